This design comes from an exercise in tuning for small area on the open sky130 flow, not from production work. In this exercise RTL edits were held to simulation tests only and were not proved equivalent to the original. Runs are listed by start time; runs that overlapped did not see each other's results, and the first one shown may already differ from the original design. Some runs may be left out. An edit can pass the tests and still lose a function that they never use.

$ cat design/flow/run.sh
#!/bin/bash
# synth_recipe.tcl (not shown) runs the flow's synth.tcl, then flattens the netlist and writes it again
# the make line also repeats each setting of config.mk as NAME=value (left out here)
make -C /OpenROAD-flow-scripts/flow DESIGN_CONFIG=/design/flow/config.mk WORK_HOME=/design/flow/orfs CLKGATE_MAP_FILE= SYNTH_SCRIPT=/design/flow/synth_recipe.tcl finish
$ cat design/flow/config.mk
export PLATFORM = sky130hd
export DESIGN_NAME = simple_gemac
export DESIGN_NICKNAME = simple_gemac
export VERILOG_FILES = /design/flow/design.v
export SDC_FILE = /design/flow/constraint.sdc
export NUM_CORES = 4
export LEC_CHECK = 0
export CAP_MARGIN = 20
export CORE_MARGIN = 2
export CORE_UTILIZATION = 40
export PLACE_DENSITY = 0.6
export SLEW_MARGIN = 20
$ cat design/flow/constraint.sdc
create_clock -name core_clock -period 8.0 [get_ports {clk}]
set_input_delay 1.6000 -clock core_clock [delete_from_list [all_inputs] [get_ports {clk}]]
set_output_delay 1.6000 -clock core_clock [all_outputs]
set_load 0.01 [all_outputs]
$ cat design/flow/design.v
`timescale 1ns / 1ps
module crc
  (input clk, 
   input reset,
   input clear, 
   input [7:0] data,
   input calc,
   output [31:0] crc_out,
   output match);
   function[31:0]  NextCRC;
      input[7:0]      D;
      input[31:0]     C;
      reg[31:0]       NewCRC;
      begin
	 NewCRC[0]   = C[24]^C[30]^D[1]^D[7];
	 NewCRC[1]   = C[25]^C[31]^D[0]^D[6]^C[24]^C[30]^D[1]^D[7];
	 NewCRC[2]   = C[26]^D[5]^C[25]^C[31]^D[0]^D[6]^C[24]^C[30]^D[1]^D[7];
	 NewCRC[3]   = C[27]^D[4]^C[26]^D[5]^C[25]^C[31]^D[0]^D[6];
	 NewCRC[4]   = C[28]^D[3]^C[27]^D[4]^C[26]^D[5]^C[24]^C[30]^D[1]^D[7];
	 NewCRC[5]   = C[29]^D[2]^C[28]^D[3]^C[27]^D[4]^C[25]^C[31]^D[0]^D[6]^C[24]^C[30]^D[1]^D[7];
	 NewCRC[6]   = C[30]^D[1]^C[29]^D[2]^C[28]^D[3]^C[26]^D[5]^C[25]^C[31]^D[0]^D[6];
	 NewCRC[7]   = C[31]^D[0]^C[29]^D[2]^C[27]^D[4]^C[26]^D[5]^C[24]^D[7];
	 NewCRC[8]   = C[0]^C[28]^D[3]^C[27]^D[4]^C[25]^D[6]^C[24]^D[7];
	 NewCRC[9]   = C[1]^C[29]^D[2]^C[28]^D[3]^C[26]^D[5]^C[25]^D[6];
	 NewCRC[10]  = C[2]^C[29]^D[2]^C[27]^D[4]^C[26]^D[5]^C[24]^D[7];
	 NewCRC[11]  = C[3]^C[28]^D[3]^C[27]^D[4]^C[25]^D[6]^C[24]^D[7];
	 NewCRC[12]  = C[4]^C[29]^D[2]^C[28]^D[3]^C[26]^D[5]^C[25]^D[6]^C[24]^C[30]^D[1]^D[7];
	 NewCRC[13]  = C[5]^C[30]^D[1]^C[29]^D[2]^C[27]^D[4]^C[26]^D[5]^C[25]^C[31]^D[0]^D[6];
	 NewCRC[14]  = C[6]^C[31]^D[0]^C[30]^D[1]^C[28]^D[3]^C[27]^D[4]^C[26]^D[5];
	 NewCRC[15]  = C[7]^C[31]^D[0]^C[29]^D[2]^C[28]^D[3]^C[27]^D[4];
	 NewCRC[16]  = C[8]^C[29]^D[2]^C[28]^D[3]^C[24]^D[7];
	 NewCRC[17]  = C[9]^C[30]^D[1]^C[29]^D[2]^C[25]^D[6];
	 NewCRC[18]  = C[10]^C[31]^D[0]^C[30]^D[1]^C[26]^D[5];
	 NewCRC[19]  = C[11]^C[31]^D[0]^C[27]^D[4];
	 NewCRC[20]  = C[12]^C[28]^D[3];
	 NewCRC[21]  = C[13]^C[29]^D[2];
	 NewCRC[22]  = C[14]^C[24]^D[7];
	 NewCRC[23]  = C[15]^C[25]^D[6]^C[24]^C[30]^D[1]^D[7];
	 NewCRC[24]  = C[16]^C[26]^D[5]^C[25]^C[31]^D[0]^D[6];
	 NewCRC[25]  = C[17]^C[27]^D[4]^C[26]^D[5];
	 NewCRC[26]  = C[18]^C[28]^D[3]^C[27]^D[4]^C[24]^C[30]^D[1]^D[7];
	 NewCRC[27]  = C[19]^C[29]^D[2]^C[28]^D[3]^C[25]^C[31]^D[0]^D[6];
	 NewCRC[28]  = C[20]^C[30]^D[1]^C[29]^D[2]^C[26]^D[5];
	 NewCRC[29]  = C[21]^C[31]^D[0]^C[30]^D[1]^C[27]^D[4];
	 NewCRC[30]  = C[22]^C[31]^D[0]^C[28]^D[3];
	 NewCRC[31]  = C[23]^C[29]^D[2];
	 NextCRC     = NewCRC;
      end
   endfunction
   reg [31:0] crc_reg;
   always @ (posedge clk)
     if (reset | clear)
       crc_reg 	    <= 32'hffffffff;
     else if (calc)
       crc_reg 	    <= NextCRC(data,crc_reg);
   assign crc_out    = ~{crc_reg[24],crc_reg[25],crc_reg[26],crc_reg[27],crc_reg[28],crc_reg[29],crc_reg[30],crc_reg[31],
		      crc_reg[16],crc_reg[17],crc_reg[18],crc_reg[19],crc_reg[20],crc_reg[21],crc_reg[22],crc_reg[23],
		      crc_reg[8],crc_reg[9],crc_reg[10],crc_reg[11],crc_reg[12],crc_reg[13],crc_reg[14],crc_reg[15],
		      crc_reg[0],crc_reg[1],crc_reg[2],crc_reg[3],crc_reg[4],crc_reg[5],crc_reg[6],crc_reg[7] };
   assign match  = (crc_reg == 32'hc704_dd7b);
endmodule
`timescale 1ns / 1ps
module address_filter
  (input clk,
   input reset,
   input go,
   input [7:0] data,
   input [47:0] address,
   output match,
   output done);
   reg [2:0] af_state;
   always @(posedge clk)
     if(reset)
       af_state     <= 0;
     else
       if(go)
	 af_state <= (data == address[47:40]) ? 3'd1 : 3'd7;
       else
	 case(af_state)
	   1 : af_state <= (data == address[39:32]) ? 3'd2 : 3'd7;
	   2 : af_state <= (data == address[31:24]) ? 3'd3 : 3'd7;
	   3 : af_state <= (data == address[23:16]) ? 3'd4 : 3'd7;
	   4 : af_state <= (data == address[15:8])  ? 3'd5 : 3'd7;
	   5 : af_state <= (data == address[7:0]) ? 3'd6 : 3'd7;
	   6, 7 : af_state <= 0;
	 endcase  
   assign match  = (af_state==6);
   assign done 	 = (af_state==6)|(af_state==7);
endmodule
`timescale 1ns / 1ps
module reset_sync
  (input clk,
   input reset_in,
   output reg reset_out);
   reg 	      reset_int;
   always @(posedge clk or posedge reset_in)
     if(reset_in)
       {reset_out,reset_int} <= 2'b11;
     else
       {reset_out,reset_int} <= {reset_int,1'b0};
endmodule
`timescale 1ns / 1ps
module flow_ctrl_tx 
(input        rst,
   input        tx_clk,
   input        tx_pause_en,
   input [15:0] pause_quanta,
   input        pause_quanta_val,
   output       pause_apply,
   input        paused);
   reg [15+6:0] pause_quanta_counter;
   reg 		pqval_d1, pqval_d2;		
   always @(posedge tx_clk) pqval_d1 <= pause_quanta_val;
   always @(posedge tx_clk) pqval_d2 <= pqval_d1;
   always @ (posedge tx_clk or posedge rst)
     if (rst)
       pause_quanta_counter <= 0;
     else if (pqval_d1 & ~pqval_d2)
       pause_quanta_counter <= {pause_quanta, 6'b0}; 
     else if((pause_quanta_counter!=0) & paused)
       pause_quanta_counter <= pause_quanta_counter - 1'b1;
   assign	pause_apply = tx_pause_en & (pause_quanta_counter != 0);
endmodule
`timescale 1ns / 1ps
module delay_line
  #(parameter WIDTH=32)
   (input clk,
    input [3:0] delay,
    input [WIDTH-1:0] din,
    output [WIDTH-1:0] dout);
   reg [WIDTH-1:0] srl [0:15];
   integer 	   k;
   always @(posedge clk)
     begin
	srl[0] <= din;
	for (k=1;k<16;k=k+1)
	  srl[k] <= srl[k-1];
     end
   assign dout = srl[delay];
endmodule
`timescale 1ns / 1ps
module simple_gemac_tx
  (input clk125, input reset,
   output GMII_GTX_CLK, output reg GMII_TX_EN, output reg GMII_TX_ER, output reg [7:0] GMII_TXD,
   output tx_clk, input [7:0] tx_data, input tx_valid, input tx_error, output tx_ack,
   input [7:0] ifg, input [47:0] mac_addr,
   input pause_req, input [15:0] pause_time,
   input pause_apply, output reg paused,
	output [7:0] debug
   );
   reg tx_en_pre, tx_er_pre;
   reg [7:0] txd_pre;
   assign GMII_GTX_CLK 	= clk125;
   assign tx_clk 	= clk125;
	(* fsm_encoding = "user" *)
   reg [7:0] tx_state;
   reg [7:0] ifg_ctr;
   reg [15:0] frame_len_ctr;
   reg [7:0] pause_ctr, pause_dat;
   wire in_ifg 		     = (ifg_ctr != 0);
   wire [31:0] crc_out;
   localparam TX_IDLE 	     = 0;
   localparam TX_PREAMBLE    = 1;
   localparam TX_SOF_DEL     = TX_PREAMBLE + 7;  
   localparam TX_FIRSTBYTE   = TX_SOF_DEL + 1;  
   localparam TX_IN_FRAME    = TX_FIRSTBYTE + 1;  
   localparam TX_IN_FRAME_2  = TX_IN_FRAME + 1;  
   localparam TX_PAD 	     = TX_IN_FRAME_2 + 1;  
   localparam TX_CRC_0 	     = 16;
   localparam TX_CRC_1 	     = TX_CRC_0 + 1;  
   localparam TX_CRC_2 	     = TX_CRC_0 + 2;  
   localparam TX_CRC_3 	     = TX_CRC_0 + 3;  
   localparam TX_ERROR 	     = 32;
   localparam TX_PAUSE 	     = 55;
   localparam TX_PAUSE_SOF   = TX_PAUSE + 7;  
   localparam TX_PAUSE_FIRST = TX_PAUSE_SOF + 1;  
   localparam TX_PAUSE_END   = TX_PAUSE_SOF + 18;  
   localparam MIN_FRAME_LEN  = 64 + 8 - 4;  
   localparam MAX_FRAME_LEN  = 8192;        
   always @(posedge tx_clk)
     if(reset |(tx_state == TX_IDLE))
       frame_len_ctr 	    <= 0;
     else
       frame_len_ctr 	    <= frame_len_ctr + 1'b1;
   reg send_pause;
   reg [15:0] pause_time_held;
   always @(posedge tx_clk)
     if(reset)
       send_pause      <= 1'b0;
     else if(pause_req)
       send_pause      <= 1'b1;
     else if(tx_state == TX_PAUSE)
       send_pause      <= 1'b0;
   always @(posedge tx_clk)
     if(pause_req)
       pause_time_held <= pause_time;
   always @(posedge tx_clk)
     if(reset)
       tx_state        <= TX_IDLE;
     else 
       case(tx_state)
	 TX_IDLE :
	   if(~in_ifg)
	     if(send_pause)
	       tx_state <= TX_PAUSE;
	     else if(tx_valid & ~pause_apply)
	       tx_state <= TX_PREAMBLE;
	 TX_FIRSTBYTE :
	   if(tx_error)
	     tx_state <= TX_ERROR;    
	   else if(~tx_valid)
	     tx_state <= TX_PAD;
	   else
	     tx_state <= TX_IN_FRAME;
	 TX_IN_FRAME :
	   if(tx_error)
	     tx_state <= TX_ERROR;    
	   else if(~tx_valid)
	     tx_state <= TX_PAD;
	   else if(frame_len_ctr == MIN_FRAME_LEN - 1)
	     tx_state <= TX_IN_FRAME_2;
	 TX_IN_FRAME_2 :
	   if(tx_error)
	     tx_state <= TX_ERROR;    
	   else if(~tx_valid)
	     tx_state <= TX_CRC_0;
	 TX_PAD :
	   if(frame_len_ctr == MIN_FRAME_LEN)
	     tx_state <= TX_CRC_0;
	 TX_CRC_3 :
	   tx_state <= TX_IDLE;
	 TX_ERROR :
	   tx_state <= TX_IDLE;
	 TX_PAUSE_END :
	   tx_state <= TX_PAD;
	 default :
	   tx_state <= tx_state + 1'b1;
       endcase  
   always @(posedge tx_clk)
     if(reset)
       begin
	  tx_en_pre <= 0;
	  tx_er_pre <= 0;
	  txd_pre   <= 0;
       end
     else
       casex(tx_state)
	 TX_IDLE :
	   begin
	      tx_en_pre <= 0;
	      tx_er_pre <= 0;
	      txd_pre <= 0;
	   end
	 TX_PREAMBLE, TX_PAUSE :
	   begin
	      txd_pre 	 <= 8'h55;
	      tx_en_pre <= 1;
	   end
	 TX_SOF_DEL, TX_PAUSE_SOF :
	   txd_pre <= 8'hD5;
	 TX_FIRSTBYTE, TX_IN_FRAME, TX_IN_FRAME_2 :
	   txd_pre <= tx_valid ? tx_data : 1'b0;
	 TX_ERROR :
	   begin
	      tx_er_pre <= 1;
	      txd_pre 	 <= 0;
	   end
	 TX_CRC_3 :
	   tx_en_pre <= 0;
	 TX_PAD :
	   txd_pre <= 0;
	 TX_PAUSE_FIRST, 8'b01xx_xxxx :   
	   txd_pre <= pause_dat;
       endcase  
   localparam SGE_FLOW_CTRL_ADDR  = 48'h01_80_C2_00_00_01;
   always @(posedge tx_clk)
     case(tx_state)
       TX_PAUSE_SOF :
	 pause_dat    <= SGE_FLOW_CTRL_ADDR[47:40];   
       TX_PAUSE_SOF + 1:
	 pause_dat    <= SGE_FLOW_CTRL_ADDR[39:32];
       TX_PAUSE_SOF + 2:
	 pause_dat    <= SGE_FLOW_CTRL_ADDR[31:24];
       TX_PAUSE_SOF + 3:
	 pause_dat    <= SGE_FLOW_CTRL_ADDR[23:16];
       TX_PAUSE_SOF + 4:
	 pause_dat    <= SGE_FLOW_CTRL_ADDR[15:8];
       TX_PAUSE_SOF + 5:
	 pause_dat    <= SGE_FLOW_CTRL_ADDR[7:0];
       TX_PAUSE_SOF + 6:
	 pause_dat    <= mac_addr[47:40];
       TX_PAUSE_SOF + 7:
	 pause_dat    <= mac_addr[39:32];
       TX_PAUSE_SOF + 8:
	 pause_dat    <= mac_addr[31:24];
       TX_PAUSE_SOF + 9:
	 pause_dat    <= mac_addr[23:16];
       TX_PAUSE_SOF + 10:
	 pause_dat    <= mac_addr[15:8];
       TX_PAUSE_SOF + 11:
	 pause_dat <= mac_addr[7:0];
       TX_PAUSE_SOF + 12:
	 pause_dat <= 8'h88;    
       TX_PAUSE_SOF + 13:
	 pause_dat <= 8'h08;
       TX_PAUSE_SOF + 14:
	 pause_dat <= 8'h00;    
       TX_PAUSE_SOF + 15:
	 pause_dat <= 8'h01;
       TX_PAUSE_SOF + 16:
	 pause_dat <= pause_time_held[15:8];
       TX_PAUSE_SOF + 17:
	 pause_dat <= pause_time_held[7:0];
     endcase  
   wire start_ifg   = (tx_state == TX_CRC_3);
   always @(posedge tx_clk)
     if(reset)
       ifg_ctr 	   <= 100;
     else if(start_ifg)
       ifg_ctr 	   <= ifg;
     else if(ifg_ctr != 0)
       ifg_ctr 	   <= ifg_ctr - 1'b1;
   wire clear_crc   = (tx_state == TX_IDLE);
   wire calc_crc    = 
	(tx_state==TX_IN_FRAME) |
	(tx_state==TX_IN_FRAME_2) |
	(tx_state==TX_PAD) |
	(tx_state[6]);
   crc crc(.clk(tx_clk), .reset(reset), .clear(clear_crc),
	    .data(txd_pre), .calc(calc_crc), .crc_out(crc_out));
   assign tx_ack    = (tx_state == TX_FIRSTBYTE);
   always @(posedge tx_clk) 
     begin
	GMII_TX_EN <= tx_en_pre;
	GMII_TX_ER <= tx_er_pre;
	case(tx_state)
	  TX_CRC_0 :
	    GMII_TXD <= crc_out[31:24];
	  TX_CRC_1 :
	    GMII_TXD <= crc_out[23:16];
	  TX_CRC_2 :
	    GMII_TXD <= crc_out[15:8];
	  TX_CRC_3 :
	    GMII_TXD <= crc_out[7:0];
	  default :
	    GMII_TXD <= txd_pre;
	endcase  
     end
   always @(posedge tx_clk)
     if(reset)
       paused 	     <= 0;
     else if(~pause_apply)
       paused 	     <= 0;
     else if(tx_state == TX_IDLE)
       paused 	     <= 1;
	assign debug = tx_state;
endmodule  
`timescale 1ns / 1ps
module simple_gemac_rx (
  input reset,
   input GMII_RX_CLK, input GMII_RX_DV, input GMII_RX_ER, input [7:0] GMII_RXD,
   output rx_clk, output [7:0] rx_data, output reg rx_valid, output rx_error, output reg rx_ack,
   input [47:0] ucast_addr, input [47:0] mcast_addr, 
   input pass_ucast, input pass_mcast, input pass_bcast, input pass_pause, input pass_all,
   output reg [15:0] pause_quanta_rcvd, output pause_rcvd,
   output [31:0] debug );
   localparam RX_IDLE 		  = 0;
   localparam RX_PREAMBLE 	  = 1;
   localparam RX_FRAME 		  = 2;
   localparam RX_GOODFRAME 	  = 3;
   localparam RX_DO_PAUSE 	  = 4;
   localparam RX_ERROR 		  = 5;
   localparam RX_DROP 		  = 6;
   localparam RX_PAUSE 		  = 16;
   localparam RX_PAUSE_CHK88 	  = RX_PAUSE + 5;
   localparam RX_PAUSE_CHK08 	  = RX_PAUSE_CHK88 + 1;
   localparam RX_PAUSE_CHK00 	  = RX_PAUSE_CHK08 + 1;
   localparam RX_PAUSE_CHK01 	  = RX_PAUSE_CHK00 + 1;
   localparam RX_PAUSE_STORE_MSB  = RX_PAUSE_CHK01 + 1;
   localparam RX_PAUSE_STORE_LSB  = RX_PAUSE_STORE_MSB + 1;
   localparam RX_PAUSE_WAIT_CRC   = RX_PAUSE_STORE_LSB + 1;
   reg [7:0] 	     rxd_d1;
   reg rx_dv_d1, rx_er_d1;
   assign rx_clk     = GMII_RX_CLK;
   always @(posedge rx_clk)
     begin
	rx_dv_d1    <= GMII_RX_DV;
	rx_er_d1    <= GMII_RX_ER;
	rxd_d1 	    <= GMII_RXD;
     end
   reg [7:0] rx_state;
   wire [7:0] rxd_del;
   wire rx_dv_del, rx_er_del;
   reg go_filt;
   wire match_crc;
   wire clear_crc 	 = rx_state == RX_IDLE;
   wire calc_crc 	 = (rx_state == RX_FRAME) | rx_state[7:4]==4'h1;
   localparam DELAY  = 4'd6;
   delay_line #(.WIDTH(10)) rx_delay
     (.clk(rx_clk), .delay(DELAY), .din({rx_dv_d1,rx_er_d1,rxd_d1}),.dout({rx_dv_del,rx_er_del,rxd_del}));
   always @(posedge rx_clk)
     if(reset)
       rx_ack 	   <= 0;
     else
       rx_ack <= (rx_state == RX_GOODFRAME);
   wire is_ucast, is_bcast, is_mcast, is_pause;
   wire keep_packet  = (pass_ucast & is_ucast) | (pass_mcast & is_mcast) | 
	(pass_bcast & is_bcast) | (pass_pause & is_pause) | pass_all;
   assign rx_data   = rxd_del;
   assign rx_error  = (rx_state == RX_ERROR);
   always @(posedge rx_clk)
     if(reset)
       rx_valid <= 0;
     else if(keep_packet)
       rx_valid <= 1;
     else if((rx_state == RX_IDLE)|(rx_state == RX_ERROR))
       rx_valid <= 0;
   address_filter af_ucast (.clk(rx_clk), .reset(reset), .go(go_filt), .data(rxd_d1),
			    .address(ucast_addr), .match(is_ucast), .done());
   address_filter af_mcast (.clk(rx_clk), .reset(reset), .go(go_filt), .data(rxd_d1),
			    .address(mcast_addr), .match(is_mcast), .done());
   address_filter af_bcast (.clk(rx_clk), .reset(reset), .go(go_filt), .data(rxd_d1),
			    .address(48'hFFFF_FFFF_FFFF), .match(is_bcast), .done());
   address_filter af_pause (.clk(rx_clk), .reset(reset), .go(go_filt), .data(rxd_d1),
			    .address(48'h0180_c200_0001), .match(is_pause), .done());
   always @(posedge rx_clk)
     go_filt 			 <= (rx_state==RX_PREAMBLE) & (rxd_d1 == 8'hD5);
   reg [15:0] pkt_len_ctr;
   always @(posedge rx_clk)
     if(reset |(rx_state == RX_IDLE))
       pkt_len_ctr 	<= 0;
     else
       pkt_len_ctr 	<= pkt_len_ctr + 1'b1;
   localparam MIN_PAUSE_LEN = 71;   
   wire pkt_long_enough  = (pkt_len_ctr >= MIN_PAUSE_LEN);
   always @(posedge rx_clk)
     if(reset)
       rx_state 	<= RX_IDLE;
     else
       if(rx_er_d1)  
	 rx_state 	<= RX_ERROR;
       else
	 case(rx_state)
	   RX_IDLE :
	     if(rx_dv_d1)
	       if(rxd_d1 == 8'h55)
		 rx_state   <= RX_PREAMBLE;
	       else
		 rx_state   <= RX_ERROR;
	   RX_PREAMBLE :
	     if(~rx_dv_d1)
	       rx_state   <= RX_ERROR;
	     else if(rxd_d1 == 8'hD5)
	       rx_state   <= RX_FRAME;
	     else if(rxd_d1 != 8'h55)
	       rx_state   <= RX_ERROR;
	   RX_FRAME :
	     if(is_pause)
	       rx_state <= RX_PAUSE;
	     else if(~rx_dv_d1)
	       if(match_crc)
		 rx_state <= RX_GOODFRAME;
	       else
		 rx_state <= RX_ERROR;
	   RX_PAUSE_CHK88 :
	     if(rxd_d1 != 8'h88)
	       rx_state <= RX_DROP;
	     else
	       rx_state <= RX_PAUSE_CHK08;
	   RX_PAUSE_CHK08 :
	     if(rxd_d1 != 8'h08)
	       rx_state <= RX_DROP;
	     else
	       rx_state <= RX_PAUSE_CHK00;
	   RX_PAUSE_CHK00 :
	     if(rxd_d1 != 8'h00)
	       rx_state <= RX_DROP;
	     else
	       rx_state <= RX_PAUSE_CHK01;
	   RX_PAUSE_CHK01 :
	     if(rxd_d1 != 8'h01)
	       rx_state <= RX_DROP;
	     else
	       rx_state <= RX_PAUSE_STORE_MSB;
	   RX_PAUSE_WAIT_CRC :
	     if(pkt_long_enough)
	       if(match_crc)
		 rx_state <= RX_DO_PAUSE;
	       else
		 rx_state <= RX_DROP;
	   RX_DO_PAUSE :
	     rx_state <= RX_IDLE;
	   RX_GOODFRAME :
	     rx_state <= RX_IDLE;
	   RX_DROP, RX_ERROR :
	     if(~rx_dv_d1)
	       rx_state <= RX_IDLE;
	   default
	     rx_state <= rx_state + 1'b1;
	 endcase  
   assign pause_rcvd = (rx_state == RX_DO_PAUSE);
   crc crc_check(.clk(rx_clk),.reset(reset),.clear(clear_crc),
		 .data(rxd_d1),.calc(calc_crc),.crc_out(),.match(match_crc));
   always @(posedge rx_clk)
     if(reset)
       pause_quanta_rcvd <= 0;
     else if(rx_state == RX_PAUSE_STORE_MSB)
       pause_quanta_rcvd[15:8] <= rxd_d1;
     else if(rx_state == RX_PAUSE_STORE_LSB)
       pause_quanta_rcvd[7:0] <= rxd_d1;
   assign debug = rx_state;
endmodule
`timescale 1ns / 1ps
module simple_gemac(
   input clk, input reset,
   output GMII_TX_EN, output GMII_TX_ER, output [7:0] GMII_TXD,
   input GMII_RX_DV, input GMII_RX_ER, input [7:0] GMII_RXD,
   input pause_req, input [15:0] pause_time_req, input pause_respect_en,
   input [47:0] ucast_addr, input [47:0] mcast_addr,
   input pass_ucast, input pass_mcast, input pass_bcast, input pass_pause, input pass_all,
   output [7:0] rx_data, output rx_valid, output rx_error, output rx_ack,
   input [7:0] tx_data, input tx_valid, input tx_error, output tx_ack
    );
   localparam SGE_IFG 		     = 8'd12;   
   wire rst_rxclk, rst_txclk;   
   reset_sync reset_sync_tx (.clk(clk),.reset_in(reset),.reset_out(rst_txclk));
   reset_sync reset_sync_rx (.clk(clk),.reset_in(reset),.reset_out(rst_rxclk));
   wire [15:0] pause_quanta_rcvd;
   wire        pause_rcvd, pause_apply, paused;
   simple_gemac_tx simple_gemac_tx
     (.clk125(clk),.reset(rst_txclk),
      .GMII_GTX_CLK(), .GMII_TX_EN(GMII_TX_EN),
      .GMII_TX_ER(GMII_TX_ER), .GMII_TXD(GMII_TXD),
      .tx_clk(), .tx_data(tx_data), .tx_valid(tx_valid), .tx_error(tx_error), .tx_ack(tx_ack),
      .ifg(SGE_IFG), .mac_addr(ucast_addr),
      .pause_req(pause_req), .pause_time(pause_time_req),   
      .pause_apply(pause_apply), .paused(paused),   
      .debug()
      );
   simple_gemac_rx simple_gemac_rx
     (.reset(rst_rxclk),
      .GMII_RX_CLK(clk), .GMII_RX_DV(GMII_RX_DV), 
      .GMII_RX_ER(GMII_RX_ER), .GMII_RXD(GMII_RXD),
      .rx_clk(), .rx_data(rx_data), .rx_valid(rx_valid), .rx_error(rx_error), .rx_ack(rx_ack),
      .ucast_addr(ucast_addr), .mcast_addr(mcast_addr),
      .pass_ucast(pass_ucast), .pass_mcast(pass_mcast), .pass_bcast(pass_bcast), 
      .pass_pause(pass_pause), .pass_all(pass_all),
      .pause_quanta_rcvd(pause_quanta_rcvd), .pause_rcvd(pause_rcvd),
      .debug()
      );
   flow_ctrl_tx flow_ctrl_tx
     (.rst(rst_txclk), .tx_clk(clk),
      .tx_pause_en(pause_respect_en),
      .pause_quanta(pause_quanta_rcvd),  
      .pause_quanta_val(pause_rcvd),
      .pause_apply(pause_apply),
      .paused(paused)
      );
endmodule
==> results of run 1 <==
-- placed cells by master, fill, tap and decap left out, types with 8 or more instances in the layout --
master	instances
o21ai_0	20
a21oi_1	76
nand3_1	48
buf_4	17
nor2b_1	8
or3_1	14
edfxtp_1	24
nand2_1	128
o21ai_1	41
nand4b_1	10
and3_1	16
o211ai_1	26
nor2_1	125
a31oi_1	9
ha_1	14
nor4_1	29
nand2b_1	10
nand4_1	25
dfxtp_1	241
clkbuf_16	35
xnor2_1	181
a22oi_1	19
clkdlybuf4s50_1	162
a221oi_1	9
nor3_1	48
inv_1	23
a221o_1	11
dfrtp_1	22
mux2i_1	12
o22ai_1	23
clkbuf_1	8
xor2_1	120
-- cell type report --
class | count | area [um2]
clock buffers | 51 | 1010
well taps | 455 | 569.3
flip-flops and latches | 289 | 6148
repair buffers | 179 | 1749
fillers | 3281 | 17400
inverters | 23 | 86.33
multi-input cells | 1149 | 7625
clock inverters | 12 | 130.1
-- layer usage --
metal	global-route usage, %	vias up
met5	0	-
met4	6.019	4
met3	4.546	60
met2	32.66	347
met1	32.27	5694
li1	-	5736
-- worst max-delay path: cells and delay by family, from the launching register on --
kind	cells	cell delay, ns
flops	1	0.34
simple gates	1	0.34
fa+ha+maj	1	0.65
buf+inv	2	0.69
-- path summary, 6_finish.rpt --
check	from	to	slack, ns	depth (start not counted)
setup / recovery	simple_gemac_tx.tx_state[1]$_SDFFE_PP0P_	tx_ack	3.85	4
hold / removal	simple_gemac_rx.rx_delay.srl[2][7]$_DFF_P_	simple_gemac_rx.rx_delay.srl[3][7]$_DFF_P_	0.31	0
setup reg to reg	simple_gemac_tx.tx_state[0]$_SDFFE_PP0P_	simple_gemac_tx.GMII_TXD[4]$_DFF_P_	4.66	8
hold reg to reg	simple_gemac_rx.rx_delay.srl[2][7]$_DFF_P_	simple_gemac_rx.rx_delay.srl[3][7]$_DFF_P_	0.31	0
max in group asynchronous	reset	reset_sync_rx.reset_out$_DFF_PP1_	6.58	2
min in group asynchronous	reset_sync_rx.reset_out$_DFF_PP1_	flow_ctrl_tx.pause_quanta_counter[16]$_DFFE_PP0P_	0.82	3
-- kinds of logic after synthesis --
| group | share of synthesized area (%) |
|---|---|
| other | 0.02645 |
| AND/OR/NAND/NOR | 18.76 |
| buffers and inverters | 2.921 |
| AO/OA/AOI/OAI | 13.86 |
| adder cells (fa/ha/maj) | 1.235 |
| multiplexers | 1.006 |
| flip-flops | 43.36 |
| XOR/XNOR | 18.82 |
-- metrics by stage --
step / cells / cell area (um2)
2_1_floorplan: 1547 / 14180
3_3_place_gp: 2095 / 16180
3_5_place_dp: 2095 / 16180
4_1_cts: 2158 / 17320
5_1_grt: 2158 / 17320
6_report: 2158 / 17320
==> results.ini, run 1 <==
[cells_and_area]
finalNetCount=1832
diodes=0
drive_above_1_share_pct=5.520
largest_reg_flops=56
area_growth_pct=22.14
fin_util_pct=49.89

[timing]
rsz0062_at_grt=false
finalSetupViolCount=0
relSlewSlack_pct=31.50
slew_violations=0
fin_hold_ws_ns=0.3147
period_share_pct=51.87
setup_slack_ns=3.850
worstMarginPinSlew_ns=1.028
max_freq_ghz=0.2410
fin_skew_ns=0.01097
finalCriticalPeriod_ns=4.150
finalSetupTns_ns=0
final-hold-violation-count=0

[route]
wl_per_cell_um=18.67
dr.pass1.iters=5
drt_iter0_markers=1013
top_layer=met5
wl_met1_um=19420
wl_met2_um=17310
routed_wl_um=40290
drcViolationCount=0
antenna_left=0
avgViaCountPerCell=5.487
route.met3.wl_um=2614
vias=11840

[global_route]
grt_pass1_vias=11420
grt.overflow.total=0
track_usage_pct=22.02
grt_pass1_wl_um=63830
antenna_found_initial=2
grt_max_degree=52

[clock_network]
ctsHoldBuffers=0
cts_setup_buffers=0
cts_root_buf=clkbuf_16
cts_buffers=35
cts.htree.levels=2
cts_tree=yes
post_cts_resized=0
clock_sinks=289
clock_latency_ns=0.52
clk_pin_slew_ns=0.06
clock_path_buffers=3

[worst_setup_path]
worstSetupStartpointType=flip-flop
cpPeakStageDelay_ns=0.65
path_cells=inv_1 -> ha_1 -> and3_1 -> clkdlybuf4s50_1
required_ns=6.40
end_kind=output pin
cp_slowest_cell=ha_1
crit_type=flip-flop to output pin
worstPathArrival_ns=2.55
crit_fanout=17

[die]
die_w_um=192.3
io_pins=163
die_y_um=192.3
core_area_um2=34710
start_util_pct=40.84
dieArea_um2=36970
row_count=68

[run]
drv_cap=0

[yosys]
yosysSeqAreaShare_pct=43.36
async_flop_share_pct=8.304
synthTopCellsByCount=dfxtp_1, xnor2_1, nand2_1
synth.top_cell.area_share_pct=34.03
synthMostInstantiatedCell=dfxtp_1
syn-instance-count=1547
synth_area_leaders=dfxtp_1, xnor2_1, xor2_1
synth_top_area_cell=dfxtp_1
synth_ff_type=dfxtp_1
yosysUniqueCellTypes=85
synth_nets=1702
ys_ff_latch=289
postSynthAreaPerCell_um2=9.165
synth-edff-count=24
yosys_warnings=8
syn_area_um2=14180

[worst_hold_path]
hold_path_class=flip-flop to flip-flop

[placement]
place_hpwl_um=28710
gp_congestion=0.8725
dp_slack_ns=4.425
io_buffers=162

[status]
outcome=finished clean

Power of run 1 is not shown: the default activity estimate is doubtful for this run.
==> inputs of run 2 (changes only) <==
==> design/flow/design.v (replaced) <==
`timescale 1ns / 1ps
module simple_gemac(
   input clk, input reset,
   output reg GMII_TX_EN, output reg GMII_TX_ER, output reg [7:0] GMII_TXD,
   input GMII_RX_DV, input GMII_RX_ER, input [7:0] GMII_RXD,
   input pause_req, input [15:0] pause_time_req, input pause_respect_en,
   input [47:0] ucast_addr, input [47:0] mcast_addr,
   input pass_ucast, input pass_mcast, input pass_bcast, input pass_pause, input pass_all,
   output [7:0] rx_data, output reg rx_valid, output rx_error, output reg rx_ack,
   input [7:0] tx_data, input tx_valid, input tx_error, output tx_ack
    );
   function [31:0] NextCRC;
      input [7:0]  D;
      input [31:0] C;
      reg [31:0]   N;
      begin
	 N[0]   = C[24]^C[30]^D[1]^D[7];
	 N[1]   = C[25]^C[31]^D[0]^D[6]^C[24]^C[30]^D[1]^D[7];
	 N[2]   = C[26]^D[5]^C[25]^C[31]^D[0]^D[6]^C[24]^C[30]^D[1]^D[7];
	 N[3]   = C[27]^D[4]^C[26]^D[5]^C[25]^C[31]^D[0]^D[6];
	 N[4]   = C[28]^D[3]^C[27]^D[4]^C[26]^D[5]^C[24]^C[30]^D[1]^D[7];
	 N[5]   = C[29]^D[2]^C[28]^D[3]^C[27]^D[4]^C[25]^C[31]^D[0]^D[6]^C[24]^C[30]^D[1]^D[7];
	 N[6]   = C[30]^D[1]^C[29]^D[2]^C[28]^D[3]^C[26]^D[5]^C[25]^C[31]^D[0]^D[6];
	 N[7]   = C[31]^D[0]^C[29]^D[2]^C[27]^D[4]^C[26]^D[5]^C[24]^D[7];
	 N[8]   = C[0]^C[28]^D[3]^C[27]^D[4]^C[25]^D[6]^C[24]^D[7];
	 N[9]   = C[1]^C[29]^D[2]^C[28]^D[3]^C[26]^D[5]^C[25]^D[6];
	 N[10]  = C[2]^C[29]^D[2]^C[27]^D[4]^C[26]^D[5]^C[24]^D[7];
	 N[11]  = C[3]^C[28]^D[3]^C[27]^D[4]^C[25]^D[6]^C[24]^D[7];
	 N[12]  = C[4]^C[29]^D[2]^C[28]^D[3]^C[26]^D[5]^C[25]^D[6]^C[24]^C[30]^D[1]^D[7];
	 N[13]  = C[5]^C[30]^D[1]^C[29]^D[2]^C[27]^D[4]^C[26]^D[5]^C[25]^C[31]^D[0]^D[6];
	 N[14]  = C[6]^C[31]^D[0]^C[30]^D[1]^C[28]^D[3]^C[27]^D[4]^C[26]^D[5];
	 N[15]  = C[7]^C[31]^D[0]^C[29]^D[2]^C[28]^D[3]^C[27]^D[4];
	 N[16]  = C[8]^C[29]^D[2]^C[28]^D[3]^C[24]^D[7];
	 N[17]  = C[9]^C[30]^D[1]^C[29]^D[2]^C[25]^D[6];
	 N[18]  = C[10]^C[31]^D[0]^C[30]^D[1]^C[26]^D[5];
	 N[19]  = C[11]^C[31]^D[0]^C[27]^D[4];
	 N[20]  = C[12]^C[28]^D[3];
	 N[21]  = C[13]^C[29]^D[2];
	 N[22]  = C[14]^C[24]^D[7];
	 N[23]  = C[15]^C[25]^D[6]^C[24]^C[30]^D[1]^D[7];
	 N[24]  = C[16]^C[26]^D[5]^C[25]^C[31]^D[0]^D[6];
	 N[25]  = C[17]^C[27]^D[4]^C[26]^D[5];
	 N[26]  = C[18]^C[28]^D[3]^C[27]^D[4]^C[24]^C[30]^D[1]^D[7];
	 N[27]  = C[19]^C[29]^D[2]^C[28]^D[3]^C[25]^C[31]^D[0]^D[6];
	 N[28]  = C[20]^C[30]^D[1]^C[29]^D[2]^C[26]^D[5];
	 N[29]  = C[21]^C[31]^D[0]^C[30]^D[1]^C[27]^D[4];
	 N[30]  = C[22]^C[31]^D[0]^C[28]^D[3];
	 N[31]  = C[23]^C[29]^D[2];
	 NextCRC = N;
      end
   endfunction
   reg rst, rst_int;
   always @(posedge clk or posedge reset)
     if(reset)
       {rst,rst_int} <= 2'b11;
     else
       {rst,rst_int} <= {rst_int,1'b0};
   localparam RX_IDLE 		  = 5'd0;
   localparam RX_PREAMBLE 	  = 5'd1;
   localparam RX_FRAME 		  = 5'd2;
   localparam RX_GOODFRAME 	  = 5'd3;
   localparam RX_DO_PAUSE 	  = 5'd4;
   localparam RX_ERROR 		  = 5'd5;
   localparam RX_DROP 		  = 5'd6;
   localparam RX_PAUSE 		  = 5'd16;
   localparam RX_PAUSE_CHK88 	  = 5'd21;
   localparam RX_PAUSE_CHK08 	  = 5'd22;
   localparam RX_PAUSE_CHK00 	  = 5'd23;
   localparam RX_PAUSE_CHK01 	  = 5'd24;
   localparam RX_PAUSE_STORE_MSB  = 5'd25;
   localparam RX_PAUSE_STORE_LSB  = 5'd26;
   localparam RX_PAUSE_WAIT_CRC   = 5'd27;
   reg [7:0] rxd_d1;
   reg 	     rx_dv_d1, rx_er_d1;
   always @(posedge clk)
     begin
	rx_dv_d1 <= GMII_RX_DV;
	rx_er_d1 <= GMII_RX_ER;
	rxd_d1 	 <= GMII_RXD;
     end
   reg [7:0] rx_dl0, rx_dl1, rx_dl2, rx_dl3, rx_dl4, rx_dl5, rx_dl6;
   always @(posedge clk)
     begin
	rx_dl0 <= rxd_d1;
	rx_dl1 <= rx_dl0;
	rx_dl2 <= rx_dl1;
	rx_dl3 <= rx_dl2;
	rx_dl4 <= rx_dl3;
	rx_dl5 <= rx_dl4;
	rx_dl6 <= rx_dl5;
     end
   assign rx_data = rx_dl6;
   reg [4:0] rx_state;
   wire rx_idle = (rx_state == RX_IDLE);
   assign rx_error = (rx_state == RX_ERROR);
   wire rx_calc = (rx_state == RX_FRAME) | rx_state[4];
   reg go_filt;
   always @(posedge clk)
     go_filt <= (rx_state == RX_PREAMBLE) & (rxd_d1 == 8'hD5);
   reg [2:0] af_pos;      
   reg af_u, af_m, af_b, af_p;
   always @(posedge clk)
     if(rst)
       af_pos <= 3'd0;
     else if(go_filt)
       af_pos <= 3'd1;
     else if((af_pos != 3'd0) & (af_pos != 3'd6))
       af_pos <= af_pos + 3'd1;
     else
       af_pos <= 3'd0;
   wire [2:0] af_idx = go_filt ? 3'd0 : af_pos;
   reg [7:0] u_byte, m_byte, p_byte;
   always @*
     case(af_idx)
       3'd0 : begin u_byte = ucast_addr[47:40]; m_byte = mcast_addr[47:40]; p_byte = 8'h01; end
       3'd1 : begin u_byte = ucast_addr[39:32]; m_byte = mcast_addr[39:32]; p_byte = 8'h80; end
       3'd2 : begin u_byte = ucast_addr[31:24]; m_byte = mcast_addr[31:24]; p_byte = 8'hC2; end
       3'd3 : begin u_byte = ucast_addr[23:16]; m_byte = mcast_addr[23:16]; p_byte = 8'h00; end
       3'd4 : begin u_byte = ucast_addr[15:8];  m_byte = mcast_addr[15:8];  p_byte = 8'h00; end
       default : begin u_byte = ucast_addr[7:0]; m_byte = mcast_addr[7:0]; p_byte = 8'h01; end
     endcase
   wire af_cont = go_filt;
   always @(posedge clk)
     begin
	af_u <= (go_filt | af_u) & (rxd_d1 == u_byte);
	af_m <= (go_filt | af_m) & (rxd_d1 == m_byte);
	af_b <= (go_filt | af_b) & (rxd_d1 == 8'hFF);
	af_p <= (go_filt | af_p) & (rxd_d1 == p_byte);
     end
   wire af_done = (af_pos == 3'd6);
   wire is_pause = af_done & af_p;
   wire keep_packet = pass_all | (af_done & ((pass_ucast & af_u) | (pass_mcast & af_m) |
					     (pass_bcast & af_b) | (pass_pause & af_p)));
   always @(posedge clk)
     if(rst)
       rx_ack <= 1'b0;
     else
       rx_ack <= (rx_state == RX_GOODFRAME);
   always @(posedge clk)
     if(rst)
       rx_valid <= 1'b0;
     else if(keep_packet)
       rx_valid <= 1'b1;
     else if(rx_idle | rx_error)
       rx_valid <= 1'b0;
   reg [15:0] pkt_len_ctr;
   always @(posedge clk)
     if(rx_idle)
       pkt_len_ctr <= 16'd0;
     else
       pkt_len_ctr <= pkt_len_ctr + 16'd1;
   wire pkt_long_enough = (pkt_len_ctr >= 16'd71);
   reg [31:0] rx_crc;
   always @(posedge clk)
     if(rx_calc)
       rx_crc <= NextCRC(rxd_d1, rx_crc);
     else
       rx_crc <= 32'hffffffff;
   wire match_crc = (rx_crc == 32'hc704_dd7b);
   always @(posedge clk)
     if(rst)
       rx_state <= RX_IDLE;
     else if(rx_er_d1)
       rx_state <= RX_ERROR;
     else
       case(rx_state)
	 RX_IDLE :
	   if(rx_dv_d1)
	     if(rxd_d1 == 8'h55)
	       rx_state <= RX_PREAMBLE;
	     else
	       rx_state <= RX_ERROR;
	 RX_PREAMBLE :
	   if(~rx_dv_d1)
	     rx_state <= RX_ERROR;
	   else if(rxd_d1 == 8'hD5)
	     rx_state <= RX_FRAME;
	   else if(rxd_d1 != 8'h55)
	     rx_state <= RX_ERROR;
	 RX_FRAME :
	   if(is_pause)
	     rx_state <= RX_PAUSE;
	   else if(~rx_dv_d1)
	     if(match_crc)
	       rx_state <= RX_GOODFRAME;
	     else
	       rx_state <= RX_ERROR;
	 RX_PAUSE_CHK88 :
	   rx_state <= (rxd_d1 != 8'h88) ? RX_DROP : RX_PAUSE_CHK08;
	 RX_PAUSE_CHK08 :
	   rx_state <= (rxd_d1 != 8'h08) ? RX_DROP : RX_PAUSE_CHK00;
	 RX_PAUSE_CHK00 :
	   rx_state <= (rxd_d1 != 8'h00) ? RX_DROP : RX_PAUSE_CHK01;
	 RX_PAUSE_CHK01 :
	   rx_state <= (rxd_d1 != 8'h01) ? RX_DROP : RX_PAUSE_STORE_MSB;
	 RX_PAUSE_WAIT_CRC :
	   if(pkt_long_enough)
	     rx_state <= match_crc ? RX_DO_PAUSE : RX_DROP;
	 RX_DO_PAUSE, RX_GOODFRAME :
	   rx_state <= RX_IDLE;
	 RX_DROP, RX_ERROR :
	   if(~rx_dv_d1)
	     rx_state <= RX_IDLE;
	 default :
	   rx_state <= rx_state + 5'd1;
       endcase
   reg [15:0] pause_quanta_rcvd;
   always @(posedge clk)
     if(rx_state == RX_PAUSE_STORE_MSB)
       pause_quanta_rcvd[15:8] <= rxd_d1;
     else if(rx_state == RX_PAUSE_STORE_LSB)
       pause_quanta_rcvd[7:0] <= rxd_d1;
   reg pqval_d1;
   always @(posedge clk)
     pqval_d1 <= (rx_state == RX_DO_PAUSE);    
   reg [21:0] pause_quanta_counter;
   reg 	      paused;
   wire       pause_cnt_nz = (pause_quanta_counter != 22'd0);
   always @(posedge clk or posedge rst)
     if(rst)
       pause_quanta_counter <= 22'd0;
     else if(pqval_d1)
       pause_quanta_counter <= {pause_quanta_rcvd, 6'b0};
     else if(pause_cnt_nz & paused)
       pause_quanta_counter <= pause_quanta_counter - 22'd1;
   wire pause_apply = pause_respect_en & pause_cnt_nz;
   localparam TX_IDLE  = 4'd0;
   localparam TX_HDR   = 4'd1;     
   localparam TX_FIRST = 4'd2;
   localparam TX_INF   = 4'd3;
   localparam TX_INF2  = 4'd4;
   localparam TX_PAD   = 4'd5;
   localparam TX_ERR   = 4'd6;
   localparam TX_PHDR  = 4'd7;     
   localparam TX_CRC0  = 4'd12;
   localparam TX_CRC1  = 4'd13;
   localparam TX_CRC2  = 4'd14;
   localparam TX_CRC3  = 4'd15;
   reg [3:0] tx_state;
   reg [6:0] tx_ctr;
   wire      tx_idle = (tx_state == TX_IDLE);
   wire      tx_in_crc = (tx_state[3:2] == 2'b11);
   wire      tx_ctr_z = (tx_ctr == 7'd0);
   reg 	     send_pause;
   reg [15:0] pause_time_held;
   reg [7:0]  pause_dat;
   reg 	      tx_en_pre, tx_er_pre;
   reg [7:0]  txd_pre;
   reg [31:0] tx_crc;
   always @(posedge clk)
     if(rst)
       send_pause <= 1'b0;
     else if(pause_req)
       send_pause <= 1'b1;
     else if((tx_state == TX_PHDR) & tx_ctr_z)
       send_pause <= 1'b0;
   always @(posedge clk)
     if(pause_req)
       pause_time_held <= pause_time_req;
   always @(posedge clk)
     if(rst)
       begin
	  tx_state <= TX_IDLE;
	  tx_ctr   <= 7'd28;          
       end
     else
       begin
	  case(tx_state)
	    TX_CRC3 : tx_ctr <= 7'd116;   
	    TX_ERR  : tx_ctr <= 7'd0;
	    TX_IDLE : if(~tx_ctr_z) tx_ctr <= tx_ctr + 7'd1;
	    default : tx_ctr <= tx_ctr + 7'd1;
	  endcase
	  case(tx_state)
	    TX_IDLE :
	      if(tx_ctr_z)
		if(send_pause)
		  tx_state <= TX_PHDR;
		else if(tx_valid & ~pause_apply)
		  tx_state <= TX_HDR;
	    TX_HDR :
	      if(tx_ctr == 7'd7)
		tx_state <= TX_FIRST;
	    TX_FIRST :
	      if(tx_error)
		tx_state <= TX_ERR;
	      else if(~tx_valid)
		tx_state <= TX_PAD;
	      else
		tx_state <= TX_INF;
	    TX_INF :
	      if(tx_error)
		tx_state <= TX_ERR;
	      else if(~tx_valid)
		tx_state <= TX_PAD;
	      else if(tx_ctr == 7'd67)
		tx_state <= TX_INF2;
	    TX_INF2 :
	      if(tx_error)
		tx_state <= TX_ERR;
	      else if(~tx_valid)
		tx_state <= TX_CRC0;
	    TX_PAD :
	      if(tx_ctr == 7'd68)
		tx_state <= TX_CRC0;
	    TX_PHDR :
	      if(tx_ctr == 7'd25)
		tx_state <= TX_PAD;
	    TX_ERR, TX_CRC3 :
	      tx_state <= TX_IDLE;
	    TX_CRC0, TX_CRC1, TX_CRC2 :
	      tx_state <= tx_state + 4'd1;
	    default :
	      tx_state <= TX_IDLE;
	  endcase
       end
   always @(posedge clk)
     case(tx_ctr)
       7'd7  : pause_dat <= 8'h01;
       7'd8  : pause_dat <= 8'h80;
       7'd9  : pause_dat <= 8'hC2;
       7'd10 : pause_dat <= 8'h00;
       7'd11 : pause_dat <= 8'h00;
       7'd12 : pause_dat <= 8'h01;
       7'd13 : pause_dat <= ucast_addr[47:40];
       7'd14 : pause_dat <= ucast_addr[39:32];
       7'd15 : pause_dat <= ucast_addr[31:24];
       7'd16 : pause_dat <= ucast_addr[23:16];
       7'd17 : pause_dat <= ucast_addr[15:8];
       7'd18 : pause_dat <= ucast_addr[7:0];
       7'd19 : pause_dat <= 8'h88;
       7'd20 : pause_dat <= 8'h08;
       7'd21 : pause_dat <= 8'h00;
       7'd22 : pause_dat <= 8'h01;
       7'd23 : pause_dat <= pause_time_held[15:8];
       7'd24 : pause_dat <= pause_time_held[7:0];
     endcase
   wire tx_data_st = (tx_state == TX_FIRST) | (tx_state == TX_INF) | (tx_state == TX_INF2);
   always @(posedge clk)
     if(rst)
       begin
	  tx_en_pre <= 1'b0;
	  tx_er_pre <= 1'b0;
	  txd_pre   <= 8'h00;
       end
     else
       begin
	  tx_en_pre <= ~tx_idle & (tx_state != TX_CRC3);
	  tx_er_pre <= (tx_state == TX_ERR);
	  if((tx_state == TX_HDR) | (tx_state == TX_PHDR))
	    txd_pre <= (tx_ctr < 7'd7) ? 8'h55 : (tx_ctr == 7'd7) ? 8'hD5 : pause_dat;
	  else if(tx_data_st & tx_valid)
	    txd_pre <= tx_data;
	  else
	    txd_pre <= 8'h00;
       end
   wire tx_calc = (tx_state == TX_INF) | (tx_state == TX_INF2) | (tx_state == TX_PAD) |
		  ((tx_state == TX_PHDR) & (tx_ctr >= 7'd9));
   always @(posedge clk)
     if(tx_calc)
       tx_crc <= NextCRC(txd_pre, tx_crc);
     else if(~tx_in_crc)
       tx_crc <= 32'hffffffff;
   assign tx_ack = (tx_state == TX_FIRST);
   always @(posedge clk)
     begin
	GMII_TX_EN <= tx_en_pre;
	GMII_TX_ER <= tx_er_pre;
	case(tx_state)
	  TX_CRC0 : GMII_TXD <= ~{tx_crc[24],tx_crc[25],tx_crc[26],tx_crc[27],tx_crc[28],tx_crc[29],tx_crc[30],tx_crc[31]};
	  TX_CRC1 : GMII_TXD <= ~{tx_crc[16],tx_crc[17],tx_crc[18],tx_crc[19],tx_crc[20],tx_crc[21],tx_crc[22],tx_crc[23]};
	  TX_CRC2 : GMII_TXD <= ~{tx_crc[8],tx_crc[9],tx_crc[10],tx_crc[11],tx_crc[12],tx_crc[13],tx_crc[14],tx_crc[15]};
	  TX_CRC3 : GMII_TXD <= ~{tx_crc[0],tx_crc[1],tx_crc[2],tx_crc[3],tx_crc[4],tx_crc[5],tx_crc[6],tx_crc[7]};
	  default : GMII_TXD <= txd_pre;
	endcase
     end
   always @(posedge clk)
     paused <= pause_apply & (paused | tx_idle);
endmodule
==> run 2 against run 1 <==
Compared with the run above: clock skew barely moved; sequential share of layout area increased by 2.8 points; cell area decreased by 9.2%; critical path depth unchanged; synthesized area down 9.7%; global-route usage decreased by 1.9 points; via count fell by 13%; setup slack better by 0.14 ns; count of clock-buffer cells in the layout down 11; largest cell class unchanged; highest routed layer is now met4.
==> results.ini, run 2 <==
[timing]
relSlewSlack_pct=33.25  ; +1.8 points
period_share_pct=50.08  ; -1.8 points
max_freq_ghz=0.2496  ; +3.6%
fin_skew_ns=0.01113  ; +0.0001578 ns
finalCriticalPeriod_ns=4.007  ; -0.1432 ns
finalSetupViolCount=0  ; unchanged
rsz0062_at_grt=false
slew_violations=0  ; unchanged
final-hold-violation-count=0  ; unchanged
worstMarginPinSlew_ns=0.9941  ; -0.03348 ns
finalSetupTns_ns=0  ; unchanged

[die]
io_pins=163  ; unchanged
start_util_pct=40.56  ; -0.29 points
die_w_um=182.9  ; -4.9%
die_y_um=182.9  ; -4.9%
row_count=65  ; -4.4%
dieArea_um2=33440  ; -9.5%
core_area_um2=31560  ; -9.1%

[global_route]
grt_max_degree=46  ; -12%
track_usage_pct=20.14  ; -1.9 points
antenna_found_initial=0  ; -2
grt_pass1_vias=9762  ; -15%
grt.overflow.total=0  ; unchanged
grt_pass1_wl_um=54030  ; -15%

[yosys]
syn_area_um2=12800  ; -9.7%
postSynthAreaPerCell_um2=9.688  ; +5.7%
synth_top_area_cell=dfxtp_1
yosysUniqueCellTypes=81  ; -4.7%
synth-edff-count=72  ; +200%
synth_nets=1480  ; -13%
yosys_warnings=1  ; -7
synth_ff_type=dfxtp_1
synth.top_cell.area_share_pct=25.50  ; -8.5 points
synth_area_leaders=dfxtp_1, edfxtp_1, xnor2_1
yosysSeqAreaShare_pct=47.11  ; +3.7 points
syn-instance-count=1321  ; -15%
ys_ff_latch=259  ; -10%
async_flop_share_pct=9.266  ; +0.96 points
synthMostInstantiatedCell=dfxtp_1
synthTopCellsByCount=dfxtp_1, nand2_1, xnor2_1

[clock_network]
ctsHoldBuffers=0  ; unchanged
clk_pin_slew_ns=0.06  ; about the same
post_cts_resized=0  ; unchanged
cts_setup_buffers=0  ; unchanged
clock_path_buffers=3  ; unchanged
clock_latency_ns=0.56  ; +0.04 ns
clock_sinks=259  ; -10%
cts.htree.levels=1  ; -1
cts_root_buf=clkbuf_16
cts_tree=yes
cts_buffers=29  ; -17%

[worst_setup_path]
crit_fanout=15  ; -2
worstPathArrival_ns=2.41  ; -0.14 ns
reg2reg_depth=5  ; -3
end_kind=output pin
required_ns=6.40  ; about the same
worstSetupStartpointType=flip-flop
crit_type=flip-flop to output pin

[worst_hold_path]
worstHoldPathCells=0  ; unchanged
hold_path_class=flip-flop to flip-flop

[cells_and_area]
finalNetCount=1617  ; -12%
drive_above_1_share_pct=7.225  ; +1.7 points
final_cell_mix=dfxtp_1, clkdlybuf4s50_1, nand2_1, xnor2_1, nor2_1
diodes=0  ; unchanged
fillers=2958  ; -9.8%
area_growth_pct=22.92

[run]
drv_cap=0  ; unchanged

[route]
wl_per_cell_um=18.22  ; -2.4%
dr.pass1.iters=7  ; +2
antenna_left=0  ; unchanged
avgViaCountPerCell=5.451  ; -0.65%
vias=10270  ; -13%
drt_iter0_markers=899  ; -11%
routed_wl_um=34310  ; -15%
drcViolationCount=0  ; unchanged

[placement]
gp_congestion=0.9010  ; +3.3%
place_hpwl_um=24270  ; -15%
io_buffers=162  ; unchanged

[status]
outcome=finished clean

## run 2: through the flow
stage / worst slack (ns) / utilization [%] / cells / hold WS [ns] / area [um2]
final: 3.993 / 49.85 / 1883 / 0.3223 / 15730
after global routing: 3.862 / 49.85 / 1883 / 0.3297 / 15730
after CTS: 3.966 / 49.81 / 1883 / 0.3239 / 15720
after detailed placement: 4.489 / 46.77 / 1829 / 0.3121 / 14760
after global placement: 4.528 / 46.77 / 1829 / 0.3104 / 14760
after floorplan: 5.189 / - / 1321 / 0.3096 / 12800
## run 2: worst paths after layout
kind | from | end | slack, ns
min reg2reg | rx_dl0[2]$_DFF_P_ | rx_dl1[2]$_DFF_P_ | 0.32
max | tx_state[0]$_SDFFE_PP0P_ | tx_ack | 3.99
max in group asynchronous | reset | rst_int$_DFF_PP1_ | 6.60
min | rx_dl0[2]$_DFF_P_ | rx_dl1[2]$_DFF_P_ | 0.32
min in group asynchronous | rst$_DFF_PP1_ | pause_quanta_counter[18]$_DFFE_PP0P_ | 0.70
max reg2reg | rxd_d1[7]$_DFF_P_ | rx_crc[4]$_SDFF_PN1_ | 5.17
## run 2: per-layer routing
layer	vias to the layer above	share of wire, %	routed length [um]	GRT usage, %
met5	-	0	0	0
met4	0	1.9	655	4.896
met3	56	7.6	2621	3.813
met2	393	45	15440	31.67
met1	4837	45	15600	28.67
li1	4979	-	-	-
## run 2: layout make-up
type	count	area, um2	share of cell area (%)
clock buffer	40	807.0	5.130
clock inverter	14	152.6	0.9704
inverter	38	142.6	0.9068
multi-input combinational	952	6354	40.39
sequential	259	6030	38.33
tap	402	503.0	3.198
timing repair buffer	178	1742	11.07
## run 2: critical path: stages, from the launching register on
cell	delay [ns]
dfxtp_1	0.35
inv_1	0.12
ha_1	0.60
and2_1	0.24
clkdlybuf4s50_1	0.54
## run 2: cell families after synthesis
group | Yosys count | synth area share, %
simple gates | 457 | 18.65
compound gates | 263 | 13.86
flops | 259 | 47.11
xor+xnor | 194 | 13.63
buf+inv | 110 | 3.363
mux | 19 | 1.594
fa+ha+maj | 18 | 1.760
other cells | 1 | 0.02930
Power of run 2 is not shown: the default activity estimate is doubtful for this run.
==> inputs of run 3 (changes only) <==
--- a/design/flow/config.mk
+++ b/design/flow/config.mk
@@ -5,8 +5,10 @@
 export SDC_FILE = /design/flow/constraint.sdc
 export NUM_CORES = 4
 export LEC_CHECK = 0
+export ABC_AREA = 1
 export CAP_MARGIN = 20
 export CORE_MARGIN = 2
 export CORE_UTILIZATION = 40
+export CTS_BUF_LIST = sky130_fd_sc_hd__clkbuf_2
 export PLACE_DENSITY = 0.6
 export SLEW_MARGIN = 20
==> run 3 against run 2 <==
Compared with the run above: wire length increased by 21%; synthesized cell count grew 26%; setup slack lost 0.098 ns; flip-flop and latch count unchanged; utilization down 0.88 points; critical path depth stayed put; hold slack got worse by 0.0068 ns; synthesized area increased by 5.9%; cell area up 4.1%; via count rose by 19%; cell count is 27% higher; count of clock-buffer cells in the layout is 76 higher; critical path type unchanged; highest routed layer unchanged.
==> results.ini, run 3 <==
[route]
vias=12210  ; +19%
drt_iter0_markers=968  ; +7.7%
antenna_left=0  ; unchanged
routed_wl_um=41490  ; +21%
dr.pass1.iters=5  ; -2
wl_per_cell_um=17.42  ; -4.4%
drcViolationCount=0  ; unchanged
avgViaCountPerCell=5.125  ; -6.0%

[yosys]
syn-instance-count=1660  ; +26%
yosysSeqAreaShare_pct=44.48  ; -2.6 points
synth_top_area_cell=dfxtp_1
synthMostInstantiatedCell=nand2_1
yosys_warnings=1  ; unchanged
synth_ff_type=dfxtp_1
yosysUniqueCellTypes=55  ; -32%
async_flop_share_pct=9.266  ; unchanged
synthTopCellsByCount=nand2_1, nor2_1, inv_1
synth_nets=1819  ; +23%
synth.top_cell.area_share_pct=24.07  ; -1.4 points
syn_area_um2=13550  ; +5.9%
ys_ff_latch=259  ; unchanged
synth-edff-count=72  ; unchanged
postSynthAreaPerCell_um2=8.165  ; -16%
synth_area_leaders=dfxtp_1, edfxtp_1, nand2_1

[timing]
finalCriticalPeriod_ns=4.105  ; +0.09832 ns
rsz0062_at_grt=false
worstMarginPinSlew_ns=1.125  ; +0.1311 ns
finalSetupViolCount=0  ; unchanged
finalSetupTns_ns=0  ; unchanged
final-hold-violation-count=0  ; unchanged
relSlewSlack_pct=24.42  ; -8.8 points
period_share_pct=51.31  ; +1.2 points
max_freq_ghz=0.2436  ; -2.4%
slew_violations=0  ; unchanged
fin_skew_ns=0.07369  ; +0.06256 ns

[global_route]
grt_max_degree=35  ; -24%
grt_pass1_wl_um=65360  ; +21%
grt.overflow.total=0  ; unchanged
antenna_found_initial=2  ; +2
track_usage_pct=23.60  ; +3.5 points
grt_pass1_vias=11880  ; +22%

[cells_and_area]
final_cell_mix=nand2_1, nor2_1, inv_1, dfxtp_1, clkdlybuf4s50_1
fin_cells=2382  ; +27%
final_common_cell=nand2_1
fin_util_pct=48.97  ; -0.88 points
area_growth_pct=20.84
drive_above_1_share_pct=9.839  ; +2.6 points
finalNetCount=2029  ; +25%

[worst_hold_path]
min-delay-start=rx_dl0[1]$_DFF_P_
hold_path_class=flip-flop to flip-flop
min_to=rx_dl1[1]$_DFF_P_
worstHoldPathCells=0  ; unchanged

[die]
core_area_um2=33450  ; +6.0%
start_util_pct=40.52  ; about the same
row_count=67  ; +3.1%
die_w_um=188.1  ; +2.9%
dieArea_um2=35370  ; +5.8%
die_y_um=188.1  ; +2.9%
io_pins=163  ; unchanged

[worst_setup_path]
timing.rr.end=GMII_TXD[5]$_DFF_P_
path_cells=nor2_1 -> nand2_1 -> inv_1 -> clkdlybuf4s50_1
required_ns=6.40  ; about the same
reg2reg_depth=7  ; +2
r2r-start=tx_state[2]$_SDFFE_PP0P_
worstSetupStartpointType=flip-flop
cpPeakStageDelay_ns=0.57  ; -0.03 ns
end_kind=output pin
regToRegSetupSlack_ns=4.89  ; -0.28 ns
crit_type=flip-flop to output pin
worstPathArrival_ns=2.50  ; +0.09 ns
cp_slowest_cell=clkdlybuf4s50_1
crit_fanout=6  ; -9

[clock_network]
clk_pin_slew_ns=0.11  ; +0.05 ns
clock_sinks=259  ; unchanged
post_cts_resized=0  ; unchanged
clock_path_buffers=3  ; unchanged
cts_tree=yes
cts.htree.levels=3  ; +2
ctsHoldBuffers=0  ; unchanged
clock_latency_ns=0.94  ; +0.38 ns
cts_root_buf=clkbuf_2
cts_setup_buffers=0  ; unchanged
cts_buffers=74  ; +160%

[placement]
place_hpwl_um=30750  ; +27%
placed_cells=2242  ; +23%
io_buffers=162  ; unchanged
gp_congestion=0.9540  ; +5.9%

[status]
outcome=finished clean

[run]
drv_cap=0  ; unchanged

==> run 3: cell types whose count changed after synthesis, sizes merged, moves of 17 or more <==
cell and change:
xor2 +43, nor2 +81, nor2b -21, nand2 +223
inv +133, a31oi -18, clkbuf -34, or2 +21
xnor2 -51, nand4 +44, and2 -17, nand3 +70
==> run 3: critical path: cells and delay by family (launching register included) <==
| family | cells | cell delay, ns |
|---|---|---|
| flip-flops | 1 | 0.38 |
| AND/OR/NAND/NOR | 2 | 0.47 |
| buffers and inverters | 2 | 0.73 |
==> run 3: cell families (layout without fill, tap and decap cells) <==
| logic type | Yosys count | after routing | share of synthesized area, % |
|---|---|---|---|
| compound gates | 208 | 208 | 9.360 |
| xor+xnor | 186 | 186 | 13.26 |
| fa+ha+maj | 18 | 18 | 1.662 |
| buf+inv | 211 | 482 | 6.194 |
| flops | 259 | 259 | 44.48 |
| other cells | 1 | 4 | 0.02767 |
| simple gates | 777 | 777 | 25.02 |
==> run 3: worst max-delay path by stage <==
stage	from	to	depth (start not counted)
after global routing	tx_state[2]$_SDFFE_PP0P_	tx_ack	4
after global placement	tx_valid	tx_state[2]$_SDFFE_PP0P_	8
final	tx_state[2]$_SDFFE_PP0P_	tx_ack	4
after CTS	tx_state[2]$_SDFFE_PP0P_	tx_ack	4
after floorplan	rx_state[1]$_SDFFE_PP0P_	rx_error	4
after detailed placement	rx_state[1]$_SDFFE_PP0P_	rx_error	5
==> run 3: cell type report <==
cell class                 count  area (um2)
sequential                   259        6028
clock inverter                21       147.6
clock buffer                 116       580.6
timing repair buffer         174        1712
antenna                        3       7.507
fill                        3288       17070
multi-input combinational   1190        6701
inverter                     171       641.9
tap                          448       560.5
==> run 3: metrics by stage <==
| step | hold slack, ns | setup slack (ns) | instance area [um2] |
|---|---|---|---|
| finish | 0.3155 | 3.895 | 16380 |
| global route | 0.3094 | 3.669 | 16380 |
| CTS | 0.3125 | 3.805 | 16360 |
| detailed placement | 0.3121 | 4.850 | 15630 |
| global placement | 0.3097 | 4.826 | 15630 |
| floorplan | 0.3096 | 5.514 | 13550 |
==> run 3: layer usage <==
metal	global-route usage, %	up-vias	share of wire [%]
met2	38.36	468	46
met4	7.965	0	2.1
met5	0	-	0
met1	31.27	5698	45
li1	-	5961	-
met3	4.885	81	6.5
Power of run 3 is not shown: the default activity estimate is doubtful for this run.
==> inputs of run 4 (changes only) <==
--- a/design/flow/design.v
+++ b/design/flow/design.v
@@ -1,4 +1,59 @@
 `timescale 1ns / 1ps
+module crc32_next
+  (input [7:0] T,
+   input [23:0] C,
+   output [31:0] N);
+   wire x0 = T[2] ^ T[7];
+   wire x1 = T[0] ^ T[6];
+   wire x2 = T[1] ^ T[4];
+   wire x3 = T[5] ^ x2;
+   wire x4 = T[0] ^ T[3];
+   wire x5 = T[3] ^ T[7];
+   wire x6 = T[1] ^ x0;
+   wire x7 = T[6] ^ x0;
+   wire x8 = T[3] ^ T[4];
+   wire x9 = T[5] ^ T[6];
+   wire x10 = T[3] ^ x6;
+   wire x11 = x1 ^ x8;
+   wire x12 = T[2] ^ x3;
+   wire x13 = x2 ^ x4;
+   wire x14 = T[4] ^ T[5];
+   wire x15 = T[5] ^ x4;
+   wire x16 = T[1] ^ x1;
+   assign N[0] = x1;
+   assign N[1] = T[7] ^ x16;
+   assign N[2] = x1 ^ x6;
+   assign N[3] = x10;
+   assign N[4] = T[2] ^ x11;
+   assign N[5] = x1 ^ x3 ^ x5;
+   assign N[6] = x3 ^ x7;
+   assign N[7] = x0 ^ x15;
+   assign N[8] = C[0] ^ x13;
+   assign N[9] = C[1] ^ x12;
+   assign N[10] = C[2] ^ T[2] ^ x15;
+   assign N[11] = C[3] ^ x13;
+   assign N[12] = C[4] ^ x1 ^ x12;
+   assign N[13] = C[5] ^ x10 ^ x9;
+   assign N[14] = C[6] ^ x7 ^ x8;
+   assign N[15] = C[7] ^ x14 ^ x5;
+   assign N[16] = C[8] ^ T[0] ^ x14;
+   assign N[17] = C[9] ^ T[1] ^ x9;
+   assign N[18] = C[10] ^ x7;
+   assign N[19] = C[11] ^ x5;
+   assign N[20] = C[12] ^ T[4];
+   assign N[21] = C[13] ^ T[5];
+   assign N[22] = C[14] ^ T[0];
+   assign N[23] = C[15] ^ x16;
+   assign N[24] = C[16] ^ x6;
+   assign N[25] = C[17] ^ T[2] ^ T[3];
+   assign N[26] = C[18] ^ x11;
+   assign N[27] = C[19] ^ T[7] ^ x3;
+   assign N[28] = C[20] ^ T[2] ^ x9;
+   assign N[29] = C[21] ^ T[6] ^ x5;
+   assign N[30] = C[22] ^ T[4] ^ T[7];
+   assign N[31] = C[23] ^ T[5];
+endmodule
+`timescale 1ns / 1ps
 module simple_gemac(
    input clk, input reset,
    output reg GMII_TX_EN, output reg GMII_TX_ER, output reg [7:0] GMII_TXD,
@@ -9,46 +64,6 @@
    output [7:0] rx_data, output reg rx_valid, output rx_error, output reg rx_ack,
    input [7:0] tx_data, input tx_valid, input tx_error, output tx_ack
     );
-   function [31:0] NextCRC;
-      input [7:0]  D;
-      input [31:0] C;
-      reg [31:0]   N;
-      begin
-	 N[0]   = C[24]^C[30]^D[1]^D[7];
-	 N[1]   = C[25]^C[31]^D[0]^D[6]^C[24]^C[30]^D[1]^D[7];
-	 N[2]   = C[26]^D[5]^C[25]^C[31]^D[0]^D[6]^C[24]^C[30]^D[1]^D[7];
-	 N[3]   = C[27]^D[4]^C[26]^D[5]^C[25]^C[31]^D[0]^D[6];
-	 N[4]   = C[28]^D[3]^C[27]^D[4]^C[26]^D[5]^C[24]^C[30]^D[1]^D[7];
-	 N[5]   = C[29]^D[2]^C[28]^D[3]^C[27]^D[4]^C[25]^C[31]^D[0]^D[6]^C[24]^C[30]^D[1]^D[7];
-	 N[6]   = C[30]^D[1]^C[29]^D[2]^C[28]^D[3]^C[26]^D[5]^C[25]^C[31]^D[0]^D[6];
-	 N[7]   = C[31]^D[0]^C[29]^D[2]^C[27]^D[4]^C[26]^D[5]^C[24]^D[7];
-	 N[8]   = C[0]^C[28]^D[3]^C[27]^D[4]^C[25]^D[6]^C[24]^D[7];
-	 N[9]   = C[1]^C[29]^D[2]^C[28]^D[3]^C[26]^D[5]^C[25]^D[6];
-	 N[10]  = C[2]^C[29]^D[2]^C[27]^D[4]^C[26]^D[5]^C[24]^D[7];
-	 N[11]  = C[3]^C[28]^D[3]^C[27]^D[4]^C[25]^D[6]^C[24]^D[7];
-	 N[12]  = C[4]^C[29]^D[2]^C[28]^D[3]^C[26]^D[5]^C[25]^D[6]^C[24]^C[30]^D[1]^D[7];
-	 N[13]  = C[5]^C[30]^D[1]^C[29]^D[2]^C[27]^D[4]^C[26]^D[5]^C[25]^C[31]^D[0]^D[6];
-	 N[14]  = C[6]^C[31]^D[0]^C[30]^D[1]^C[28]^D[3]^C[27]^D[4]^C[26]^D[5];
-	 N[15]  = C[7]^C[31]^D[0]^C[29]^D[2]^C[28]^D[3]^C[27]^D[4];
-	 N[16]  = C[8]^C[29]^D[2]^C[28]^D[3]^C[24]^D[7];
-	 N[17]  = C[9]^C[30]^D[1]^C[29]^D[2]^C[25]^D[6];
-	 N[18]  = C[10]^C[31]^D[0]^C[30]^D[1]^C[26]^D[5];
-	 N[19]  = C[11]^C[31]^D[0]^C[27]^D[4];
-	 N[20]  = C[12]^C[28]^D[3];
-	 N[21]  = C[13]^C[29]^D[2];
-	 N[22]  = C[14]^C[24]^D[7];
-	 N[23]  = C[15]^C[25]^D[6]^C[24]^C[30]^D[1]^D[7];
-	 N[24]  = C[16]^C[26]^D[5]^C[25]^C[31]^D[0]^D[6];
-	 N[25]  = C[17]^C[27]^D[4]^C[26]^D[5];
-	 N[26]  = C[18]^C[28]^D[3]^C[27]^D[4]^C[24]^C[30]^D[1]^D[7];
-	 N[27]  = C[19]^C[29]^D[2]^C[28]^D[3]^C[25]^C[31]^D[0]^D[6];
-	 N[28]  = C[20]^C[30]^D[1]^C[29]^D[2]^C[26]^D[5];
-	 N[29]  = C[21]^C[31]^D[0]^C[30]^D[1]^C[27]^D[4];
-	 N[30]  = C[22]^C[31]^D[0]^C[28]^D[3];
-	 N[31]  = C[23]^C[29]^D[2];
-	 NextCRC = N;
-      end
-   endfunction
    reg rst, rst_int;
    always @(posedge clk or posedge reset)
      if(reset)
@@ -151,9 +166,13 @@
        pkt_len_ctr <= pkt_len_ctr + 16'd1;
    wire pkt_long_enough = (pkt_len_ctr >= 16'd71);
    reg [31:0] rx_crc;
+   wire [31:0] rx_crc_next;
+   crc32_next rx_crc32
+     (.T(rx_crc[31:24] ^ {rxd_d1[0],rxd_d1[1],rxd_d1[2],rxd_d1[3],rxd_d1[4],rxd_d1[5],rxd_d1[6],rxd_d1[7]}),
+      .C(rx_crc[23:0]), .N(rx_crc_next));
    always @(posedge clk)
      if(rx_calc)
-       rx_crc <= NextCRC(rxd_d1, rx_crc);
+       rx_crc <= rx_crc_next;
      else
        rx_crc <= 32'hffffffff;
    wire match_crc = (rx_crc == 32'hc704_dd7b);
@@ -336,6 +355,10 @@
        7'd24 : pause_dat <= pause_time_held[7:0];
      endcase
    wire tx_data_st = (tx_state == TX_FIRST) | (tx_state == TX_INF) | (tx_state == TX_INF2);
+   wire tx_fcs_next = ((tx_state == TX_INF2) & ~tx_error & ~tx_valid) |
+		      ((tx_state == TX_PAD) & (tx_ctr == 7'd68)) |
+		      (tx_state == TX_CRC0) | (tx_state == TX_CRC1) | (tx_state == TX_CRC2);
+   wire [31:0] tx_crc_next;
    always @(posedge clk)
      if(rst)
        begin
@@ -349,30 +372,30 @@
 	  tx_er_pre <= (tx_state == TX_ERR);
 	  if((tx_state == TX_HDR) | (tx_state == TX_PHDR))
 	    txd_pre <= (tx_ctr < 7'd7) ? 8'h55 : (tx_ctr == 7'd7) ? 8'hD5 : pause_dat;
+	  else if(tx_fcs_next)
+	    txd_pre <= ~{tx_crc_next[24],tx_crc_next[25],tx_crc_next[26],tx_crc_next[27],
+			 tx_crc_next[28],tx_crc_next[29],tx_crc_next[30],tx_crc_next[31]};
 	  else if(tx_data_st & tx_valid)
 	    txd_pre <= tx_data;
 	  else
 	    txd_pre <= 8'h00;
        end
    wire tx_calc = (tx_state == TX_INF) | (tx_state == TX_INF2) | (tx_state == TX_PAD) |
-		  ((tx_state == TX_PHDR) & (tx_ctr >= 7'd9));
+		  ((tx_state == TX_PHDR) & (tx_ctr >= 7'd9)) | tx_in_crc;
+   crc32_next tx_crc32
+     (.T((tx_crc[31:24] ^ {txd_pre[0],txd_pre[1],txd_pre[2],txd_pre[3],txd_pre[4],txd_pre[5],txd_pre[6],txd_pre[7]}) & {8{~tx_in_crc}}),
+      .C(tx_crc[23:0]), .N(tx_crc_next));
    always @(posedge clk)
      if(tx_calc)
-       tx_crc <= NextCRC(txd_pre, tx_crc);
-     else if(~tx_in_crc)
+       tx_crc <= tx_crc_next;
+     else
        tx_crc <= 32'hffffffff;
    assign tx_ack = (tx_state == TX_FIRST);
    always @(posedge clk)
      begin
 	GMII_TX_EN <= tx_en_pre;
 	GMII_TX_ER <= tx_er_pre;
-	case(tx_state)
-	  TX_CRC0 : GMII_TXD <= ~{tx_crc[24],tx_crc[25],tx_crc[26],tx_crc[27],tx_crc[28],tx_crc[29],tx_crc[30],tx_crc[31]};
-	  TX_CRC1 : GMII_TXD <= ~{tx_crc[16],tx_crc[17],tx_crc[18],tx_crc[19],tx_crc[20],tx_crc[21],tx_crc[22],tx_crc[23]};
-	  TX_CRC2 : GMII_TXD <= ~{tx_crc[8],tx_crc[9],tx_crc[10],tx_crc[11],tx_crc[12],tx_crc[13],tx_crc[14],tx_crc[15]};
-	  TX_CRC3 : GMII_TXD <= ~{tx_crc[0],tx_crc[1],tx_crc[2],tx_crc[3],tx_crc[4],tx_crc[5],tx_crc[6],tx_crc[7]};
-	  default : GMII_TXD <= txd_pre;
-	endcase
+	GMII_TXD   <= txd_pre;
      end
    always @(posedge clk)
      paused <= pause_apply & (paused | tx_idle);
==> design/flow/flow/run.sh (new file) <==
#!/bin/bash
# Own layout flow: the standard flow, with
#  - the combinational logic of the standard synthesis re-mapped by ABC for area
#    (registers kept exactly as the standard synthesis made them),
#  - small port buffers (every port still gets its own buffer),
#  - a clock tree of smaller buffers and no dummy loads.
set -euo pipefail
cd "$(dirname "$0")/.."
W=$PWD
R=$W/orfs/results/$FLOW_PLATFORM/simple_gemac/base

export BUFFER_PORTS_ARGS="-buffer_cell sky130_fd_sc_hd__buf_1"
export CTS_ARGS="-sink_clustering_enable -repair_clock_nets -buf_list sky130_fd_sc_hd__clkbuf_8 -root_buf sky130_fd_sc_hd__clkbuf_8 -dont_use_dummy_load"

bash standard.sh synth > $W/flow_synth.log 2>&1
cp $R/1_2_yosys.v $W/1_2_yosys.standard.v
bash flow/resynth.ys.sh $W/1_2_yosys.standard.v $W/1_2_yosys.resynth.v $W/flow/deepsyn.abc $W/flow_resynth.log
cp $W/1_2_yosys.resynth.v $R/1_2_yosys.v
touch $R/1_2_yosys.v
bash standard.sh finish > $W/flow_finish.log 2>&1
==> design/flow/flow/deepsyn.abc (new file) <==
strash
&get -n
&deepsyn -T 60
&put
dch -f
amap
topo
==> design/flow/flow/resynth.ys.sh (new file) <==
#!/bin/bash
# resynth.ys.sh IN.v OUT.v ABC_SCRIPT LOG
# Re-maps the combinational cells of the standard synthesis's netlist with ABC.
# Flip-flops (and tie cells) stay as they are: same instances, names and cell types.
set -euo pipefail
IN=$1; OUT=$2; SCR=$3; LOG=$4
LIB=$FLOW_HOME/platforms/sky130hd/lib/sky130_fd_sc_hd__tt_025C_1v80.lib
DU=""
for c in $(sed -n '/DONT_USE_CELLS/,/^$/p' $FLOW_HOME/platforms/sky130hd/config.mk | grep -o 'sky130_fd_sc_hd__[a-z0-9_]*'); do DU="$DU -dont_use $c"; done
yosys -l $LOG -p "
read_liberty -ignore_miss_func $LIB
blackbox sky130_fd_sc_hd__df* sky130_fd_sc_hd__edf* sky130_fd_sc_hd__sdf* sky130_fd_sc_hd__dl* sky130_fd_sc_hd__sedf* sky130_fd_sc_hd__conb*
read_verilog $IN
hierarchy -top $FLOW_TOP
flatten
opt -purge
abc -liberty $LIB $DU -script $SCR
opt_clean -purge
hilomap -singleton -hicell sky130_fd_sc_hd__conb_1 HI -locell sky130_fd_sc_hd__conb_1 LO
splitnets
opt_clean -purge
stat -liberty $LIB
write_verilog -noattr -nohex -nodec -selected $OUT
" > /dev/null
==> design/flow/standard.sh (new file) <==
#!/bin/bash
# synth_recipe.tcl (not shown) runs the flow's synth.tcl, then flattens the netlist and writes it again
# the make line also repeats each setting of config.mk as NAME=value (left out here)
make -C /OpenROAD-flow-scripts/flow DESIGN_CONFIG=/design/flow/config.mk WORK_HOME=/design/flow/orfs CLKGATE_MAP_FILE= SYNTH_SCRIPT=/design/flow/synth_recipe.tcl "${@:-finish}"
==> design/flow/config.mk (replaced) <==
export PLATFORM = sky130hd
export DESIGN_NAME = simple_gemac
export DESIGN_NICKNAME = simple_gemac
export VERILOG_FILES = /design/flow/design.v
export SDC_FILE = /design/flow/constraint.sdc
export NUM_CORES = 4
export LEC_CHECK = 0
export CAP_MARGIN = 20
export CORE_MARGIN = 2
export CORE_UTILIZATION = 40
export PLACE_DENSITY = 0.6
export SLEW_MARGIN = 20
removed: design/flow/run.sh
==> run 4 against run 3 <==
Compared with the run above: via count shrank 17%; first-iteration DRC count down 1.5%; sequential share of layout area is 9.1 points higher; register-to-register slack worse by 1.6 ns; synthesized area shrank 21%; flip-flop and latch count stayed put; clock skew fell by 0.041 ns.
==> results.ini, run 4 <==
[timing]
relSlewSlack_pct=30.36  ; +5.9 points
fin_skew_ns=0.03288  ; -0.04081 ns
finalCriticalPeriod_ns=4.686  ; +0.5807 ns
worstMarginPinSlew_ns=1.041  ; -0.08434 ns
rsz0062_at_grt=false
period_share_pct=58.57  ; +7.3 points
finalSetupViolCount=0  ; unchanged
max_freq_ghz=0.2134  ; -12%
fin_hold_ws_ns=0.3151  ; -0.0003880 ns
finalSetupTns_ns=0  ; unchanged
slew_violations=0  ; unchanged
final-hold-violation-count=0  ; unchanged

[worst_setup_path]
worstPathArrival_ns=5.13  ; +2.63 ns
cp_slowest_cell=or3_1
crit_type=flip-flop to flip-flop
timing.rr.end=pause_quanta_counter[21]$_DFFE_PP0P_
end_kind=flip-flop
cpPeakStageDelay_ns=0.38  ; -0.19 ns
crit_top_cell=nor2_1
reg2reg_depth=32  ; +25
regToRegSetupSlack_ns=3.31  ; -1.58 ns
crit_fanout=3  ; -3
r2r-start=pause_quanta_counter[3]$_DFFE_PP0P_
worstSetupStartpointType=flip-flop
required_ns=8.44  ; +2.04 ns

[clock_network]
ctsHoldBuffers=0  ; unchanged
cts_setup_buffers=0  ; unchanged
clk_pin_slew_ns=0.06  ; -0.05 ns
clock_sinks=259  ; unchanged
cts.htree.levels=2  ; -1
post_cts_resized=0  ; unchanged
cts_tree=yes
cts_buffers=44  ; -41%
cts_root_buf=clkbuf_8
clock_path_buffers=3  ; unchanged
clock_latency_ns=0.55  ; -0.39 ns

[worst_hold_path]
worstHoldPathCells=0  ; unchanged
min-delay-start=rx_dl4[3]$_DFF_P_
hold_path_class=flip-flop to flip-flop
min_to=rx_dl5[3]$_DFF_P_

[yosys]
yosys_warnings=1  ; unchanged
syn-instance-count=1250  ; -25%
syn_area_um2=10750  ; -21%
synth_nets=1391  ; -24%
postSynthAreaPerCell_um2=8.602  ; +5.4%

[cells_and_area]
area_growth_pct=15.53
fin_cells=1801  ; -24%
multi_input_area_um2=4365  ; -35%
fillers=2640  ; -20%
final_common_cell=nor2_1
finalNetCount=1603  ; -21%
regArea_um2=5708  ; -5.3%
drive_above_1_share_pct=3.425  ; -6.4 points
diodes=0  ; -3
final_cell_mix=nor2_1, dfxtp_1, clkinv_1, buf_1, a21oi_1

[global_route]
grt_pass1_vias=9351  ; -21%
track_usage_pct=24.18  ; +0.58 points
antenna_found_initial=0  ; -2
grt.overflow.total=0  ; unchanged
grt_max_degree=33  ; -5.7%
grt_pass1_wl_um=52950  ; -19%

[die]
core_area_um2=26650  ; -20%
io_pins=163  ; unchanged
die_w_um=168.0  ; -11%
die_y_um=168.0  ; -11%
row_count=60  ; -10%
dieArea_um2=28210  ; -20%
start_util_pct=40.35  ; -0.18 points

[route]
drcViolationCount=0  ; unchanged
routed_wl_um=34530  ; -17%
drt_iter0_markers=953  ; -1.5%
antenna_left=0  ; unchanged
avgViaCountPerCell=5.618  ; +9.6%
dr.pass1.iters=5  ; unchanged
wl_per_cell_um=19.17  ; +10%
vias=10120  ; -17%

[placement]
io_buffers=162  ; unchanged
gp_congestion=0.9765  ; +2.4%
placed_cells=1757  ; -22%
place_hpwl_um=26390  ; -14%

[run]
drv_cap=0  ; unchanged

[status]
outcome=finished clean

-- run 4: how the worst max path moves through the flow --
stage                                               from                                   end  slack (ns)  depth (start not counted)
floorplan           pause_quanta_counter[14]$_DFFE_PP0P_  pause_quanta_counter[21]$_DFFE_PP0P_        3.86                         32
global placement     pause_quanta_counter[3]$_DFFE_PP0P_  pause_quanta_counter[21]$_DFFE_PP0P_        3.47                         32
detailed placement   pause_quanta_counter[3]$_DFFE_PP0P_  pause_quanta_counter[21]$_DFFE_PP0P_        3.32                         32
CTS                  pause_quanta_counter[3]$_DFFE_PP0P_  pause_quanta_counter[21]$_DFFE_PP0P_        3.28                         32
global route         pause_quanta_counter[3]$_DFFE_PP0P_  pause_quanta_counter[21]$_DFFE_PP0P_        2.57                         32
finish               pause_quanta_counter[3]$_DFFE_PP0P_  pause_quanta_counter[21]$_DFFE_PP0P_        3.31                         32
-- run 4: per-layer routing --
layer | vias up | global-route usage [%] | share of wire, %
met1 | 4654 | 33.65 | 44
met4 | 0 | 8.847 | 3.5
met3 | 92 | 5.101 | 8.0
met5 | - | 0 | 0
met2 | 461 | 37.17 | 44
li1 | 4911 | - | -
-- run 4: critical path, delay by kind of cell, from the launching register on --
kind                   cells  cell delay (ns)
flip-flops                 1             0.36
AO/OA/AOI/OAI              1             0.13
buffers and inverters     10             1.03
AND/OR/NAND/NOR           21             3.07
-- run 4: cell type report --
type / instances / area share, %
clock buffers: 44 / 4.875
inverters: 181 / 5.469
multi-input cells: 810 / 35.14
flip-flops and latches: 259 / 45.95
well taps: 341 / 3.434
repair buffers: 166 / 5.136
-- run 4: through the flow --
step	setup slack, ns	cell area (um2)	util [%]
2_1_floorplan	3.862	10750	-
4_1_cts	3.284	12420	46.62
5_1_grt	2.571	12420	46.62
3_3_place_gp	3.466	11820	44.34
6_report	3.314	12420	46.62
3_5_place_dp	3.324	11820	44.34
Power of run 4 is not shown: the default activity estimate is doubtful for this run.
==> inputs of run 5 (changes only) <==
--- a/design/flow/flow/run.sh
+++ b/design/flow/flow/run.sh
@@ -10,11 +10,11 @@
 R=$W/orfs/results/$FLOW_PLATFORM/simple_gemac/base
 
 export BUFFER_PORTS_ARGS="-buffer_cell sky130_fd_sc_hd__buf_1"
-export CTS_ARGS="-sink_clustering_enable -repair_clock_nets -buf_list sky130_fd_sc_hd__clkbuf_8 -root_buf sky130_fd_sc_hd__clkbuf_8 -dont_use_dummy_load"
+export CTS_ARGS="-sink_clustering_enable -repair_clock_nets -buf_list sky130_fd_sc_hd__clkbuf_8 -root_buf sky130_fd_sc_hd__clkbuf_8 -dont_use_dummy_load -sink_clustering_size 20 -sink_clustering_max_diameter 50"
 
 bash standard.sh synth > $W/flow_synth.log 2>&1
 cp $R/1_2_yosys.v $W/1_2_yosys.standard.v
-bash flow/resynth.ys.sh $W/1_2_yosys.standard.v $W/1_2_yosys.resynth.v $W/flow/deepsyn.abc $W/flow_resynth.log
+bash flow/resynth.ys.sh $W/1_2_yosys.standard.v $W/1_2_yosys.resynth.v $W/flow/area.abc $W/flow_resynth.log
 cp $W/1_2_yosys.resynth.v $R/1_2_yosys.v
 touch $R/1_2_yosys.v
 bash standard.sh finish > $W/flow_finish.log 2>&1
==> design/flow/flow/area.abc (new file) <==
strash
&get -n
&deepsyn -T 60
&dch -f
&nf -R 1000
&put
--- a/design/flow/config.mk
+++ b/design/flow/config.mk
@@ -7,6 +7,6 @@
 export LEC_CHECK = 0
 export CAP_MARGIN = 20
 export CORE_MARGIN = 2
-export CORE_UTILIZATION = 40
-export PLACE_DENSITY = 0.6
+export CORE_UTILIZATION = 70
+export PLACE_DENSITY = 0.8
 export SLEW_MARGIN = 20
removed: design/flow/flow/deepsyn.abc
==> run 5 against run 4 <==
Compared with the run above: via count is 9.9% lower; setup slack worse by 0.33 ns; still clean on timing, DRC and antenna; critical endpoint is now pause_quanta_counter[20]$_DFFE_PP0P_; first-iteration DRC count is 13% lower; critical path depth is 13 lower; flip-flop and latch count stayed put; synthesized area is 2.2% lower; register-to-register slack worse by 0.33 ns; die area is 43% lower; cell area is 6.0% lower.
==> results.ini, run 5 <==
[timing]
final-hold-violation-count=0  ; unchanged
fin_skew_ns=0.07137  ; +0.03849 ns
period_share_pct=62.71  ; +4.1 points
slew_violations=0  ; unchanged
finalSetupTns_ns=0  ; unchanged
rsz0062_at_grt=false
finalSetupViolCount=0  ; unchanged
worstMarginPinSlew_ns=0.9659  ; -0.07481 ns
max_freq_ghz=0.1993  ; -6.6%
finalCriticalPeriod_ns=5.017  ; +0.3316 ns
relSlewSlack_pct=35.21  ; +4.8 points

[yosys]
syn-instance-count=1072  ; -14%
postSynthAreaPerCell_um2=9.810  ; +14%
synth_nets=1213  ; -13%
syn_area_um2=10520  ; -2.2%
yosys_warnings=1  ; unchanged

[cells_and_area]
area_growth_pct=11.08
fin_util_pct=80.07  ; +33 points
final_cell_mix=dfxtp_1, buf_1, nor2_1, nand2_1, a21oi_1
drive_above_1_share_pct=2.303  ; -1.1 points
diodes=0  ; unchanged
finalNetCount=1402  ; -13%
fin_cells=1443  ; -20%
fillers=980  ; -63%
final_common_cell=dfxtp_1

[clock_network]
cts_root_buf=clkbuf_8
clock_sinks=259  ; unchanged
cts_buffers=21  ; -52%
cts_tree=yes
clk_pin_slew_ns=0.10  ; +0.04 ns
ctsHoldBuffers=0  ; unchanged
clock_path_buffers=3  ; unchanged
cts_setup_buffers=0  ; unchanged
cts.htree.levels=1  ; -1
clock_latency_ns=0.54  ; about the same
post_cts_resized=0  ; unchanged

[die]
core_area_um2=14590  ; -45%
row_count=44  ; -27%
dieArea_um2=16020  ; -43%
io_pins=163  ; unchanged
die_w_um=126.6  ; -25%
start_util_pct=72.08  ; +32 points
die_y_um=126.6  ; -25%

[global_route]
grt_pass1_wl_um=44480  ; -16%
grt_pass1_vias=8982  ; -3.9%
grt_max_degree=38  ; +15%
track_usage_pct=34.48  ; +10 points
grt_util_met1_pct=43.32  ; +9.7 points
grt_most_used_layer=met2
antenna_found_initial=0  ; unchanged
grt_util_met3_pct=5.905  ; +0.80 points
met2_usage_pct=58.19  ; +21 points
grt.overflow.total=0  ; unchanged

[worst_setup_path]
end_kind=flip-flop
crit_fanout=4  ; +1
worstPathArrival_ns=5.43  ; +0.30 ns
crit_type=flip-flop to flip-flop
cp_slowest_cell=dfrtp_1
path_cells=nor4_1 -> nand4_1 -> nor2_1 -> or3b_1 -> nor3_1 -> clkinv_1 -> or3_1 -> nor3_1 -> nand2b_1 -> nor3_1 -> nand2b_1 -> nor2_1 -> nand2_1 -> or3_1 -> nor3_1 -> nand2b_1 -> nor2_1 -> nor2_1 -> a221o_1
required_ns=8.41  ; -0.03 ns
cpPeakStageDelay_ns=0.43  ; +0.05 ns
worstSetupStartpointType=flip-flop

[route]
avgViaCountPerCell=6.316  ; +12%
vias=9114  ; -9.9%
drcViolationCount=0  ; unchanged
routed_wl_um=27650  ; -20%
wl_per_cell_um=19.16  ; about the same
dr.pass1.iters=7  ; +2
antenna_left=0  ; unchanged
drt_iter0_markers=833  ; -13%

[placement]
place_hpwl_um=19900  ; -25%
io_buffers=162  ; unchanged
placed_cells=1422  ; -19%
gp_congestion=0.9754  ; -0.11%

[run]
drv_cap=0  ; unchanged

[status]
outcome=finished clean

[worst_hold_path]
hold_path_class=flip-flop to flip-flop

run 5: layer usage:
layer | part of all wire (%) | vias to the layer above
li1 | - | 4272
met3 | 8.0 | 98
met5 | 0 | -
met2 | 48 | 527
met4 | 4.5 | 0
met1 | 39 | 4217
run 5: per-stage QoR:
| stage | area (um2) | worst slack, ns | hold WS [ns] |
|---|---|---|---|
| 2_1_floorplan | 10520 | 3.800 | 0.3096 |
| 3_3_place_gp | 11390 | 3.513 | 0.3100 |
| 3_5_place_dp | 11390 | 3.128 | 0.3121 |
| 4_1_cts | 11680 | 3.051 | 0.3245 |
| 5_1_grt | 11680 | 2.558 | 0.3261 |
| 6_report | 11680 | 2.983 | 0.3200 |
run 5: path summary, 6_finish.rpt:
path                                                       from                                   end  slack, ns  depth (start not counted)
max in group asynchronous                                 reset                         rst$_DFF_PP1_       6.92                          2
min in group asynchronous                         rst$_DFF_PP1_   pause_quanta_counter[9]$_DFFE_PP0P_       0.56                          1
hold / removal                                rx_dl2[7]$_DFF_P_                     rx_dl3[7]$_DFF_P_       0.32                          0
setup / recovery           pause_quanta_counter[14]$_DFFE_PP0P_  pause_quanta_counter[20]$_DFFE_PP0P_       2.98                         19
hold reg to reg                               rx_dl2[7]$_DFF_P_                     rx_dl3[7]$_DFF_P_       0.32                          0
setup reg to reg           pause_quanta_counter[14]$_DFFE_PP0P_  pause_quanta_counter[20]$_DFFE_PP0P_       2.98                         19
run 5: cell type report:
type | instances | area (um2) | share of cell area (%)
Clock buffer | 21 | 289.0 | 2.474
Tap cell | 184 | 230.2 | 1.971
Timing Repair Buffer | 166 | 638.1 | 5.463
Sequential cell | 259 | 5709 | 48.88
Multi-Input combinational cell | 803 | 4777 | 40.90
Inverter | 10 | 37.54 | 0.3213
run 5: critical path, delay by kind of cell, from the launching register on:
kind,cells,cell delay (ns)
and+or+nand+nor,17,3.93
buffers and inverters,1,0.20
AOI/OAI and AO/OA,1,0.33
DFF,1,0.43
Power of run 5 is not shown: the default activity estimate is doubtful for this run.
==> inputs of run 6 (changes only) <==
--- a/design/flow/design.v
+++ b/design/flow/design.v
@@ -232,16 +232,28 @@
    reg pqval_d1;
    always @(posedge clk)
      pqval_d1 <= (rx_state == RX_DO_PAUSE);    
-   reg [21:0] pause_quanta_counter;
+   reg [15:0] pause_hi;
+   reg [5:0]  pause_lo;
    reg 	      paused;
-   wire       pause_cnt_nz = (pause_quanta_counter != 22'd0);
+   wire       pause_lo_z = (pause_lo == 6'd0);
+   wire       pause_cnt_nz = (pause_hi != 16'd0) | ~pause_lo_z;
    always @(posedge clk or posedge rst)
      if(rst)
-       pause_quanta_counter <= 22'd0;
+       begin
+	  pause_hi <= 16'd0;
+	  pause_lo <= 6'd0;
+       end
      else if(pqval_d1)
-       pause_quanta_counter <= {pause_quanta_rcvd, 6'b0};
+       begin
+	  pause_hi <= pause_quanta_rcvd;
+	  pause_lo <= 6'd0;
+       end
      else if(pause_cnt_nz & paused)
-       pause_quanta_counter <= pause_quanta_counter - 22'd1;
+       begin
+	  pause_lo <= {pause_lo[4:0], pause_lo[5] ^ pause_lo[4] ^ (pause_lo[4:0] == 5'd0)};
+	  if(pause_lo_z)
+	    pause_hi <= pause_hi - 16'd1;
+       end
    wire pause_apply = pause_respect_en & pause_cnt_nz;
    localparam TX_IDLE  = 4'd0;
    localparam TX_HDR   = 4'd1;     
@@ -352,7 +364,7 @@
        7'd21 : pause_dat <= 8'h00;
        7'd22 : pause_dat <= 8'h01;
        7'd23 : pause_dat <= pause_time_held[15:8];
-       7'd24 : pause_dat <= pause_time_held[7:0];
+       default : pause_dat <= pause_time_held[7:0];    
      endcase
    wire tx_data_st = (tx_state == TX_FIRST) | (tx_state == TX_INF) | (tx_state == TX_INF2);
    wire tx_fcs_next = ((tx_state == TX_INF2) & ~tx_error & ~tx_valid) |
==> run 6 against run 5 <==
Compared with the run above: synthesized area is 1.7% lower; sequential share of layout area is essentially flat; clock skew rose by 0.0036 ns; largest cell class unchanged; via count grew 4.4%; wire length rose by 11%; setup slack improved by 1.0 ns; register-to-register slack improved by 1.0 ns.
==> results.ini, run 6 <==
[route]
vias=9519  ; +4.4%
drt_iter0_markers=1207  ; +45%
drcViolationCount=0  ; unchanged
wl_per_cell_um=21.44  ; +12%
avgViaCountPerCell=6.652  ; +5.3%
antenna_left=0  ; unchanged
dr.pass1.iters=6  ; -1
routed_wl_um=30680  ; +11%

[worst_setup_path]
worstPathArrival_ns=4.36  ; -1.07 ns
crit_type=flip-flop to flip-flop
path_cells=nor4_1 -> nor2_1 -> or2_0 -> nor2_1 -> nand2_1 -> or2_0 -> nor4_1 -> nand2b_1 -> nor3_1 -> nand2b_1 -> nor3_1 -> xnor2_1 -> o21ai_0
cp_slowest_cell=nor3_1
worstSetupStartpointType=flip-flop
end_kind=flip-flop
cp_top_family=simple AND/OR/NAND/NOR gates
crit_fanout=5  ; +1
worst-path-buf-inv=0  ; -1
r2r-start=pause_lo[1]$_DFFE_PP0P_
required_ns=8.37  ; -0.04 ns
cpPeakStageDelay_ns=0.44  ; about the same
startpoint=pause_lo[1]$_DFFE_PP0P_

[die]
row_count=44  ; unchanged
core_area_um2=14480  ; -0.75%
die_y_um=125.5  ; -0.83%
dieArea_um2=15750  ; -1.7%
io_pins=163  ; unchanged
die_w_um=125.5  ; -0.83%
start_util_pct=71.39  ; -0.70 points

[clock_network]
cts.htree.levels=1  ; unchanged
clock_latency_ns=0.56  ; +0.02 ns
cts_root_buf=clkbuf_8
post_cts_resized=0  ; unchanged
clk_pin_slew_ns=0.11  ; about the same
cts_setup_buffers=0  ; unchanged
ctsHoldBuffers=0  ; unchanged
cts_buffers=22  ; +4.8%
clock_sinks=259  ; unchanged
clock_path_buffers=3  ; unchanged
cts_tree=yes

[yosys]
synth_nets=1199  ; -1.2%
postSynthAreaPerCell_um2=9.770  ; -0.41%
yosys_warnings=1  ; unchanged
syn-instance-count=1058  ; -1.3%
syn_area_um2=10340  ; -1.7%

[timing]
worstMarginPinSlew_ns=1.173  ; +0.2066 ns
fin_skew_ns=0.07495  ; +0.003584 ns
period_share_pct=49.85  ; -13 points
finalSetupTns_ns=0  ; unchanged
rsz0062_at_grt=false
max_freq_ghz=0.2508  ; +26%
slew_violations=0  ; unchanged
finalCriticalPeriod_ns=3.988  ; -1.029 ns
fin_hold_ws_ns=0.2945  ; -0.02551 ns
final-hold-violation-count=0  ; unchanged
relSlewSlack_pct=21.23  ; -14 points
finalSetupViolCount=0  ; unchanged

[worst_hold_path]
min-delay-start=rx_dl0[5]$_DFF_P_
hold_path_class=flip-flop to flip-flop

[global_route]
met2_usage_pct=63.75  ; +5.6 points
grt_util_met1_pct=48.97  ; +5.7 points
track_usage_pct=38.10  ; +3.6 points
grt_most_used_layer=met2
grt_pass1_vias=9085  ; +1.1%
grt_max_degree=31  ; -18%
grt_pass1_wl_um=47650  ; +7.1%
grt.overflow.total=0  ; unchanged
antenna_found_initial=0  ; unchanged
grt_util_met3_pct=5.691  ; -0.21 points

[run]
drv_cap=0  ; unchanged

[placement]
place_hpwl_um=22330  ; +12%
gp_congestion=1.080  ; +11%
io_buffers=162  ; unchanged

[cells_and_area]
final_cell_mix=dfxtp_1, buf_1, nand2_1, nor2_1, o21ai_0
final_common_cell=dfxtp_1
finalNetCount=1389  ; -0.93%
area_growth_pct=11.35
drive_above_1_share_pct=2.247  ; -0.056 points

[status]
outcome=finished clean

[run 6: path summary, 6_finish.rpt]
check | slack [ns] | end | cells past startpoint
max | 4.01 | pause_hi[10]$_DFFE_PP0P_ | 13
min | 0.29 | rx_dl1[5]$_DFF_P_ | 0
max reg2reg | 4.01 | pause_hi[10]$_DFFE_PP0P_ | 13
min reg2reg | 0.29 | rx_dl1[5]$_DFF_P_ | 0
max in group asynchronous | 6.98 | rst$_DFF_PP1_ | 2
min in group asynchronous | 0.58 | pause_hi[8]$_DFFE_PP0P_ | 2
[run 6: per-layer routing]
metal,wire (um),part of all wire [%]
met5,0,0
met2,14590,48
met3,3160,10
met1,11300,37
met4,1637,5.3
[run 6: layout make-up]
cell class | instances | area, um2
Inverter | 16 | 60.06
Tap cell | 184 | 230.2
Multi-Input combinational cell | 783 | 4648
Sequential cell | 259 | 5628
Clock buffer | 22 | 302.8
Timing Repair Buffer | 166 | 638.1
Antenna cell | 1 | 2.502
Fill cell | 923 | 2969
[run 6: per-stage QoR]
stage | worst slack [ns] | std cells | utilization (%) | cell area [um2]
floorplan | 5.109 | 1058 | - | 10340
global placement | 4.865 | 1408 | 77.39 | 11200
detailed placement | 4.452 | 1408 | 77.39 | 11200
CTS | 4.258 | 1430 | 79.48 | 11510
global route | 3.759 | 1430 | 79.48 | 11510
finish | 4.012 | 1431 | 79.49 | 11510
Power of run 6 is not shown: the default activity estimate is doubtful for this run.
==> inputs of run 7 (changes only) <==
==> design/flow/flow/run.sh (replaced) <==
#!/bin/bash
# Own layout flow: the standard flow, with
#  - the combinational logic of the standard synthesis re-mapped by ABC for area
#    (registers kept exactly as the standard synthesis made them): a few ABC runs
#    from two starting netlists, keeping the smallest,
#  - small port buffers (every port still gets its own buffer),
#  - a clock tree of clkbuf_8 clusters and no dummy loads.
set -euo pipefail
cd "$(dirname "$0")/.."
W=$PWD
R=$W/orfs/results/$FLOW_PLATFORM/simple_gemac/base

export BUFFER_PORTS_ARGS="-buffer_cell sky130_fd_sc_hd__buf_1"
export CTS_ARGS="-sink_clustering_enable -repair_clock_nets -buf_list sky130_fd_sc_hd__clkbuf_8 -root_buf sky130_fd_sc_hd__clkbuf_8 -dont_use_dummy_load -sink_clustering_size 18 -sink_clustering_max_diameter 70"

# standard synthesis, and a second one with ABC's area script as another starting point
bash standard.sh synth > $W/flow_synth.log 2>&1
sed -e "s#WORK_HOME=[^ ]*#WORK_HOME=$W/orfs_alt#" -e "s#^make #make ABC_AREA=1 #" standard.sh > $W/standard_alt.sh
bash $W/standard_alt.sh synth > $W/flow_synth_alt.log 2>&1 || true
RA=$W/orfs_alt/results/$FLOW_PLATFORM/simple_gemac/base

cp $R/1_2_yosys.v $W/1_2_yosys.standard.v
flops() { grep -E '^\s*sky130_fd_sc_hd__(df|edf|sdf|dl)' "$1" | awk '{print $1, $2}' | sort; }
flops $W/1_2_yosys.standard.v > $W/flops.standard.txt

mkdir -p $W/resynth
i=0
for start in $W/1_2_yosys.standard.v $RA/1_2_yosys.v; do
  [ -f $start ] || continue
  for scr in $W/flow/deepsyn_a.abc $W/flow/deepsyn_b.abc; do
    i=$((i+1))
    bash flow/resynth.ys.sh $start $W/resynth/c$i.v $scr $W/resynth/c$i.log &
  done
done
wait || true

best=$W/1_2_yosys.standard.v
bestarea=1e12
bestarea=${bestarea:-1e12}
for c in $W/resynth/c*.v; do
  [ -f $c ] || continue
  flops $c > ${c%.v}.flops
  if ! cmp -s ${c%.v}.flops $W/flops.standard.txt; then echo "$c: registers differ, skipped"; continue; fi
  a=$(grep -E "Chip area" ${c%.v}.log | tail -1 | awk "{print \$NF}" || true)
  [ -n "$a" ] || continue
  echo "$c: $a"
  if awk -v a="$a" -v b="$bestarea" 'BEGIN{exit !(a<b)}'; then best=$c; bestarea=$a; fi
done > $W/flow_resynth_pick.log
echo "picked $best $bestarea" >> $W/flow_resynth_pick.log

cp $best $R/1_2_yosys.v
touch $R/1_2_yosys.v
bash standard.sh finish > $W/flow_finish.log 2>&1
==> design/flow/flow/deepsyn_a.abc (new file) <==
strash
&get -n
&deepsyn -T 60
&dch -f
&nf -R 1000
&put
==> design/flow/flow/deepsyn_b.abc (new file) <==
strash
&get -n
&syn4
&deepsyn -T 60
&dch -f
&nf -R 1000
&put
removed: design/flow/flow/area.abc
==> run 7 against run 6 <==
Compared with the run above: still clean on timing, DRC and antenna; critical path depth unchanged; cell area shrank 0.97%; synthesized area fell by 0.99%; utilization down 0.47 points; hold slack improved by 0.027 ns; maximum frequency rose by 2.3%; critical path type unchanged; highest routed layer unchanged.
==> results.ini, run 7 <==
[global_route]
track_usage_pct=32.90  ; -5.2 points
antenna_found_initial=1  ; +1
grt_pass1_wl_um=41720  ; -12%
grt_max_degree=32  ; +3.2%
grt.overflow.total=0  ; unchanged
grt_pass1_vias=8361  ; -8.0%

[clock_network]
clock_path_buffers=3  ; unchanged
cts_setup_buffers=0  ; unchanged
cts_tree=yes
cts_root_buf=clkbuf_8
cts_buffers=18  ; -18%
clock_latency_ns=0.54  ; -0.02 ns
clk_pin_slew_ns=0.11  ; about the same
clock_sinks=259  ; unchanged
cts.htree.levels=1  ; unchanged
post_cts_resized=0  ; unchanged
ctsHoldBuffers=0  ; unchanged

[die]
row_count=44  ; unchanged
die_y_um=124.9  ; -0.48%
start_util_pct=70.95  ; -0.44 points
core_area_um2=14420  ; -0.38%
die_w_um=124.9  ; -0.48%
dieArea_um2=15600  ; -0.96%
io_pins=163  ; unchanged

[worst_hold_path]
min-delay-start=tx_en_pre$_SDFF_PP0_
hold_path_class=flip-flop to flip-flop

[worst_setup_path]
cp-endpoint=txd_pre[3]$_SDFF_PP0_
worstSetupStartpointType=flip-flop
required_ns=8.41  ; +0.04 ns
regToRegSetupSlack_ns=4.10  ; +0.09 ns
crit_fanout=28  ; +23
worstPathArrival_ns=4.31  ; -0.05 ns
timing.rr.end=txd_pre[3]$_SDFF_PP0_
reg2reg_depth=13  ; unchanged
crit_type=flip-flop to flip-flop
r2r-start=tx_state[3]$_SDFFE_PP0P_
end_kind=flip-flop
startpoint=tx_state[3]$_SDFFE_PP0P_

[timing]
finalSetupViolCount=0  ; unchanged
slew_violations=0  ; unchanged
max_freq_ghz=0.2566  ; +2.3%
final-hold-violation-count=0  ; unchanged
period_share_pct=48.72  ; -1.1 points
finalCriticalPeriod_ns=3.898  ; -0.09020 ns
finalSetupTns_ns=0  ; unchanged
worstMarginPinSlew_ns=0.9948  ; -0.1778 ns
fin_skew_ns=0.03973  ; -0.03522 ns
rsz0062_at_grt=false
relSlewSlack_pct=33.64  ; +12 points

[status]
outcome=finished clean

[cells_and_area]
fin_cells=1386  ; -3.1%
fin_util_pct=79.03  ; -0.47 points
final_cell_mix=dfxtp_1, buf_1, nand2_1, nor2_1, xnor2_1
regArea_um2=5628  ; unchanged
area_growth_pct=11.38  ; about the same
multi_input_area_um2=4569  ; -1.7%
final_common_cell=dfxtp_1
finalNetCount=1344  ; -3.2%
fillers=995  ; +7.8%
drive_above_1_share_pct=2.581  ; +0.33 points

[route]
drt_iter0_markers=913  ; -24%
avgViaCountPerCell=6.354  ; -4.5%
routed_wl_um=26300  ; -14%
drcViolationCount=0  ; unchanged
dr.pass1.iters=9  ; +3
antenna_left=0  ; unchanged
wl_per_cell_um=18.98  ; -11%
vias=8806  ; -7.5%

[yosys]
synth_nets=1155  ; -3.7%
yosys_warnings=1  ; unchanged
syn-instance-count=1014  ; -4.2%
postSynthAreaPerCell_um2=10.09  ; +3.3%
syn_area_um2=10230  ; -0.99%

[placement]
place_hpwl_um=18790  ; -16%
gp_congestion=0.9962  ; -7.8%
placed_cells=1367  ; -2.9%
io_buffers=162  ; unchanged

[run]
drv_cap=0  ; unchanged

## run 7: worst min path at each step
| stage | end | slack, ns | depth (start not counted) |
|---|---|---|---|
| 2_1_floorplan | GMII_TX_EN$_DFF_P_ | 0.31 | 0 |
| 3_3_place_gp | rx_dl4[4]$_DFF_P_ | 0.31 | 0 |
| 3_5_place_dp | rx_dl1[7]$_DFF_P_ | 0.31 | 0 |
| 4_1_cts | GMII_TX_EN$_DFF_P_ | 0.30 | 0 |
| 5_1_grt | GMII_TX_EN$_DFF_P_ | 0.32 | 0 |
| 6_report | GMII_TX_EN$_DFF_P_ | 0.32 | 0 |
## run 7: per-layer routing
| metal | GRT usage, % | routed length (um) | up-vias |
|---|---|---|---|
| met4 | 13.01 | 1133 | 0 |
| met3 | 4.811 | 2239 | 89 |
| met1 | 44.59 | 10570 | 4104 |
| met2 | 53.97 | 12360 | 501 |
| met5 | 0 | 0 | - |
| li1 | - | - | 4112 |
## run 7: layout make-up
cell class | instances | share of cell area (%)
Clock buffer | 18 | 2.173
Multi-Input combinational cell | 739 | 40.09
Tap cell | 184 | 2.020
Timing Repair Buffer | 169 | 5.796
Inverter | 16 | 0.5269
Antenna cell | 1 | 0.02195
Sequential cell | 259 | 49.37
## run 7: worst max-delay path, cell delays in order, from the launching register on
cell,delay (ns)
dfxtp_1,0.90
nor2_1,0.22
nand2_1,0.14
nor2_1,0.11
or3_1,0.45
nor3_1,0.34
and2_0,0.36
a21oi_1,0.15
nand3_1,0.13
a21oi_1,0.06
nor3b_1,0.22
and2_0,0.23
a222oi_1,0.35
clkinv_1,0.10
## run 7: metrics by stage
step	hold WS (ns)	area, um2	setup WS [ns]
3_3_place_gp	0.3098	11130	4.359
5_1_grt	0.3159	11400	3.626
6_report	0.3216	11400	4.102
2_1_floorplan	0.3096	10230	4.774
4_1_cts	0.3009	11380	4.184
3_5_place_dp	0.3121	11140	4.230
Power of run 7 is not shown: the default activity estimate is doubtful for this run.
==> inputs of run 8 (changes only) <==
--- a/design/flow/design.v
+++ b/design/flow/design.v
@@ -367,9 +367,6 @@
        default : pause_dat <= pause_time_held[7:0];    
      endcase
    wire tx_data_st = (tx_state == TX_FIRST) | (tx_state == TX_INF) | (tx_state == TX_INF2);
-   wire tx_fcs_next = ((tx_state == TX_INF2) & ~tx_error & ~tx_valid) |
-		      ((tx_state == TX_PAD) & (tx_ctr == 7'd68)) |
-		      (tx_state == TX_CRC0) | (tx_state == TX_CRC1) | (tx_state == TX_CRC2);
    wire [31:0] tx_crc_next;
    always @(posedge clk)
      if(rst)
@@ -384,9 +381,6 @@
 	  tx_er_pre <= (tx_state == TX_ERR);
 	  if((tx_state == TX_HDR) | (tx_state == TX_PHDR))
 	    txd_pre <= (tx_ctr < 7'd7) ? 8'h55 : (tx_ctr == 7'd7) ? 8'hD5 : pause_dat;
-	  else if(tx_fcs_next)
-	    txd_pre <= ~{tx_crc_next[24],tx_crc_next[25],tx_crc_next[26],tx_crc_next[27],
-			 tx_crc_next[28],tx_crc_next[29],tx_crc_next[30],tx_crc_next[31]};
 	  else if(tx_data_st & tx_valid)
 	    txd_pre <= tx_data;
 	  else
@@ -407,7 +401,8 @@
      begin
 	GMII_TX_EN <= tx_en_pre;
 	GMII_TX_ER <= tx_er_pre;
-	GMII_TXD   <= txd_pre;
+	GMII_TXD   <= tx_in_crc ? ~{tx_crc[24],tx_crc[25],tx_crc[26],tx_crc[27],
+				    tx_crc[28],tx_crc[29],tx_crc[30],tx_crc[31]} : txd_pre;
      end
    always @(posedge clk)
      paused <= pause_apply & (paused | tx_idle);
--- a/design/flow/flow/run.sh
+++ b/design/flow/flow/run.sh
@@ -1,8 +1,8 @@
 #!/bin/bash
 # Own layout flow: the standard flow, with
 #  - the combinational logic of the standard synthesis re-mapped by ABC for area
-#    (registers kept exactly as the standard synthesis made them): a few ABC runs
-#    from two starting netlists, keeping the smallest,
+#    (registers kept exactly as the standard synthesis made them): ABC runs with
+#    several seeds from two starting netlists, keeping the smallest,
 #  - small port buffers (every port still gets its own buffer),
 #  - a clock tree of clkbuf_8 clusters and no dummy loads.
 set -euo pipefail
@@ -24,15 +24,23 @@
 flops $W/1_2_yosys.standard.v > $W/flops.standard.txt
 
 mkdir -p $W/resynth
-i=0
+# ABC scripts: deep synthesis with several random seeds, then area mapping
+for seed in 0 1 2 3 4 5; do
+  printf 'strash\n&get -n\n&syn4\n&deepsyn -S %d -T 60\n&dch -f\n&nf -R 1000\n&put\n' $seed > $W/resynth/s$seed.abc
+done
+jobs=()
 for start in $W/1_2_yosys.standard.v $RA/1_2_yosys.v; do
   [ -f $start ] || continue
-  for scr in $W/flow/deepsyn_a.abc $W/flow/deepsyn_b.abc; do
-    i=$((i+1))
-    bash flow/resynth.ys.sh $start $W/resynth/c$i.v $scr $W/resynth/c$i.log &
+  for seed in 0 1 2 3 4 5; do
+    jobs+=("$start $W/resynth/s$seed.abc")
   done
 done
-wait || true
+i=0
+for j in "${jobs[@]}"; do
+  i=$((i+1)); set -- $j
+  echo "$1 $W/resynth/c$i.v $2 $W/resynth/c$i.log"
+done > $W/resynth/jobs.txt
+xargs -P ${NUM_CORES:-4} -L 1 bash flow/resynth.ys.sh < $W/resynth/jobs.txt || true
 
 best=$W/1_2_yosys.standard.v
 bestarea=1e12
removed: design/flow/flow/deepsyn_a.abc
removed: design/flow/flow/deepsyn_b.abc
==> run 8 against run 7 <==
Compared with the run above: global-route usage increased by 0.44 points; synthesized cell count shrank 0.20%; cell count about the same; hold slack got worse by 0.0030 ns; critical endpoint is now pause_hi[15]$_DFFE_PP0P_.
==> results.ini, run 8 <==
[clock_network]
clk_pin_slew_ns=0.10  ; about the same
cts.htree.levels=1  ; unchanged
cts_setup_buffers=0  ; unchanged
clock_path_buffers=3  ; unchanged
cts_tree=yes
post_cts_resized=0  ; unchanged
clock_sinks=259  ; unchanged
cts_root_buf=clkbuf_8
cts_buffers=18  ; unchanged
ctsHoldBuffers=0  ; unchanged
clock_latency_ns=0.54  ; about the same

[route]
wl_per_cell_um=19.21  ; +1.2%
avgViaCountPerCell=6.331  ; -0.36%
antenna_left=0  ; unchanged
dr.pass1.iters=6  ; -3
routed_wl_um=26610  ; +1.2%
vias=8768  ; -0.43%
drcViolationCount=0  ; unchanged
drt_iter0_markers=1104  ; +21%

[worst_hold_path]
worstHoldPathCells=0  ; unchanged
min-delay-start=rx_dl0[6]$_DFF_P_
hold_path_class=flip-flop to flip-flop
min_to=rx_dl1[6]$_DFF_P_

[global_route]
grt_pass1_wl_um=42390  ; +1.6%
grt.overflow.total=0  ; unchanged
antenna_found_initial=0  ; -1
track_usage_pct=33.34  ; +0.44 points
grt_max_degree=34  ; +6.3%
grt_pass1_vias=8588  ; +2.7%

[timing]
worstMarginPinSlew_ns=1.102  ; +0.1073 ns
fin_skew_ns=0.05990  ; +0.02017 ns
final-hold-violation-count=0  ; unchanged
period_share_pct=50.34  ; +1.6 points
max_freq_ghz=0.2483  ; -3.2%
finalSetupTns_ns=0  ; unchanged
rsz0062_at_grt=false
finalCriticalPeriod_ns=4.027  ; +0.1299 ns
slew_violations=0  ; unchanged
finalSetupViolCount=0  ; unchanged
relSlewSlack_pct=26.53  ; -7.1 points
setup_slack_ns=3.973  ; -0.1299 ns

[cells_and_area]
drive_above_1_share_pct=2.581  ; unchanged
finalNetCount=1344  ; unchanged
final_cell_mix=dfxtp_1, buf_1, nand2_1, nor2_1, o21ai_0
area_growth_pct=11.43  ; about the same
final_common_cell=dfxtp_1
diodes=0  ; -1

[die]
dieArea_um2=15550  ; -0.37%
core_area_um2=14370  ; -0.38%
io_pins=163  ; unchanged
die_y_um=124.7  ; -0.18%
start_util_pct=70.95  ; about the same
row_count=44  ; unchanged
die_w_um=124.7  ; -0.18%

[yosys]
synth_nets=1153  ; -0.17%
postSynthAreaPerCell_um2=10.07  ; -0.18%
syn_area_um2=10190  ; -0.38%
syn-instance-count=1012  ; -0.20%
yosys_warnings=1  ; unchanged

[placement]
dp_slack_ns=4.032  ; -0.1986 ns
io_buffers=162  ; unchanged
place_hpwl_um=19040  ; +1.3%
gp_congestion=0.9739  ; -2.2%

[worst_setup_path]
r2r-start=pause_lo[3]$_DFFE_PP0P_
startpoint=pause_lo[3]$_DFFE_PP0P_
timing.rr.end=pause_hi[15]$_DFFE_PP0P_
end_kind=flip-flop
crit_type=flip-flop to flip-flop
reg2reg_depth=12  ; -1
crit_fanout=5  ; -82%
required_ns=8.42  ; about the same
worstSetupStartpointType=flip-flop
regToRegSetupSlack_ns=3.97  ; -0.13 ns
worstPathArrival_ns=4.44  ; +0.13 ns

[status]
outcome=finished clean

[run]
drv_cap=0  ; unchanged

[run 8: cell count changes in the layout (fill, tap and decap cells not counted), sizes merged, moves of 9 or more]
cell,change
xor2,+15
nor2b,+9
a22oi,-22
a222oi,+11
xnor2,-16
o21ai,+26
[run 8: area by class of cell]
| type | count | area, um2 |
|---|---|---|
| Inverter | 11 | 41.29 |
| Fill cell | 937 | 3009 |
| Multi-Input combinational cell | 742 | 4537 |
| Clock buffer | 18 | 247.7 |
| Tap cell | 184 | 230.2 |
| Timing Repair Buffer | 171 | 675.6 |
| Sequential cell | 259 | 5628 |
[run 8: routing by layer]
metal  routed length (um)  track usage (%)  share of wire [%]
met4                  874            12.03                3.3
met5                    0                0                  0
met3                 2269            4.467                8.5
met1                10610            43.68                 40
met2                12850            56.93                 48
[run 8: worst max-delay path by stage]
stage,to,slack [ns],cells after the start
2_1_floorplan,pause_hi[15]$_DFFE_PP0P_,4.59,12
3_3_place_gp,pause_hi[15]$_DFFE_PP0P_,4.38,12
3_5_place_dp,pause_hi[15]$_DFFE_PP0P_,4.03,12
4_1_cts,pause_hi[15]$_DFFE_PP0P_,4.00,12
5_1_grt,pause_hi[15]$_DFFE_PP0P_,3.68,12
6_report,pause_hi[15]$_DFFE_PP0P_,3.97,12
[run 8: through the flow]
step / hold WS, ns / util (%) / area, um2 / instances
floorplan: 0.3096 / - / 10190 / 1012
global placement: 0.3096 / 77.33 / 11110 / 1367
detailed placement: 0.3121 / 77.33 / 11110 / 1367
CTS: 0.3121 / 79.06 / 11360 / 1385
global route: 0.3236 / 79.06 / 11360 / 1385
finish: 0.3186 / 79.06 / 11360 / 1385
[run 8: worst max-delay path: stages, from the launching register on]
cell      delay, ns
dfrtp_1        0.40
or4_1          0.54
or3_1          0.39
or3_1          0.47
nor4_1         0.38
nand2b_1       0.19
nor4_1         0.44
nand2_1        0.20
nor3_1         0.34
nand2b_1       0.12
nor2_1         0.11
nor2_1         0.07
a22o_1         0.25
Power of run 8 is not shown: the default activity estimate is doubtful for this run.
==> inputs of run 9 (changes only) <==
--- a/design/flow/design.v
+++ b/design/flow/design.v
@@ -71,12 +71,18 @@
      else
        {rst,rst_int} <= {rst_int,1'b0};
    localparam RX_IDLE 		  = 5'd0;
-   localparam RX_PREAMBLE 	  = 5'd1;
-   localparam RX_FRAME 		  = 5'd2;
-   localparam RX_GOODFRAME 	  = 5'd3;
-   localparam RX_DO_PAUSE 	  = 5'd4;
-   localparam RX_ERROR 		  = 5'd5;
-   localparam RX_DROP 		  = 5'd6;
+   localparam RX_IDLE_A 	  = 5'd1;     
+   localparam RX_IDLE_P 	  = 5'd2;     
+   localparam RX_FRAME_G 	  = 5'd3;     
+   localparam RX_ERROR 		  = 5'd4;
+   localparam RX_ERROR_A 	  = 5'd5;     
+   localparam RX_ERROR_P 	  = 5'd6;     
+   localparam RX_ERROR_G 	  = 5'd7;     
+   localparam RX_PREAMBLE 	  = 5'd8;
+   localparam RX_FRAME 		  = 5'd9;
+   localparam RX_GOODFRAME 	  = 5'd10;
+   localparam RX_DO_PAUSE 	  = 5'd11;
+   localparam RX_DROP 		  = 5'd12;
    localparam RX_PAUSE 		  = 5'd16;
    localparam RX_PAUSE_CHK88 	  = 5'd21;
    localparam RX_PAUSE_CHK08 	  = 5'd22;
@@ -106,12 +112,13 @@
      end
    assign rx_data = rx_dl6;
    reg [4:0] rx_state;
-   wire rx_idle = (rx_state == RX_IDLE);
-   assign rx_error = (rx_state == RX_ERROR);
-   wire rx_calc = (rx_state == RX_FRAME) | rx_state[4];
-   reg go_filt;
-   always @(posedge clk)
-     go_filt <= (rx_state == RX_PREAMBLE) & (rxd_d1 == 8'hD5);
+   wire rx_idle  = (rx_state[4:2] == 3'b000) & (rx_state[1:0] != 2'b11);
+   assign rx_error = (rx_state[4:2] == 3'b001);
+   wire rx_frame = (rx_state == RX_FRAME) | (rx_state == RX_FRAME_G);
+   wire rx_calc  = rx_frame | rx_state[4];
+   wire go_filt  = (rx_state[4:3] == 2'b00) & (rx_state[1:0] == 2'b11);
+   wire pqval_d1 = (rx_state[4:3] == 2'b00) & (rx_state[1:0] == 2'b10);
+   always @* rx_ack = (rx_state[4:3] == 2'b00) & (rx_state[1:0] == 2'b01);
    reg [2:0] af_pos;      
    reg af_u, af_m, af_b, af_p;
    always @(posedge clk)
@@ -134,7 +141,6 @@
        3'd4 : begin u_byte = ucast_addr[15:8];  m_byte = mcast_addr[15:8];  p_byte = 8'h00; end
        default : begin u_byte = ucast_addr[7:0]; m_byte = mcast_addr[7:0]; p_byte = 8'h01; end
      endcase
-   wire af_cont = go_filt;
    always @(posedge clk)
      begin
 	af_u <= (go_filt | af_u) & (rxd_d1 == u_byte);
@@ -148,11 +154,6 @@
 					     (pass_bcast & af_b) | (pass_pause & af_p)));
    always @(posedge clk)
      if(rst)
-       rx_ack <= 1'b0;
-     else
-       rx_ack <= (rx_state == RX_GOODFRAME);
-   always @(posedge clk)
-     if(rst)
        rx_valid <= 1'b0;
      else if(keep_packet)
        rx_valid <= 1'b1;
@@ -176,62 +177,78 @@
      else
        rx_crc <= 32'hffffffff;
    wire match_crc = (rx_crc == 32'hc704_dd7b);
-   always @(posedge clk)
-     if(rst)
-       rx_state <= RX_IDLE;
-     else if(rx_er_d1)
-       rx_state <= RX_ERROR;
+   reg [4:0] rx_next;
+   always @*
+     if(rx_er_d1)
+       rx_next = RX_ERROR;
      else
        case(rx_state)
-	 RX_IDLE :
+	 RX_IDLE, RX_IDLE_A, RX_IDLE_P :
 	   if(rx_dv_d1)
 	     if(rxd_d1 == 8'h55)
-	       rx_state <= RX_PREAMBLE;
+	       rx_next = RX_PREAMBLE;
 	     else
-	       rx_state <= RX_ERROR;
+	       rx_next = RX_ERROR;
+	   else
+	     rx_next = RX_IDLE;
 	 RX_PREAMBLE :
 	   if(~rx_dv_d1)
-	     rx_state <= RX_ERROR;
+	     rx_next = RX_ERROR;
 	   else if(rxd_d1 == 8'hD5)
-	     rx_state <= RX_FRAME;
+	     rx_next = RX_FRAME;
 	   else if(rxd_d1 != 8'h55)
-	     rx_state <= RX_ERROR;
-	 RX_FRAME :
+	     rx_next = RX_ERROR;
+	   else
+	     rx_next = RX_PREAMBLE;
+	 RX_FRAME, RX_FRAME_G :
 	   if(is_pause)
-	     rx_state <= RX_PAUSE;
+	     rx_next = RX_PAUSE;
 	   else if(~rx_dv_d1)
 	     if(match_crc)
-	       rx_state <= RX_GOODFRAME;
+	       rx_next = RX_GOODFRAME;
 	     else
-	       rx_state <= RX_ERROR;
+	       rx_next = RX_ERROR;
+	   else
+	     rx_next = RX_FRAME;
 	 RX_PAUSE_CHK88 :
-	   rx_state <= (rxd_d1 != 8'h88) ? RX_DROP : RX_PAUSE_CHK08;
+	   rx_next = (rxd_d1 != 8'h88) ? RX_DROP : RX_PAUSE_CHK08;
 	 RX_PAUSE_CHK08 :
-	   rx_state <= (rxd_d1 != 8'h08) ? RX_DROP : RX_PAUSE_CHK00;
+	   rx_next = (rxd_d1 != 8'h08) ? RX_DROP : RX_PAUSE_CHK00;
 	 RX_PAUSE_CHK00 :
-	   rx_state <= (rxd_d1 != 8'h00) ? RX_DROP : RX_PAUSE_CHK01;
+	   rx_next = (rxd_d1 != 8'h00) ? RX_DROP : RX_PAUSE_CHK01;
 	 RX_PAUSE_CHK01 :
-	   rx_state <= (rxd_d1 != 8'h01) ? RX_DROP : RX_PAUSE_STORE_MSB;
+	   rx_next = (rxd_d1 != 8'h01) ? RX_DROP : RX_PAUSE_STORE_MSB;
 	 RX_PAUSE_WAIT_CRC :
 	   if(pkt_long_enough)
-	     rx_state <= match_crc ? RX_DO_PAUSE : RX_DROP;
+	     rx_next = match_crc ? RX_DO_PAUSE : RX_DROP;
+	   else
+	     rx_next = RX_PAUSE_WAIT_CRC;
 	 RX_DO_PAUSE, RX_GOODFRAME :
-	   rx_state <= RX_IDLE;
-	 RX_DROP, RX_ERROR :
-	   if(~rx_dv_d1)
-	     rx_state <= RX_IDLE;
+	   rx_next = RX_IDLE;
+	 RX_DROP :
+	   rx_next = rx_dv_d1 ? RX_DROP : RX_IDLE;
+	 RX_ERROR, RX_ERROR_A, RX_ERROR_P, RX_ERROR_G :
+	   rx_next = rx_dv_d1 ? RX_ERROR : RX_IDLE;
 	 default :
-	   rx_state <= rx_state + 5'd1;
+	   rx_next = rx_state + 5'd1;
        endcase
+   always @(posedge clk)
+     if(rst)
+       rx_state <= RX_IDLE;
+     else if(rx_state == RX_GOODFRAME)
+       rx_state <= {rx_next[4:2], 2'b01};        
+     else if(rx_state == RX_DO_PAUSE)
+       rx_state <= {rx_next[4:2], 2'b10};        
+     else if((rx_state == RX_PREAMBLE) & (rxd_d1 == 8'hD5))
+       rx_state <= rx_er_d1 | ~rx_dv_d1 ? RX_ERROR_G : RX_FRAME_G;
+     else
+       rx_state <= rx_next;
    reg [15:0] pause_quanta_rcvd;
    always @(posedge clk)
      if(rx_state == RX_PAUSE_STORE_MSB)
        pause_quanta_rcvd[15:8] <= rxd_d1;
      else if(rx_state == RX_PAUSE_STORE_LSB)
        pause_quanta_rcvd[7:0] <= rxd_d1;
-   reg pqval_d1;
-   always @(posedge clk)
-     pqval_d1 <= (rx_state == RX_DO_PAUSE);    
    reg [15:0] pause_hi;
    reg [5:0]  pause_lo;
    reg 	      paused;
@@ -263,19 +280,20 @@
    localparam TX_PAD   = 4'd5;
    localparam TX_ERR   = 4'd6;
    localparam TX_PHDR  = 4'd7;     
+   localparam TX_IDLE_E = 4'd8;    
    localparam TX_CRC0  = 4'd12;
    localparam TX_CRC1  = 4'd13;
    localparam TX_CRC2  = 4'd14;
    localparam TX_CRC3  = 4'd15;
    reg [3:0] tx_state;
    reg [6:0] tx_ctr;
-   wire      tx_idle = (tx_state == TX_IDLE);
+   wire      tx_idle = (tx_state[2:0] == 3'd0);    
    wire      tx_in_crc = (tx_state[3:2] == 2'b11);
    wire      tx_ctr_z = (tx_ctr == 7'd0);
    reg 	     send_pause;
    reg [15:0] pause_time_held;
    reg [7:0]  pause_dat;
-   reg 	      tx_en_pre, tx_er_pre;
+   wire       tx_en_pre, tx_er_pre;
    reg [7:0]  txd_pre;
    reg [31:0] tx_crc;
    always @(posedge clk)
@@ -299,16 +317,17 @@
 	  case(tx_state)
 	    TX_CRC3 : tx_ctr <= 7'd116;   
 	    TX_ERR  : tx_ctr <= 7'd0;
-	    TX_IDLE : if(~tx_ctr_z) tx_ctr <= tx_ctr + 7'd1;
+	    TX_IDLE, TX_IDLE_E : if(~tx_ctr_z) tx_ctr <= tx_ctr + 7'd1;
 	    default : tx_ctr <= tx_ctr + 7'd1;
 	  endcase
 	  case(tx_state)
-	    TX_IDLE :
-	      if(tx_ctr_z)
-		if(send_pause)
-		  tx_state <= TX_PHDR;
-		else if(tx_valid & ~pause_apply)
-		  tx_state <= TX_HDR;
+	    TX_IDLE, TX_IDLE_E :
+	      if(tx_ctr_z & send_pause)
+		tx_state <= TX_PHDR;
+	      else if(tx_ctr_z & tx_valid & ~pause_apply)
+		tx_state <= TX_HDR;
+	      else
+		tx_state <= TX_IDLE;
 	    TX_HDR :
 	      if(tx_ctr == 7'd7)
 		tx_state <= TX_FIRST;
@@ -337,7 +356,9 @@
 	    TX_PHDR :
 	      if(tx_ctr == 7'd25)
 		tx_state <= TX_PAD;
-	    TX_ERR, TX_CRC3 :
+	    TX_ERR :
+	      tx_state <= TX_IDLE_E;
+	    TX_CRC3 :
 	      tx_state <= TX_IDLE;
 	    TX_CRC0, TX_CRC1, TX_CRC2 :
 	      tx_state <= tx_state + 4'd1;
@@ -366,19 +387,19 @@
        7'd23 : pause_dat <= pause_time_held[15:8];
        default : pause_dat <= pause_time_held[7:0];    
      endcase
+   assign tx_er_pre = (tx_state == TX_IDLE_E);
+   assign tx_en_pre = (((tx_state == TX_HDR) | (tx_state == TX_PHDR)) & ~tx_ctr_z) |
+		      (tx_state == TX_FIRST) | (tx_state == TX_INF) | (tx_state == TX_INF2) |
+		      (tx_state == TX_PAD) | (tx_state == TX_ERR) | tx_in_crc | (tx_state == TX_IDLE_E);
    wire tx_data_st = (tx_state == TX_FIRST) | (tx_state == TX_INF) | (tx_state == TX_INF2);
    wire [31:0] tx_crc_next;
    always @(posedge clk)
      if(rst)
        begin
-	  tx_en_pre <= 1'b0;
-	  tx_er_pre <= 1'b0;
 	  txd_pre   <= 8'h00;
        end
      else
        begin
-	  tx_en_pre <= ~tx_idle & (tx_state != TX_CRC3);
-	  tx_er_pre <= (tx_state == TX_ERR);
 	  if((tx_state == TX_HDR) | (tx_state == TX_PHDR))
 	    txd_pre <= (tx_ctr < 7'd7) ? 8'h55 : (tx_ctr == 7'd7) ? 8'hD5 : pause_dat;
 	  else if(tx_data_st & tx_valid)
==> run 9 against run 8 <==
Compared with the run above: sequential share of layout area decreased by 0.47 points; register-to-register slack gained 0.54 ns; cell count up 0.51%; first-iteration DRC count increased by 12%; die area fell by 0.89%; critical endpoint is now pause_hi[14]$_DFFE_PP0P_; clock skew fell by 0.026 ns; maximum frequency increased by 16%.
==> results.ini, run 9 <==
[status]
outcome=finished clean

[route]
dr.pass1.iters=7  ; +1
drt_iter0_markers=1232  ; +12%
wl_per_cell_um=18.79  ; -2.2%
vias=8891  ; +1.4%
drcViolationCount=0  ; unchanged
routed_wl_um=26160  ; -1.7%
avgViaCountPerCell=6.387  ; +0.89%
antenna_left=0  ; unchanged

[cells_and_area]
diodes=0  ; unchanged
finalNetCount=1355  ; +0.82%
drive_above_1_share_pct=2.640  ; +0.059 points
regArea_um2=5528  ; -1.8%
final_common_cell=dfxtp_1
multi_input_area_um2=4564  ; +0.61%
area_growth_pct=11.51  ; about the same
fillers=988  ; +5.4%
final_cell_mix=dfxtp_1, buf_1, nand2_1, nor2_1, a21oi_1

[die]
core_area_um2=13990  ; -2.6%
die_w_um=124.1  ; -0.45%
row_count=43  ; -2.3%
start_util_pct=72.21  ; +1.3 points
die_y_um=124.1  ; -0.45%
io_pins=163  ; unchanged
dieArea_um2=15410  ; -0.89%

[global_route]
grt_pass1_wl_um=40250  ; -5.1%
antenna_found_initial=0  ; unchanged
track_usage_pct=33.41  ; +0.069 points
grt_pass1_vias=8398  ; -2.2%
grt_max_degree=28  ; -18%
grt.overflow.total=0  ; unchanged

[clock_network]
clock_latency_ns=0.52  ; -0.02 ns
cts_root_buf=clkbuf_8
cts_tree=yes
clk_pin_slew_ns=0.10  ; about the same
ctsHoldBuffers=0  ; unchanged
cts_setup_buffers=0  ; unchanged
clock_sinks=254  ; -1.9%
cts.htree.levels=1  ; unchanged
clock_path_buffers=3  ; unchanged
cts_buffers=18  ; unchanged
post_cts_resized=0  ; unchanged

[run]
drv_cap=0  ; unchanged

[timing]
finalCriticalPeriod_ns=3.487  ; -0.5407 ns
finalSetupTns_ns=0  ; unchanged
max_freq_ghz=0.2868  ; +16%
rsz0062_at_grt=false
relSlewSlack_pct=32.34  ; +5.8 points
final-hold-violation-count=0  ; unchanged
slew_violations=0  ; unchanged
period_share_pct=43.58  ; -6.8 points
worstMarginPinSlew_ns=1.009  ; -0.09348 ns
finalSetupViolCount=0  ; unchanged
setup_slack_ns=4.513  ; +0.5407 ns
fin_skew_ns=0.03382  ; -0.02607 ns

[yosys]
yosys_warnings=1  ; unchanged
synth_nets=1166  ; +1.1%
postSynthAreaPerCell_um2=9.855  ; -2.2%
syn_area_um2=10100  ; -0.92%
syn-instance-count=1025  ; +1.3%

[worst_setup_path]
crit_type=flip-flop to flip-flop
cp_slowest_cell=or4_1
cpPeakStageDelay_ns=0.59  ; +0.05 ns
required_ns=8.44  ; +0.02 ns
crit_fanout=5  ; unchanged
end_kind=flip-flop
worstPathArrival_ns=3.93  ; -0.51 ns
path_cells=or4_1 -> or3_1 -> nor2_1 -> nand3_1 -> nor3_1 -> clkinv_1 -> or3_1 -> nor2_1 -> nand2_1 -> nor3_1 -> o21bai_1
worstSetupStartpointType=flip-flop

[placement]
gp_congestion=0.9637  ; -1.0%
io_buffers=162  ; unchanged
place_hpwl_um=18890  ; -0.77%
dp_slack_ns=4.675  ; +0.6432 ns

[worst_hold_path]
hold_path_class=flip-flop to flip-flop

run 9: final cells by class:
class | instances | area share (%)
Multi-Input combinational cell | 761 | 40.52
Timing Repair Buffer | 169 | 5.865
Tap cell | 180 | 2.000
Clock buffer | 18 | 2.200
Inverter | 10 | 0.3333
Sequential cell | 254 | 49.08
run 9: through the flow:
| stage | cells | area (um2) | hold WS [ns] | util [%] |
|---|---|---|---|---|
| 2_1_floorplan | 1025 | 10100 | 0.3096 | - |
| 3_3_place_gp | 1374 | 11010 | 0.3097 | 78.69 |
| 3_5_place_dp | 1374 | 11010 | 0.3121 | 78.69 |
| 4_1_cts | 1392 | 11250 | 0.3351 | 80.46 |
| 5_1_grt | 1392 | 11260 | 0.3399 | 80.52 |
| 6_report | 1392 | 11260 | 0.3332 | 80.52 |
run 9: per-layer routing:
metal  vias to the layer above  global-route usage [%]  wire length, um
met4                         0                   15.10             1091
met2                       562                   55.19            12260
met5                         -                       0                0
met3                       117                   5.678             2348
li1                       4122                       -                -
met1                      4090                   43.10            10460
run 9: worst paths after layout:
path                                              start                       end  cells past startpoint  slack, ns
max in group asynchronous                         reset             rst$_DFF_PP1_                      2       6.92
min in group asynchronous                 rst$_DFF_PP1_   pause_hi[3]$_DFFE_PP0P_                      1       0.56
worst max register to register  pause_lo[3]$_DFFE_PP0P_  pause_hi[14]$_DFFE_PP0P_                     11       4.51
worst min-delay path                  rx_dl4[1]$_DFF_P_         rx_dl5[1]$_DFF_P_                      0       0.33
worst max-delay path            pause_lo[3]$_DFFE_PP0P_  pause_hi[14]$_DFFE_PP0P_                     11       4.51
worst min register to register        rx_dl4[1]$_DFF_P_         rx_dl5[1]$_DFF_P_                      0       0.33
run 9: critical path, delay by kind of cell (launching register included):
family                 cells  cell delay, ns
buffers and inverters      1            0.18
AND/OR/NAND/NOR            9            2.64
AO/OA/AOI/OAI              1            0.16
flip-flops                 1            0.42
Power of run 9 is not shown: the default activity estimate is doubtful for this run.
==> inputs of run 10 (changes only) <==
--- a/design/flow/config.mk
+++ b/design/flow/config.mk
@@ -8,5 +8,6 @@
 export CAP_MARGIN = 20
 export CORE_MARGIN = 2
 export CORE_UTILIZATION = 70
+export GPL_TIMING_DRIVEN = 0
 export PLACE_DENSITY = 0.8
 export SLEW_MARGIN = 20
==> run 10 against run 9 <==
Compared with the run above: global-route usage down 0.58 points; hold slack gained 0.00083 ns; flip-flop and latch count is the same; synthesized cell count unchanged; setup slack worse by 0.35 ns; critical path depth did not move; register-to-register slack worse by 0.35 ns; wire length down 2.5%; cell area grew 0.16%.
==> results.ini, run 10 <==
[clock_network]
ctsHoldBuffers=0  ; unchanged
clock_path_buffers=3  ; unchanged
cts_root_buf=clkbuf_8
cts_tree=yes
cts_buffers=18  ; unchanged
post_cts_resized=0  ; unchanged
cts.htree.levels=1  ; unchanged
clock_latency_ns=0.54  ; +0.02 ns
cts_setup_buffers=0  ; unchanged
clk_pin_slew_ns=0.11  ; about the same
clock_sinks=254  ; unchanged

[die]
dieArea_um2=15410  ; unchanged
start_util_pct=72.21  ; unchanged
io_pins=163  ; unchanged
die_w_um=124.1  ; unchanged
core_area_um2=13990  ; unchanged
row_count=43  ; unchanged
die_y_um=124.1  ; unchanged

[yosys]
synth_nets=1166  ; unchanged
postSynthAreaPerCell_um2=9.855  ; unchanged
syn_area_um2=10100  ; unchanged
yosys_warnings=1  ; unchanged
syn-instance-count=1025  ; unchanged

[timing]
finalSetupViolCount=0  ; unchanged
setup_slack_ns=4.163  ; -0.3500 ns
fin_hold_ws_ns=0.3340  ; +0.0008280 ns
finalSetupTns_ns=0  ; unchanged
relSlewSlack_pct=26.37  ; -6.0 points
rsz0062_at_grt=false
max_freq_ghz=0.2606  ; -9.1%
finalCriticalPeriod_ns=3.837  ; +0.3500 ns
fin_skew_ns=0.07328  ; +0.03946 ns
slew_violations=0  ; unchanged
final-hold-violation-count=0  ; unchanged
worstMarginPinSlew_ns=1.104  ; +0.09518 ns
period_share_pct=47.96  ; +4.4 points

[run]
drv_cap=0  ; unchanged

[status]
outcome=finished clean

[route]
routed_wl_um=25500  ; -2.5%
wl_per_cell_um=18.34  ; -2.4%
dr.pass1.iters=9  ; +2
vias=8770  ; -1.4%
drt_iter0_markers=1182  ; -4.1%
antenna_left=0  ; unchanged
avgViaCountPerCell=6.309  ; -1.2%
drcViolationCount=0  ; unchanged

[cells_and_area]
diodes=0  ; unchanged
fillers=935  ; -5.4%
area_growth_pct=11.68
final_cell_mix=dfxtp_1, buf_1, nand2_1, nor2_1, a21oi_1
final_common_cell=dfxtp_1
finalNetCount=1353  ; -0.15%
drive_above_1_share_pct=2.645  ; +0.0044 points

[worst_setup_path]
crit_top_cell=nand2_1
required_ns=8.41  ; -0.03 ns
path_cells=nor2_1 -> nand2_1 -> nand2_1 -> nor2_2 -> nor3_1 -> and2_0 -> a21oi_1 -> xnor2_1 -> a221oi_1 -> o2111ai_1 -> nor4_1
cp_slowest_cell=dfxtp_1
worstPathArrival_ns=4.25  ; +0.32 ns
cpPeakStageDelay_ns=0.68  ; +0.09 ns
regToRegSetupSlack_ns=4.16  ; -0.35 ns
end_kind=flip-flop
crit_type=flip-flop to flip-flop
worstSetupStartpointType=flip-flop
crit_fanout=19  ; +14

[global_route]
antenna_found_initial=0  ; unchanged
grt_max_degree=28  ; unchanged
grt_pass1_wl_um=39830  ; -1.0%
grt.overflow.total=0  ; unchanged
track_usage_pct=32.83  ; -0.58 points
grt_pass1_vias=8284  ; -1.4%

[placement]
dp_slack_ns=4.332  ; -0.3432 ns
gp_congestion=0.9440  ; -2.0%
io_buffers=162  ; unchanged
place_hpwl_um=18390  ; -2.7%

[worst_hold_path]
hold_path_class=flip-flop to flip-flop

run 10: changes by cell type in the layout (fill, tap and decap cells not counted), sizes merged:
cell	before	now
buf	169	167
run 10: worst max-delay path: cells and delay by family, from the launching register on:
family / cells / cell delay (ns)
xor gates and xnor gates: 1 / 0.09
AOI/OAI and AO/OA: 3 / 0.77
DFF: 1 / 0.68
and+or+nand+nor: 7 / 2.21
run 10: metrics by stage:
stage                     util, %  std cells  instance area (um2)
after global placement      78.17       1367                10930
after CTS                   80.64       1390                11280
after detailed placement    78.87       1372                11030
after global routing        80.64       1390                11280
final                       80.64       1390                11280
after floorplan                 -       1025                10100
run 10: final cells by class:
cell class | instances | area (um2) | area share (%)
clock buffers | 18 | 247.7 | 2.196
inverters | 10 | 37.54 | 0.3327
multi-input cells | 761 | 4578 | 40.58
flip-flops and latches | 254 | 5528 | 49.00
well taps | 180 | 225.2 | 1.996
repair buffers | 167 | 664.4 | 5.890
run 10: path summary, 6_finish.rpt:
| check | from | to | cells after the start |
|---|---|---|---|
| setup reg to reg | rx_state[4]$_SDFF_PP0_ | af_m$_DFF_P_ | 11 |
| max in group asynchronous | reset | rst_int$_DFF_PP1_ | 2 |
| setup / recovery | rx_state[4]$_SDFF_PP0_ | af_m$_DFF_P_ | 11 |
| hold / removal | rx_dl5[3]$_DFF_P_ | rx_dl6[3]$_DFF_P_ | 0 |
| min in group asynchronous | rst$_DFF_PP1_ | pause_hi[2]$_DFFE_PP0P_ | 1 |
| hold reg to reg | rx_dl5[3]$_DFF_P_ | rx_dl6[3]$_DFF_P_ | 0 |
run 10: routing by layer:
layer  part of all wire (%)  track usage (%)  wire length (um)
met5                      0                0                 0
met3                    7.8            4.533              1991
met2                     48            55.70             12320
met1                     40            42.35             10200
met4                    3.9            13.34               984
Power of run 10 is not shown: the default activity estimate is doubtful for this run.
==> inputs of run 11 (changes only) <==
--- a/design/flow/design.v
+++ b/design/flow/design.v
@@ -79,9 +79,9 @@
    localparam RX_ERROR_P 	  = 5'd6;     
    localparam RX_ERROR_G 	  = 5'd7;     
    localparam RX_PREAMBLE 	  = 5'd8;
-   localparam RX_FRAME 		  = 5'd9;
+   localparam RX_DO_PAUSE 	  = 5'd9;
    localparam RX_GOODFRAME 	  = 5'd10;
-   localparam RX_DO_PAUSE 	  = 5'd11;
+   localparam RX_FRAME 		  = 5'd11;
    localparam RX_DROP 		  = 5'd12;
    localparam RX_PAUSE 		  = 5'd16;
    localparam RX_PAUSE_CHK88 	  = 5'd21;
@@ -114,7 +114,7 @@
    reg [4:0] rx_state;
    wire rx_idle  = (rx_state[4:2] == 3'b000) & (rx_state[1:0] != 2'b11);
    assign rx_error = (rx_state[4:2] == 3'b001);
-   wire rx_frame = (rx_state == RX_FRAME) | (rx_state == RX_FRAME_G);
+   wire rx_frame = (rx_state[4] == 1'b0) & (rx_state[2:0] == 3'b011);    
    wire rx_calc  = rx_frame | rx_state[4];
    wire go_filt  = (rx_state[4:3] == 2'b00) & (rx_state[1:0] == 2'b11);
    wire pqval_d1 = (rx_state[4:3] == 2'b00) & (rx_state[1:0] == 2'b10);
--- a/design/flow/flow/run.sh
+++ b/design/flow/flow/run.sh
@@ -2,7 +2,8 @@
 # Own layout flow: the standard flow, with
 #  - the combinational logic of the standard synthesis re-mapped by ABC for area
 #    (registers kept exactly as the standard synthesis made them): ABC runs with
-#    several seeds from two starting netlists, keeping the smallest,
+#    several seeds from two starting netlists, keeping the smallest whose registers
+#    match the standard synthesis's,
 #  - small port buffers (every port still gets its own buffer),
 #  - a clock tree of clkbuf_8 clusters and no dummy loads.
 set -euo pipefail
@@ -13,11 +14,16 @@
 export BUFFER_PORTS_ARGS="-buffer_cell sky130_fd_sc_hd__buf_1"
 export CTS_ARGS="-sink_clustering_enable -repair_clock_nets -buf_list sky130_fd_sc_hd__clkbuf_8 -root_buf sky130_fd_sc_hd__clkbuf_8 -dont_use_dummy_load -sink_clustering_size 18 -sink_clustering_max_diameter 70"
 
-# standard synthesis, and a second one with ABC's area script as another starting point
+# Standard synthesis, plus two more runs of it as starting points for ABC:
+# with ABC's area script, and with ABC's area script module by module.
 bash standard.sh synth > $W/flow_synth.log 2>&1
 sed -e "s#WORK_HOME=[^ ]*#WORK_HOME=$W/orfs_alt#" -e "s#^make #make ABC_AREA=1 #" standard.sh > $W/standard_alt.sh
-bash $W/standard_alt.sh synth > $W/flow_synth_alt.log 2>&1 || true
+sed -e "s#WORK_HOME=[^ ]*#WORK_HOME=$W/orfs_alt2#" -e "s#^make #make ABC_AREA=1 SYNTH_HIERARCHICAL=1 #" standard.sh > $W/standard_alt2.sh
+bash $W/standard_alt.sh synth > $W/flow_synth_alt.log 2>&1 &
+bash $W/standard_alt2.sh synth > $W/flow_synth_alt2.log 2>&1 &
+wait || true
 RA=$W/orfs_alt/results/$FLOW_PLATFORM/simple_gemac/base
+RA2=$W/orfs_alt2/results/$FLOW_PLATFORM/simple_gemac/base
 
 cp $R/1_2_yosys.v $W/1_2_yosys.standard.v
 flops() { grep -E '^\s*sky130_fd_sc_hd__(df|edf|sdf|dl)' "$1" | awk '{print $1, $2}' | sort; }
@@ -25,16 +31,17 @@
 
 mkdir -p $W/resynth
 # ABC scripts: deep synthesis with several random seeds, then area mapping
-for seed in 0 1 2 3 4 5; do
+for seed in 0 1 2 3 4 5 6 7; do
   printf 'strash\n&get -n\n&syn4\n&deepsyn -S %d -T 60\n&dch -f\n&nf -R 1000\n&put\n' $seed > $W/resynth/s$seed.abc
 done
 jobs=()
-for start in $W/1_2_yosys.standard.v $RA/1_2_yosys.v; do
-  [ -f $start ] || continue
-  for seed in 0 1 2 3 4 5; do
-    jobs+=("$start $W/resynth/s$seed.abc")
-  done
-done
+if [ -f $RA/1_2_yosys.v ]; then
+  for seed in 0 1 2 3 4 5 6 7; do jobs+=("$RA/1_2_yosys.v $W/resynth/s$seed.abc"); done
+fi
+if [ -f $RA2/1_2_yosys.v ]; then
+  for seed in 0 1 2 3; do jobs+=("$RA2/1_2_yosys.v $W/resynth/s$seed.abc"); done
+fi
+if [ ${#jobs[@]} -eq 0 ]; then jobs+=("$W/1_2_yosys.standard.v $W/resynth/s0.abc"); fi
 i=0
 for j in "${jobs[@]}"; do
   i=$((i+1)); set -- $j
@@ -44,7 +51,6 @@
 
 best=$W/1_2_yosys.standard.v
 bestarea=1e12
-bestarea=${bestarea:-1e12}
 for c in $W/resynth/c*.v; do
   [ -f $c ] || continue
   flops $c > ${c%.v}.flops
--- a/design/flow/config.mk
+++ b/design/flow/config.mk
@@ -8,6 +8,5 @@
 export CAP_MARGIN = 20
 export CORE_MARGIN = 2
 export CORE_UTILIZATION = 70
-export GPL_TIMING_DRIVEN = 0
 export PLACE_DENSITY = 0.8
 export SLEW_MARGIN = 20
==> run 11 against run 10 <==
Compared with the run above: synthesized cell count shrank 2.0%; critical path depth increased by 1; still clean on timing, DRC and antenna; first-iteration DRC count grew 14%; utilization shrank 0.14 points; maximum frequency increased by 3.5%; setup slack better by 0.13 ns; hold slack got worse by 0.0059 ns; register-to-register slack gained 0.13 ns; count of clock-buffer cells in the layout unchanged.
==> results.ini, run 11 <==
[clock_network]
clk_pin_slew_ns=0.10  ; about the same
ctsHoldBuffers=0  ; unchanged
clock_sinks=254  ; unchanged
clock_path_buffers=3  ; unchanged
cts_root_buf=clkbuf_8
cts_tree=yes
cts_buffers=18  ; unchanged
post_cts_resized=0  ; unchanged
clock_latency_ns=0.52  ; -0.02 ns
cts_setup_buffers=0  ; unchanged
cts.htree.levels=1  ; unchanged

[die]
row_count=43  ; unchanged
io_pins=163  ; unchanged
dieArea_um2=15320  ; -0.54%
start_util_pct=72.08  ; -0.13 points
die_y_um=123.8  ; -0.27%
core_area_um2=13930  ; -0.38%
die_w_um=123.8  ; -0.27%

[global_route]
grt_pass1_vias=8344  ; +0.72%
grt_pass1_wl_um=40480  ; +1.6%
antenna_found_initial=0  ; unchanged
grt_max_degree=29  ; +3.6%
grt.overflow.total=0  ; unchanged
track_usage_pct=33.49  ; +0.67 points

[timing]
worstMarginPinSlew_ns=1.174  ; +0.07054 ns
final-hold-violation-count=0  ; unchanged
period_share_pct=46.35  ; -1.6 points
slew_violations=0  ; unchanged
rsz0062_at_grt=false
finalCriticalPeriod_ns=3.708  ; -0.1290 ns
fin_skew_ns=0.08245  ; +0.009169 ns
max_freq_ghz=0.2697  ; +3.5%
relSlewSlack_pct=21.11  ; -5.3 points
finalSetupTns_ns=0  ; unchanged
finalSetupViolCount=0  ; unchanged

[worst_hold_path]
min_to=rx_dl3[0]$_DFF_P_
worstHoldPathCells=0  ; unchanged
min-delay-start=rx_dl2[0]$_DFF_P_
hold_path_class=flip-flop to flip-flop

[worst_setup_path]
worstPathArrival_ns=4.12  ; -0.13 ns
crit_type=flip-flop to flip-flop
r2r-start=pause_lo[3]$_DFFE_PP0P_
worstSetupStartpointType=flip-flop
reg2reg_depth=12  ; +1
crit_fanout=7  ; -12
regToRegSetupSlack_ns=4.29  ; +0.13 ns
required_ns=8.41  ; about the same
end_kind=flip-flop
timing.rr.end=pause_hi[4]$_DFFE_PP0P_

[cells_and_area]
fin_util_pct=80.51  ; -0.14 points
final_cell_mix=dfxtp_1, buf_1, nand2_1, nor2_1, o21ai_0
fin_area_um2=11220  ; -0.55%
finalNetCount=1337  ; -1.2%
area_growth_pct=11.68  ; about the same
drive_above_1_share_pct=2.931  ; +0.29 points
diodes=0  ; unchanged
final_common_cell=dfxtp_1

[route]
routed_wl_um=25820  ; +1.2%
antenna_left=0  ; unchanged
avgViaCountPerCell=6.497  ; +3.0%
vias=8927  ; +1.8%
drt_iter0_markers=1346  ; +14%
drcViolationCount=0  ; unchanged
dr.pass1.iters=10  ; +1
wl_per_cell_um=18.79  ; +2.4%

[placement]
place_area_um2=10970  ; -0.57%
place_hpwl_um=18510  ; +0.70%
gp_congestion=0.9418  ; -0.23%
io_buffers=162  ; unchanged

[yosys]
syn-instance-count=1005  ; -2.0%
synth_nets=1146  ; -1.7%
yosys_warnings=1  ; unchanged
syn_area_um2=10040  ; -0.56%
postSynthAreaPerCell_um2=9.995  ; +1.4%

[status]
outcome=finished clean

[run]
drv_cap=0  ; unchanged

run 11: through the flow:
step	setup slack [ns]	instances	hold WS, ns
2_1_floorplan	4.988	1005	0.3096
3_3_place_gp	4.849	1356	0.3096
3_5_place_dp	4.507	1356	0.3121
4_1_cts	4.421	1374	0.3238
5_1_grt	4.107	1374	0.3369
6_report	4.292	1374	0.3281
run 11: cell type report:
| cell class | instances | area, um2 |
|---|---|---|
| fillers | 908 | 2716 |
| flip-flops and latches | 254 | 5528 |
| inverters | 10 | 37.54 |
| repair buffers | 171 | 675.6 |
| clock buffers | 18 | 247.7 |
| well taps | 180 | 225.2 |
| multi-input cells | 741 | 4504 |
run 11: how the worst max path moves through the flow:
stage                                       start                       to  slack, ns  depth (start not counted)
after global routing      pause_lo[2]$_DFFE_PP0P_  pause_hi[4]$_DFFE_PP0P_       4.11                         12
after detailed placement  pause_lo[3]$_DFFE_PP0P_  pause_hi[4]$_DFFE_PP0P_       4.51                         12
after CTS                 pause_lo[3]$_DFFE_PP0P_  pause_hi[4]$_DFFE_PP0P_       4.42                         12
after global placement    pause_lo[3]$_DFFE_PP0P_  pause_hi[4]$_DFFE_PP0P_       4.85                         12
final                     pause_lo[3]$_DFFE_PP0P_  pause_hi[4]$_DFFE_PP0P_       4.29                         12
after floorplan            rx_state[4]$_SDFF_PP0_             af_m$_DFF_P_       4.99                          9
run 11: routing by layer:
metal  global-route usage [%]  routed length (um)
met2                    55.15               12170
met4                    13.21                 947
met3                    5.815                2262
met1                    44.11               10440
met5                        0                   0
run 11: worst max-delay path, cell delays in order (launching register included):
cell and delay [ns]:
dfrtp_1 0.40, or4_1 0.54, or3_1 0.37, nand3b_1 0.24, or3_1 0.39, nand3b_1 0.24
nand2_1 0.22, or3_1 0.17, or2_0 0.27, or3_1 0.25, o21ai_0 0.15, a21oi_1 0.28
nor2_1 0.06
Power of run 11 is not shown: the default activity estimate is doubtful for this run.
==> inputs of run 12 (changes only) <==
--- a/design/flow/design.v
+++ b/design/flow/design.v
@@ -3,54 +3,68 @@
   (input [7:0] T,
    input [23:0] C,
    output [31:0] N);
-   wire x0 = T[2] ^ T[7];
-   wire x1 = T[0] ^ T[6];
-   wire x2 = T[1] ^ T[4];
-   wire x3 = T[5] ^ x2;
-   wire x4 = T[0] ^ T[3];
-   wire x5 = T[3] ^ T[7];
-   wire x6 = T[1] ^ x0;
-   wire x7 = T[6] ^ x0;
-   wire x8 = T[3] ^ T[4];
-   wire x9 = T[5] ^ T[6];
-   wire x10 = T[3] ^ x6;
-   wire x11 = x1 ^ x8;
-   wire x12 = T[2] ^ x3;
-   wire x13 = x2 ^ x4;
-   wire x14 = T[4] ^ T[5];
-   wire x15 = T[5] ^ x4;
-   wire x16 = T[1] ^ x1;
-   assign N[0] = x1;
-   assign N[1] = T[7] ^ x16;
-   assign N[2] = x1 ^ x6;
-   assign N[3] = x10;
-   assign N[4] = T[2] ^ x11;
-   assign N[5] = x1 ^ x3 ^ x5;
-   assign N[6] = x3 ^ x7;
-   assign N[7] = x0 ^ x15;
-   assign N[8] = C[0] ^ x13;
-   assign N[9] = C[1] ^ x12;
-   assign N[10] = C[2] ^ T[2] ^ x15;
-   assign N[11] = C[3] ^ x13;
-   assign N[12] = C[4] ^ x1 ^ x12;
-   assign N[13] = C[5] ^ x10 ^ x9;
-   assign N[14] = C[6] ^ x7 ^ x8;
-   assign N[15] = C[7] ^ x14 ^ x5;
-   assign N[16] = C[8] ^ T[0] ^ x14;
-   assign N[17] = C[9] ^ T[1] ^ x9;
-   assign N[18] = C[10] ^ x7;
-   assign N[19] = C[11] ^ x5;
+   wire x0 = T[0] ^ T[6];
+   wire x1 = T[3] ^ T[7];
+   wire x2 = T[1] ^ T[2];
+   wire x3 = T[4] ^ T[5];
+   wire x4 = T[7] ^ x2;
+   wire x5 = T[1] ^ x0;
+   wire x6 = T[2] ^ T[6];
+   wire x7 = T[5] ^ x6;
+   wire x8 = x1 ^ x3;
+   wire x9 = T[3] ^ x0;
+   wire x10 = x7 ^ x9;
+   wire x11 = x2 ^ x3;
+   wire x12 = T[7] ^ x10;
+   wire x13 = x5 ^ x8;
+   wire x14 = x9 ^ x13;
+   wire x15 = T[4] ^ x9;
+   wire x16 = T[3] ^ x4;
+   wire x17 = T[6] ^ x1;
+   wire x18 = x9 ^ x16;
+   wire x19 = T[4] ^ T[7];
+   wire x20 = T[7] ^ x5;
+   wire x21 = x7 ^ x8;
+   wire x22 = T[2] ^ x15;
+   wire x23 = x0 ^ x11;
+   wire x24 = x2 ^ x7;
+   wire x25 = T[0] ^ x3;
+   wire x26 = T[2] ^ T[3];
+   wire x27 = x18 ^ x25;
+   wire x28 = x17 ^ x26;
+   wire x29 = x10 ^ x11;
+   wire x30 = x10 ^ x20;
+   assign N[0] = x0;
+   assign N[1] = x20;
+   assign N[2] = x18;
+   assign N[3] = x16;
+   assign N[4] = x22;
+   assign N[5] = x13;
+   assign N[6] = x27;
+   assign N[7] = x12;
+   assign N[8] = C[0] ^ x29;
+   assign N[9] = C[1] ^ x11;
+   assign N[10] = C[2] ^ x10;
+   assign N[11] = C[3] ^ x29;
+   assign N[12] = C[4] ^ x23;
+   assign N[13] = C[5] ^ x30;
+   assign N[14] = C[6] ^ x21;
+   assign N[15] = C[7] ^ x8;
+   assign N[16] = C[8] ^ x25;
+   assign N[17] = C[9] ^ x24;
+   assign N[18] = C[10] ^ x28;
+   assign N[19] = C[11] ^ x1;
    assign N[20] = C[12] ^ T[4];
    assign N[21] = C[13] ^ T[5];
    assign N[22] = C[14] ^ T[0];
-   assign N[23] = C[15] ^ x16;
-   assign N[24] = C[16] ^ x6;
-   assign N[25] = C[17] ^ T[2] ^ T[3];
-   assign N[26] = C[18] ^ x11;
-   assign N[27] = C[19] ^ T[7] ^ x3;
-   assign N[28] = C[20] ^ T[2] ^ x9;
-   assign N[29] = C[21] ^ T[6] ^ x5;
-   assign N[30] = C[22] ^ T[4] ^ T[7];
+   assign N[23] = C[15] ^ x5;
+   assign N[24] = C[16] ^ x4;
+   assign N[25] = C[17] ^ x26;
+   assign N[26] = C[18] ^ x15;
+   assign N[27] = C[19] ^ x14;
+   assign N[28] = C[20] ^ x7;
+   assign N[29] = C[21] ^ x17;
+   assign N[30] = C[22] ^ x19;
    assign N[31] = C[23] ^ T[5];
 endmodule
 `timescale 1ns / 1ps
--- a/design/flow/flow/run.sh
+++ b/design/flow/flow/run.sh
@@ -26,7 +26,7 @@
 RA2=$W/orfs_alt2/results/$FLOW_PLATFORM/simple_gemac/base
 
 cp $R/1_2_yosys.v $W/1_2_yosys.standard.v
-flops() { grep -E '^\s*sky130_fd_sc_hd__(df|edf|sdf|dl)' "$1" | awk '{print $1, $2}' | sort; }
+flops() { grep -E '^\s*sky130_fd_sc_hd__(df|edf|sdf|sedf|dlx|dlr)' "$1" | awk '{print $1, $2}' | sort; }
 flops $W/1_2_yosys.standard.v > $W/flops.standard.txt
 
 mkdir -p $W/resynth
==> run 12 against run 11 <==
Compared with the run above: non-clock buffer count unchanged; maximum frequency increased by 7.7%; die area decreased by 0.60%; register-to-register slack improved by 0.27 ns; first-iteration DRC count decreased by 22%; critical path depth decreased by 2; sequential share of layout area increased by 0.24 points; count of clock-buffer cells in the layout unchanged.
==> results.ini, run 12 <==
[status]
outcome=finished clean

[cells_and_area]
drive_above_1_share_pct=2.864  ; -0.067 points
final_cell_mix=dfxtp_1, buf_1, nand2_1, nor2_1, a21oi_1
finalNetCount=1330  ; -0.52%
final_common_cell=dfxtp_1
area_growth_pct=11.83
diodes=0  ; unchanged

[global_route]
antenna_found_initial=0  ; unchanged
grt_max_degree=30  ; +3.4%
grt_pass1_wl_um=38080  ; -5.9%
grt_pass1_vias=8009  ; -4.0%
track_usage_pct=31.41  ; -2.1 points
grt.overflow.total=0  ; unchanged

[worst_setup_path]
crit_fanout=17  ; +10
crit_type=flip-flop to flip-flop
critical_path_depth=10  ; -2
path_cells=nand2_1 -> nor3_1 -> nor2_1 -> nand2_1 -> nor2_2 -> a222oi_1 -> and2_0 -> o21ai_0 -> or4_1 -> a2111oi_0
worstSetupStartpointType=flip-flop
end_kind=flip-flop
startpoint=rx_state[0]$_SDFF_PP0_
required_ns=8.38  ; -0.03 ns
crit_top_cell=nand2_1
worst-path-buf-inv=0  ; unchanged
reg2reg_depth=10  ; -2
cp_slowest_cell=nor3_1
regToRegSetupSlack_ns=4.56  ; +0.27 ns
cp-endpoint=af_m$_DFF_P_
worstPathArrival_ns=3.82  ; -0.30 ns
r2r-start=rx_state[0]$_SDFF_PP0_
timing.rr.end=af_m$_DFF_P_
cp_top_family=simple AND/OR/NAND/NOR gates
cpPeakStageDelay_ns=0.82  ; +0.28 ns

[route]
drcViolationCount=0  ; unchanged
wl_per_cell_um=18.00  ; -4.2%
drt_iter0_markers=1055  ; -22%
avgViaCountPerCell=6.307  ; -2.9%
antenna_left=0  ; unchanged
vias=8622  ; -3.4%
routed_wl_um=24610  ; -4.7%
dr.pass1.iters=11  ; +1

[die]
io_pins=163  ; unchanged
die_y_um=123.4  ; -0.30%
start_util_pct=71.91  ; -0.17 points
dieArea_um2=15230  ; -0.60%
core_area_um2=13880  ; -0.39%
row_count=43  ; unchanged
die_w_um=123.4  ; -0.30%

[clock_network]
clk_pin_slew_ns=0.11  ; about the same
clock_path_buffers=3  ; unchanged
cts.htree.levels=1  ; unchanged
ctsHoldBuffers=0  ; unchanged
cts_tree=yes
post_cts_resized=0  ; unchanged
cts_buffers=18  ; unchanged
clock_latency_ns=0.53  ; about the same
cts_setup_buffers=0  ; unchanged
cts_root_buf=clkbuf_8
clock_sinks=254  ; unchanged

[timing]
slew_violations=0  ; unchanged
finalCriticalPeriod_ns=3.442  ; -0.2654 ns
fin_skew_ns=0.08616  ; +0.003712 ns
final-hold-violation-count=0  ; unchanged
max_freq_ghz=0.2905  ; +7.7%
period_share_pct=43.03  ; -3.3 points
rsz0062_at_grt=false
worstMarginPinSlew_ns=1.109  ; -0.06549 ns
relSlewSlack_pct=25.51  ; +4.4 points
finalSetupTns_ns=0  ; unchanged
finalSetupViolCount=0  ; unchanged

[yosys]
synth_nets=1139  ; -0.61%
yosys_warnings=1  ; unchanged
syn-instance-count=998  ; -0.70%
postSynthAreaPerCell_um2=10.00  ; about the same
syn_area_um2=9982  ; -0.62%

[placement]
place_hpwl_um=17620  ; -4.8%
io_buffers=162  ; unchanged
gp_congestion=0.9221  ; -2.1%

[worst_hold_path]
hold_path_class=flip-flop to flip-flop
worstHoldPathCells=0  ; unchanged

[run]
drv_cap=0  ; unchanged

run 12: how the worst min path moves through the flow:
stage,from,to,slack [ns]
floorplan,rx_dl0[0]$_DFF_P_,rx_dl1[0]$_DFF_P_,0.31
global placement,rx_dl0[6]$_DFF_P_,rx_dl1[6]$_DFF_P_,0.31
detailed placement,rx_dl1[7]$_DFF_P_,rx_dl2[7]$_DFF_P_,0.31
CTS,rx_dl0[7]$_DFF_P_,rx_dl1[7]$_DFF_P_,0.33
global route,rx_dl5[6]$_DFF_P_,rx_dl6[6]$_DFF_P_,0.34
finish,rx_dl0[7]$_DFF_P_,rx_dl1[7]$_DFF_P_,0.33
run 12: routing by layer:
layer  part of all wire, %  up-vias  track usage [%]  wire (um)
met2                    47      500            51.75      11580
met3                   8.8       98            5.304       2155
li1                      -     4034                -          -
met1                    41     3990            41.74      10070
met5                     0        -                0          0
met4                   3.3        0            11.72        806
run 12: area by class of cell:
| cell class | count | area [um2] |
|---|---|---|
| Multi-Input combinational cell | 737 | 4457 |
| Inverter | 7 | 26.28 |
| Timing Repair Buffer | 171 | 679.4 |
| Fill cell | 931 | 2718 |
| Clock buffer | 18 | 247.7 |
| Tap cell | 180 | 225.2 |
| Sequential cell | 254 | 5528 |
run 12: through the flow:
step                      hold WS, ns  setup WS (ns)  area, um2  util [%]  instances
after detailed placement       0.3121          4.383      10900     78.49       1348
after global placement         0.3095          4.517      10900     78.49       1348
after CTS                      0.3338          4.371      11140     80.28       1366
after global routing           0.3391          4.215      11160     80.42       1367
after floorplan                0.3096          4.649       9982         -        998
final                          0.3322          4.558      11160     80.42       1367
Power of run 12 is not shown: the default activity estimate is doubtful for this run.
==> inputs of run 13 (changes only) <==
--- a/design/flow/flow/run.sh
+++ b/design/flow/flow/run.sh
@@ -5,14 +5,14 @@
 #    several seeds from two starting netlists, keeping the smallest whose registers
 #    match the standard synthesis's,
 #  - small port buffers (every port still gets its own buffer),
-#  - a clock tree of clkbuf_8 clusters and no dummy loads.
+#  - a clock tree of clkbuf_8 clusters under a clkbuf_4 root, and no dummy loads.
 set -euo pipefail
 cd "$(dirname "$0")/.."
 W=$PWD
 R=$W/orfs/results/$FLOW_PLATFORM/simple_gemac/base
 
 export BUFFER_PORTS_ARGS="-buffer_cell sky130_fd_sc_hd__buf_1"
-export CTS_ARGS="-sink_clustering_enable -repair_clock_nets -buf_list sky130_fd_sc_hd__clkbuf_8 -root_buf sky130_fd_sc_hd__clkbuf_8 -dont_use_dummy_load -sink_clustering_size 18 -sink_clustering_max_diameter 70"
+export CTS_ARGS="-sink_clustering_enable -repair_clock_nets -buf_list sky130_fd_sc_hd__clkbuf_8 -root_buf sky130_fd_sc_hd__clkbuf_4 -dont_use_dummy_load -sink_clustering_size 19 -sink_clustering_max_diameter 80"
 
 # Standard synthesis, plus two more runs of it as starting points for ABC:
 # with ABC's area script, and with ABC's area script module by module.
==> run 13 against run 12 <==
Compared with the run above: still clean; first-iteration DRC count down 5.1%; clock skew is 0.036 ns lower; die area unchanged; sequential share of layout area is 0.16 points higher; utilization is 0.25 points lower; global-route usage shrank 0.13 points.
==> results.ini, run 13 <==
[timing]
worstMarginPinSlew_ns=1.085  ; -0.02343 ns
finalSetupViolCount=0  ; unchanged
period_share_pct=43.16  ; +0.13 points
finalSetupTns_ns=0  ; unchanged
fin_skew_ns=0.05051  ; -0.03565 ns
rsz0062_at_grt=false
fin_hold_ws_ns=0.3338  ; +0.001584 ns
relSlewSlack_pct=27.08  ; +1.6 points
finalCriticalPeriod_ns=3.453  ; +0.01015 ns
final-hold-violation-count=0  ; unchanged
slew_violations=0  ; unchanged
max_freq_ghz=0.2896  ; -0.29%

[worst_setup_path]
cp_top_family=simple AND/OR/NAND/NOR gates
cp_slowest_cell=nor3_1
reg2reg_depth=8  ; -2
crit_type=flip-flop to flip-flop
required_ns=8.48  ; +0.10 ns
worst-path-buf-inv=0  ; unchanged
worstSetupStartpointType=flip-flop
critical_path_depth=8  ; -2
path_cells=nand2_1 -> nor3_1 -> nor3b_2 -> a222oi_1 -> nand3_1 -> xor2_1 -> or4_1 -> a2111oi_0
crit_fanout=9  ; -8
cpPeakStageDelay_ns=0.82  ; about the same
end_kind=flip-flop
worstPathArrival_ns=3.93  ; +0.11 ns

[clock_network]
cts_setup_buffers=0  ; unchanged
clk_pin_slew_ns=0.12  ; about the same
post_cts_resized=0  ; unchanged
cts.htree.levels=1  ; unchanged
cts_tree=yes
cts_buffers=17  ; -1
cts_root_buf=clkbuf_4
clock_path_buffers=3  ; unchanged
clock_sinks=254  ; unchanged
clock_latency_ns=0.61  ; +0.08 ns
ctsHoldBuffers=0  ; unchanged

[placement]
place_hpwl_um=17620  ; unchanged
gp_congestion=0.9221  ; unchanged
placed_cells=1348  ; unchanged
io_buffers=162  ; unchanged

[yosys]
postSynthAreaPerCell_um2=10.00  ; unchanged
syn_area_um2=9982  ; unchanged
yosys_warnings=1  ; unchanged
syn-instance-count=998  ; unchanged
synth_nets=1139  ; unchanged

[route]
drcViolationCount=0  ; unchanged
routed_wl_um=24710  ; +0.41%
dr.pass1.iters=10  ; -1
vias=8542  ; -0.93%
wl_per_cell_um=18.09  ; +0.48%
avgViaCountPerCell=6.253  ; -0.86%
drt_iter0_markers=1001  ; -5.1%
antenna_left=0  ; unchanged

[worst_hold_path]
hold_path_class=flip-flop to flip-flop
worstHoldPathCells=0  ; unchanged

[die]
dieArea_um2=15230  ; unchanged
die_w_um=123.4  ; unchanged
start_util_pct=71.91  ; unchanged
row_count=43  ; unchanged
die_y_um=123.4  ; unchanged
core_area_um2=13880  ; unchanged
io_pins=163  ; unchanged

[cells_and_area]
drive_above_1_share_pct=2.700  ; -0.16 points
final_cell_mix=dfxtp_1, buf_1, nand2_1, nor2_1, a21oi_1
fin_cells=1366  ; -0.073%
area_growth_pct=11.48
fin_util_pct=80.17  ; -0.25 points
final_common_cell=dfxtp_1
finalNetCount=1328  ; -0.15%

[global_route]
grt_pass1_wl_um=37910  ; -0.45%
grt.overflow.total=0  ; unchanged
antenna_found_initial=1  ; +1
grt_pass1_vias=8009  ; unchanged
track_usage_pct=31.28  ; -0.13 points
grt_max_degree=30  ; unchanged

[run]
drv_cap=0  ; unchanged

[status]
outcome=finished clean

run 13: cell types whose count changed in the layout (fill, tap and decap cells not counted), sizes merged:
cell,before,now
clkbuf,18,17
diode,0,1
buf,171,170
run 13: worst paths after layout:
check / startpoint / endpoint / slack, ns
max reg2reg: rx_state[0]$_SDFF_PP0_ / af_m$_DFF_P_ / 4.55
max: rx_state[0]$_SDFF_PP0_ / af_m$_DFF_P_ / 4.55
min: rx_dl4[2]$_DFF_P_ / rx_dl5[2]$_DFF_P_ / 0.33
min reg2reg: rx_dl4[2]$_DFF_P_ / rx_dl5[2]$_DFF_P_ / 0.33
min in group asynchronous: rst$_DFF_PP1_ / pause_hi[11]$_DFFE_PP0P_ / 0.48
max in group asynchronous: reset / rst$_DFF_PP1_ / 6.96
run 13: layer usage:
layer	up-vias	wire length (um)	track usage [%]
met5	-	0	0
met4	0	746	10.87
met3	89	2104	5.212
met2	481	11730	52.44
met1	3943	10120	41.15
li1	4029	-	-
run 13: final cells by class:
cell class,instances,area (um2)
multi-input cells,737,4463
fillers,943,2753
inverters,7,26.28
diodes,1,2.502
flip-flops and latches,254,5528
repair buffers,170,668.1
clock buffers,17,215.2
well taps,180,225.2
run 13: per-stage QoR:
step	instance area, um2	setup slack [ns]
6_report	11130	4.547
5_1_grt	11130	4.214
4_1_cts	11110	4.367
3_5_place_dp	10900	4.383
3_3_place_gp	10900	4.517
2_1_floorplan	9982	4.649
Power of run 13 is not shown: the default activity estimate is doubtful for this run.

==> separate check: timing with driven ports <==
How much do the figures lean on ideal ports? The routed layouts below were timed once more, with nothing changed but the port constraints. Step 1: set_driving_cell puts a clkbuf_16 on clk and a buf_2 on each other input, an assumption about the parent block. Step 2 adds t to the input delays and takes it off the output delays; t is the mean of the earliest and latest rising clock arrival at the registers after step 1. Input paths then give back, and output paths get back, about the clock's delay inside the block. a / b / c = ideal / step 1 / step 2; a / b = the first two.
run | shift t [ns] | setup slack, ns | worst setup path at the end | worst slew at a driven data input, ns
run 1 | 0.566 | 3.850 / 3.798 / 4.364 | register to output | 0.11
run 2 | 0.601 | 3.993 / 3.942 / 4.436 | input to register | 0.06
run 3 | 0.948 | 3.895 / 3.842 / 4.790 | register to output | 0.08
run 4 | 0.579 | 3.314 / 3.314 / 3.314 | register to register | 0.07
run 5 | 0.546 | 2.983 / 2.983 / 2.983 | register to register | 0.06
run 6 | 0.558 | 4.012 / 4.012 / 4.012 | register to register | 0.07
run 7 | 0.556 | 4.102 / 4.102 / 4.102 | register to register | 0.08
run 8 | 0.548 | 3.973 / 3.973 / 3.973 | register to register | 0.06
run 9 | 0.542 | 4.513 / 4.513 / 4.513 | register to register | 0.06
run 10 | 0.544 | 4.163 / 4.163 / 4.163 | register to register | 0.07
run 11 | 0.527 | 4.292 / 4.292 / 4.292 | register to register | 0.06
run 12 | 0.532 | 4.558 / 4.558 / 4.558 | register to register | 0.05
run 13 | 0.623 | 4.547 / 4.547 / 4.547 | register to register | 0.05
After both steps setup and hold are still met in every run listed.
